What follows belongs to an exercise in optimizing a design on an open flow for small area; a production flow would make more cautious choices.
Where RTL was checked, it was by simulation tests only, not by an equivalence proof against the original.
The runs stand in the order in which they began. Some may have run side by side, so a run need not build on the results above it, and the first need not be the original design.
Some runs may be left out. An edit can pass the tests and still lose a function that they never use.
No functional check of the RTL was part of runs 20 and 21.
No driver is modelled on the clock port, so clocking that relies on it looks cheaper here than on a real chip.

==> design.v <==
module LFSR (
    input clock,
    input enable,
    input init,
    input [6-1:0] init_val,
    output [6-1:0] out_val
);
    reg [6:1] LFSR_reg;
    wire              XNOR_reg;
    always @(posedge clock)
    begin
    if (init == 1'b1)
        LFSR_reg <= init_val;
    else if (enable == 1'b1)
        LFSR_reg <= {LFSR_reg[6-1:1], XNOR_reg};
    end
    assign XNOR_reg = LFSR_reg[6] ^~ LFSR_reg[5];
    assign out_val = LFSR_reg[6:1];
endmodule
module SNG (
    input clock,
    input reset,
    input enable,
    input [(6 - 1) : 0] in_val,
    output out_val
);
    wire [(6 - 1) : 0] random_number;
    LFSR UUT (
        .clock(clock),
        .enable(enable),
        .init(reset),
        .init_val(6'd10),
        .out_val(random_number)
    );
    assign out_val = (in_val >= random_number) ? 1 : 0;
endmodule
module ESL_multiplier(
    input a_x, a_y, b_x, b_y,
    output o_x, o_y
);
    assign o_x = a_x ~^ b_x;
    assign o_y = a_y ~^ b_y;
endmodule
module ESL_adder(
    input half_sc,
    input half_cnt,
    input a_x, a_y, b_x, b_y,
    output o_x, o_y
);
    assign o_x = (half_cnt == 1) ? a_x ~^ b_y : a_y ~^ b_x;
    assign o_y = a_y ~^ b_y ~^ half_sc;
endmodule
module one_counter(
    input clock,
    input reset,
    input enable,
    output reg count
);
    always@(posedge clock) begin
        if(reset) begin
            count <= 0;
        end else if(enable) begin
            count <= 1 - count;
        end
    end
endmodule
module processing_element(
    input clock,
    input reset,
    input enable,
    input input_val_x,
    input input_val_y,
    input init_val_x,
    input init_val_y,
    input [(6 - 1) : 0] weight_val,
    output reg output_val_x,
    output reg output_val_y
);
    wire weight_x;
    wire mult_x, mult_y;
    wire half_cnt;
    wire half_sc;
    wire output_val_x_tmp;
    wire output_val_y_tmp;
    SNG SNG_weight_inst(
        .clock(clock),
        .reset(reset),
        .enable(enable),
        .in_val(weight_val),
        .out_val(weight_x)
    );
    ESL_multiplier multiplier_inst(
        .a_x(weight_x),
        .a_y(1'b1),
        .b_x(input_val_x),
        .b_y(input_val_y),
        .o_x(mult_x),
        .o_y(mult_y)
    );
    SNG SNG_half_inst(
        .clock(clock),
        .reset(reset),
        .enable(enable),
        .in_val({1'b1, {(6 - 1){1'b0}}}),
        .out_val(half_sc)
    );
    one_counter one_counter_inst(
        .clock(clock),
        .reset(reset),
        .enable(enable),
        .count(half_cnt)
    );
    ESL_adder adder_inst(
        .half_sc(half_sc),
        .half_cnt(half_cnt),
        .a_x(mult_x),
        .a_y(mult_y),
        .b_x(init_val_x),
        .b_y(init_val_y),
        .o_x(output_val_x_tmp),
        .o_y(output_val_y_tmp)
    );
    always@(posedge clock) begin
        if(reset) begin
            output_val_x <= 0;
            output_val_y <= 0;
        end else if(enable) begin
            output_val_x <= output_val_x_tmp;
            output_val_y <= output_val_y_tmp;
        end
    end
endmodule
module P2B(
    input clock,
    input reset,
    input enable,
    input in_val,
    output reg [(6 - 1) : 0] out_val
);
    reg [(6 - 1) : 0] n_out_val;
    reg [(6 - 1) : 0] modulus_m;
    wire storage_ld;
    always@(posedge clock) begin
        if(reset || storage_ld) begin
            n_out_val <= 0;
        end else if(enable && in_val) begin
            n_out_val <= n_out_val + 1;
        end
    end
    always@(posedge clock) begin
        if(reset) begin
            modulus_m <= 0;
        end else if(enable) begin
            if(storage_ld) begin
                modulus_m <= 0;
            end else begin
                modulus_m <= modulus_m + 1;
            end
        end
    end
    assign storage_ld = (modulus_m == 6'd10 - 1) ? 1 : 0;
    always@(posedge clock) begin
        if(reset) begin
            out_val <= 0;
        end else if (enable && storage_ld) begin
            out_val <= n_out_val;
        end
    end
endmodule
module ESL_bioilar_divider(
    input clock,
    input reset,
    input enable,
    input a_x, a_y,
    output reg [(6 - 1) : 0] out_bin
);
    wire up_or_down;
    wire up_down_count_enable;
    reg est_max;
    reg est_min;
    wire SC_estimation;
    reg [(6 - 1) : 0] estimation_tmp;
    wire [(6 - 1) : 0] a_y_bin;
    assign est_max = (estimation_tmp == {6{1'b1}}) ? 1 : 0;
    assign est_min = (estimation_tmp == 0) ? 1 : 0;
    assign up_or_down = (~est_max) & (a_x | est_min);
    assign up_down_count_enable = a_x ^ (a_y ~^ SC_estimation);
    assign out_bin = (a_y_bin >= {1'b1, {(6-1){1'b0}}}) ? estimation_tmp : ~estimation_tmp;
    P2B P2B_inst(
        .clock(clock),
        .reset(reset),
        .enable(enable),
        .in_val(a_y),
        .out_val(a_y_bin)
    );
    always@(posedge clock) begin
        if(reset) begin
            estimation_tmp <= 0;
        end else if (enable && up_down_count_enable) begin
            if(up_or_down) begin
                estimation_tmp <= estimation_tmp + 1;
            end else begin
                estimation_tmp <= estimation_tmp - 1;
            end
        end
    end
    SNG SNG_inst(
        .clock(clock),
        .reset(reset),
        .enable(enable),
        .in_val(estimation_tmp),
        .out_val(SC_estimation)
    );
endmodule
module index_counter(
    input clock,
    input reset,
    input enable,
    output reg [($clog2(4) - 1) : 0] width_index,
    output reg [($clog2(4) - 1) : 0] height_index
);
    always@(posedge clock) begin
        if(reset) begin
            width_index <= 0;
            height_index <= 0;
        end else if (enable) begin
            if(width_index == 4 - 1) begin
                width_index <= 0;
                height_index <= height_index + 1;
            end else begin
                width_index <= width_index + 1;
            end
        end
    end
endmodule
module sc_counter(
    input clock,
    input reset,
    input enable,
    output reg [($clog2(64) - 1) : 0] sc_count,
    output wire sc_count_done
);
    always@(posedge clock) begin
        if(reset) begin
            sc_count <= 0;
        end else if(enable) begin
            sc_count <= sc_count + 1;
        end
    end
    assign sc_count_done = (sc_count == 64-1) ? 1 : 0;
endmodule
module partial_result_buffer(
    input clock,
    input reset,
    input enable,
    input [(2 - 1) : 0] store_vals_x,
    input [(2 - 1) : 0] store_vals_y,
    input [($clog2(4) - 1) : 0] width_index,
    input [($clog2(64) - 1) : 0] sc_count,
    output reg [(2 - 1) : 0] fetch_vals_x,
    output reg [(2 - 1) : 0] fetch_vals_y
);
    reg [(64 - 1) : 0] stored_partial_sums_x [(2 - 2) : 0][(4 - 1) : 0];
    reg [(64 - 1) : 0] stored_partial_sums_y [(2 - 2) : 0][(4 - 1) : 0];
    always@(posedge clock) begin
        if(reset) begin
            for(int i = 0; i < 2 - 1; i++) begin
                for(int j = 0; j < 4; j++) begin
                    stored_partial_sums_x[i][j] <= 0;
                    stored_partial_sums_y[i][j] <= 0;
                end
            end
        end else if(enable && (width_index >= (2 - 1))) begin
            for(int i = 0; i < 2 - 1; i++) begin
                stored_partial_sums_x[i][width_index - (2 - 1)][sc_count] <= store_vals_x[i];
                stored_partial_sums_y[i][width_index - (2 - 1)][sc_count] <= store_vals_y[i];
            end
        end
    end
    always@(*) begin
        for (int i = 1; i < 2; i = i + 1) begin
            fetch_vals_x[i] = stored_partial_sums_x[i - 1][width_index][sc_count];
            fetch_vals_y[i] = stored_partial_sums_y[i - 1][width_index][sc_count];
        end
        fetch_vals_x[0] = 0;
        fetch_vals_y[0] = 1;
    end
endmodule
module controller(
    input clock,
    input reset,
    input start,
    input input_ready,
    input sc_count_done,
    input [($clog2(4) - 1) : 0] width_index,
    input [($clog2(4) - 1) : 0] height_index,
    output reg PE_reset,
    output reg PE_enable,
    output reg PE_init,
    output reg index_reset,
    output reg index_enable,
    output reg partial_sum_reset,
    output reg partial_sum_enable,
    output reg output_valid,
    output reg input_req,
    output reg sc_count_enable,
    output reg sc_count_reset,
    output reg SNG_enable,
    output reg ESL_bipolar_divider_enable,
    output reg done
);
    parameter   WAIT_FOR_START = 3'd0,
                RESET_SIGNALS = 3'd1,
                WAIT_FOR_INPUT = 3'd2,
                INIT_SIGNALS = 3'd3,
                WAIT_FOR_ZERO = 3'd4,
                OUTPUT_IS_READY = 3'd5,
                INDEX_INCREMENT = 3'd6,
                DONE_FLAG = 3'd7;
    reg [2:0] state, next_state;
    always@(state) begin
        input_req = 0;
        PE_reset = 0;
        PE_enable = 0;
        PE_init = 0;
        index_reset = 0;
        index_enable = 0;
        partial_sum_reset = 0;
        partial_sum_enable = 0;
        output_valid = 0;
        sc_count_enable = 0;
        sc_count_reset = 0;
        SNG_enable = 0;
        ESL_bipolar_divider_enable = 0;
        done = 0;
        case (state)
            RESET_SIGNALS: begin
                index_reset = 1;
                PE_reset = 1;
                partial_sum_reset = 1;
            end
            WAIT_FOR_INPUT: input_req = 1;
            INIT_SIGNALS: begin
                PE_init = 1;
                sc_count_reset = 1;
            end
            WAIT_FOR_ZERO: begin
                PE_enable = 1;
                SNG_enable = 1;
                sc_count_enable = 1;
                partial_sum_enable = 1;
                ESL_bipolar_divider_enable = 1;
            end
            OUTPUT_IS_READY: begin
                output_valid = 1;
            end
            INDEX_INCREMENT: begin
                index_enable = 1;
            end
            DONE_FLAG: done = 1;
            default: begin
                input_req = 0;
                PE_reset = 0;
                PE_enable = 0;
                PE_init = 0;
                index_reset = 0;
                index_enable = 0;
                partial_sum_reset = 0;
                partial_sum_enable = 0;
                output_valid = 0;
                sc_count_enable = 0;
                sc_count_reset = 0;
                SNG_enable = 0;
                ESL_bipolar_divider_enable = 0;
                done = 0;
            end
        endcase
    end
    always@(*) begin
        next_state = WAIT_FOR_START;
        case (state)
            WAIT_FOR_START:
                if(start)
                    next_state = RESET_SIGNALS;
                else
                    next_state = WAIT_FOR_START;
            RESET_SIGNALS: next_state = WAIT_FOR_INPUT;
            WAIT_FOR_INPUT:
                if(input_ready)
                    next_state = INIT_SIGNALS;
                else
                    next_state = WAIT_FOR_INPUT;
            INIT_SIGNALS: next_state = WAIT_FOR_ZERO;
            WAIT_FOR_ZERO:
                if(sc_count_done)
                    next_state = OUTPUT_IS_READY;
                else
                    next_state = WAIT_FOR_ZERO;
            OUTPUT_IS_READY:
                next_state = INDEX_INCREMENT;
            INDEX_INCREMENT:
                if((width_index == 4 - 1) && (height_index == 4 - 1))
                    next_state = DONE_FLAG;
                else
                    next_state = WAIT_FOR_INPUT;
            DONE_FLAG: next_state = WAIT_FOR_START;
            default: next_state = WAIT_FOR_START;
        endcase
    end
    always@(posedge clock) begin
        if(reset) begin
            state <= WAIT_FOR_START;
        end else begin
            state <= next_state;
        end
    end
endmodule
module processing_unit(
    input clock,
    input reset,
    input start,
    output input_req,
    input [(6 - 1) : 0] input_val,
    input input_ready,
    input [(2 * 2 * 6 - 1) : 0] weight_vals,
    output [(6 - 1) : 0] output_val,
    output output_valid,
    output done
);
    genvar i, j;
    wire input_x;
    reg init_vals_x [(2 - 1) : 0][(2 - 1) : 0];
    reg init_vals_y [(2 - 1) : 0][(2 - 1) : 0];
    reg enables [(2 - 1) : 0][(2 - 1) : 0];
    reg [($clog2(4) - 1) : 0] width_index;
    reg [($clog2(4) - 1) : 0] height_index;
    wire PE_reset, PE_enable, PE_init;
    wire index_reset, index_enable;
    wire partial_sum_reset, partial_sum_enable;
    wire SNG_enable;
    wire output_valid_tmp;
    wire sc_count_enable, sc_count_reset;
    wire [($clog2(64) - 1) : 0] sc_count;
    wire sc_count_done;
    wire ESL_bipolar_divider_enable;
    wire [(2 - 1) : 0][(2 - 1) : 0] output_val_x, output_val_y;
    reg [(2 - 1) : 0] store_vals_x;
    reg [(2 - 1) : 0] store_vals_y;
    wire [(2 - 1) : 0] fetch_vals_x;
    wire [(2 - 1) : 0] fetch_vals_y;
    controller controller_inst(
        .clock(clock),
        .reset(reset),
        .start(start),
        .input_ready(input_ready),
        .sc_count_done(sc_count_done),
        .width_index(width_index),
        .height_index(height_index),
        .PE_reset(PE_reset),
        .PE_enable(PE_enable),
        .PE_init(PE_init),
        .index_reset(index_reset),
        .index_enable(index_enable),
        .partial_sum_reset(partial_sum_reset),
        .partial_sum_enable(partial_sum_enable),
        .output_valid(output_valid_tmp),
        .input_req(input_req),
        .sc_count_enable(sc_count_enable),
        .sc_count_reset(sc_count_reset),
        .SNG_enable(SNG_enable),
        .ESL_bipolar_divider_enable(ESL_bipolar_divider_enable),
        .done(done)
    );
    SNG SNG_inst(
        .clock(clock),
        .reset(reset),
        .enable(SNG_enable),
        .in_val(input_val),
        .out_val(input_x)
    );
    for (i = 0; i < 2; i = i + 1) begin : PE_row
        for (j = 0; j < 2; j = j + 1) begin : PE_column
            processing_element PEs(
                .clock(clock),
                .reset(PE_reset|reset),
                .enable(enables[i][j] && PE_enable),
                .input_val_x(input_x),
                .input_val_y(1'b1),
                .init_val_x(init_vals_x[i][j]),
                .init_val_y(init_vals_y[i][j]),
                .weight_val(weight_vals[((i * 2 + j) * 6) +: 6]),
                .output_val_x(output_val_x[i][j]),
                .output_val_y(output_val_y[i][j])
            );
        end
    end
    always@(*) begin
        for (int i = 0; i < 2; i = i + 1) begin
            for (int j = 1; j < 2; j = j + 1) begin
                init_vals_x[i][j] = output_val_x[i][j-1];
                init_vals_y[i][j] = output_val_y[i][j-1];
            end
            for (int j = 0; j < 2; j = j + 1) begin
                enables[i][j] = ((i <= height_index) && (j <= width_index) && (width_index + 2 - 1 - j < 4) && (height_index + 2 - 1 - i < 4)) ? 1 : 0;
            end
            store_vals_x[i] = output_val_x[i][(2 - 1)];
            store_vals_y[i] = output_val_y[i][(2 - 1)];
            init_vals_x[i][0] = fetch_vals_x[i];
            init_vals_y[i][0] = fetch_vals_y[i];
        end
    end
    assign output_valid = ((output_valid_tmp == 1) && (width_index >= (2 - 1)) && (height_index >= (2 - 1))) ? 1 : 0;
    ESL_bioilar_divider ESL_bioilar_divider_inst(
        .clock(clock),
        .reset(reset),
        .enable(ESL_bipolar_divider_enable),
        .a_x(output_val_x[(2 - 1)][(2 - 1)]),
        .a_y(output_val_y[(2 - 1)][(2 - 1)]),
        .out_bin(output_val)
    );
    index_counter index_counter_inst(
        .clock(clock),
        .reset(index_reset|reset),
        .enable(index_enable),
        .width_index(width_index),
        .height_index(height_index)
    );
    partial_result_buffer partial_result_buffer_inst(
        .clock(clock),
        .reset(partial_sum_reset|reset),
        .enable(partial_sum_enable),
        .store_vals_x(store_vals_x),
        .store_vals_y(store_vals_y),
        .width_index(width_index),
        .sc_count(sc_count),
        .fetch_vals_x(fetch_vals_x),
        .fetch_vals_y(fetch_vals_y)
    );
    sc_counter sc_counter_inst(
        .clock(clock),
        .reset(sc_count_reset|reset),
        .enable(sc_count_enable),
        .sc_count(sc_count),
        .sc_count_done(sc_count_done)
    );
endmodule
==> run.sh <==
#!/bin/bash
# synth_recipe.tcl (not shown) runs the flow's synth.tcl, then flattens the netlist and writes it again
# the make line also repeats each setting of config.mk as NAME=value (left out here)
make -C /OpenROAD-flow-scripts/flow DESIGN_CONFIG=/design/flow/config.mk WORK_HOME=/design/flow/orfs CLKGATE_MAP_FILE= SYNTH_SCRIPT=/design/flow/synth_recipe.tcl finish
==> config.mk <==
export PLATFORM = sky130hd
export DESIGN_NAME = processing_unit
export DESIGN_NICKNAME = processing_unit
export VERILOG_FILES = /design/flow/design.v
export SDC_FILE = /design/flow/constraint.sdc
export NUM_CORES = 4
export LEC_CHECK = 0
export CAP_MARGIN = 20
export CORE_MARGIN = 2
export CORE_UTILIZATION = 40
export SLEW_MARGIN = 20
==> constraint.sdc <==
create_clock -name core_clock -period 6.0 [get_ports {clock}]
set_input_delay 1.2000 -clock core_clock [delete_from_list [all_inputs] [get_ports {clock}]]
set_output_delay 1.2000 -clock core_clock [all_outputs]
set_load 0.01 [all_outputs]
==> metrics.md, run 1 <==
| Metric | Value |
|---|---|
| WP data required | 6.28 ns |
| Final setup viols | 0 |
| Number of routed nets with antenna violations | 0 |
| Biggest regs | partial_result_buffer_inst.stored_partial_sums_x: 256 flops, partial_result_buffer_inst.stored_partial_sums_y: 256 flops |
| Peak Freq | 0.207 GHz |
| Critical path launch point type | flop |
| Initial antenna violation count | 2 |
| H-tree Lvls | 3 |
| Area grow syn2layout | 10.7% |
| Top-count cell post-synth | nor2_1 |
| Number of port buffers | 42 |
| Synth Flop Type | edfxtp_1 |
| Total DRC errors in the routed layout | 0 |
| Vias per std cell | 6.01 |
| Core area | 77200 sq um |
| Post-Synthesis Net Count | 2951 |
| Synth cell types | 72 |
| I/O pins | 43 |
| Post-Synthesis Cells | 2855 |
| Outcome | no timing/DRC/antenna violations |
| First-pass iteration count of the detailed router | 6 |
| Final slew viol count | 0 |
| FFs w/ async S/R, synth | 0% |
| Root buffer cell | clkbuf_16 |
| Largest net degree at the start of global routing | 122 |
| Gpl congestion | 0.963 |
| Row cnt | 102 |
| Area leader, netlist | edfxtp_1 |
| Largest fanout on the critical path | 49 |
| Post-CTS Hold Buffers | 0 |
| NumNets Final | 2900 |
| Iter 0 DRT Violations | 2787 |
| Final hold violations | 0 |
| Starting density of the core | 40.3% |
| Arr. time, crit path | 5.10 ns |
| Final worst-path cycle share | 80.5% |
| Setup TNS | 0 ns |
| Max_cap viols | 0 |
| Share of cells above drive strength 1 | 11.7% |
| Die Width | 283 microns |
| Worst Tran Pin Value | 0.969 ns |
| Area contributors post-synth | edfxtp_1 49%, mux4_2 8.5%, nor2_1 7.3%, dfxtp_1 6.7%, o21ai_0 3.8% |
| Vias in the first global route | 23100 |
| Worst Hold Class | flop to flop |
| Worst setup EP type | flop |
| Gr ovfl total | 0 |
| CTS tree | built |
| Synthesized area | 31100 sq um |
| Clk sink count | 616 |
| CTS Buffer Depth | 3 |
| Total CTS buffers | 69 |
| Worst-Skew Late Latency | 0.61 ns |
| Yosys warns | 19 |
| Max-slew headroom | 34.5% |
| DP HPWL | 63.9 mm |
| Number of synthesized flops with an enable pin | 512 |
| Post-CTS sizing | 0 |
| Sequential fraction of the synthesis area | 56.1% |
| Kind of critical path | flop to flop |
| Global-route wire length before repair | 143 mm |
| Post-Syn Area per Cell | 10.9 sq um |
| Clk pin slew, worst setup/hold paths | 0.06 ns |
| GRT Overall Usage | 24.1% |
| Skew final | 0.0251 ns |
| Post-CTS Setup Bufs | 0 |
| Die Height | 283 microns |
| Synth top cells by count | 602 x nor2_1, 512 x edfxtp_1, 290 x nand2_1 |
| Final WL | 95.8 mm |
| RSZ-0062 raised after global routing | false |
| Post-synth top area share | 49.5% |
| Area of the die | 80000 sq um |
| Fin crit period | 4.83 ns |
| # diodes | 0 |
| Register bit total from synthesis | 616 |
| Wire per inst | 24.6 microns |
| Vias | 23400 |
placed cells by master (no fill, tap or decap), types with 14 or more instances in the layout:
cell type	instances
o21ai_0	235
edfxtp_1	512
or2_2	23
o211ai_1	14
buf_4	57
a21oi_2	14
a21o_1	22
mux2i_1	41
ha_1	61
a22oi_1	24
nor2_1	596
nor3_1	47
or3_1	19
inv_1	57
clkdlybuf4s50_1	42
mux4_2	117
nand2_1	290
clkbuf_1	18
dfxtp_1	101
xnor2_1	30
clkbuf_16	72
a21oi_1	146
nor2b_1	22
o22ai_1	14
nand3_1	81
path summary, 6_finish.rpt:
| path | cells after the start | endpoint | from | slack (ns) |
|---|---|---|---|---|
| setup reg to reg | 9 | flop | index_counter_inst.width_index[0] | 1.17 |
| hold / removal | 2 | flop | flop | 0.44 |
| hold reg to reg | 2 | flop | flop | 0.44 |
| setup / recovery | 9 | flop | index_counter_inst.width_index[0] | 1.17 |
worst max-delay path: stages, from the launching register on:
cell and delay, ns:
dfxtp_4 0.83, inv_1 0.29, ha_1 0.33, nor3b_1 0.65, nand3_1 0.42, nor2_1 0.23, or3_4 0.28, nand3b_4 0.34
or2_4 0.65, o21ai_0 0.41
metrics by stage:
stage	util [%]	std cells	instance area [sq um]	hold WS [ns]	setup slack, ns
after CTS	44.6	3893	34400	0.438	1.34
final	44.6	3893	34400	0.438	1.17
after global placement	41.8	3773	32300	0.438	1.36
after global routing	44.6	3893	34400	0.465	0.929
after detailed placement	41.8	3773	32300	0.452	1.22
after floorplan	-	2855	31100	0.431	2.48
cell families (layout without fill, tap and decap cells):
| kind of cell | count (synthesis) | after routing | share of synthesized area [%] |
|---|---|---|---|
| fa+ha+maj | 62 | 62 | 2.52 |
| flops | 616 | 616 | 56.1 |
| mux | 159 | 159 | 9.83 |
| xor+xnor | 43 | 43 | 1.31 |
| compound gates | 534 | 534 | 10.0 |
| buf+inv | 287 | 285 | 4.44 |
| simple gates | 1154 | 1154 | 15.7 |
layout make-up:
| cell class | count | area, sq um |
|---|---|---|
| Fill cell | 7158 | 42800 |
| Sequential cell | 616 | 17500 |
| Multi-Input combinational cell | 1952 | 12300 |
| Clock buffer | 96 | 1940 |
| Tap cell | 1040 | 1300 |
| Timing Repair Buffer | 106 | 988 |
| Inverter | 59 | 221 |
| Clock inverter | 24 | 171 |
per-layer routing:
metal  up-vias  GRT usage (%)  routed length [microns]  share of wire [%]
li1      10200              -                        -                  -
met2      1440           38.6                    44400                 46
met3       276           5.01                    10400                 11
met5         -              0                       13              0.014
met1     11500           31.4                    36200                 38
met4         2           11.0                     4850                5.1
Power of run 1 is not shown: the default activity estimate is doubtful for this run.
==> run 2: changes to the inputs <==
==> design.v (replaced) <==
module processing_unit(
    input clock,
    input reset,
    input start,
    output input_req,
    input [(6 - 1) : 0] input_val,
    input input_ready,
    input [(2 * 2 * 6 - 1) : 0] weight_vals,
    output [(6 - 1) : 0] output_val,
    output output_valid,
    output done
);
    localparam  WAIT_FOR_START = 3'd0,
                RESET_SIGNALS = 3'd1,
                WAIT_FOR_INPUT = 3'd2,
                INIT_SIGNALS = 3'd3,
                WAIT_FOR_ZERO = 3'd4,
                OUTPUT_IS_READY = 3'd5,
                INDEX_INCREMENT = 3'd6,
                DONE_FLAG = 3'd7;
    reg [2:0] state, next_state;
    reg [5:0] sc_count;
    reg [1:0] width_index, height_index;
    wire s_frame = (state == RESET_SIGNALS);
    wire run     = (state == WAIT_FOR_ZERO);
    wire last    = (sc_count == 6'd63);
    assign input_req = (state == WAIT_FOR_INPUT);
    assign done = (state == DONE_FLAG);
    assign output_valid = (state == OUTPUT_IS_READY) && (width_index != 2'd0) && (height_index != 2'd0);
    always @(*) begin
        case (state)
            WAIT_FOR_START:  next_state = start ? RESET_SIGNALS : WAIT_FOR_START;
            RESET_SIGNALS:   next_state = WAIT_FOR_INPUT;
            WAIT_FOR_INPUT:  next_state = input_ready ? INIT_SIGNALS : WAIT_FOR_INPUT;
            INIT_SIGNALS:    next_state = WAIT_FOR_ZERO;
            WAIT_FOR_ZERO:   next_state = last ? OUTPUT_IS_READY : WAIT_FOR_ZERO;
            OUTPUT_IS_READY: next_state = INDEX_INCREMENT;
            INDEX_INCREMENT: next_state = ((width_index == 2'd3) && (height_index == 2'd3)) ? DONE_FLAG : WAIT_FOR_INPUT;
            default:         next_state = WAIT_FOR_START;
        endcase
    end
    always @(posedge clock) begin
        if (reset)
            state <= WAIT_FOR_START;
        else
            state <= next_state;
    end
    always @(posedge clock) begin
        if (reset)
            sc_count <= 0;
        else if (run)
            sc_count <= sc_count + 1'b1;
    end
    always @(posedge clock) begin
        if (s_frame)
            {height_index, width_index} <= 4'd0;
        else if (state == INDEX_INCREMENT)
            {height_index, width_index} <= {height_index, width_index} + 1'b1;
    end
    wire half_cnt = sc_count[0];
    reg [6:1] g;
    always @(posedge clock) begin
        if (reset)
            g <= 6'd10;
        else if (run)
            g <= {g[5:1], g[6] ~^ g[5]};
    end
    reg [7:1] q;
    wire q_en = run && !((width_index == 2'd3) && last);
    always @(posedge clock) begin
        if (s_frame)
            q[6:1] <= 6'd25;
        else if (q_en)
            q[6:1] <= {q[5:1], q[6] ~^ q[5]};
        if (q_en)
            q[7] <= q[6];
    end
    wire [5:0] l3 = q[6:1];
    wire [5:0] l4 = q[7:2];
    wire h3 = (6'd32 >= l3);
    wire h4 = (6'd32 >= l4);
    wire in_x = (input_val >= g);
    wire mx10 = (weight_vals[12 +: 6] >= l3) ~^ in_x;
    wire mx11 = (weight_vals[18 +: 6] >= l4) ~^ in_x;
    wire ry00 = (width_index == 2'd2) ? height_index[1] : h3;
    reg ry01, x10, y10, x11, y11;
    always @(posedge clock) begin
        if (s_frame) begin
            {ry01, x10, y10, x11, y11} <= 5'd0;
        end else if (run && (height_index != 2'd0)) begin
            if (width_index != 2'd3) begin
                ry01 <= ry00 ~^ h3;
                x10 <= mx10 ~^ ry01;
                y10 <= ry01 ~^ h3;
            end
            if (width_index != 2'd0) begin
                x11 <= half_cnt ? (mx11 ~^ y10) : x10;
                y11 <= y10 ~^ h4;
            end
        end
    end
    reg [5:0] est;
    wire sc_est = (est >= g);
    wire est_max = (est == 6'd63);
    wire est_min = (est == 6'd0);
    wire up = (~est_max) & (x11 | est_min);
    wire cnt_en = x11 ^ (y11 ~^ sc_est);
    always @(posedge clock) begin
        if (reset)
            est <= 0;
        else if (run && cnt_en)
            est <= up ? est + 1'b1 : est - 1'b1;
    end
    assign output_val = ~est;
endmodule
==> run 2 against run 1 <==
  * Critical path depth is 6 lower
  * Largest cell class is now multi-input combinational cells
  * Via count is 92% lower
  * Final cell count is 90% lower
  * Highest routed layer is now met4
==> metrics.md, run 2 <==
| Metric | Value |
|---|---|
| Arr. time, crit path | 2.09 ns (-3.01 ns) |
| Fin crit period | 3.29 ns (-1.54 ns) |
| Area leader, netlist | dfxtp_1 |
| Row cnt | 28 (-73%) |
| Final core occ | 48.5% (+3.9 points) |
| Post-synth top area share | 29.7% (-20 points) |
| # diodes | 0 (unchanged) |
| GRT Overall Usage | 14.9% (-9.2 points) |
| Area of the die | 6710 sq um (-92%) |
| Top-count cell post-synth | dfxtp_1 |
| Clk pin slew, worst setup/hold paths | 0.07 ns (about the same) |
| Synth Flop Type | dfxtp_1 |
| Gpl congestion | 0.772 (-20%) |
| Final setup viols | 0 (unchanged) |
| Number of synthesized flops with an enable pin | 1 (-99.8%) |
| Worst Tran Pin Value | 0.911 ns (-0.0587 ns) |
| Number of port buffers | 30 (-29%) |
| H-tree Lvls | 2 (-1) |
| Outcome | no timing/DRC/antenna violations |
| Yosys warns | 1 (-18) |
| Min-delay src | q[4] |
| Register bit total from synthesis | 37 (-94%) |
| Area contributors post-synth | dfxtp_1 30%, ha_1 17%, a21oi_1 5.4%, nor2_1 4.8%, inv_1 4.2% |
| Vias | 1962 (-92%) |
| Max_cap viols | 0 (unchanged) |
| Reg-to-reg startpoint | est[1] |
| Largest fanout on the critical path | 19 (-61%) |
| Worst setup EP type | output pin |
| Final WL | 4.63 mm (-95%) |
| Synth cell types | 43 (-40%) |
| Clk sink count | 37 (-94%) |
| CTS Buffer Depth | 2 (-1) |
| Setup TNS | 0 ns (unchanged) |
| Critical path launch point type | flop |
| First-pass iteration count of the detailed router | 4 (-2) |
| Starting density of the core | 41.3% (+1.0 points) |
| Post-CTS Setup Bufs | 0 (unchanged) |
| Gr ovfl total | 0 (unchanged) |
| Skew final | 0.00575 ns (-0.0193 ns) |
| DP HPWL | 3.61 mm (-94%) |
| Post-Synthesis Cells | 285 (-90%) |
| Core area | 5890 sq um (-92%) |
| Most frequent cells in the layout | 36 x dfxtp_1, 33 x ha_1, 31 x nor2_1 |
| Number of routed nets with antenna violations | 0 (unchanged) |
| RR Endpoint | est[5] |
| NumNets Final | 381 (-87%) |
| Total CTS buffers | 5 (-93%) |
| Wire per inst | 11.9 microns (-52%) |
| Iter 0 DRT Violations | 52 (-98%) |
| Post-Synthesis Net Count | 353 (-88%) |
| Max FFs per register | 7 |
| Reg2reg path depth | 11 (+2) |
| Kind of critical path | flop to output pin |
| I/O pins | 43 (unchanged) |
| Die Width | 81.9 microns (-71%) |
| Vias in the first global route | 1767 (-92%) |
| Post-CTS Hold Buffers | 0 (unchanged) |
| Worst reg-to-reg setup slack | 3.50 ns (+2.33 ns) |
| Vias per std cell | 5.04 (-16%) |
| Peak Freq | 0.304 GHz (+47%) |
| Die Height | 81.9 microns (-71%) |
| FFs w/ async S/R, synth | 0% (unchanged) |
| Total DRC errors in the routed layout | 0 (unchanged) |
| Synth top cells by count | 36 x dfxtp_1, 33 x ha_1, 31 x nor2_1 |
| WP data required | 4.80 ns (-1.48 ns) |
| Share of cells above drive strength 1 | 4.46% (-7.3 points) |
| RSZ-0062 raised after global routing | false |
| Biggest register | q |
| Max-slew headroom | 39.3% (+4.8 points) |
| Final worst-path cycle share | 54.8% (-26 points) |
| Hold Path End | q[5] |
| Area grow syn2layout | 17.6% |
| CTS tree | built |
| Initial antenna violation count | 0 (-2) |
| Synthesized area | 2430 sq um (-92%) |
| Global-route wire length before repair | 7.91 mm (-94%) |
| Post-CTS sizing | 0 (unchanged) |
| Worst hold stages | 1 (-1) |
| Sequential fraction of the synthesis area | 30.9% (-25 points) |
| Post-Syn Area per Cell | 8.52 sq um (-22%) |
| Root buffer cell | clkbuf_8 |
| Most common cell after layout, fill and taps aside | dfxtp_1 |
| Final slew viol count | 0 (unchanged) |
| Final hold violations | 0 (unchanged) |
| Largest net degree at the start of global routing | 21 (-83%) |
| Worst Hold Class | flop to flop |
| Worst-Skew Late Latency | 0.28 ns (-0.33 ns) |
run 2: area by class of cell:
class                   count  area (sq um)
clock buffers               6          72.6
clock inverters             2          10.0
fillers                   597          3030
inverters                  27           101
multi-input cells         212          1530
flip-flops and latches     37           751
well taps                  75          93.8
repair buffers             30           300
run 2: metrics by stage:
| stage | hold WS (ns) | cells | setup slack [ns] | area [sq um] |
|---|---|---|---|---|
| after floorplan | 0.432 | 285 | 3.34 | 2430 |
| after global placement | 0.444 | 381 | 2.77 | 2770 |
| after detailed placement | 0.446 | 381 | 2.73 | 2770 |
| after CTS | 0.465 | 389 | 2.70 | 2860 |
| after global routing | 0.492 | 389 | 2.59 | 2860 |
| final | 0.463 | 389 | 2.71 | 2860 |
run 2: kinds of logic after synthesis:
kind of cell	synth area share [%]
compound gates	18.0
fa+ha+maj	17.8
flops	30.9
simple gates	17.3
mux	3.40
buf+inv	6.23
xor+xnor	6.34
run 2: worst max-delay path by stage:
stage / start / endpoint / cells after the start
after CTS: state[2] / output_valid / 3
after detailed placement: input_val[0] / x10 / 9
after global placement: input_val[0] / x10 / 9
final: state[2] / output_valid / 3
after global routing: state[2] / output_valid / 3
after floorplan: input_val[2] / x10 / 7
run 2: metal layers:
layer	track usage, %	wire length, microns	vias up
li1	-	-	1053
met1	21.1	2420	878
met2	23.2	2000	27
met3	3.08	181	4
met4	3.50	29	0
met5	0	0	-
run 2: worst max-delay path: stages (launching register included):
cell and delay [ns]:
dfxtp_1 0.74, nand2_1 0.14, nor4_1 0.33, clkdlybuf4s50_1 0.60
Power of run 2 is not shown: the default activity estimate is doubtful for this run.
==> run 3: changes to the inputs <==
--- a/design.v
+++ b/design.v
@@ -24,4 +24,5 @@
     wire s_frame = (state == RESET_SIGNALS);
     wire run     = (state == WAIT_FOR_ZERO);
+    wire s_inc   = (state == INDEX_INCREMENT);
     wire last    = (sc_count == 6'd63);
     assign input_req = (state == WAIT_FOR_INPUT);
@@ -49,13 +50,26 @@
         if (reset)
             sc_count <= 0;
-        else if (run)
-            sc_count <= sc_count + 1'b1;
+        else
+            sc_count <= sc_count ^ {run & (&sc_count[4:0]), run & (&sc_count[3:0]), run & (&sc_count[2:0]),
+                                    run & (&sc_count[1:0]), run & sc_count[0], run};
     end
     always @(posedge clock) begin
         if (s_frame)
             {height_index, width_index} <= 4'd0;
-        else if (state == INDEX_INCREMENT)
-            {height_index, width_index} <= {height_index, width_index} + 1'b1;
+        else begin
+            width_index[0] <= width_index[0] ^ s_inc;
+            width_index[1] <= width_index[1] ^ (s_inc & width_index[0]);
+            height_index[0] <= height_index[0] ^ (s_inc & (&width_index));
+            height_index[1] <= height_index[1] ^ (s_inc & (&width_index) & height_index[0]);
+        end
     end
+    function automatic ge6(input [5:0] a, input [5:0] b);
+        integer k;
+        begin
+            ge6 = 1'b1;
+            for (k = 0; k < 6; k = k + 1)
+                ge6 = (a[k] ^ b[k]) ? a[k] : ge6;
+        end
+    endfunction
     wire half_cnt = sc_count[0];
     reg [6:1] g;
@@ -80,7 +94,7 @@
     wire h3 = (6'd32 >= l3);
     wire h4 = (6'd32 >= l4);
-    wire in_x = (input_val >= g);
-    wire mx10 = (weight_vals[12 +: 6] >= l3) ~^ in_x;
-    wire mx11 = (weight_vals[18 +: 6] >= l4) ~^ in_x;
+    wire in_x = ge6(input_val, g);
+    wire mx10 = ge6(weight_vals[12 +: 6], l3) ~^ in_x;
+    wire mx11 = ge6(weight_vals[18 +: 6], l4) ~^ in_x;
     wire ry00 = (width_index == 2'd2) ? height_index[1] : h3;
     reg ry01, x10, y10, x11, y11;
@@ -100,16 +114,23 @@
         end
     end
-    reg [5:0] est;
-    wire sc_est = (est >= g);
-    wire est_max = (est == 6'd63);
-    wire est_min = (est == 6'd0);
+    reg [5:0] ne;
+    wire sc_est = ge6(~g, ne);
+    wire est_max = (ne == 6'd0);
+    wire est_min = (ne == 6'd63);
     wire up = (~est_max) & (x11 | est_min);
     wire cnt_en = x11 ^ (y11 ~^ sc_est);
+    reg [6:0] ne_t;
+    integer k;
+    always @(*) begin
+        ne_t[0] = run & cnt_en;
+        for (k = 0; k < 6; k = k + 1)
+            ne_t[k + 1] = ne_t[k] & (ne[k] ^ up);
+    end
     always @(posedge clock) begin
         if (reset)
-            est <= 0;
-        else if (run && cnt_en)
-            est <= up ? est + 1'b1 : est - 1'b1;
+            ne <= 6'd63;
+        else
+            ne <= ne ^ ne_t[5:0];
     end
-    assign output_val = ~est;
+    assign output_val = ne;
 endmodule
==> run 3 against run 2 <==
  * Still clean
  * Hold slack gained 0.039 ns
  * Non-clock buffer count is the same
  * Maximum frequency grew 6.7%
  * Clock skew fell by 0.00072 ns
  * Wire length decreased by 5.6%
  * Synthesized area down 12%
  * First-iteration DRC count rose by 110%
  * Register-to-register slack improved by 0.09 ns
  * Sequential share of layout area grew 2.6 points
==> metrics.md, run 3 <==
| Metric | Value |
|---|---|
| Worst Tran Pin Value | 0.796 ns (-0.114 ns) |
| Most frequent CP cell | maj3_1 |
| Hold Path End | g[1] |
| First-pass iteration count of the detailed router | 4 (unchanged) |
| Max-slew headroom | 46.5% (+7.2 points) |
| I/O pins | 43 (unchanged) |
| Area of the die | 5970 sq um (-11%) |
| Gpl congestion | 0.805 (+4.2%) |
| Register area | 751 sq um (unchanged) |
| Critical path launch point type | input pin |
| Area leader, netlist | dfxtp_1 |
| Reg2reg path depth | 5 (-6) |
| CP Cell Sequence | clkdlybuf4s50_1 -> nand2b_1 -> maj3_1 -> maj3_1 -> o2bb2ai_1 -> nor2b_1 -> a41o_1 -> o21a_1 |
| Max_cap viols | 0 (unchanged) |
| Synthesized area | 2150 sq um (-12%) |
| Fin crit period | 3.09 ns (-0.206 ns) |
| NumNets Final | 327 (-14%) |
| Final setup viols | 0 (unchanged) |
| Min-delay src | g[1] |
| Global-route wire length before repair | 7.51 mm (-5.1%) |
| Starting density of the core | 41.8% (+0.51 points) |
| # diodes | 0 (unchanged) |
| Peak Freq | 0.324 GHz (+6.7%) |
| Outcome | no timing/DRC/antenna violations |
| Row cnt | 26 (-7.1%) |
| Top-count cell post-synth | dfxtp_1 |
| Core area | 5140 sq um (-13%) |
| Register bit total from synthesis | 37 (unchanged) |
| Crit-path max cell delay | 0.39 ns (-0.35 ns) |
| Worst path slowest cell | clkdlybuf4s50_1 |
| Post-CTS sizing | 0 (unchanged) |
| Largest fanout on the critical path | 3 (-16) |
| Post-CTS Setup Bufs | 0 (unchanged) |
| Worst reg-to-reg setup slack | 3.59 ns (+0.09 ns) |
| Worst hold stages | 2 (+1) |
| Die Width | 77.3 microns (-5.7%) |
| Yosys warns | 1 (unchanged) |
| CTS Buffer Depth | 2 (unchanged) |
| Area grow syn2layout | 20.9% |
| Final worst-path cycle share | 51.4% (-3.4 points) |
| Total CTS buffers | 5 (unchanged) |
| GRT Overall Usage | 15.3% (+0.42 points) |
| DP HPWL | 3.21 mm (-11%) |
| Most common cell after layout, fill and taps aside | dfxtp_1 |
| Footprint of the multi-input gates | 1270 sq um (-17%) |
| Synth Flop Type | dfxtp_1 |
| FILL cells | 528 (-12%) |
| Gr ovfl total | 0 (unchanged) |
| Vias | 1862 (-5.1%) |
| Share of cells above drive strength 1 | 5.52% (+1.1 points) |
| Final slew viol count | 0 (unchanged) |
| Worst Hold Class | flop to flop |
| Clk pin slew, worst setup/hold paths | 0.07 ns (about the same) |
| Arr. time, crit path | 3.26 ns (+1.17 ns) |
| Wire per inst | 12.1 microns (+2.0%) |
| Start point of the critical path | input_val[0] |
| Skew final | 0.00502 ns (-0.000723 ns) |
| Largest net degree at the start of global routing | 22 (+4.8%) |
| Setup TNS | 0 ns (unchanged) |
| Initial antenna violation count | 0 (unchanged) |
| Number of routed nets with antenna violations | 0 (unchanged) |
| Number of port buffers | 30 (unchanged) |
| Die Height | 77.3 microns (-5.7%) |
| Synth top cells by count | 36 x dfxtp_1, 29 x nand2_1, 29 x nor2_1 |
| Post-synth top area share | 33.6% (+3.9 points) |
| Most frequent cells in the layout | 36 x dfxtp_1, 30 x clkdlybuf4s50_1, 29 x nand2_1, 29 x nor2_1, 18 x inv_1 |
| Clk sink count | 37 (unchanged) |
| Biggest register | q |
| Area contributors post-synth | dfxtp_1 34%, nand2_1 5.1%, nor2_1 5.1%, xnor2_1 4.1%, mux2i_1 3.3% |
| Post-Synthesis Cells | 266 (-6.7%) |
| Total DRC errors in the routed layout | 0 (unchanged) |
| Root buffer cell | clkbuf_8 |
| Iter 0 DRT Violations | 107 (+110%) |
| Worst-Skew Late Latency | 0.28 ns (about the same) |
| Post-Syn Area per Cell | 8.07 sq um (-5.3%) |
| Vias in the first global route | 1616 (-8.5%) |
| H-tree Lvls | 2 (unchanged) |
| RR Endpoint | q[7] |
| Final hold violations | 0 (unchanged) |
| RSZ-0062 raised after global routing | false |
| Post-CTS Hold Buffers | 0 (unchanged) |
| Sequential fraction of the synthesis area | 35.0% (+4.1 points) |
| WP data required | 6.18 ns (+1.38 ns) |
| Number of synthesized flops with an enable pin | 1 (unchanged) |
| Vias per std cell | 5.17 (+2.5%) |
| Kind of critical path | input pin to flop |
| FFs w/ async S/R, synth | 0% (unchanged) |
| Reg-to-reg startpoint | state[2] |
| Final WL | 4.37 mm (-5.6%) |
| Synth cell types | 54 (+26%) |
| CTS tree | built |
| Worst setup EP type | flop |
| Max FFs per register | 7 (unchanged) |
| Post-Synthesis Net Count | 304 (-14%) |
-- run 3: changes by cell type after synthesis, sizes merged, moves of 6 or more --
cell | before | now
inv | 27 | 18
a21oi | 26 | 12
a21o | 7 | 0
clkbuf | 3 | 13
maj3 | 0 | 8
ha | 33 | 4
nor2b | 2 | 8
-- run 3: worst max path at each step --
stage | end | cells after the start
detailed placement | x11 | 8
global route | x11 | 8
global placement | x11 | 8
finish | x11 | 8
CTS | x11 | 8
floorplan | x11 | 7
-- run 3: critical path, delay by kind of cell --
kind / cells / cell delay, ns
buffers and inverters: 1 / 0.39
AND/OR/NAND/NOR: 2 / 0.30
adder cells (fa/ha/maj): 2 / 0.75
AO/OA/AOI/OAI: 3 / 0.62
-- run 3: cell families (layout without fill, tap and decap cells) --
group,Yosys count,after routing,share of synthesized area (%)
buffers and inverters,32,56,5.77
AO/OA/AOI/OAI,59,59,19.1
flip-flops,37,37,35.0
AND/OR/NAND/NOR,103,103,24.2
XOR/XNOR,16,16,6.53
adder cells (fa/ha/maj),12,12,6.18
multiplexers,7,7,3.26
-- run 3: layout make-up --
cell class | count | area share, %
clock buffer | 7 | 3.33
clock inverter | 1 | 1.16
inverter | 18 | 2.60
multi-input combinational | 197 | 49.0
sequential | 37 | 28.9
tap | 70 | 3.38
timing repair buffer | 30 | 11.6
-- run 3: routing by layer --
layer	GRT usage, %	wire, microns	vias up
met3	2.94	133	5
met1	22.6	2360	847
met2	22.1	1830	30
li1	-	-	980
met4	5.36	50	0
met5	0	0	-
-- run 3: stage by stage --
stage          utilization [%]  hold slack, ns  instance area [sq um]  std cells  setup slack [ns]
2_1_floorplan                -           0.458                   2150        266              3.18
3_3_place_gp              48.2           0.477                   2480        352              2.63
3_5_place_dp              48.2           0.495                   2480        352              2.60
4_1_cts                   50.5           0.506                   2590        360              2.90
5_1_grt                   50.5           0.536                   2590        360              2.82
6_report                  50.5           0.502                   2590        360              2.91
Power of run 3 is not shown: the default activity estimate is doubtful for this run.
==> run 4: changes to the inputs <==
==> flow/run.sh (new file) <==
#!/bin/bash
# Standard layout, with plain buf_1 cells as the port buffers.
set -euo pipefail
export BUFFER_PORTS_ARGS="-buffer_cell sky130_fd_sc_hd__buf_1"
bash standard.sh > standard.log 2>&1
==> standard.sh (new file) <==
#!/bin/bash
# synth_recipe.tcl (not shown) runs the flow's synth.tcl, then flattens the netlist and writes it again
# the make line also repeats each setting of config.mk as NAME=value (left out here)
make -C /OpenROAD-flow-scripts/flow DESIGN_CONFIG=/design/flow/config.mk WORK_HOME=/design/flow/orfs CLKGATE_MAP_FILE= SYNTH_SCRIPT=/design/flow/synth_recipe.tcl "${@:-finish}"
removed: run.sh
==> run 4 against run 3 <==
  * Critical path depth unchanged
  * Setup slack improved by 0.34 ns
  * Maximum frequency increased by 12%
  * Synthesized cell count is the same
  * Synthesized area unchanged
  * Highest routed layer unchanged
==> metrics.md, run 4 <==
| Metric | Value |
|---|---|
| CTS Buffer Depth | 2 (unchanged) |
| GRT Overall Usage | 15.9% (+0.59 points) |
| Crit-path max cell delay | 0.40 ns (about the same) |
| Gpl congestion | 0.810 (+0.63%) |
| Final worst-path cycle share | 45.7% (-5.7 points) |
| Largest net degree at the start of global routing | 22 (unchanged) |
| Vias | 1866 (+0.21%) |
| H-tree Lvls | 2 (unchanged) |
| DP HPWL | 3.09 mm (-3.7%) |
| Skew final | 0.00558 ns (+0.000556 ns) |
| Register bit total from synthesis | 37 (unchanged) |
| Post-Synthesis Net Count | 304 (unchanged) |
| Die Width | 77.3 microns (unchanged) |
| Area leader, netlist | dfxtp_1 |
| Outcome | no timing/DRC/antenna violations |
| Area grow syn2layout | 12.1% |
| Setup WS post-layout | 3.26 ns (+0.342 ns) |
| Buf/Inv on CP | 1 (unchanged) |
| Core area | 5140 sq um (unchanged) |
| # diodes | 0 (unchanged) |
| Vias in the first global route | 1704 (+5.4%) |
| Final slew viol count | 0 (unchanged) |
| Die Height | 77.3 microns (unchanged) |
| Number of routed nets with antenna violations | 0 (unchanged) |
| Setup TNS | 0 ns (unchanged) |
| I/O pins | 43 (unchanged) |
| Post-CTS Hold Buffers | 0 (unchanged) |
| Iter 0 DRT Violations | 77 (-28%) |
| Wire per inst | 12.2 microns (+0.57%) |
| Most common cell after layout, fill and taps aside | dfxtp_1 |
| Sequential fraction of the synthesis area | 35.0% (unchanged) |
| Row cnt | 26 (unchanged) |
| Share of cells above drive strength 1 | 5.86% (+0.34 points) |
| Biggest register | q |
| Max FFs per register | 7 (unchanged) |
| Yosys warns | 1 (unchanged) |
| Synthesized area | 2150 sq um (unchanged) |
| Total DRC errors in the routed layout | 0 (unchanged) |
| Worst Hold Class | flop to flop |
| Most frequent cells in the layout | 36 x dfxtp_1, 30 x buf_1, 29 x nand2_1, 29 x nor2_1, 18 x inv_1 |
| CP Cell Sequence | buf_1 -> nand2b_1 -> maj3_1 -> maj3_1 -> o2bb2ai_1 -> nor2b_1 -> a41o_1 -> o21a_1 |
| Clk pin slew, worst setup/hold paths | 0.08 ns (about the same) |
| Number of synthesized flops with an enable pin | 1 (unchanged) |
| Largest fanout on the critical path | 3 (unchanged) |
| Synth cell types | 54 (unchanged) |
| Initial antenna violation count | 0 (unchanged) |
| Post-Synthesis Cells | 266 (unchanged) |
| Starting density of the core | 41.8% (unchanged) |
| Post-CTS Setup Bufs | 0 (unchanged) |
| NumNets Final | 327 (unchanged) |
| Post-synth top area share | 33.6% (unchanged) |
| Worst slack, placed | 2.94 ns (+0.345 ns) |
| Clk sink count | 37 (unchanged) |
| Final hold violations | 0 (unchanged) |
| WP data required | 6.19 ns (about the same) |
| Worst-Skew Late Latency | 0.29 ns (about the same) |
| Post-CTS sizing | 0 (unchanged) |
| Arr. time, crit path | 2.93 ns (-0.33 ns) |
| FFs w/ async S/R, synth | 0% (unchanged) |
| Area of the die | 5970 sq um (unchanged) |
| Final WL | 4.40 mm (+0.57%) |
| Area contributors post-synth | dfxtp_1 34%, nand2_1 5.1%, nor2_1 5.1%, xnor2_1 4.1%, mux2i_1 3.3% |
| Placed cell area | 2290 sq um (-7.6%) |
| CTS tree | built |
| Crit-path leading delay family | adder cells |
| Post-Syn Area per Cell | 8.07 sq um (unchanged) |
| Synth top cells by count | 36 x dfxtp_1, 29 x nand2_1, 29 x nor2_1 |
| Gr ovfl total | 0 (unchanged) |
| Number of port buffers | 30 (unchanged) |
| Worst path slowest cell | maj3_1 |
| RSZ-0062 raised after global routing | false |
| Max_cap viols | 0 (unchanged) |
| First-pass iteration count of the detailed router | 4 (unchanged) |
| Worst setup EP type | flop |
| Vias per std cell | 5.18 (+0.21%) |
| Kind of critical path | input pin to flop |
| Critical path launch point type | input pin |
| Root buffer cell | clkbuf_8 |
| Top-count cell post-synth | dfxtp_1 |
| Max-slew headroom | 47.7% (+1.2 points) |
| Global-route wire length before repair | 7.68 mm (+2.2%) |
| Worst Tran Pin Value | 0.778 ns (-0.0181 ns) |
| Final setup viols | 0 (unchanged) |
| Non-Filler Cell Area, Final | 2410 sq um (-7.3%) |
| Fin crit period | 2.74 ns (-0.342 ns) |
| Peak Freq | 0.365 GHz (+12%) |
| Synth Flop Type | dfxtp_1 |
| Most frequent CP cell | maj3_1 |
| Final core occ | 46.8% (-3.7 points) |
| Total CTS buffers | 5 (unchanged) |
==> run 4: final timing paths <==
path	start	end	slack (ns)	cells past startpoint
max reg2reg	state[2]	q[7]	3.59	5
max	input_val[0]	x11	3.26	8
min reg2reg	g[2]	g[3]	0.49	2
min	g[2]	g[3]	0.49	2
==> run 4: final cells by class <==
| type | instances | area (sq um) |
|---|---|---|
| tap | 70 | 87.6 |
| fill | 553 | 2730 |
| sequential | 37 | 751 |
| clock inverter | 3 | 46.3 |
| inverter | 18 | 67.6 |
| clock buffer | 5 | 68.8 |
| multi-input combinational | 197 | 1270 |
| timing repair buffer | 30 | 113 |
==> run 4: kinds of logic (layout without fill, tap and decap cells) <==
group                    after synthesis  in the layout  share of synthesized area [%]
flip-flops                            37             37                           35.0
multiplexers                           7              7                           3.26
AND/OR/NAND/NOR                      103            103                           24.2
AO/OA/AOI/OAI                         59             59                           19.1
adder cells (fa/ha/maj)               12             12                           6.18
XOR/XNOR                              16             16                           6.53
buffers and inverters                 32             56                           5.77
==> run 4: stage by stage <==
stage,hold WS (ns),std cells
2_1_floorplan,0.458,266
3_3_place_gp,0.482,352
3_5_place_dp,0.485,352
4_1_cts,0.496,360
5_1_grt,0.528,360
6_report,0.490,360
==> run 4: layer usage <==
| metal | track usage, % | wire length [microns] |
|---|---|---|
| met4 | 6.07 | 70 |
| met2 | 24.8 | 1880 |
| met5 | 0 | 0 |
| met1 | 21.2 | 2300 |
| met3 | 4.00 | 155 |
==> run 4: worst reg2reg max path: stages (launching register included) <==
cell and delay, ns:
dfxtp_1 0.43, inv_1 0.12, or3_1 0.49, inv_1 0.52
nand2_1 0.35, inv_1 0.20
Power of run 4 is not shown: the default activity estimate is doubtful for this run.
==> run 5: changes to the inputs <==
==> run.sh (new file) <==
#!/bin/bash
# synth_recipe.tcl (not shown) runs the flow's synth.tcl, then flattens the netlist and writes it again
# the make line also repeats each setting of config.mk as NAME=value (left out here)
make -C /OpenROAD-flow-scripts/flow DESIGN_CONFIG=/design/flow/config.mk WORK_HOME=/design/flow/orfs CLKGATE_MAP_FILE= SYNTH_SCRIPT=/design/flow/synth_recipe.tcl finish
--- a/config.mk
+++ b/config.mk
@@ -8,4 +8,4 @@
 export CAP_MARGIN = 20
 export CORE_MARGIN = 2
-export CORE_UTILIZATION = 40
+export CORE_UTILIZATION = 70
 export SLEW_MARGIN = 20
removed: flow/run.sh
removed: standard.sh
==> run 5 against run 4 <==
  * Clock skew increased by 0.0046 ns
  * Critical path depth stayed put
  * Sequential cell count is the same
  * Count of clock-buffer cells in the layout up 2
  * Synthesized area stayed put
  * Design area is 4.6% higher
  * Utilization is 38 points higher
  * Sequential share of layout area shrank 1.4 points
  * Die area fell by 41%
  * First-iteration DRC count grew 6.5%
  * Synthesized cell count did not move
  * Final cell count is 10% lower
  * Critical path type unchanged
  * Critical endpoint unchanged
==> metrics.md, run 5 <==
| Metric | Value |
|---|---|
| Reg-to-reg startpoint | state[2] |
| Register bit total from synthesis | 37 (unchanged) |
| DP HPWL | 3.12 mm (+0.78%) |
| Worst-Skew Late Latency | 0.35 ns (+0.06 ns) |
| Placed cell area | 2430 sq um (+6.2%) |
| Initial antenna violation count | 0 (unchanged) |
| Final setup viols | 0 (unchanged) |
| Vias in the first global route | 1795 (+5.3%) |
| Fin crit period | 3.03 ns (+0.292 ns) |
| Max_cap viols | 0 (unchanged) |
| Post-CTS Setup Bufs | 0 (unchanged) |
| Global-route wire length before repair | 7.28 mm (-5.2%) |
| Post-synth top area share | 33.6% (unchanged) |
| Final hold violations | 0 (unchanged) |
| Peak Freq | 0.329 GHz (-9.6%) |
| CTS tree | built |
| Post-Synthesis Net Count | 304 (unchanged) |
| Post-Syn Area per Cell | 8.07 sq um (unchanged) |
| Hold Path End | g[3] |
| Worst reg-to-reg setup slack | 3.62 ns (+0.03 ns) |
| Sequential fraction of the synthesis area | 35.0% (unchanged) |
| Post-CTS sizing | 0 (unchanged) |
| Outcome | no timing/DRC/antenna violations |
| Starting density of the core | 72.1% (+30 points) |
| Area leader, netlist | dfxtp_1 |
| Gr ovfl total | 0 (unchanged) |
| RR Endpoint | q[7] |
| Worst Hold Class | flop to flop |
| FILL cells | 183 (-67%) |
| Number of routed nets with antenna violations | 0 (unchanged) |
| Dpl cells | 315 (-11%) |
| WP data required | 6.25 ns (+0.06 ns) |
| Total CTS buffers | 5 (unchanged) |
| Synthesized area | 2150 sq um (unchanged) |
| Reg2reg path depth | 5 (unchanged) |
| Total DRC errors in the routed layout | 0 (unchanged) |
| Non-Filler Cell Area, Final | 2520 sq um (+4.6%) |
| Max-slew headroom | 52.6% (+4.9 points) |
| FFs w/ async S/R, synth | 0% (unchanged) |
| Min-delay src | g[2] |
| Clk sink count | 37 (unchanged) |
| Synth cell types | 54 (unchanged) |
| # diodes | 0 (unchanged) |
| Most common cell after layout, fill and taps aside | dfxtp_1 |
| Synth top cells by count | 36 x dfxtp_1, 29 x nand2_1, 29 x nor2_1 |
| Wire per inst | 13.4 microns (+9.5%) |
| Area grow syn2layout | 17.2% |
| Top-count cell post-synth | dfxtp_1 |
| Gpl congestion | 0.855 (+5.6%) |
| RSZ-0062 raised after global routing | false |
| Post-Synthesis Cells | 266 (unchanged) |
| Die Width | 59.4 microns (-23%) |
| Final worst-path cycle share | 50.6% (+4.9 points) |
| Final WL | 4.32 mm (-1.7%) |
| Area contributors post-synth | dfxtp_1 34%, nand2_1 5.1%, nor2_1 5.1%, xnor2_1 4.1%, mux2i_1 3.3% |
| GRT Overall Usage | 27.4% (+12 points) |
| Largest net degree at the start of global routing | 22 (unchanged) |
| Row cnt | 20 (-23%) |
| Arr. time, crit path | 3.28 ns (+0.35 ns) |
| Critical path launch point type | input pin |
| H-tree Lvls | 2 (unchanged) |
| Setup TNS | 0 ns (unchanged) |
| Yosys warns | 1 (unchanged) |
| Worst hold stages | 2 (unchanged) |
| Vias | 1926 (+3.2%) |
| Most frequent cells in the layout | 36 x dfxtp_1, 30 x clkdlybuf4s50_1, 29 x nand2_1, 29 x nor2_1, 18 x inv_1 |
| Kind of critical path | input pin to flop |
| Share of cells above drive strength 1 | 5.52% (-0.34 points) |
| CTS Buffer Depth | 2 (unchanged) |
| Largest fanout on the critical path | 3 (unchanged) |
| Die Height | 59.4 microns (-23%) |
| Core area | 2980 sq um (-42%) |
| Clk pin slew, worst setup/hold paths | 0.11 ns (+0.03 ns) |
| Root buffer cell | clkbuf_4 |
| Final slew viol count | 0 (unchanged) |
| Vias per std cell | 5.96 (+15%) |
| Skew final | 0.0102 ns (+0.00462 ns) |
| Biggest register | q |
| Worst Tran Pin Value | 0.706 ns (-0.0726 ns) |
| Post-CTS Hold Buffers | 0 (unchanged) |
| Worst setup EP type | flop |
| Final cell count without fillers | 323 (-10%) |
| Iter 0 DRT Violations | 82 (+6.5%) |
| Synth Flop Type | dfxtp_1 |
| NumNets Final | 327 (unchanged) |
| Area of the die | 3530 sq um (-41%) |
| Number of port buffers | 30 (unchanged) |
| I/O pins | 43 (unchanged) |
| Max FFs per register | 7 (unchanged) |
| First-pass iteration count of the detailed router | 4 (unchanged) |
| Number of synthesized flops with an enable pin | 1 (unchanged) |
run 5: cell families after synthesis:
family	Yosys count	share of synthesized area (%)
XOR/XNOR	16	6.53
AND/OR/NAND/NOR	103	24.2
adder cells (fa/ha/maj)	12	6.18
buffers and inverters	32	5.77
flip-flops	37	35.0
AO/OA/AOI/OAI	59	19.1
multiplexers	7	3.26
run 5: final cells by class:
class                      count  area, sq um  area share, %
multi-input combinational    197         1270           50.5
inverter                      18         67.6           2.68
sequential                    37          751           29.8
timing repair buffer          30          300           11.9
clock inverter                 1         30.0           1.19
clock buffer                   7         55.1           2.19
tap                           33         41.3           1.64
run 5: how the worst max path moves through the flow:
stage / start / end / slack (ns) / depth (start not counted)
3_5_place_dp: input_val[0] / x11 / 2.61 / 8
3_3_place_gp: input_val[0] / x11 / 2.63 / 8
4_1_cts: input_val[0] / x11 / 2.97 / 8
5_1_grt: input_val[0] / x11 / 2.93 / 8
2_1_floorplan: input_val[0] / x11 / 3.18 / 7
6_report: input_val[0] / x11 / 2.97 / 8
run 5: critical path: stages:
cell and delay (ns):
clkdlybuf4s50_1 0.39, nand2b_1 0.14, maj3_1 0.35, maj3_1 0.37, o2bb2ai_1 0.23, nor2b_1 0.18
a41o_1 0.23, o21a_1 0.18
run 5: layer usage:
layer / track usage, % / part of all wire (%)
met1: 30.5 / 44
met2: 47.6 / 49
met3: 6.77 / 3.8
met4: 14.9 / 2.8
met5: 0 / 0
run 5: per-stage QoR:
stage	utilization (%)	setup slack (ns)	hold WS [ns]
final	84.5	2.97	0.526
after floorplan	-	3.18	0.458
after detailed placement	81.7	2.61	0.496
after CTS	84.5	2.97	0.519
after global routing	84.5	2.93	0.543
after global placement	81.7	2.63	0.477
Power of run 5 is not shown: the default activity estimate is doubtful for this run.
==> run 6: changes to the inputs <==
==> flow/run.sh (new file) <==
#!/bin/bash
# Standard layout, with plain buf_1 cells as the port buffers.
set -euo pipefail
export BUFFER_PORTS_ARGS="-buffer_cell sky130_fd_sc_hd__buf_1"
bash standard.sh > standard.log 2>&1
==> standard.sh (new file) <==
#!/bin/bash
# synth_recipe.tcl (not shown) runs the flow's synth.tcl, then flattens the netlist and writes it again
# the make line also repeats each setting of config.mk as NAME=value (left out here)
make -C /OpenROAD-flow-scripts/flow DESIGN_CONFIG=/design/flow/config.mk WORK_HOME=/design/flow/orfs CLKGATE_MAP_FILE= SYNTH_SCRIPT=/design/flow/synth_recipe.tcl "${@:-finish}"
--- a/config.mk
+++ b/config.mk
@@ -8,4 +8,7 @@
 export CAP_MARGIN = 20
 export CORE_MARGIN = 2
-export CORE_UTILIZATION = 70
+export CORE_UTILIZATION = 40
+export CTS_BUF_LIST = sky130_fd_sc_hd__clkbuf_8
+export CTS_CLUSTER_DIAMETER = 200
+export CTS_CLUSTER_SIZE = 40
 export SLEW_MARGIN = 20
removed: run.sh
==> run 6 against run 5 <==
  * Still clean
  * Via count down 3.1%
  * Utilization down 38 points
  * Maximum frequency up 11%
  * Register-to-register slack worse by 0.03 ns
  * Critical path depth unchanged
  * Critical path type unchanged
  * Critical endpoint unchanged
  * Largest cell class unchanged
  * Highest routed layer unchanged
==> metrics.md, run 6 <==
| Metric | Value |
|---|---|
| Most common cell after layout, fill and taps aside | dfxtp_1 |
| Most frequent CP cell | maj3_1 |
| Critical path launch point type | input pin |
| Worst Tran Pin Value | 0.778 ns (+0.0726 ns) |
| Initial antenna violation count | 0 (unchanged) |
| Starting density of the core | 41.8% (-30 points) |
| Worst hold stages | 2 (unchanged) |
| Max_cap viols | 0 (unchanged) |
| Area of the die | 5970 sq um (+69%) |
| Worst slack, placed | 2.94 ns (+0.328 ns) |
| CTS Buffer Depth | 2 (unchanged) |
| First-pass iteration count of the detailed router | 4 (unchanged) |
| RR Endpoint | q[7] |
| Sequential fraction of the synthesis area | 35.0% (unchanged) |
| Clk sink count | 37 (unchanged) |
| Kind of critical path | input pin to flop |
| Area contributors post-synth | dfxtp_1 34%, nand2_1 5.1%, nor2_1 5.1%, xnor2_1 4.1%, mux2i_1 3.3% |
| Row cnt | 26 (+30%) |
| Global-route wire length before repair | 7.68 mm (+5.5%) |
| Gr ovfl total | 0 (unchanged) |
| Met1 Use GR | 21.2% (-9.3 points) |
| Total DRC errors in the routed layout | 0 (unchanged) |
| Gpl congestion | 0.810 (-5.3%) |
| Min-delay src | g[2] |
| DP HPWL | 3.09 mm (-0.77%) |
| Worst-Skew Late Latency | 0.29 ns (-0.06 ns) |
| Max FFs per register | 7 (unchanged) |
| Worst reg-to-reg setup slack | 3.59 ns (-0.03 ns) |
| Synth Flop Type | dfxtp_1 |
| Vias in the first global route | 1704 (-5.1%) |
| Setup WS post-layout | 3.26 ns (+0.292 ns) |
| H-tree Lvls | 2 (unchanged) |
| NumNets Final | 327 (unchanged) |
| Crit-path max cell delay | 0.40 ns (about the same) |
| WP data required | 6.19 ns (-0.06 ns) |
| Post-Syn Area per Cell | 8.07 sq um (unchanged) |
| Non-Filler Cell Area, Final | 2410 sq um (-4.4%) |
| FILL cells | 553 (+200%) |
| Max-slew headroom | 47.7% (-4.9 points) |
| Hold Path End | g[3] |
| Biggest register | q |
| Post-Synthesis Cells | 266 (unchanged) |
| Clk pin slew, worst setup/hold paths | 0.08 ns (-0.03 ns) |
| Reg-to-reg startpoint | state[2] |
| CP Cell Sequence | buf_1 -> nand2b_1 -> maj3_1 -> maj3_1 -> o2bb2ai_1 -> nor2b_1 -> a41o_1 -> o21a_1 |
| Iter 0 DRT Violations | 77 (-6.1%) |
| Area leader, netlist | dfxtp_1 |
| Peak Freq | 0.365 GHz (+11%) |
| Synth cell types | 54 (unchanged) |
| Post-synth top area share | 33.6% (unchanged) |
| Largest fanout on the critical path | 3 (unchanged) |
| RSZ-0062 raised after global routing | false |
| Post-CTS Hold Buffers | 0 (unchanged) |
| Area grow syn2layout | 12.1% |
| Setup TNS | 0 ns (unchanged) |
| CTS tree | built |
| Outcome | no timing/DRC/antenna violations |
| Reg2reg path depth | 5 (unchanged) |
| I/O pins | 43 (unchanged) |
| Final setup viols | 0 (unchanged) |
| GR Layer Usage met3 | 4.00% (-2.8 points) |
| Number of synthesized flops with an enable pin | 1 (unchanged) |
| Worst setup EP type | flop |
| # diodes | 0 (unchanged) |
| GRT Overall Usage | 15.9% (-12 points) |
| Top-count cell post-synth | dfxtp_1 |
| Number of routed nets with antenna violations | 0 (unchanged) |
| Wire per inst | 12.2 microns (-8.7%) |
| Skew final | 0.00558 ns (-0.00462 ns) |
| Synthesized area | 2150 sq um (unchanged) |
| Core area | 5140 sq um (+73%) |
| Placed cell area | 2290 sq um (-5.8%) |
| Total CTS buffers | 5 (unchanged) |
| Final worst-path cycle share | 45.7% (-4.9 points) |
| Yosys warns | 1 (unchanged) |
| Post-CTS Setup Bufs | 0 (unchanged) |
| Die Height | 77.3 microns (+30%) |
| Most frequent cells in the layout | 36 x dfxtp_1, 30 x buf_1, 29 x nand2_1, 29 x nor2_1, 18 x inv_1 |
| Arr. time, crit path | 2.93 ns (-0.35 ns) |
| Vias per std cell | 5.18 (-13%) |
| Final slew viol count | 0 (unchanged) |
| Vias | 1866 (-3.1%) |
| Worst Hold Class | flop to flop |
| Synth top cells by count | 36 x dfxtp_1, 29 x nand2_1, 29 x nor2_1 |
| Number of port buffers | 30 (unchanged) |
| M2 GR Usage | 24.8% (-23 points) |
| Worst path slowest cell | maj3_1 |
| Register bit total from synthesis | 37 (unchanged) |
| Start point of the critical path | input_val[0] |
| Most used routing layer | met2 |
| Die Width | 77.3 microns (+30%) |
| Final hold violations | 0 (unchanged) |
| Largest net degree at the start of global routing | 22 (unchanged) |
| Final WL | 4.40 mm (+1.8%) |
| Root buffer cell | clkbuf_8 |
| Post-Synthesis Net Count | 304 (unchanged) |
| Post-CTS sizing | 0 (unchanged) |
| Fin crit period | 2.74 ns (-0.292 ns) |
| FFs w/ async S/R, synth | 0% (unchanged) |
| Share of cells above drive strength 1 | 5.86% (+0.34 points) |
[run 6: cells by family after synthesis]
| group | count (synthesis) | synth area share (%) |
|---|---|---|
| buf+inv | 32 | 5.77 |
| xor+xnor | 16 | 6.53 |
| simple gates | 103 | 24.2 |
| fa+ha+maj | 12 | 6.18 |
| compound gates | 59 | 19.1 |
| mux | 7 | 3.26 |
| flops | 37 | 35.0 |
[run 6: final cells by class]
cell class | count | area, sq um | area share (%)
sequential | 37 | 751 | 31.2
timing repair buffer | 30 | 113 | 4.68
tap | 70 | 87.6 | 3.64
inverter | 18 | 67.6 | 2.81
clock buffer | 5 | 68.8 | 2.86
multi-input combinational | 197 | 1270 | 52.9
clock inverter | 3 | 46.3 | 1.92
[run 6: through the flow]
stage | hold WS [ns] | cells | util, %
finish | 0.490 | 360 | 46.8
global placement | 0.482 | 352 | 44.6
detailed placement | 0.485 | 352 | 44.6
global route | 0.528 | 360 | 46.8
CTS | 0.496 | 360 | 46.8
floorplan | 0.458 | 266 | -
[run 6: worst max-delay path by stage]
stage	depth (start not counted)	end
finish	8	x11
global route	8	x11
CTS	8	x11
detailed placement	8	x11
global placement	8	x11
floorplan	7	x11
[run 6: routing by layer]
| metal | share of wire, % | routed length (microns) | up-vias |
|---|---|---|---|
| li1 | - | - | 978 |
| met1 | 52 | 2300 | 853 |
| met2 | 43 | 1880 | 28 |
| met3 | 3.5 | 155 | 7 |
| met4 | 1.6 | 70 | 0 |
| met5 | 0 | 0 | - |
[run 6: worst max-delay path, delay by kind of cell]
family / cells / cell delay [ns]
adders and majority gates: 2 / 0.75
AOI/OAI and AO/OA: 3 / 0.62
and+or+nand+nor: 2 / 0.29
buffers and inverters: 1 / 0.06
Power of run 6 is not shown: the default activity estimate is doubtful for this run.
==> run 7: changes to the inputs <==
--- a/config.mk
+++ b/config.mk
@@ -9,5 +9,5 @@
 export CORE_MARGIN = 2
 export CORE_UTILIZATION = 40
-export CTS_BUF_LIST = sky130_fd_sc_hd__clkbuf_8
+export CTS_BUF_LIST = sky130_fd_sc_hd__clkbuf_4
 export CTS_CLUSTER_DIAMETER = 200
 export CTS_CLUSTER_SIZE = 40
==> run 7 against run 6 <==
  * Still clean
  * Synthesized area unchanged
  * Hold slack better by 0.0085 ns
  * Setup slack better by 0.065 ns
  * Via count about the same
  * Count of clock-buffer cells in the layout unchanged
  * Global-route usage down 0.40 points
  * Register-to-register slack about the same
  * Utilization down 0.61 points
  * Maximum frequency up 2.4%
==> metrics.md, run 7 <==
| Metric | Value |
|---|---|
| Most frequent CP cell | maj3_1 |
| Post-synth top area share | 33.6% (unchanged) |
| Worst Hold Class | flop to flop |
| Number of port buffers | 30 (unchanged) |
| Worst hold stages | 2 (unchanged) |
| Sequential fraction of the synthesis area | 35.0% (unchanged) |
| WP data required | 6.24 ns (+0.05 ns) |
| First-pass iteration count of the detailed router | 4 (unchanged) |
| Final core occ | 46.2% (-0.61 points) |
| Outcome | no timing/DRC/antenna violations |
| Max_cap viols | 0 (unchanged) |
| Area grow syn2layout | 10.6% |
| RSZ-0062 raised after global routing | false |
| Area leader, netlist | dfxtp_1 |
| Peak Freq | 0.373 GHz (+2.4%) |
| Skew final | 0.0111 ns (+0.00549 ns) |
| Footprint of the multi-input gates | 1270 sq um (unchanged) |
| Global-route wire length before repair | 7.59 mm (-1.2%) |
| Synthesized area | 2150 sq um (unchanged) |
| Starting density of the core | 41.8% (unchanged) |
| CTS tree | built |
| DP HPWL | 3.09 mm (unchanged) |
| Vias in the first global route | 1687 (-1.0%) |
| Biggest register | q |
| Worst-Skew Late Latency | 0.34 ns (+0.05 ns) |
| Clk pin slew, worst setup/hold paths | 0.12 ns (+0.04 ns) |
| Final WL | 4.33 mm (-1.6%) |
| Final slew viol count | 0 (unchanged) |
| Worst slack, placed | 2.94 ns (unchanged) |
| CTS Buffer Depth | 2 (unchanged) |
| Max FFs per register | 7 (unchanged) |
| Most frequent cells in the layout | 36 x dfxtp_1, 30 x buf_1, 29 x nand2_1, 29 x nor2_1, 18 x inv_1 |
| Register bit total from synthesis | 37 (unchanged) |
| Area of the die | 5970 sq um (unchanged) |
| FILL cells | 552 (-0.18%) |
| Most common cell after layout, fill and taps aside | dfxtp_1 |
| Yosys warns | 1 (unchanged) |
| Area contributors post-synth | dfxtp_1 34%, nand2_1 5.1%, nor2_1 5.1%, xnor2_1 4.1%, mux2i_1 3.3% |
| Post-Synthesis Net Count | 304 (unchanged) |
| Worst Tran Pin Value | 0.761 ns (-0.0170 ns) |
| Max-slew headroom | 48.9% (+1.1 points) |
| Final worst-path cycle share | 44.6% (-1.1 points) |
| Register area | 751 sq um (unchanged) |
| Post-CTS Hold Buffers | 0 (unchanged) |
| Final cell count without fillers | 360 (unchanged) |
| Largest fanout on the critical path | 3 (unchanged) |
| Reg2reg path depth | 5 (unchanged) |
| Core area | 5140 sq um (unchanged) |
| GRT Overall Usage | 15.5% (-0.40 points) |
| # diodes | 0 (unchanged) |
| Vias | 1865 (-0.054%) |
| Vias per std cell | 5.18 (about the same) |
| Worst setup EP type | flop |
| Final setup viols | 0 (unchanged) |
| Synth top cells by count | 36 x dfxtp_1, 29 x nand2_1, 29 x nor2_1 |
| Initial antenna violation count | 0 (unchanged) |
| Worst path slowest cell | maj3_1 |
| Total CTS buffers | 5 (unchanged) |
| Critical path launch point type | input pin |
| Number of synthesized flops with an enable pin | 1 (unchanged) |
| Total DRC errors in the routed layout | 0 (unchanged) |
| Dpl cells | 352 (unchanged) |
| Wire per inst | 12.0 microns (-1.6%) |
| Clk sink count | 37 (unchanged) |
| Post-Syn Area per Cell | 8.07 sq um (unchanged) |
| NumNets Final | 327 (unchanged) |
| Iter 0 DRT Violations | 68 (-12%) |
| H-tree Lvls | 2 (unchanged) |
| Top-count cell post-synth | dfxtp_1 |
| Row cnt | 26 (unchanged) |
| Share of cells above drive strength 1 | 5.86% (unchanged) |
| FFs w/ async S/R, synth | 0% (unchanged) |
| Number of routed nets with antenna violations | 0 (unchanged) |
| CP Cell Sequence | buf_1 -> nand2b_1 -> maj3_1 -> maj3_1 -> o2bb2ai_1 -> nor2b_1 -> a41o_1 -> o21a_1 |
| Root buffer cell | clkbuf_4 |
| I/O pins | 43 (unchanged) |
| Kind of critical path | input pin to flop |
| Setup TNS | 0 ns (unchanged) |
| Final hold violations | 0 (unchanged) |
| Post-CTS Setup Bufs | 0 (unchanged) |
| Arr. time, crit path | 2.92 ns (about the same) |
| Post-CTS sizing | 0 (unchanged) |
| Synth Flop Type | dfxtp_1 |
| Post-Synthesis Cells | 266 (unchanged) |
| Largest net degree at the start of global routing | 22 (unchanged) |
| Setup WS post-layout | 3.32 ns (+0.0654 ns) |
| Die Height | 77.3 microns (unchanged) |
| Die Width | 77.3 microns (unchanged) |
| Crit-path max cell delay | 0.40 ns (about the same) |
| Synth cell types | 54 (unchanged) |
| Fin crit period | 2.68 ns (-0.0654 ns) |
| Gr ovfl total | 0 (unchanged) |
| Gpl congestion | 0.810 (unchanged) |
==> run 7: routing by layer <==
metal / vias to the layer above / GRT usage [%] / part of all wire (%)
met1: 852 / 21.3 / 52
li1: 981 / - / -
met3: 2 / 4.35 / 3.6
met2: 30 / 24.0 / 43
met4: 0 / 3.93 / 0.62
met5: - / 0 / 0
==> run 7: final cells by class <==
type | count | area share, %
clock buffers | 5 | 1.58
clock inverters | 3 | 1.95
inverters | 18 | 2.85
multi-input cells | 197 | 53.6
flip-flops and latches | 37 | 31.6
well taps | 70 | 3.69
repair buffers | 30 | 4.74
==> run 7: worst paths after layout <==
kind | from | to | slack (ns)
max reg2reg | state[2] | q[7] | 3.60
max | input_val[0] | x11 | 3.32
min reg2reg | g[2] | g[3] | 0.50
min | g[2] | g[3] | 0.50
==> run 7: through the flow <==
stage	cell area (sq um)	hold slack (ns)
2_1_floorplan	2150	0.458
3_3_place_gp	2290	0.482
3_5_place_dp	2290	0.485
4_1_cts	2370	0.502
5_1_grt	2370	0.534
6_report	2370	0.498
==> run 7: worst max-delay path: cells and delay by family <==
family,cells,cell delay (ns)
simple gates,2,0.29
fa+ha+maj,2,0.75
compound gates,3,0.62
buf+inv,1,0.06
==> run 7: logic make-up after synthesis <==
logic type               after synthesis  share of synthesized area (%)
adder cells (fa/ha/maj)               12                           6.18
XOR/XNOR                              16                           6.53
multiplexers                           7                           3.26
flip-flops                            37                           35.0
AND/OR/NAND/NOR                      103                           24.2
AO/OA/AOI/OAI                         59                           19.1
buffers and inverters                 32                           5.77
Power of run 7 is not shown: the default activity estimate is doubtful for this run.
==> run 8: changes to the inputs <==
--- a/config.mk
+++ b/config.mk
@@ -9,5 +9,5 @@
 export CORE_MARGIN = 2
 export CORE_UTILIZATION = 40
-export CTS_BUF_LIST = sky130_fd_sc_hd__clkbuf_4
+export CTS_BUF_LIST = sky130_fd_sc_hd__clkbuf_16
 export CTS_CLUSTER_DIAMETER = 200
 export CTS_CLUSTER_SIZE = 40
==> run 8 against run 7 <==
  * Largest cell class unchanged
  * Synthesized cell count unchanged
  * Final cell count unchanged
  * Hold slack worse by 0.0099 ns
  * Design area up 3.7%
  * Sequential cell count unchanged
  * Non-clock buffer count unchanged
  * Register-to-register slack about the same
  * Wire length up 2.8%
  * Critical path type unchanged
==> metrics.md, run 8 <==
| Metric | Value |
|---|---|
| Outcome | no timing/DRC/antenna violations |
| Die Height | 77.3 microns (unchanged) |
| Synthesized area | 2150 sq um (unchanged) |
| Biggest register | q |
| RSZ-0062 raised after global routing | false |
| Final WL | 4.45 mm (+2.8%) |
| GRT Overall Usage | 15.9% (+0.42 points) |
| Die Width | 77.3 microns (unchanged) |
| CP Cell Sequence | buf_1 -> nand2b_1 -> maj3_1 -> maj3_1 -> o2bb2ai_1 -> nor2b_1 -> a41o_1 -> o21a_1 |
| Most frequent cells in the layout | 36 x dfxtp_1, 30 x buf_1, 29 x nand2_1, 29 x nor2_1, 18 x inv_1 |
| Arr. time, crit path | 2.94 ns (+0.02 ns) |
| Post-CTS sizing | 0 (unchanged) |
| Synth Flop Type | dfxtp_1 |
| Final slew viol count | 0 (unchanged) |
| Area grow syn2layout | 14.7% |
| Yosys warns | 1 (unchanged) |
| Area leader, netlist | dfxtp_1 |
| WP data required | 6.17 ns (-0.07 ns) |
| Final setup viols | 0 (unchanged) |
| Non-Filler Cell Area, Final | 2460 sq um (+3.7%) |
| Starting density of the core | 41.8% (unchanged) |
| CTS Buffer Depth | 2 (unchanged) |
| Largest fanout on the critical path | 3 (unchanged) |
| Peak Freq | 0.361 GHz (-3.2%) |
| Vias per std cell | 5.22 (+0.70%) |
| Final core occ | 47.9% (+1.7 points) |
| Most common cell after layout, fill and taps aside | dfxtp_1 |
| Synth top cells by count | 36 x dfxtp_1, 29 x nand2_1, 29 x nor2_1 |
| CTS tree | built |
| Vias | 1878 (+0.70%) |
| Placed cell area | 2290 sq um (unchanged) |
| Vias in the first global route | 1726 (+2.3%) |
| H-tree Lvls | 2 (unchanged) |
| Core area | 5140 sq um (unchanged) |
| Skew final | 0.00424 ns (-0.00683 ns) |
| Fin crit period | 2.77 ns (+0.0889 ns) |
| Kind of critical path | input pin to flop |
| Total CTS buffers | 5 (unchanged) |
| Post-CTS Setup Bufs | 0 (unchanged) |
| DP HPWL | 3.09 mm (unchanged) |
| FFs w/ async S/R, synth | 0% (unchanged) |
| Post-Syn Area per Cell | 8.07 sq um (unchanged) |
| Crit-path leading delay family | adder cells |
| Worst Tran Pin Value | 0.755 ns (-0.00660 ns) |
| Max-slew headroom | 49.3% (+0.44 points) |
| Setup TNS | 0 ns (unchanged) |
| Max_cap viols | 0 (unchanged) |
| # diodes | 0 (unchanged) |
| Worst path slowest cell | maj3_1 |
| Post-Synthesis Net Count | 304 (unchanged) |
| Post-synth top area share | 33.6% (unchanged) |
| First-pass iteration count of the detailed router | 4 (unchanged) |
| Area of the die | 5970 sq um (unchanged) |
| Worst slack, placed | 2.94 ns (unchanged) |
| Area contributors post-synth | dfxtp_1 34%, nand2_1 5.1%, nor2_1 5.1%, xnor2_1 4.1%, mux2i_1 3.3% |
| Share of cells above drive strength 1 | 5.86% (unchanged) |
| I/O pins | 43 (unchanged) |
| Final hold violations | 0 (unchanged) |
| Total DRC errors in the routed layout | 0 (unchanged) |
| Setup WS post-layout | 3.23 ns (-0.0889 ns) |
| Worst reg-to-reg setup slack | 3.61 ns (about the same) |
| NumNets Final | 327 (unchanged) |
| Final worst-path cycle share | 46.1% (+1.5 points) |
| Max FFs per register | 7 (unchanged) |
| Root buffer cell | clkbuf_16 |
| Post-Synthesis Cells | 266 (unchanged) |
| Initial antenna violation count | 0 (unchanged) |
| Number of routed nets with antenna violations | 0 (unchanged) |
| Sequential fraction of the synthesis area | 35.0% (unchanged) |
| Global-route wire length before repair | 7.73 mm (+1.8%) |
| Largest net degree at the start of global routing | 22 (unchanged) |
| Wire per inst | 12.4 microns (+2.8%) |
| Buf/Inv on CP | 1 (unchanged) |
| Worst setup EP type | flop |
| Synth cell types | 54 (unchanged) |
| Iter 0 DRT Violations | 72 (+5.9%) |
| Clk pin slew, worst setup/hold paths | 0.06 ns (-0.06 ns) |
| Most frequent CP cell | maj3_1 |
| Gr ovfl total | 0 (unchanged) |
| Number of synthesized flops with an enable pin | 1 (unchanged) |
| FILL cells | 538 (-2.5%) |
| Register bit total from synthesis | 37 (unchanged) |
| Number of port buffers | 30 (unchanged) |
| Crit-path max cell delay | 0.41 ns (about the same) |
| Post-CTS Hold Buffers | 0 (unchanged) |
| Row cnt | 26 (unchanged) |
| Gpl congestion | 0.810 (unchanged) |
| Worst-Skew Late Latency | 0.28 ns (-0.06 ns) |
| Worst Hold Class | flop to flop |
| Critical path launch point type | input pin |
| Top-count cell post-synth | dfxtp_1 |
| Clk sink count | 37 (unchanged) |
[run 8: cell count changes in the layout (fill, tap and decap cells not counted)]
cell	change
clkbuf_4	-5
clkbuf_16	+5
[run 8: path summary, 6_finish.rpt]
check | end | startpoint | cells after the start
min | g[3] | g[2] | 2
min reg2reg | g[3] | g[2] | 2
max | x11 | input_val[0] | 8
max reg2reg | q[7] | state[2] | 5
[run 8: area by class of cell]
type,instances,area (sq um),share of cell area [%]
Tap cell,70,87.6,3.56
Sequential cell,37,751,30.5
Timing Repair Buffer,30,113,4.57
Clock inverter,3,46.3,1.88
Clock buffer,5,125,5.08
Multi-Input combinational cell,197,1270,51.7
Inverter,18,67.6,2.74
[run 8: routing by layer]
layer | global-route usage [%] | vias up | share of wire [%]
met2 | 24.5 | 30 | 45
li1 | - | 982 | -
met3 | 4.59 | 4 | 3.4
met1 | 21.1 | 862 | 51
met4 | 6.07 | 0 | 1.4
met5 | 0 | - | 0
[run 8: cell families (layout without fill, tap and decap cells)]
family,count (synthesis),count (layout),synth area share (%)
xor+xnor,16,16,6.53
buf+inv,32,56,5.77
simple gates,103,103,24.2
flops,37,37,35.0
compound gates,59,59,19.1
fa+ha+maj,12,12,6.18
mux,7,7,3.26
[run 8: worst register-to-register path, cell delays in order (launching register included)]
cell and delay, ns:
dfxtp_1 0.43, inv_1 0.12, or3_1 0.49, inv_1 0.52
nand2_1 0.34, inv_1 0.20
[run 8: stage by stage]
stage,instances,hold WS [ns]
after global routing,360,0.524
after global placement,352,0.482
after floorplan,266,0.458
after CTS,360,0.493
final,360,0.489
after detailed placement,352,0.485
Power of run 8 is not shown: the default activity estimate is doubtful for this run.
==> run 9: changes to the inputs <==
==> flow/run.sh (replaced) <==
#!/bin/bash
set -euo pipefail
export BUFFER_PORTS_ARGS="-buffer_cell sky130_fd_sc_hd__buf_1"
export CTS_ARGS="-sink_clustering_enable -repair_clock_nets -dont_use_dummy_load -buf_list sky130_fd_sc_hd__clkbuf_16 -sink_clustering_size 40 -sink_clustering_max_diameter 200"
bash standard.sh > standard.log 2>&1
--- a/config.mk
+++ b/config.mk
@@ -9,6 +9,3 @@
 export CORE_MARGIN = 2
 export CORE_UTILIZATION = 40
-export CTS_BUF_LIST = sky130_fd_sc_hd__clkbuf_16
-export CTS_CLUSTER_DIAMETER = 200
-export CTS_CLUSTER_SIZE = 40
 export SLEW_MARGIN = 20
==> run 9 against run 8 <==
  * Still clean on timing, DRC and antenna
  * Hold slack lost 0.0027 ns
  * Sequential share of layout area grew 0.58 points
  * Via count shrank 0.75%
  * Critical path type unchanged
==> metrics.md, run 9 <==
| Metric | Value |
|---|---|
| Most common cell after layout, fill and taps aside | dfxtp_1 |
| FFs w/ async S/R, synth | 0% (unchanged) |
| Max_cap viols | 0 (unchanged) |
| Post-Synthesis Net Count | 304 (unchanged) |
| Largest net degree at the start of global routing | 22 (unchanged) |
| WP data required | 6.16 ns (about the same) |
| First-pass iteration count of the detailed router | 4 (unchanged) |
| Area contributors post-synth | dfxtp_1 34%, nand2_1 5.1%, nor2_1 5.1%, xnor2_1 4.1%, mux2i_1 3.3% |
| Die Width | 77.3 microns (unchanged) |
| Clk sink count | 37 (unchanged) |
| RSZ-0062 raised after global routing | false |
| Clk pin slew, worst setup/hold paths | 0.05 ns (about the same) |
| Post-CTS Setup Bufs | 0 (unchanged) |
| Total DRC errors in the routed layout | 0 (unchanged) |
| Root buffer cell | clkbuf_16 |
| Area of the die | 5970 sq um (unchanged) |
| DP HPWL | 3.09 mm (unchanged) |
| Gpl congestion | 0.810 (unchanged) |
| Max-slew headroom | 50.1% (+0.82 points) |
| Register bit total from synthesis | 37 (unchanged) |
| Post-Synthesis Cells | 266 (unchanged) |
| Critical path launch point type | input pin |
| Vias in the first global route | 1707 (-1.1%) |
| Arr. time, crit path | 2.94 ns (about the same) |
| Yosys warns | 1 (unchanged) |
| Gr ovfl total | 0 (unchanged) |
| Final WL | 4.41 mm (-0.88%) |
| Final slew viol count | 0 (unchanged) |
| Iter 0 DRT Violations | 83 (+15%) |
| Worst setup EP type | flop |
| Post-CTS Hold Buffers | 0 (unchanged) |
| Sequential fraction of the synthesis area | 35.0% (unchanged) |
| Worst reg-to-reg setup slack | 3.60 ns (about the same) |
| Starting density of the core | 41.8% (unchanged) |
| Most frequent cells in the layout | 36 x dfxtp_1, 30 x buf_1, 29 x nand2_1, 29 x nor2_1, 18 x inv_1 |
| Vias | 1864 (-0.75%) |
| Share of cells above drive strength 1 | 4.88% (-0.98 points) |
| Final worst-path cycle share | 46.4% (+0.30 points) |
| # diodes | 0 (unchanged) |
| Post-Syn Area per Cell | 8.07 sq um (unchanged) |
| Final setup viols | 0 (unchanged) |
| Skew final | 0.0148 ns (+0.0106 ns) |
| Number of routed nets with antenna violations | 0 (unchanged) |
| Dpl cells | 352 (unchanged) |
| Global-route wire length before repair | 7.67 mm (-0.82%) |
| CTS tree | built |
| Number of synthesized flops with an enable pin | 1 (unchanged) |
| Synth Flop Type | dfxtp_1 |
| Worst Hold Class | flop to flop |
| Initial antenna violation count | 0 (unchanged) |
| Wire per inst | 12.4 microns (about the same) |
| Area grow syn2layout | 12.5% |
| Post-synth top area share | 33.6% (unchanged) |
| Top-count cell post-synth | dfxtp_1 |
| CTS Buffer Depth | 2 (unchanged) |
| Largest fanout on the critical path | 3 (unchanged) |
| Final cell count without fillers | 357 (-0.83%) |
| Max FFs per register | 7 (unchanged) |
| Number of port buffers | 30 (unchanged) |
| Post-CTS sizing | 0 (unchanged) |
| Final core occ | 47.0% (-0.90 points) |
| Final hold violations | 0 (unchanged) |
| H-tree Lvls | 2 (unchanged) |
| I/O pins | 43 (unchanged) |
| Row cnt | 26 (unchanged) |
| Worst-Skew Late Latency | 0.28 ns (about the same) |
| NumNets Final | 327 (unchanged) |
| Kind of critical path | input pin to flop |
| Fin crit period | 2.78 ns (+0.0179 ns) |
| Outcome | no timing/DRC/antenna violations |
| Total CTS buffers | 5 (unchanged) |
| Die Height | 77.3 microns (unchanged) |
| Area leader, netlist | dfxtp_1 |
| Core area | 5140 sq um (unchanged) |
| Synth cell types | 54 (unchanged) |
| Synthesized area | 2150 sq um (unchanged) |
| Synth top cells by count | 36 x dfxtp_1, 29 x nand2_1, 29 x nor2_1 |
| Biggest register | q |
| Peak Freq | 0.359 GHz (-0.64%) |
| Vias per std cell | 5.22 (about the same) |
| Worst Tran Pin Value | 0.743 ns (-0.0122 ns) |
| GRT Overall Usage | 15.8% (-0.12 points) |
| Setup TNS | 0 ns (unchanged) |
## run 9: changes by cell type in the layout (fill, tap and decap cells not counted)
cell	change
bufinv_16	-1
clkinvlp_4	-1
clkinv_4	-1
## run 9: layout make-up
cell class                 instances  area [sq um]
inverter                          18          67.6
multi-input combinational        197          1270
timing repair buffer              30           113
fill                             548          2720
tap                               70          87.6
sequential                        37           751
clock buffer                       5           125
## run 9: worst max-delay path: stages
cell,delay [ns]
buf_1,0.06
nand2b_1,0.13
maj3_1,0.35
maj3_1,0.41
o2bb2ai_1,0.21
nor2b_1,0.16
a41o_1,0.23
o21a_1,0.18
## run 9: stage by stage
step / setup slack [ns] / instance area, sq um / hold WS, ns
3_5_place_dp: 2.94 / 2290 / 0.485
6_report: 3.22 / 2420 / 0.486
5_1_grt: 3.12 / 2420 / 0.523
4_1_cts: 3.22 / 2420 / 0.492
3_3_place_gp: 2.95 / 2290 / 0.482
2_1_floorplan: 3.18 / 2150 / 0.458
## run 9: final timing paths
path,start,end,cells after the start
hold reg to reg,g[2],g[3],2
setup / recovery,input_val[0],x11,8
setup reg to reg,state[2],q[7],5
hold / removal,g[2],g[3],2
## run 9: routing by layer
layer / up-vias / track usage, % / share of wire (%)
li1: 980 / - / -
met1: 847 / 21.1 / 51
met3: 4 / 4.59 / 3.7
met5: - / 0 / 0
met2: 33 / 24.1 / 44
met4: 0 / 6.07 / 1.5
## run 9: kinds of logic after synthesis
kind of cell / Yosys count / synth area share, %
AND/OR/NAND/NOR: 103 / 24.2
AO/OA/AOI/OAI: 59 / 19.1
flip-flops: 37 / 35.0
buffers and inverters: 32 / 5.77
XOR/XNOR: 16 / 6.53
adder cells (fa/ha/maj): 12 / 6.18
multiplexers: 7 / 3.26
Power of run 9 is not shown: the default activity estimate is doubtful for this run.
==> run 10: changes to the inputs <==
==> flow/run.sh (replaced) <==
#!/bin/bash
set -euo pipefail
export BUFFER_PORTS_ARGS="-buffer_cell sky130_fd_sc_hd__buf_1"
export CTS_ARGS="-sink_clustering_enable -repair_clock_nets -dont_use_dummy_load"
bash standard.sh > standard.log 2>&1
==> run 10 against run 9 <==
  * Sequential share of layout area rose by 0.74 points
  * Hold slack improved by 0.0017 ns
  * Critical path depth did not move
  * Via count fell by 0.97%
  * Final cell count did not move
  * Count of clock-buffer cells in the layout did not move
  * Die area did not move
  * Global-route usage fell by 0.099 points
  * Critical endpoint unchanged
  * Largest cell class unchanged
==> metrics.md, run 10 <==
| Metric | Value |
|---|---|
| Reg-to-reg startpoint | state[2] |
| FILL cells | 558 (+1.8%) |
| Final slew viol count | 0 (unchanged) |
| Worst Tran Pin Value | 0.748 ns (+0.00537 ns) |
| Die Height | 77.3 microns (unchanged) |
| Total DRC errors in the routed layout | 0 (unchanged) |
| NumNets Final | 327 (unchanged) |
| Core area | 5140 sq um (unchanged) |
| Gpl congestion | 0.810 (unchanged) |
| H-tree Lvls | 2 (unchanged) |
| CTS tree | built |
| Peak Freq | 0.364 GHz (+1.5%) |
| Post-Synthesis Net Count | 304 (unchanged) |
| Total CTS buffers | 5 (unchanged) |
| Critical path launch point type | input pin |
| Area contributors post-synth | dfxtp_1 34%, nand2_1 5.1%, nor2_1 5.1%, xnor2_1 4.1%, mux2i_1 3.3% |
| CTS Buffer Depth | 2 (unchanged) |
| Max_cap viols | 0 (unchanged) |
| Post-CTS sizing | 0 (unchanged) |
| Starting density of the core | 41.8% (unchanged) |
| Post-CTS Hold Buffers | 0 (unchanged) |
| Register bit total from synthesis | 37 (unchanged) |
| Wire per inst | 12.2 microns (-1.1%) |
| Sequential fraction of the synthesis area | 35.0% (unchanged) |
| Post-Synthesis Cells | 266 (unchanged) |
| Worst Hold Class | flop to flop |
| Final setup viols | 0 (unchanged) |
| Largest net degree at the start of global routing | 22 (unchanged) |
| Kind of critical path | input pin to flop |
| Post-synth top area share | 33.6% (unchanged) |
| Worst reg-to-reg setup slack | 3.60 ns (about the same) |
| Arr. time, crit path | 2.92 ns (-0.02 ns) |
| Final worst-path cycle share | 45.7% (-0.68 points) |
| Vias per std cell | 5.17 (-0.97%) |
| Min-delay src | g[2] |
| Iter 0 DRT Violations | 78 (-6.0%) |
| Worst slack, placed | 2.94 ns (unchanged) |
| Vias in the first global route | 1687 (-1.2%) |
| Final core occ | 45.9% (-1.1 points) |
| Initial antenna violation count | 0 (unchanged) |
| Fin crit period | 2.74 ns (-0.0406 ns) |
| Max-slew headroom | 49.8% (-0.36 points) |
| Clk sink count | 37 (unchanged) |
| Final hold violations | 0 (unchanged) |
| First-pass iteration count of the detailed router | 4 (unchanged) |
| Most frequent cells in the layout | 36 x dfxtp_1, 30 x buf_1, 29 x nand2_1, 29 x nor2_1, 18 x inv_1 |
| Synthesized area | 2150 sq um (unchanged) |
| Dpl cells | 352 (unchanged) |
| Most common cell after layout, fill and taps aside | dfxtp_1 |
| Die Width | 77.3 microns (unchanged) |
| Setup TNS | 0 ns (unchanged) |
| Start point of the critical path | input_val[0] |
| Gr ovfl total | 0 (unchanged) |
| Skew final | 0.0188 ns (+0.00399 ns) |
| Clk pin slew, worst setup/hold paths | 0.06 ns (about the same) |
| Synth Flop Type | dfxtp_1 |
| Row cnt | 26 (unchanged) |
| I/O pins | 43 (unchanged) |
| Root buffer cell | clkbuf_8 |
| Worst setup EP type | flop |
| GRT Overall Usage | 15.7% (-0.099 points) |
| Vias | 1846 (-0.97%) |
| Final cell count without fillers | 357 (unchanged) |
| Area grow syn2layout | 9.91% |
| RSZ-0062 raised after global routing | false |
| Outcome | no timing/DRC/antenna violations |
| Largest fanout on the critical path | 3 (unchanged) |
| Yosys warns | 1 (unchanged) |
| Share of cells above drive strength 1 | 4.88% (unchanged) |
| # diodes | 0 (unchanged) |
| Number of routed nets with antenna violations | 0 (unchanged) |
| Post-CTS Setup Bufs | 0 (unchanged) |
| Number of synthesized flops with an enable pin | 1 (unchanged) |
| Biggest register | q |
| Top-count cell post-synth | dfxtp_1 |
| WP data required | 6.17 ns (about the same) |
| Setup WS post-layout | 3.26 ns (+0.0406 ns) |
| Global-route wire length before repair | 7.59 mm (-0.98%) |
| Post-Syn Area per Cell | 8.07 sq um (unchanged) |
| Synth cell types | 54 (unchanged) |
| Area leader, netlist | dfxtp_1 |
| Number of port buffers | 30 (unchanged) |
| Final WL | 4.36 mm (-1.1%) |
| Area of the die | 5970 sq um (unchanged) |
| Max FFs per register | 7 (unchanged) |
| FFs w/ async S/R, synth | 0% (unchanged) |
| Worst-Skew Late Latency | 0.29 ns (about the same) |
| DP HPWL | 3.09 mm (unchanged) |
| Synth top cells by count | 36 x dfxtp_1, 29 x nand2_1, 29 x nor2_1 |
[run 10: layer usage]
layer	part of all wire (%)	routed length [microns]	global-route usage (%)
met1	52	2290	21.2
met4	0.78	34	5.54
met3	3.0	133	4.35
met5	0	0	0
met2	44	1910	24.1
[run 10: cell families (layout without fill, tap and decap cells)]
kind of cell / after synthesis / count (layout) / share of synthesized area, %
DFF: 37 / 37 / 35.0
and+or+nand+nor: 103 / 103 / 24.2
AOI/OAI and AO/OA: 59 / 59 / 19.1
buffers and inverters: 32 / 53 / 5.77
adders and majority gates: 12 / 12 / 6.18
muxes: 7 / 7 / 3.26
xor gates and xnor gates: 16 / 16 / 6.53
[run 10: through the flow]
step,instance area (sq um),hold slack [ns]
5_1_grt,2360,0.526
4_1_cts,2360,0.494
3_3_place_gp,2290,0.482
2_1_floorplan,2150,0.458
6_report,2360,0.488
3_5_place_dp,2290,0.485
[run 10: final cells by class]
type	instances	area [sq um]	area share [%]
repair buffers	30	113	4.77
inverters	18	67.6	2.86
flip-flops and latches	37	751	31.8
clock buffers	5	68.8	2.92
multi-input cells	197	1270	53.9
well taps	70	87.6	3.71
[run 10: worst paths after layout]
path	cells past startpoint	to
worst max-delay path	8	x11
worst min-delay path	2	g[3]
worst max register to register	5	q[7]
worst min register to register	2	g[3]
[run 10: critical path, stage by stage]
cell	delay, ns
buf_1	0.06
nand2b_1	0.13
maj3_1	0.35
maj3_1	0.40
o2bb2ai_1	0.20
nor2b_1	0.16
a41o_1	0.23
o21a_1	0.18
Power of run 10 is not shown: the default activity estimate is doubtful for this run.
==> run 11: changes to the inputs <==
==> flow/run.sh (replaced) <==
#!/bin/bash
set -euo pipefail
export BUFFER_PORTS_ARGS="-buffer_cell sky130_fd_sc_hd__buf_1"
export CTS_ARGS="-sink_clustering_enable -repair_clock_nets -dont_use_dummy_load -buf_list sky130_fd_sc_hd__clkbuf_8 -sink_clustering_size 40 -sink_clustering_max_diameter 200"
bash standard.sh > standard.log 2>&1
==> run 11 against run 10 <==
  * Sequential share of layout area is the same
  * Wire length is the same
  * Global-route usage is the same
  * Synthesized cell count is the same
  * Non-clock buffer count is the same
  * Clock skew is the same
  * Die area is the same
  * Critical path depth is the same
  * Register-to-register slack is essentially flat
  * Sequential cell count is the same
  * Highest routed layer unchanged
==> metrics.md, run 11 <==
| Metric | Value |
|---|---|
| Outcome | no timing/DRC/antenna violations |
| Post-CTS Setup Bufs | 0 (unchanged) |
| RSZ-0062 raised after global routing | false |
| Max FFs per register | 7 (unchanged) |
| Vias | 1846 (unchanged) |
| WP data required | 6.17 ns (about the same) |
| Wire per inst | 12.2 microns (unchanged) |
| Synth Flop Type | dfxtp_1 |
| Vias per std cell | 5.17 (unchanged) |
| Area of the die | 5970 sq um (unchanged) |
| Post-synth top area share | 33.6% (unchanged) |
| Fin crit period | 2.74 ns (unchanged) |
| Post-CTS Hold Buffers | 0 (unchanged) |
| Worst Tran Pin Value | 0.748 ns (unchanged) |
| Most common cell after layout, fill and taps aside | dfxtp_1 |
| Final worst-path cycle share | 45.7% (unchanged) |
| Largest net degree at the start of global routing | 22 (unchanged) |
| FILL cells | 558 (unchanged) |
| Row cnt | 26 (unchanged) |
| Post-CTS sizing | 0 (unchanged) |
| Total DRC errors in the routed layout | 0 (unchanged) |
| FFs w/ async S/R, synth | 0% (unchanged) |
| H-tree Lvls | 2 (unchanged) |
| NumNets Final | 327 (unchanged) |
| Post-Synthesis Cells | 266 (unchanged) |
| Final WL | 4.36 mm (unchanged) |
| Gr ovfl total | 0 (unchanged) |
| Number of routed nets with antenna violations | 0 (unchanged) |
| Kind of critical path | input pin to flop |
| Area contributors post-synth | dfxtp_1 34%, nand2_1 5.1%, nor2_1 5.1%, xnor2_1 4.1%, mux2i_1 3.3% |
| CTS Buffer Depth | 2 (unchanged) |
| Area leader, netlist | dfxtp_1 |
| Number of synthesized flops with an enable pin | 1 (unchanged) |
| Max-slew headroom | 49.8% (unchanged) |
| Biggest register | q |
| Clk sink count | 37 (unchanged) |
| Global-route wire length before repair | 7.59 mm (unchanged) |
| Top-count cell post-synth | dfxtp_1 |
| Share of cells above drive strength 1 | 4.88% (unchanged) |
| Peak Freq | 0.364 GHz (unchanged) |
| Register bit total from synthesis | 37 (unchanged) |
| Synthesized area | 2150 sq um (unchanged) |
| Sequential fraction of the synthesis area | 35.0% (unchanged) |
| Worst setup EP type | flop |
| Iter 0 DRT Violations | 78 (unchanged) |
| Initial antenna violation count | 0 (unchanged) |
| Yosys warns | 1 (unchanged) |
| CTS tree | built |
| Arr. time, crit path | 2.92 ns (about the same) |
| Final slew viol count | 0 (unchanged) |
| Worst Hold Class | flop to flop |
| Post-Syn Area per Cell | 8.07 sq um (unchanged) |
| Vias in the first global route | 1687 (unchanged) |
| Largest fanout on the critical path | 3 (unchanged) |
| Max_cap viols | 0 (unchanged) |
| Post-Synthesis Net Count | 304 (unchanged) |
| Final setup viols | 0 (unchanged) |
| Root buffer cell | clkbuf_8 |
| Total CTS buffers | 5 (unchanged) |
| Final hold violations | 0 (unchanged) |
| Die Width | 77.3 microns (unchanged) |
| DP HPWL | 3.09 mm (unchanged) |
| # diodes | 0 (unchanged) |
| Synth cell types | 54 (unchanged) |
| Clk pin slew, worst setup/hold paths | 0.06 ns (about the same) |
| Skew final | 0.0188 ns (unchanged) |
| First-pass iteration count of the detailed router | 4 (unchanged) |
| I/O pins | 43 (unchanged) |
| Core area | 5140 sq um (unchanged) |
| Worst-Skew Late Latency | 0.29 ns (about the same) |
| Area grow syn2layout | 9.91% (unchanged) |
| Starting density of the core | 41.8% (unchanged) |
| Final core occ | 45.9% (unchanged) |
| Critical path launch point type | input pin |
| Most frequent cells in the layout | 36 x dfxtp_1, 30 x buf_1, 29 x nand2_1, 29 x nor2_1, 18 x inv_1 |
| Die Height | 77.3 microns (unchanged) |
| Setup TNS | 0 ns (unchanged) |
| Gpl congestion | 0.810 (unchanged) |
| Synth top cells by count | 36 x dfxtp_1, 29 x nand2_1, 29 x nor2_1 |
| Number of port buffers | 30 (unchanged) |
| GRT Overall Usage | 15.7% (unchanged) |
-- run 11: cell counts after synthesis --
Identical to the previous run, type by type.
-- run 11: worst paths after layout --
path	start	end	slack (ns)	cells past startpoint
hold / removal	g[2]	g[3]	0.49	2
setup / recovery	input_val[0]	x11	3.26	8
hold reg to reg	g[2]	g[3]	0.49	2
setup reg to reg	state[2]	q[7]	3.60	5
-- run 11: area by class of cell --
class                           count  area (sq um)  share of cell area (%)
Clock buffer                        5          68.8                    2.92
Inverter                           18          67.6                    2.86
Multi-Input combinational cell    197          1270                    53.9
Sequential cell                    37           751                    31.8
Tap cell                           70          87.6                    3.71
Timing Repair Buffer               30           113                    4.77
-- run 11: metal layers --
metal	up-vias	global-route usage [%]	part of all wire (%)
met5	-	0	0
met4	0	5.54	0.78
met3	4	4.35	3.0
met2	21	24.1	44
met1	846	21.2	52
li1	975	-	-
-- run 11: cell families (layout without fill, tap and decap cells) --
group	after synthesis	count (layout)	share of synthesized area, %
AO/OA/AOI/OAI	59	59	19.1
buffers and inverters	32	53	5.77
flip-flops	37	37	35.0
AND/OR/NAND/NOR	103	103	24.2
XOR/XNOR	16	16	6.53
adder cells (fa/ha/maj)	12	12	6.18
multiplexers	7	7	3.26
-- run 11: critical path: stages --
cell,delay (ns)
buf_1,0.06
nand2b_1,0.13
maj3_1,0.35
maj3_1,0.40
o2bb2ai_1,0.20
nor2b_1,0.16
a41o_1,0.23
o21a_1,0.18
-- run 11: per-stage QoR --
stage	hold slack [ns]	worst slack [ns]	instances	area, sq um
floorplan	0.458	3.18	266	2150
finish	0.488	3.26	357	2360
detailed placement	0.485	2.94	352	2290
global placement	0.482	2.95	352	2290
global route	0.526	3.14	357	2360
CTS	0.494	3.24	357	2360
Power of run 11 is not shown: the default activity estimate is doubtful for this run.
==> run 12: changes to the inputs <==
==> flow/run.sh (replaced) <==
#!/bin/bash
set -euo pipefail
export BUFFER_PORTS_ARGS="-buffer_cell sky130_fd_sc_hd__buf_1"
export CTS_ARGS="-repair_clock_nets -dont_use_dummy_load -buf_list sky130_fd_sc_hd__clkbuf_16"
bash standard.sh > standard.log 2>&1
==> run 12 against run 11 <==
  * Utilization up 1.1 points
  * Critical path depth did not move
  * First-iteration DRC count grew 6.4%
  * Clock skew fell by 0.0040 ns
  * Still clean
==> metrics.md, run 12 <==
| Metric | Value |
|---|---|
| Outcome | no timing/DRC/antenna violations |
| End of the critical path | x11 |
| Reg2reg path depth | 5 (unchanged) |
| FFs w/ async S/R, synth | 0% (unchanged) |
| Gr ovfl total | 0 (unchanged) |
| Area contributors post-synth | dfxtp_1 34%, nand2_1 5.1%, nor2_1 5.1%, xnor2_1 4.1%, mux2i_1 3.3% |
| Crit-path leading delay family | adder cells |
| Wire per inst | 12.4 microns (+1.1%) |
| Number of synthesized flops with an enable pin | 1 (unchanged) |
| Largest net degree at the start of global routing | 22 (unchanged) |
| CP Cell Sequence | buf_1 -> nand2b_1 -> maj3_1 -> maj3_1 -> o2bb2ai_1 -> nor2b_1 -> a41o_1 -> o21a_1 |
| Row cnt | 26 (unchanged) |
| Vias in the first global route | 1707 (+1.2%) |
| RR Endpoint | q[7] |
| Clk pin slew, worst setup/hold paths | 0.05 ns (about the same) |
| Critical path launch point type | input pin |
| Synth cell types | 54 (unchanged) |
| Crit-path max cell delay | 0.41 ns (about the same) |
| Iter 0 DRT Violations | 83 (+6.4%) |
| Max_cap viols | 0 (unchanged) |
| Initial antenna violation count | 0 (unchanged) |
| Die Width | 77.3 microns (unchanged) |
| Global-route wire length before repair | 7.67 mm (+0.99%) |
| Synth Flop Type | dfxtp_1 |
| GRT Overall Usage | 15.8% (+0.099 points) |
| Post-CTS Setup Bufs | 0 (unchanged) |
| # diodes | 0 (unchanged) |
| Start point of the critical path | input_val[0] |
| Starting density of the core | 41.8% (unchanged) |
| Synth top cells by count | 36 x dfxtp_1, 29 x nand2_1, 29 x nor2_1 |
| Most common cell after layout, fill and taps aside | dfxtp_1 |
| NumNets Final | 327 (unchanged) |
| Arr. time, crit path | 2.94 ns (+0.02 ns) |
| CTS tree | built |
| CTS Buffer Depth | 2 (unchanged) |
| Share of cells above drive strength 1 | 4.88% (unchanged) |
| Final hold violations | 0 (unchanged) |
| Most frequent CP cell | maj3_1 |
| WP data required | 6.16 ns (about the same) |
| Core area | 5140 sq um (unchanged) |
| Largest fanout on the critical path | 3 (unchanged) |
| Synthesized area | 2150 sq um (unchanged) |
| Final slew viol count | 0 (unchanged) |
| CP Depth | 8 (unchanged) |
| Fin crit period | 2.78 ns (+0.0406 ns) |
| Post-CTS sizing | 0 (unchanged) |
| Top-count cell post-synth | dfxtp_1 |
| I/O pins | 43 (unchanged) |
| Worst path slowest cell | maj3_1 |
| Max-slew headroom | 50.1% (+0.36 points) |
| Post-Synthesis Net Count | 304 (unchanged) |
| Final worst-path cycle share | 46.4% (+0.68 points) |
| Register bit total from synthesis | 37 (unchanged) |
| Peak Freq | 0.359 GHz (-1.5%) |
| Final cell count without fillers | 357 (unchanged) |
| Die Height | 77.3 microns (unchanged) |
| Vias per std cell | 5.22 (+0.98%) |
| Biggest register | q |
| RSZ-0062 raised after global routing | false |
| H-tree Lvls | 2 (unchanged) |
| Total CTS buffers | 5 (unchanged) |
| Area leader, netlist | dfxtp_1 |
| Worst reg-to-reg setup slack | 3.60 ns (about the same) |
| Yosys warns | 1 (unchanged) |
| Sequential fraction of the synthesis area | 35.0% (unchanged) |
| Buf/Inv on CP | 1 (unchanged) |
| Hold WS | 0.486 ns (-0.00175 ns) |
| Dpl cells | 352 (unchanged) |
| Vias | 1864 (+0.98%) |
| Final WL | 4.41 mm (+1.1%) |
| Total DRC errors in the routed layout | 0 (unchanged) |
| Worst Tran Pin Value | 0.743 ns (-0.00537 ns) |
| Setup TNS | 0 ns (unchanged) |
| Max FFs per register | 7 (unchanged) |
| Worst-Skew Late Latency | 0.28 ns (about the same) |
| Skew final | 0.0148 ns (-0.00399 ns) |
| Clk sink count | 37 (unchanged) |
| Area grow syn2layout | 12.5% |
| Gpl congestion | 0.810 (unchanged) |
| First-pass iteration count of the detailed router | 4 (unchanged) |
| Post-Syn Area per Cell | 8.07 sq um (unchanged) |
| DP HPWL | 3.09 mm (unchanged) |
| Most frequent cells in the layout | 36 x dfxtp_1, 30 x buf_1, 29 x nand2_1, 29 x nor2_1, 18 x inv_1 |
| Area of the die | 5970 sq um (unchanged) |
| Kind of critical path | input pin to flop |
| Root buffer cell | clkbuf_16 |
| Post-CTS Hold Buffers | 0 (unchanged) |
| Worst setup EP type | flop |
| Number of routed nets with antenna violations | 0 (unchanged) |
| Final setup viols | 0 (unchanged) |
| Post-synth top area share | 33.6% (unchanged) |
| Reg-to-reg startpoint | state[2] |
| Number of port buffers | 30 (unchanged) |
| Post-Synthesis Cells | 266 (unchanged) |
| Worst Hold Class | flop to flop |
run 12: cell counts after synthesis:
Identical to the previous run, type by type.
run 12: how the worst min path moves through the flow:
stage,startpoint,endpoint,slack (ns),cells past startpoint
after floorplan,g[2],g[3],0.46,2
after global placement,g[3],g[3],0.48,2
after detailed placement,g[2],g[3],0.48,2
after CTS,g[2],g[3],0.49,2
after global routing,g[2],g[3],0.52,2
final,g[2],g[3],0.49,2
run 12: cell type report:
cell class / instances / area (sq um)
fillers: 548 / 2720
clock buffers: 5 / 125
well taps: 70 / 87.6
repair buffers: 30 / 113
inverters: 18 / 67.6
flip-flops and latches: 37 / 751
multi-input cells: 197 / 1270
run 12: worst reg2reg max path, cell delays in order, from the launching register on:
cell and delay, ns:
dfxtp_1 0.43, inv_1 0.12, or3_1 0.49, inv_1 0.52, nand2_1 0.35, inv_1 0.20
run 12: metal layers:
layer  vias up  global-route usage [%]  wire, microns
met5         -                       0              0
met1       847                    21.1           2260
met4         0                    6.07             64
li1        980                       -              -
met2        33                    24.1           1920
met3         4                    4.59            163
run 12: per-stage QoR:
step | util, % | worst slack [ns] | area [sq um]
3_5_place_dp | 44.6 | 2.94 | 2290
6_report | 47.0 | 3.22 | 2420
4_1_cts | 47.0 | 3.22 | 2420
2_1_floorplan | - | 3.18 | 2150
3_3_place_gp | 44.6 | 2.95 | 2290
5_1_grt | 47.0 | 3.12 | 2420
run 12: kinds of logic after synthesis:
kind of cell	share of synthesized area, %
AOI/OAI and AO/OA	19.1
adders and majority gates	6.18
DFF	35.0
and+or+nand+nor	24.2
buffers and inverters	5.77
xor gates and xnor gates	6.53
muxes	3.26
Power of run 12 is not shown: the default activity estimate is doubtful for this run.
==> run 13: changes to the inputs <==
==> flow/run.sh (replaced) <==
#!/bin/bash
set -euo pipefail
export BUFFER_PORTS_ARGS="-buffer_cell sky130_fd_sc_hd__buf_1"
export CTS_ARGS="-sink_clustering_enable -sink_clustering_levels 1 -sink_clustering_size 40 -sink_clustering_max_diameter 300 -repair_clock_nets -dont_use_dummy_load -buf_list sky130_fd_sc_hd__clkbuf_16"
bash standard.sh > standard.log 2>&1
==> run 13 against run 12 <==
  * Still clean
  * Sequential cell count did not move
  * Design area did not move
  * Sequential share of layout area is the same
  * Synthesized area did not move
  * Die area unchanged
  * Non-clock buffer count unchanged
  * Critical path depth unchanged
  * Wire length unchanged
  * Count of clock-buffer cells in the layout unchanged
  * Synthesized cell count unchanged
  * Utilization is the same
==> metrics.md, run 13 <==
| Metric | Value |
|---|---|
| Outcome | no timing/DRC/antenna violations |
| CTS Buffer Depth | 2 (unchanged) |
| Root buffer cell | clkbuf_16 |
| WP data required | 6.16 ns (about the same) |
| Global-route wire length before repair | 7.67 mm (unchanged) |
| Post-Synthesis Cells | 266 (unchanged) |
| Kind of critical path | input pin to flop |
| Die Height | 77.3 microns (unchanged) |
| Worst Hold Class | flop to flop |
| Final slew viol count | 0 (unchanged) |
| NumNets Final | 327 (unchanged) |
| First-pass iteration count of the detailed router | 4 (unchanged) |
| Hold WS | 0.486 ns (unchanged) |
| Worst-Skew Late Latency | 0.28 ns (about the same) |
| Post-CTS Hold Buffers | 0 (unchanged) |
| Clk pin slew, worst setup/hold paths | 0.05 ns (about the same) |
| RSZ-0062 raised after global routing | false |
| Yosys warns | 1 (unchanged) |
| Number of routed nets with antenna violations | 0 (unchanged) |
| Number of port buffers | 30 (unchanged) |
| Reg2reg path depth | 5 (unchanged) |
| DP HPWL | 3.09 mm (unchanged) |
| I/O pins | 43 (unchanged) |
| Total CTS buffers | 5 (unchanged) |
| H-tree Lvls | 2 (unchanged) |
| Critical path launch point type | input pin |
| Largest fanout on the critical path | 3 (unchanged) |
| Core area | 5140 sq um (unchanged) |
| Vias in the first global route | 1707 (unchanged) |
| GRT Overall Usage | 15.8% (unchanged) |
| Worst hold stages | 2 (unchanged) |
| Met1 Use GR | 21.1% (unchanged) |
| Register bit total from synthesis | 37 (unchanged) |
| Max-slew headroom | 50.1% (unchanged) |
| Largest net degree at the start of global routing | 22 (unchanged) |
| Synth cell types | 54 (unchanged) |
| Fin crit period | 2.78 ns (unchanged) |
| Starting density of the core | 41.8% (unchanged) |
| CTS tree | built |
| Post-Synthesis Net Count | 304 (unchanged) |
| Synthesized area | 2150 sq um (unchanged) |
| Synth Flop Type | dfxtp_1 |
| Max FFs per register | 7 (unchanged) |
| Vias per std cell | 5.22 (unchanged) |
| Top-count cell post-synth | dfxtp_1 |
| Die Width | 77.3 microns (unchanged) |
| Post-CTS sizing | 0 (unchanged) |
| Final worst-path cycle share | 46.4% (unchanged) |
| M2 GR Usage | 24.1% (unchanged) |
| Most common cell after layout, fill and taps aside | dfxtp_1 |
| Share of cells above drive strength 1 | 4.88% (unchanged) |
| Worst Tran Pin Value | 0.743 ns (unchanged) |
| Post-CTS Setup Bufs | 0 (unchanged) |
| Final WL | 4.41 mm (unchanged) |
| Gpl congestion | 0.810 (unchanged) |
| Setup TNS | 0 ns (unchanged) |
| FFs w/ async S/R, synth | 0% (unchanged) |
| Final setup viols | 0 (unchanged) |
| Biggest register | q |
| Synth top cells by count | 36 x dfxtp_1, 29 x nand2_1, 29 x nor2_1 |
| Area grow syn2layout | 12.5% (unchanged) |
| Vias | 1864 (unchanged) |
| Post-synth top area share | 33.6% (unchanged) |
| Arr. time, crit path | 2.94 ns (about the same) |
| Post-Syn Area per Cell | 8.07 sq um (unchanged) |
| Clk sink count | 37 (unchanged) |
| Non-Filler Cell Area, Final | 2420 sq um (unchanged) |
| Gr ovfl total | 0 (unchanged) |
| Most used routing layer | met2 |
| Iter 0 DRT Violations | 83 (unchanged) |
| Area of the die | 5970 sq um (unchanged) |
| Wire per inst | 12.4 microns (unchanged) |
| Number of synthesized flops with an enable pin | 1 (unchanged) |
| Worst setup EP type | flop |
| Most frequent cells in the layout | 36 x dfxtp_1, 30 x buf_1, 29 x nand2_1, 29 x nor2_1, 18 x inv_1 |
| Skew final | 0.0148 ns (unchanged) |
| Initial antenna violation count | 0 (unchanged) |
| Final hold violations | 0 (unchanged) |
| Sequential fraction of the synthesis area | 35.0% (unchanged) |
| Total DRC errors in the routed layout | 0 (unchanged) |
| Placed cell area | 2290 sq um (unchanged) |
| Area leader, netlist | dfxtp_1 |
| # diodes | 0 (unchanged) |
| GR Layer Usage met3 | 4.59% (unchanged) |
| Max_cap viols | 0 (unchanged) |
| Peak Freq | 0.359 GHz (unchanged) |
| Area contributors post-synth | dfxtp_1 34%, nand2_1 5.1%, nor2_1 5.1%, xnor2_1 4.1%, mux2i_1 3.3% |
| Row cnt | 26 (unchanged) |
[run 13: cell counts after synthesis]
Identical to the previous run, type by type.
[run 13: path summary, 6_finish.rpt]
| kind | startpoint | end | slack (ns) |
|---|---|---|---|
| setup / recovery | input_val[0] | x11 | 3.22 |
| hold / removal | g[2] | g[3] | 0.49 |
| setup reg to reg | state[2] | q[7] | 3.60 |
| hold reg to reg | g[2] | g[3] | 0.49 |
[run 13: area by class of cell]
type                       instances  area (sq um)
tap                               70          87.6
clock buffer                       5           125
inverter                          18          67.6
multi-input combinational        197          1270
timing repair buffer              30           113
sequential                        37           751
fill                             548          2720
[run 13: per-layer routing]
layer	vias up	share of wire [%]
met4	0	1.5
met3	4	3.7
li1	980	-
met2	33	44
met1	847	51
met5	-	0
[run 13: kinds of logic after synthesis]
family,share of synthesized area (%)
AO/OA/AOI/OAI,19.1
XOR/XNOR,6.53
adder cells (fa/ha/maj),6.18
buffers and inverters,5.77
flip-flops,35.0
multiplexers,3.26
AND/OR/NAND/NOR,24.2
[run 13: critical path: stages]
cell       delay (ns)
buf_1            0.06
nand2b_1         0.13
maj3_1           0.35
maj3_1           0.41
o2bb2ai_1        0.21
nor2b_1          0.16
a41o_1           0.23
o21a_1           0.18
[run 13: metrics by stage]
stage               util [%]  setup slack (ns)  instances
floorplan                  -              3.18        266
global route            47.0              3.12        357
detailed placement      44.6              2.94        352
global placement        44.6              2.95        352
finish                  47.0              3.22        357
CTS                     47.0              3.22        357
Power of run 13 is not shown: the default activity estimate is doubtful for this run.
==> run 14: changes to the inputs <==
==> flow/run.sh (replaced) <==
#!/bin/bash
# Standard layout, except:
# - port buffers are plain buf_1 cells;
# - the clock tree is a single clock buffer driving every register, built by
#   flow/cts_one_buffer.tcl in place of ORFS's CTS step.
set -euo pipefail
export BUFFER_PORTS_ARGS="-buffer_cell sky130_fd_sc_hd__buf_1"
bash standard.sh place > standard_place.log 2>&1
R=orfs/results/${FLOW_PLATFORM}/processing_unit/base
export RESULTS_DIR=$PWD/$R
export CLKBUF_CELL=${CLKBUF_CELL:-sky130_fd_sc_hd__clkbuf_16}
export CLKBUF_COUNT=${CLKBUF_COUNT:-1}
openroad -no_init -exit flow/cts_one_buffer.tcl > cts_one_buffer.log 2>&1
cp $R/4_1_cts.odb $R/4_cts.odb
touch $R/4_cts.sdc
bash standard.sh finish > standard_finish.log 2>&1
==> flow/cts_one_buffer.tcl (new file) <==
# Small clock tree: the clock port drives CLKBUF_COUNT clock buffers, each at
# the centre of its share of the registers (split by x position), and each
# buffer drives its registers' clock pins directly.
set plat $::env(FLOW_HOME)/platforms/$::env(FLOW_PLATFORM)
read_liberty $plat/lib/sky130_fd_sc_hd__tt_025C_1v80.lib
read_db $::env(RESULTS_DIR)/3_place.odb
read_sdc $::env(RESULTS_DIR)/3_place.sdc
source $plat/setRC.tcl

set block [ord::get_db_block]
set dbu [$block getDbUnitsPerMicron]
set k $::env(CLKBUF_COUNT)
set regs {}
foreach inst [$block getInsts] {
  if { [[$inst getMaster] isSequential] } {
    set bb [$inst getBBox]
    lappend regs [list [expr {([$bb xMin] + [$bb xMax]) / 2.0 / $dbu}] \
                       [expr {([$bb yMin] + [$bb yMax]) / 2.0 / $dbu}] [$inst getName]]
  }
}
set regs [lsort -real -index 0 $regs]
set n [llength $regs]
puts "registers: $n, clock buffers: $k"
for {set g 0} {$g < $k} {incr g} {
  set lo [expr {$g * $n / $k}]
  set hi [expr {($g + 1) * $n / $k - 1}]
  set sx 0.0; set sy 0.0; set pins {}
  foreach r [lrange $regs $lo $hi] {
    set sx [expr {$sx + [lindex $r 0]}]
    set sy [expr {$sy + [lindex $r 1]}]
    lappend pins [get_pins "[lindex $r 2]/CLK"]
  }
  set m [expr {$hi - $lo + 1}]
  insert_buffer -buffer_cell $::env(CLKBUF_CELL) -net clock -load_pins $pins \
    -location [list [expr {$sx / $m}] [expr {$sy / $m}]] -buffer_name clkbuf_$g
}
set clkin [$block findNet clock]
$clkin setSigType CLOCK
foreach it [$clkin getITerms] {
  set buf [$it getInst]
  set net [[$buf findITerm X] getNet]
  $net setSigType CLOCK
  puts "clock buffer [$buf getName] ([[$buf getMaster] getName]) drives [llength [$net getITerms]] pins"
}
if { [llength [$clkin getITerms]] != $k } { error "clock port drives [llength [$clkin getITerms]] pins" }

detailed_placement
check_placement -verbose
set_propagated_clock [all_clocks]
estimate_parasitics -placement
report_clock_skew
report_checks -path_delay min_max
report_check_types -max_slew -max_capacitance -violators
write_db $::env(RESULTS_DIR)/4_1_cts.odb
write_sdc -no_timestamp $::env(RESULTS_DIR)/4_cts.sdc
--- a/config.mk
+++ b/config.mk
@@ -8,4 +8,4 @@
 export CAP_MARGIN = 20
 export CORE_MARGIN = 2
-export CORE_UTILIZATION = 40
+export CORE_UTILIZATION = 70
 export SLEW_MARGIN = 20
==> run 14 against run 13 <==
  * Count of clock-buffer cells in the layout down 4
  * Register-to-register slack better by 0.04 ns
  * Still clean on timing, DRC and antenna
  * Synthesized cell count unchanged
  * Critical path depth is the same
  * Global-route usage grew 7.1 points
  * Wire length shrank 8.1%
  * Sequential cell count unchanged
==> metrics.md, run 14 <==
| Metric | Value |
|---|---|
| Max-slew headroom | 51.4% (+1.3 points) |
| Area leader, netlist | dfxtp_1 |
| Die Height | 59.4 microns (-23%) |
| Arr. time, crit path | 2.90 ns (-0.04 ns) |
| Die Width | 59.4 microns (-23%) |
| Biggest register | q |
| Largest fanout on the critical path | 3 (unchanged) |
| Core area | 2980 sq um (-42%) |
| Post-Synthesis Cells | 266 (unchanged) |
| DP HPWL | 3.05 mm (-1.2%) |
| Final worst-path cycle share | 46.8% (+0.43 points) |
| Max FFs per register | 7 (unchanged) |
| Synth top cells by count | 36 x dfxtp_1, 29 x nand2_1, 29 x nor2_1 |
| Iter 0 DRT Violations | 141 (+70%) |
| Starting density of the core | 72.1% (+30 points) |
| # diodes | 0 (unchanged) |
| Synthesized area | 2150 sq um (unchanged) |
| CP Cell Sequence | buf_1 -> nand2b_1 -> maj3_1 -> maj3_1 -> o2bb2ai_1 -> nor2b_1 -> a41o_1 -> o21a_1 |
| Worst setup EP type | flop |
| WP data required | 6.09 ns (-0.07 ns) |
| Skew final | 0.00425 ns (-0.0106 ns) |
| Final WL | 4.05 mm (-8.1%) |
| Register bit total from synthesis | 37 (unchanged) |
| Worst Hold Class | flop to flop |
| Vias in the first global route | 1534 (-10%) |
| Synth Flop Type | dfxtp_1 |
| Setup TNS | 0 ns (unchanged) |
| I/O pins | 43 (unchanged) |
| Gr ovfl total | 0 (unchanged) |
| Crit-path max cell delay | 0.36 ns (-0.05 ns) |
| Most frequent CP cell | maj3_1 |
| Worst reg-to-reg setup slack | 3.64 ns (+0.04 ns) |
| Final hold violations | 0 (unchanged) |
| Number of routed nets with antenna violations | 0 (unchanged) |
| Wire per inst | 12.8 microns (+3.8%) |
| Max_cap viols | 0 (unchanged) |
| Number of port buffers | 30 (unchanged) |
| NumNets Final | 323 (-1.2%) |
| Clk pin slew, worst setup/hold paths | 0.12 ns (+0.07 ns) |
| Post-synth top area share | 33.6% (unchanged) |
| Final slew viol count | 0 (unchanged) |
| Area of the die | 3530 sq um (-41%) |
| Worst slack, placed | 2.97 ns (+0.0251 ns) |
| Area contributors post-synth | dfxtp_1 34%, nand2_1 5.1%, nor2_1 5.1%, xnor2_1 4.1%, mux2i_1 3.3% |
| Critical path launch point type | input pin |
| Share of cells above drive strength 1 | 3.53% (-1.3 points) |
| Setup WS post-layout | 3.19 ns (-0.0258 ns) |
| Area grow syn2layout | 5.71% |
| Most frequent cells in the layout | 36 x dfxtp_1, 30 x buf_1, 29 x nand2_1, 29 x nor2_1, 18 x inv_1 |
| Number of synthesized flops with an enable pin | 1 (unchanged) |
| FFs w/ async S/R, synth | 0% (unchanged) |
| GRT Overall Usage | 23.0% (+7.1 points) |
| Post-Synthesis Net Count | 304 (unchanged) |
| Vias | 1869 (+0.27%) |
| Total DRC errors in the routed layout | 0 (unchanged) |
| Sequential fraction of the synthesis area | 35.0% (unchanged) |
| Peak Freq | 0.356 GHz (-0.92%) |
| Yosys warns | 1 (unchanged) |
| Kind of critical path | input pin to flop |
| Final setup viols | 0 (unchanged) |
| Dpl cells | 315 (-11%) |
| Initial antenna violation count | 0 (unchanged) |
| FILL cells | 224 (-59%) |
| Worst Tran Pin Value | 0.724 ns (-0.0188 ns) |
| RSZ-0062 raised after global routing | false |
| Fin crit period | 2.81 ns (+0.0258 ns) |
| Synth cell types | 54 (unchanged) |
| Vias per std cell | 5.91 (+13%) |
| Global-route wire length before repair | 6.49 mm (-15%) |
| Largest net degree at the start of global routing | 38 (+73%) |
| Top-count cell post-synth | dfxtp_1 |
| First-pass iteration count of the detailed router | 4 (unchanged) |
| Post-Syn Area per Cell | 8.07 sq um (unchanged) |
| Gpl congestion | 0.812 (+0.23%) |
| Outcome | no timing/DRC/antenna violations |
| Most common cell after layout, fill and taps aside | dfxtp_1 |
| Worst path slowest cell | maj3_1 |
| Worst-Skew Late Latency | 0.18 ns (-0.10 ns) |
| Row cnt | 20 (-23%) |
| Final cell count without fillers | 316 (-11%) |
[run 14: cell counts after synthesis]
Identical to the previous run, type by type.
[run 14: cells by family (layout without fill, tap and decap cells)]
family,Yosys count,after routing,share of synthesized area (%)
buffers and inverters,32,49,5.77
muxes,7,7,3.26
adders and majority gates,12,12,6.18
xor gates and xnor gates,16,16,6.53
and+or+nand+nor,103,103,24.2
AOI/OAI and AO/OA,59,59,19.1
DFF,37,37,35.0
[run 14: worst max-delay path: cells and delay by family]
kind | cells | cell delay [ns]
AOI/OAI and AO/OA | 3 | 0.62
adders and majority gates | 2 | 0.71
buffers and inverters | 1 | 0.06
and+or+nand+nor | 2 | 0.30
[run 14: final timing paths]
kind / endpoint / startpoint / cells past startpoint
setup / recovery: x11 / input_val[0] / 8
hold reg to reg: g[3] / g[2] / 2
hold / removal: g[3] / g[2] / 2
setup reg to reg: q[7] / state[2] / 5
[run 14: final cells by class]
class	instances	area [sq um]	area share [%]
flip-flops and latches	37	751	33.1
inverters	18	67.6	2.98
multi-input cells	197	1270	56.1
repair buffers	30	113	4.96
well taps	33	41.3	1.82
clock buffers	1	25.0	1.10
[run 14: layer usage]
metal,track usage [%],vias to the layer above,routed length [microns]
li1,-,973,-
met3,1.09,2,116
met4,2.27,0,17
met1,28.2,861,1890
met2,45.1,33,2030
met5,0,-,0
[run 14: metrics by stage]
step                area, sq um  utilization (%)  hold WS [ns]
floorplan                  2150                -         0.458
global placement           2240             75.4         0.485
detailed placement         2240             75.4         0.486
global route               2270             76.2         0.531
finish                     2270             76.2         0.507
Power of run 14 is not shown: the default activity estimate is doubtful for this run.
==> run 15: changes to the inputs <==
--- a/flow/run.sh
+++ b/flow/run.sh
@@ -9,6 +9,6 @@
 R=orfs/results/${FLOW_PLATFORM}/processing_unit/base
 export RESULTS_DIR=$PWD/$R
-export CLKBUF_CELL=${CLKBUF_CELL:-sky130_fd_sc_hd__clkbuf_16}
-export CLKBUF_COUNT=${CLKBUF_COUNT:-1}
+export CLKBUF_CELL=${CLKBUF_CELL:-sky130_fd_sc_hd__clkbuf_8}
+export CLKBUF_COUNT=${CLKBUF_COUNT:-2}
 openroad -no_init -exit flow/cts_one_buffer.tcl > cts_one_buffer.log 2>&1
 cp $R/4_1_cts.odb $R/4_cts.odb
--- a/config.mk
+++ b/config.mk
@@ -8,4 +8,4 @@
 export CAP_MARGIN = 20
 export CORE_MARGIN = 2
-export CORE_UTILIZATION = 70
+export CORE_UTILIZATION = 40
 export SLEW_MARGIN = 20
==> run 15 against run 14 <==
  * Final cell count is 12% higher
  * Highest routed layer unchanged
  * Non-clock buffer count stayed put
  * Utilization is 31 points lower
  * Sequential cell count stayed put
  * Synthesized area stayed put
  * Hold slack worse by 0.023 ns
  * Register-to-register slack worse by 0.04 ns
  * Design area is 2.1% higher
  * Via count is 2.0% lower
  * Die area is 69% higher
  * Critical path type unchanged
==> metrics.md, run 15 <==
| Metric | Value |
|---|---|
| GRT Overall Usage | 14.3% (-8.7 points) |
| Final worst-path cycle share | 47.3% (+0.44 points) |
| Total DRC errors in the routed layout | 0 (unchanged) |
| Final setup viols | 0 (unchanged) |
| Synth Flop Type | dfxtp_1 |
| Most frequent cells in the layout | 36 x dfxtp_1, 30 x buf_1, 29 x nand2_1, 29 x nor2_1, 18 x inv_1 |
| Largest fanout on the critical path | 3 (unchanged) |
| Vias per std cell | 5.17 (-13%) |
| Synthesized area | 2150 sq um (unchanged) |
| Clk pin slew, worst setup/hold paths | 0.12 ns (about the same) |
| Worst Tran Pin Value | 0.757 ns (+0.0328 ns) |
| Non-Filler Cell Area, Final | 2320 sq um (+2.1%) |
| Final hold violations | 0 (unchanged) |
| Biggest register | q |
| Number of synthesized flops with an enable pin | 1 (unchanged) |
| Area leader, netlist | dfxtp_1 |
| Most common cell after layout, fill and taps aside | dfxtp_1 |
| Core area | 5140 sq um (+73%) |
| Footprint of the multi-input gates | 1270 sq um (unchanged) |
| Die Width | 77.3 microns (+30%) |
| NumNets Final | 324 (+0.31%) |
| Area contributors post-synth | dfxtp_1 34%, nand2_1 5.1%, nor2_1 5.1%, xnor2_1 4.1%, mux2i_1 3.3% |
| Top-count cell post-synth | dfxtp_1 |
| Outcome | no timing/DRC/antenna violations |
| Arr. time, crit path | 2.92 ns (+0.02 ns) |
| Register area | 751 sq um (unchanged) |
| Gpl congestion | 0.810 (-0.23%) |
| Vias in the first global route | 1666 (+8.6%) |
| Post-Syn Area per Cell | 8.07 sq um (unchanged) |
| I/O pins | 43 (unchanged) |
| First-pass iteration count of the detailed router | 4 (unchanged) |
| Largest net degree at the start of global routing | 22 (-42%) |
| Vias | 1831 (-2.0%) |
| Area of the die | 5970 sq um (+69%) |
| Setup WS post-layout | 3.16 ns (-0.0262 ns) |
| Area grow syn2layout | 7.98% |
| Gr ovfl total | 0 (unchanged) |
| Kind of critical path | input pin to flop |
| Critical path launch point type | input pin |
| WP data required | 6.08 ns (about the same) |
| Initial antenna violation count | 0 (unchanged) |
| Starting density of the core | 41.8% (-30 points) |
| Max_cap viols | 0 (unchanged) |
| Max FFs per register | 7 (unchanged) |
| Max-slew headroom | 49.2% (-2.2 points) |
| Sequential fraction of the synthesis area | 35.0% (unchanged) |
| # diodes | 0 (unchanged) |
| Share of cells above drive strength 1 | 3.87% (+0.34 points) |
| Final WL | 4.27 mm (+5.5%) |
| Placed cell area | 2290 sq um (+2.1%) |
| Die Height | 77.3 microns (+30%) |
| Worst-Skew Late Latency | 0.17 ns (about the same) |
| Synth top cells by count | 36 x dfxtp_1, 29 x nand2_1, 29 x nor2_1 |
| Skew final | 0.00949 ns (+0.00524 ns) |
| Number of port buffers | 30 (unchanged) |
| Post-Synthesis Net Count | 304 (unchanged) |
| Yosys warns | 1 (unchanged) |
| Iter 0 DRT Violations | 66 (-53%) |
| RSZ-0062 raised after global routing | false |
| Synth cell types | 54 (unchanged) |
| Row cnt | 26 (+30%) |
| Number of routed nets with antenna violations | 0 (unchanged) |
| Worst reg-to-reg setup slack | 3.60 ns (-0.04 ns) |
| Wire per inst | 12.1 microns (-5.9%) |
| Post-Synthesis Cells | 266 (unchanged) |
| FILL cells | 556 (+150%) |
| Setup TNS | 0 ns (unchanged) |
| Fin crit period | 2.84 ns (+0.0262 ns) |
| Global-route wire length before repair | 7.45 mm (+15%) |
| Peak Freq | 0.353 GHz (-0.92%) |
| Final slew viol count | 0 (unchanged) |
| Post-synth top area share | 33.6% (unchanged) |
| Worst Hold Class | flop to flop |
| Worst slack, placed | 2.94 ns (-0.0251 ns) |
| Register bit total from synthesis | 37 (unchanged) |
| FFs w/ async S/R, synth | 0% (unchanged) |
| DP HPWL | 3.09 mm (+1.3%) |
| Worst setup EP type | flop |
-- run 15: through the flow --
stage	std cells	hold slack [ns]	util, %
2_1_floorplan	266	0.458	-
3_3_place_gp	352	0.482	44.6
3_5_place_dp	352	0.485	44.6
5_1_grt	354	0.532	45.1
6_report	354	0.484	45.1
-- run 15: cell type report --
| class | count | share of cell area, % |
|---|---|---|
| clock buffers | 2 | 1.19 |
| repair buffers | 30 | 4.86 |
| flip-flops and latches | 37 | 32.4 |
| multi-input cells | 197 | 54.9 |
| inverters | 18 | 2.91 |
| well taps | 70 | 3.78 |
-- run 15: worst paths after layout --
check / from / endpoint / depth (start not counted)
hold reg to reg: g[2] / g[3] / 2
hold / removal: g[2] / g[3] / 2
setup / recovery: input_val[0] / x11 / 8
setup reg to reg: state[2] / q[7] / 5
-- run 15: metal layers --
metal	GRT usage (%)	up-vias	share of wire, %
met4	0.714	0	0.51
li1	-	968	-
met2	24.5	23	43
met3	0.941	2	3.3
met5	0	-	0
met1	20.7	838	53
-- run 15: critical path: stages --
cell and delay [ns]:
buf_1 0.06, nand2b_1 0.13, maj3_1 0.35, maj3_1 0.40, o2bb2ai_1 0.20, nor2b_1 0.16
a41o_1 0.23, o21a_1 0.18
-- run 15: logic make-up (layout without fill, tap and decap cells) --
group                    Yosys count  count (layout)  synth area share [%]
multiplexers                       7               7                  3.26
adder cells (fa/ha/maj)           12              12                  6.18
AND/OR/NAND/NOR                  103             103                  24.2
flip-flops                        37              37                  35.0
buffers and inverters             32              50                  5.77
AO/OA/AOI/OAI                     59              59                  19.1
XOR/XNOR                          16              16                  6.53
Power of run 15 is not shown: the default activity estimate is doubtful for this run.
==> run 16: changes to the inputs <==
--- a/config.mk
+++ b/config.mk
@@ -8,4 +8,4 @@
 export CAP_MARGIN = 20
 export CORE_MARGIN = 2
-export CORE_UTILIZATION = 40
+export CORE_UTILIZATION = 70
 export SLEW_MARGIN = 20
==> run 16 against run 15 <==
  * Maximum frequency shrank 0.43%
  * Via count up 1.9%
  * Synthesized cell count is the same
  * Design area is 2.0% lower
  * First-iteration DRC count grew 130%
  * Hold slack improved by 0.028 ns
==> metrics.md, run 16 <==
| Metric | Value |
|---|---|
| Setup TNS | 0 ns (unchanged) |
| Share of cells above drive strength 1 | 3.87% (unchanged) |
| Gpl congestion | 0.812 (+0.23%) |
| Final core occ | 76.3% (+31 points) |
| Skew final | 0.00560 ns (-0.00389 ns) |
| Simple-Gate Fraction of Synth Area | 24.2% (unchanged) |
| Die Height | 59.4 microns (-23%) |
| Sequential fraction of the synthesis area | 35.0% (unchanged) |
| Post-Synthesis Net Count | 304 (unchanged) |
| CP Cell Sequence | buf_1 -> nand2b_1 -> maj3_1 -> maj3_1 -> o2bb2ai_1 -> nor2b_1 -> a41o_1 -> o21a_1 |
| Peak Freq | 0.351 GHz (-0.43%) |
| Worst Hold Class | flop to flop |
| Max-slew headroom | 51.5% (+2.3 points) |
| RSZ-0062 raised after global routing | false |
| Synth Area in Adders | 6.18% (unchanged) |
| Fin crit period | 2.85 ns (+0.0123 ns) |
| Dpl cells | 315 (-11%) |
| Vias per std cell | 5.89 (+14%) |
| Die Width | 59.4 microns (-23%) |
| Worst Tran Pin Value | 0.723 ns (-0.0338 ns) |
| Synthesized area | 2150 sq um (unchanged) |
| Area of the die | 3530 sq um (-41%) |
| Yosys warns | 1 (unchanged) |
| Final worst-path cycle share | 47.5% (+0.20 points) |
| Register bit total from synthesis | 37 (unchanged) |
| Final slew viol count | 0 (unchanged) |
| Most frequent CP cell | maj3_1 |
| Core area | 2980 sq um (-42%) |
| Post-synth top area share | 33.6% (unchanged) |
| Mux share of post-synthesis cell area | 3.26% (unchanged) |
| Arr. time, crit path | 2.91 ns (about the same) |
| Biggest register | q |
| Final cell count without fillers | 317 (-10%) |
| Synth cell types | 54 (unchanged) |
| Total DRC errors in the routed layout | 0 (unchanged) |
| Max FFs per register | 7 (unchanged) |
| Most common cell after layout, fill and taps aside | dfxtp_1 |
| Worst setup EP type | flop |
| Outcome | no timing/DRC/antenna violations |
| Largest family of logic cells by synthesized area | simple AND/OR/NAND/NOR gates |
| Vias in the first global route | 1579 (-5.2%) |
| Max_cap viols | 0 (unchanged) |
| First-pass iteration count of the detailed router | 4 (unchanged) |
| Largest net degree at the start of global routing | 22 (unchanged) |
| Post-Synthesis Cells | 266 (unchanged) |
| WP data required | 6.06 ns (-0.02 ns) |
| Area contributors post-synth | dfxtp_1 34%, nand2_1 5.1%, nor2_1 5.1%, xnor2_1 4.1%, mux2i_1 3.3% |
| Largest fanout on the critical path | 3 (unchanged) |
| Post-Syn Area per Cell | 8.07 sq um (unchanged) |
| Starting density of the core | 72.1% (+30 points) |
| # diodes | 0 (unchanged) |
| Global-route wire length before repair | 6.53 mm (-12%) |
| Number of port buffers | 30 (unchanged) |
| Worst path slowest cell | maj3_1 |
| Wire per inst | 12.9 microns (+6.9%) |
| Area leader, netlist | dfxtp_1 |
| Number of synthesized flops with an enable pin | 1 (unchanged) |
| Iter 0 DRT Violations | 150 (+130%) |
| Most frequent cells in the layout | 36 x dfxtp_1, 30 x buf_1, 29 x nand2_1, 29 x nor2_1, 18 x inv_1 |
| NumNets Final | 324 (unchanged) |
| Final WL | 4.09 mm (-4.3%) |
| Row cnt | 20 (-23%) |
| Setup WS post-layout | 3.15 ns (-0.0123 ns) |
| DP HPWL | 3.05 mm (-1.2%) |
| Kind of critical path | input pin to flop |
| Gr ovfl total | 0 (unchanged) |
| GRT Overall Usage | 23.1% (+8.8 points) |
| Clk pin slew, worst setup/hold paths | 0.11 ns (about the same) |
| I/O pins | 43 (unchanged) |
| Area grow syn2layout | 5.83% |
| Compound-Gate Fraction of Synth Area | 19.1% (unchanged) |
| Critical path launch point type | input pin |
| Crit-path max cell delay | 0.36 ns (-0.04 ns) |
| Number of routed nets with antenna violations | 0 (unchanged) |
| Final setup viols | 0 (unchanged) |
| Worst slack, placed | 2.97 ns (+0.0251 ns) |
| Worst-Skew Late Latency | 0.16 ns (about the same) |
| Vias | 1866 (+1.9%) |
| Synth Flop Type | dfxtp_1 |
| Final hold violations | 0 (unchanged) |
| Synth top cells by count | 36 x dfxtp_1, 29 x nand2_1, 29 x nor2_1 |
| FFs w/ async S/R, synth | 0% (unchanged) |
| Initial antenna violation count | 0 (unchanged) |
| Top-count cell post-synth | dfxtp_1 |
| Xor/xnor cell area share of the yosys netlist | 6.53% (unchanged) |
run 16: worst paths after layout:
kind                startpoint    to  slack, ns  cells after the start
setup reg to reg      state[2]  q[7]       3.65                      5
hold / removal            g[2]  g[3]       0.51                      2
setup / recovery  input_val[0]   x11       3.15                      8
hold reg to reg           g[2]  g[3]       0.51                      2
run 16: metal layers:
layer  GRT usage, %  up-vias  wire [microns]
met1           27.7      852            1870
met4           3.57        0              22
met3           2.40        2             156
li1               -      972               -
met2           44.3       40            2040
met5              0        -               0
run 16: final cells by class:
class                      count  area [sq um]
multi-input combinational    197          1270
sequential                    37           751
fill                         219           706
timing repair buffer          30           113
inverter                      18          67.6
tap                           33          41.3
clock buffer                   2          27.5
run 16: cell families (layout without fill, tap and decap cells):
group,count (synthesis),count (layout)
AOI/OAI and AO/OA,59,59
xor gates and xnor gates,16,16
adders and majority gates,12,12
buffers and inverters,32,50
DFF,37,37
muxes,7,7
and+or+nand+nor,103,103
run 16: critical path, delay by kind of cell:
kind	cells	cell delay (ns)
compound gates	3	0.63
fa+ha+maj	2	0.71
simple gates	2	0.31
buf+inv	1	0.06
run 16: stage by stage:
step                hold WS (ns)  instance area [sq um]
finish                     0.512                   2270
global route               0.529                   2270
detailed placement         0.486                   2240
global placement           0.485                   2240
floorplan                  0.458                   2150
Power of run 16 is not shown: the default activity estimate is doubtful for this run.
==> run 17: changes to the inputs <==
--- a/design.v
+++ b/design.v
@@ -48,9 +48,6 @@
     end
     always @(posedge clock) begin
-        if (reset)
-            sc_count <= 0;
-        else
-            sc_count <= sc_count ^ {run & (&sc_count[4:0]), run & (&sc_count[3:0]), run & (&sc_count[2:0]),
-                                    run & (&sc_count[1:0]), run & sc_count[0], run};
+        sc_count <= {6{run}} & (sc_count ^ {&sc_count[4:0], &sc_count[3:0], &sc_count[2:0],
+                                            &sc_count[1:0], sc_count[0], 1'b1});
     end
     always @(posedge clock) begin
@@ -101,5 +98,5 @@
     always @(posedge clock) begin
         if (s_frame) begin
-            {ry01, x10, y10, x11, y11} <= 5'd0;
+            {ry01, x11, y11} <= 3'd0;
         end else if (run && (height_index != 2'd0)) begin
             if (width_index != 2'd3) begin
==> run 17 against run 16 <==
  * Synthesized cell count shrank 1.5%
  * Design area is essentially flat
  * Highest routed layer unchanged
  * Setup slack gained 0.076 ns
  * Maximum frequency grew 2.8%
  * First-iteration DRC count shrank 5.3%
  * Non-clock buffer count grew 1
  * Critical endpoint is now x10
  * Count of clock-buffer cells in the layout is the same
  * Clock skew grew 0.0075 ns
  * Largest cell class unchanged
==> metrics.md, run 17 <==
| Metric | Value |
|---|---|
| Worst hold stages | 1 (-1) |
| Worst Tran Pin Value | 0.752 ns (+0.0290 ns) |
| Total DRC errors in the routed layout | 0 (unchanged) |
| Worst setup EP type | flop |
| Arr. time, crit path | 2.69 ns (-0.22 ns) |
| Max-slew headroom | 49.5% (-1.9 points) |
| Hold WS | 0.481 ns (-0.0314 ns) |
| Synth cell types | 51 (-5.6%) |
| Iter 0 DRT Violations | 142 (-5.3%) |
| Yosys warns | 1 (unchanged) |
| FILL cells | 230 (+5.0%) |
| DP HPWL | 2.99 mm (-2.0%) |
| Vias | 1834 (-1.7%) |
| Most common cell after layout, fill and taps aside | dfxtp_1 |
| Starting density of the core | 71.8% (-0.27 points) |
| Post-Synthesis Net Count | 302 (-0.66%) |
| Post-synth top area share | 31.6% (-2.0 points) |
| Largest net degree at the start of global routing | 20 (-9.1%) |
| RSZ-0062 raised after global routing | false |
| Worst-Skew Late Latency | 0.17 ns (about the same) |
| Final setup viols | 0 (unchanged) |
| Largest fanout on the critical path | 1 (-2) |
| Worst Hold Class | flop to flop |
| Final slew viol count | 0 (unchanged) |
| Sequential fraction of the synthesis area | 35.7% (+0.77 points) |
| Kind of critical path | input pin to flop |
| Core area | 3000 sq um (+0.84%) |
| Final hold violations | 0 (unchanged) |
| Wire per inst | 13.1 microns (+1.8%) |
| Synthesized area | 2160 sq um (+0.47%) |
| Vias in the first global route | 1676 (+6.1%) |
| # diodes | 0 (unchanged) |
| Clk pin slew, worst setup/hold paths | 0.12 ns (about the same) |
| Final worst-path cycle share | 46.2% (-1.3 points) |
| WP data required | 5.92 ns (-0.14 ns) |
| Global-route wire length before repair | 6.91 mm (+5.7%) |
| Fin crit period | 2.77 ns (-0.0763 ns) |
| Outcome | no timing/DRC/antenna violations |
| Final WL | 4.10 mm (+0.15%) |
| Skew final | 0.0131 ns (+0.00752 ns) |
| Post-Syn Area per Cell | 8.23 sq um (+2.0%) |
| Number of routed nets with antenna violations | 0 (unchanged) |
| Die Width | 59.5 microns (+0.22%) |
| Number of synthesized flops with an enable pin | 3 (+2) |
| Peak Freq | 0.361 GHz (+2.8%) |
| Critical path launch point type | input pin |
| Area of the die | 3540 sq um (+0.44%) |
| Synth top cells by count | 34 x dfxtp_1, 25 x nand2_1, 25 x nor2_1 |
| Area leader, netlist | dfxtp_1 |
| FFs w/ async S/R, synth | 0% (unchanged) |
| I/O pins | 43 (unchanged) |
| Max_cap viols | 0 (unchanged) |
| Gpl congestion | 0.825 (+1.6%) |
| Area grow syn2layout | 5.39% |
| NumNets Final | 321 (-0.93%) |
| Gr ovfl total | 0 (unchanged) |
| Start point of the critical path | weight_vals[12] |
| GRT Overall Usage | 24.0% (+0.91 points) |
| Row cnt | 20 (unchanged) |
| Register bit total from synthesis | 37 (unchanged) |
| Share of cells above drive strength 1 | 4.30% (+0.43 points) |
| Reg-to-reg startpoint | state[2] |
| Biggest register | q |
| Top-count cell post-synth | dfxtp_1 |
| Post-Synthesis Cells | 262 (-1.5%) |
| Max FFs per register | 7 (unchanged) |
| Number of port buffers | 30 (unchanged) |
| Die Height | 59.5 microns (+0.22%) |
| Area contributors post-synth | dfxtp_1 32%, nand2_1 4.4%, nor2_1 4.4%, edfxtp_1 4.2%, xnor2_1 3.7% |
| Setup TNS | 0 ns (unchanged) |
| First-pass iteration count of the detailed router | 4 (unchanged) |
| Synth Flop Type | dfxtp_1 |
| Reg2reg path depth | 5 (unchanged) |
| Most frequent cells in the layout | 34 x dfxtp_1, 30 x buf_1, 25 x nand2_1, 25 x nor2_1, 15 x inv_1 |
| Min-delay src | sc_count[0] |
| Initial antenna violation count | 0 (unchanged) |
| Vias per std cell | 5.88 (-0.14%) |
-- run 17: layer usage --
metal	vias to the layer above	track usage (%)	share of wire [%]
met4	0	4.76	0.78
met2	36	44.0	49
met3	4	2.40	4.5
met5	-	0	0
met1	833	30.4	45
li1	961	-	-
-- run 17: cell families after synthesis --
group | synth area share (%)
multiplexers | 3.31
AO/OA/AOI/OAI | 17.6
XOR/XNOR | 4.47
buffers and inverters | 5.97
flip-flops | 35.7
adder cells (fa/ha/maj) | 6.84
AND/OR/NAND/NOR | 26.0
-- run 17: critical path: stages --
cell and delay, ns:
buf_1 0.07, nand2b_1 0.13, maj3_1 0.35, maj3_1 0.36
maj3_2 0.31, o2bb2ai_1 0.18, xnor2_1 0.09
-- run 17: worst paths after layout --
check / endpoint / slack, ns
setup reg to reg: x11 / 3.90
hold reg to reg: sc_count[0] / 0.48
setup / recovery: x10 / 3.23
hold / removal: sc_count[0] / 0.48
-- run 17: layout make-up --
| type | count | area (sq um) | share of cell area [%] |
|---|---|---|---|
| multi-input combinational | 194 | 1260 | 55.3 |
| sequential | 37 | 771 | 33.9 |
| timing repair buffer | 31 | 120 | 5.28 |
| inverter | 15 | 56.3 | 2.48 |
| tap | 33 | 41.3 | 1.82 |
| clock buffer | 2 | 27.5 | 1.21 |
-- run 17: per-stage QoR --
step	utilization, %	area [sq um]	worst slack (ns)	instances
6_report	75.7	2270	3.23	312
3_5_place_dp	74.8	2250	3.03	310
2_1_floorplan	-	2160	3.17	262
3_3_place_gp	74.8	2250	3.04	310
5_1_grt	75.7	2270	3.12	312
Power of run 17 is not shown: the default activity estimate is doubtful for this run.
==> run 18: changes to the inputs <==
==> flow/run.sh (replaced) <==
#!/bin/bash
# The standard layout (standard.sh), with three changes:
# - synthesis is the standard one (synth_recipe.tcl and ORFS's synth.tcl) with
#   only ABC's script swapped for an area-oriented one (flow/area.abc); the
#   registers are mapped before ABC runs, so they are the standard ones;
# - port buffers are plain buf_1 cells;
# - the clock tree is CLKBUF_COUNT clock buffers built by
#   flow/cts_one_buffer.tcl in place of ORFS's CTS step.
# Each tool's output goes to a log file of its own in this folder.
set -euo pipefail
W=$PWD
export BUFFER_PORTS_ARGS="-buffer_cell sky130_fd_sc_hd__buf_1"
export AREA_ABC_SCRIPT=$W/flow/area.abc

sed -e 's#log_cmd abc {\*}\$abc_args#set abc_args [lreplace $abc_args 1 1 $::env(AREA_ABC_SCRIPT)]\n  log_cmd abc {*}$abc_args#' \
  $FLOW_HOME/scripts/synth.tcl > $W/synth_area.tcl
grep -q AREA_ABC_SCRIPT $W/synth_area.tcl
sed -e "s#source \$::env(SCRIPTS_DIR)/synth.tcl#source $W/synth_area.tcl#" synth_recipe.tcl > $W/synth_recipe_area.tcl
grep -q synth_area.tcl $W/synth_recipe_area.tcl
sed -e "s#SYNTH_SCRIPT=[^ ]*#SYNTH_SCRIPT=$W/synth_recipe_area.tcl#" standard.sh > $W/synth_area.sh
grep -q synth_recipe_area.tcl $W/synth_area.sh
bash $W/synth_area.sh synth > synth_area.log 2>&1

bash standard.sh place > standard_place.log 2>&1
R=orfs/results/${FLOW_PLATFORM}/processing_unit/base
export RESULTS_DIR=$W/$R
export CLKBUF_CELL=${CLKBUF_CELL:-sky130_fd_sc_hd__clkbuf_8}
export CLKBUF_COUNT=${CLKBUF_COUNT:-2}
openroad -no_init -exit flow/cts_one_buffer.tcl > cts_one_buffer.log 2>&1
cp $R/4_1_cts.odb $R/4_cts.odb
touch $R/4_cts.sdc
bash standard.sh finish > standard_finish.log 2>&1
==> flow/area.abc (new file) <==
strash
dch
map -a
topo
stime -c
==> run 18 against run 17 <==
  * Wire length is 10% lower
  * Non-clock buffer count unchanged
  * Die area shrank 14%
  * Final cell count decreased by 5.4%
  * Hold slack improved by 0.0064 ns
  * Count of clock-buffer cells in the layout unchanged
  * Maximum frequency down 9.3%
  * Clock skew shrank 0.0028 ns
  * Register-to-register slack got worse by 0.49 ns
  * First-iteration DRC count fell by 68%
  * Synthesized area decreased by 15%
==> metrics.md, run 18 <==
| Metric | Value |
|---|---|
| Outcome | no timing/DRC/antenna violations |
| DP HPWL | 2.84 mm (-5.2%) |
| Vias per std cell | 5.74 (-2.3%) |
| Hold WS | 0.487 ns (+0.00642 ns) |
| Post-synth top area share | 37.2% (+5.6 points) |
| Die Width | 55.2 microns (-7.3%) |
| First-pass iteration count of the detailed router | 4 (unchanged) |
| Sequential fraction of the synthesis area | 42.1% (+6.3 points) |
| Critical path launch point type | input pin |
| Number of routed nets with antenna violations | 0 (unchanged) |
| Biggest register | q |
| Post-Syn Area per Cell | 7.90 sq um (-4.1%) |
| Worst hold stages | 2 (+1) |
| Clk pin slew, worst setup/hold paths | 0.11 ns (about the same) |
| Reg2reg path depth | 14 (+9) |
| Core area | 2480 sq um (-17%) |
| Area contributors post-synth | dfxtp_1 37%, clkinv_1 7.6%, a21oi_1 6.8%, o21ai_0 6.6%, nor2_1 5.9% |
| Gpl congestion | 0.777 (-5.8%) |
| Initial antenna violation count | 0 (unchanged) |
| NumNets Final | 307 (-4.4%) |
| Worst setup EP type | flop |
| Row cnt | 18 (-10%) |
| Final hold violations | 0 (unchanged) |
| Peak Freq | 0.327 GHz (-9.3%) |
| Worst Tran Pin Value | 0.946 ns (+0.194 ns) |
| Most frequent cells in the layout | 37 x clkinv_1, 34 x dfxtp_1, 30 x buf_1 |
| Synth top cells by count | 37 x clkinv_1, 34 x dfxtp_1, 29 x nor2_1 |
| Vias in the first global route | 1415 (-16%) |
| Setup TNS | 0 ns (unchanged) |
| Fin crit period | 3.06 ns (+0.285 ns) |
| Synth Flop Type | dfxtp_1 |
| Number of port buffers | 30 (unchanged) |
| Total DRC errors in the routed layout | 0 (unchanged) |
| Max FFs per register | 7 (unchanged) |
| Area grow syn2layout | 10.1% |
| Iter 0 DRT Violations | 46 (-68%) |
| Worst Hold Class | flop to flop |
| Synth cell types | 25 (-51%) |
| Global-route wire length before repair | 5.70 mm (-17%) |
| Post-Synthesis Net Count | 272 (-9.9%) |
| Worst reg-to-reg setup slack | 3.41 ns (-0.49 ns) |
| Die Height | 55.2 microns (-7.3%) |
| Register bit total from synthesis | 37 (unchanged) |
| Final WL | 3.69 mm (-10%) |
| GRT Overall Usage | 25.0% (+0.99 points) |
| Max_cap viols | 0 (unchanged) |
| Number of synthesized flops with an enable pin | 3 (unchanged) |
| Gr ovfl total | 0 (unchanged) |
| Largest fanout on the critical path | 2 (+1) |
| Starting density of the core | 73.9% (+2.1 points) |
| Yosys warns | 1 (unchanged) |
| Top-count cell post-synth | clkinv_1 |
| Arr. time, crit path | 3.16 ns (+0.47 ns) |
| Most common cell after layout, fill and taps aside | clkinv_1 |
| Setup WS post-layout | 2.94 ns (-0.285 ns) |
| WP data required | 6.10 ns (+0.18 ns) |
| Post-Synthesis Cells | 232 (-11%) |
| Final core occ | 81.4% (+5.7 points) |
| Skew final | 0.0103 ns (-0.00279 ns) |
| Largest net degree at the start of global routing | 20 (unchanged) |
| Worst slack, placed | 2.76 ns (-0.266 ns) |
| # diodes | 0 (unchanged) |
| Final worst-path cycle share | 50.9% (+4.7 points) |
| I/O pins | 43 (unchanged) |
| Area leader, netlist | dfxtp_1 |
| RSZ-0062 raised after global routing | false |
| Final setup viols | 0 (unchanged) |
| Max-slew headroom | 36.1% (-13 points) |
| Wire per inst | 12.5 microns (-4.8%) |
| Vias | 1694 (-7.6%) |
| Final slew viol count | 0 (unchanged) |
| Worst-Skew Late Latency | 0.17 ns (about the same) |
| Area of the die | 3040 sq um (-14%) |
| Kind of critical path | input pin to flop |
| Share of cells above drive strength 1 | 2.26% (-2.0 points) |
| Synthesized area | 1830 sq um (-15%) |
| FFs w/ async S/R, synth | 0% (unchanged) |
==> run 18: cell types whose count changed after synthesis, sizes merged, moves of 6 or more <==
cell and delta:
clkinv +37, and2 -6, o21ai +16, a21oi +14
mux2i -6, clkbuf -11, nor2b -10, nand2b -9
nand2 -9, inv -15
==> run 18: layout make-up <==
cell class / instances / area, sq um
multi-input cells: 158 / 922
flip-flops and latches: 37 / 771
fillers: 178 / 460
inverters: 37 / 139
repair buffers: 31 / 120
well taps: 30 / 37.5
clock buffers: 2 / 27.5
==> run 18: stage by stage <==
stage / area [sq um] / instances
final: 2020 / 295
after floorplan: 1830 / 232
after global routing: 2020 / 295
after global placement: 1990 / 293
after detailed placement: 1990 / 293
==> run 18: worst paths after layout <==
check,startpoint,end
setup / recovery,weight_vals[19],x11
hold / removal,q[1],q[2]
setup reg to reg,ne[1],ne[5]
hold reg to reg,q[1],q[2]
==> run 18: logic make-up (layout without fill, tap and decap cells) <==
| family | after synthesis | in the layout | share of synthesized area, % |
|---|---|---|---|
| compound gates | 77 | 77 | 25.1 |
| xor+xnor | 13 | 13 | 6.22 |
| fa+ha+maj | 9 | 9 | 5.74 |
| buf+inv | 37 | 70 | 7.58 |
| flops | 37 | 37 | 42.1 |
| simple gates | 59 | 59 | 13.3 |
==> run 18: worst max-delay path, cell delays in order <==
cell and delay [ns]:
buf_1 0.08, o22ai_1 0.17, a31oi_1 0.10, maj3_1 0.33
maj3_1 0.34, maj3_1 0.35, xor2_1 0.18, nand2_1 0.08
nand2_1 0.07, o221ai_1 0.11, a21oi_1 0.15
==> run 18: layer usage <==
layer / global-route usage [%] / vias up / part of all wire [%]
met5: 0 / - / 0
met4: 3.25 / 0 / 0.90
met3: 2.15 / 6 / 3.5
met2: 49.4 / 38 / 50
met1: 29.5 / 768 / 45
li1: - / 882 / -
Power of run 18 is not shown: the default activity estimate is doubtful for this run.
==> run 19: changes to the inputs <==
==> flow/area.abc (replaced) <==
strash
dch -f
amap
topo
stime -c
==> run 19 against run 18 <==
  * Via count grew 5.1%
  * Utilization shrank 0.25 points
  * First-iteration DRC count grew 22%
  * Wire length grew 7.1%
  * Setup slack lost 0.086 ns
  * Critical path type is now flop to flop
  * Critical endpoint is now ne[4]
==> metrics.md, run 19 <==
| Metric | Value |
|---|---|
| FFs w/ async S/R, synth | 0% (unchanged) |
| Kind of critical path | flop to flop |
| Number of port buffers | 30 (unchanged) |
| Arr. time, crit path | 3.24 ns (+0.08 ns) |
| Sequential fraction of the synthesis area | 42.2% (+0.14 points) |
| Vias | 1780 (+5.1%) |
| Critical path launch point type | flop |
| Largest fanout on the critical path | 6 (+4) |
| Crit-path max cell delay | 0.45 ns (+0.10 ns) |
| Vias per std cell | 6.33 (+10%) |
| Xor/xnor cell area share of the yosys netlist | 0% (-6.2 points) |
| Yosys warns | 1 (unchanged) |
| Post-Syn Area per Cell | 8.37 sq um (+6.1%) |
| Final core occ | 81.2% (-0.25 points) |
| Worst Tran Pin Value | 0.812 ns (-0.134 ns) |
| Starting density of the core | 73.7% (-0.25 points) |
| Number of synthesized flops with an enable pin | 3 (unchanged) |
| Number of routed nets with antenna violations | 0 (unchanged) |
| Area leader, netlist | dfxtp_1 |
| Synth cell types | 26 (+4.0%) |
| Top-count cell post-synth | clkinv_1 |
| NumNets Final | 293 (-4.6%) |
| GR Layer Usage met3 | 2.42% (+0.27 points) |
| Max_cap viols | 0 (unchanged) |
| Simple-Gate Fraction of Synth Area | 14.7% (+1.3 points) |
| RSZ-0062 raised after global routing | false |
| Worst Hold Class | flop to flop |
| Initial antenna violation count | 0 (unchanged) |
| Post-synth top area share | 37.3% (+0.13 points) |
| M2 GR Usage | 51.6% (+2.2 points) |
| Biggest register | q |
| Die Width | 55.1 microns (-0.16%) |
| Max-slew headroom | 45.3% (+9.2 points) |
| GRT Overall Usage | 26.7% (+1.7 points) |
| Area of the die | 3030 sq um (-0.33%) |
| Outcome | no timing/DRC/antenna violations |
| Gpl congestion | 0.896 (+15%) |
| Area contributors post-synth | dfxtp_1 37%, clkinv_1 8.2%, nor2_1 5.8%, o221ai_1 5.8%, edfxtp_1 4.9% |
| Max FFs per register | 7 (unchanged) |
| Hold WS | 0.471 ns (-0.0170 ns) |
| First-pass iteration count of the detailed router | 5 (+1) |
| Peak Freq | 0.318 GHz (-2.7%) |
| Final worst-path cycle share | 52.4% (+1.4 points) |
| Mux share of post-synthesis cell area | 0% (unchanged) |
| Worst reg-to-reg setup slack | 2.86 ns (-0.55 ns) |
| Largest net degree at the start of global routing | 20 (unchanged) |
| Worst hold stages | 1 (-1) |
| Final setup viols | 0 (unchanged) |
| Synth top cells by count | 40 x clkinv_1, 34 x dfxtp_1, 28 x nor2_1 |
| Share of cells above drive strength 1 | 1.20% (-1.1 points) |
| Dpl cells | 279 (-4.8%) |
| Reg-to-reg startpoint | ne[1] |
| Vias in the first global route | 1496 (+5.7%) |
| Row cnt | 18 (unchanged) |
| Synth Area in Adders | 4.11% (-1.6 points) |
| Met1 Use GR | 32.4% (+2.8 points) |
| Total DRC errors in the routed layout | 0 (unchanged) |
| Largest family of logic cells by synthesized area | compound AO/OA/AOI/OAI gates |
| Reg2reg path depth | 17 (+3) |
| I/O pins | 43 (unchanged) |
| Final cell count without fillers | 281 (-4.7%) |
| Most used routing layer | met2 |
| Worst-Skew Late Latency | 0.17 ns (about the same) |
| RR Endpoint | ne[4] |
| Gr ovfl total | 0 (unchanged) |
| Final WL | 3.95 mm (+7.1%) |
| Area grow syn2layout | 10.1% (about the same) |
| Clk pin slew, worst setup/hold paths | 0.11 ns (about the same) |
| Post-Synthesis Cells | 218 (-6.0%) |
| WP data required | 6.10 ns (about the same) |
| Worst setup EP type | flop |
| Iter 0 DRT Violations | 56 (+22%) |
| Compound-Gate Fraction of Synth Area | 30.8% (+5.7 points) |
| Hold Path End | sc_count[3] |
| Most common cell after layout, fill and taps aside | clkinv_1 |
| Min-delay src | sc_count[3] |
| Die Height | 55.1 microns (-0.16%) |
| Synth Flop Type | dfxtp_1 |
| Most frequent CP cell | clkinv_1 |
| Fin crit period | 3.14 ns (+0.0857 ns) |
| Setup TNS | 0 ns (unchanged) |
| Core area | 2480 sq um (unchanged) |
| Worst path slowest cell | dfxtp_1 |
| Post-Synthesis Net Count | 258 (-5.1%) |
| DP HPWL | 3.07 mm (+8.2%) |
| Skew final | 0.00763 ns (-0.00270 ns) |
| Most frequent cells in the layout | 40 x clkinv_1, 34 x dfxtp_1, 30 x buf_1 |
| Final hold violations | 0 (unchanged) |
| CP Cell Sequence | clkinv_1 -> a222oi_1 -> a221oi_1 -> a221o_1 -> a32oi_1 -> a21oi_1 -> o21ai_0 -> clkinv_1 -> o221ai_1 -> clkinv_1 -> o221ai_1 -> clkinv_1 -> o221ai_1 -> clkinv_1 -> o221ai_1 -> a21oi_1 -> o21ai_0 |
| Global-route wire length before repair | 6.13 mm (+7.6%) |
| # diodes | 0 (unchanged) |
| Register bit total from synthesis | 37 (unchanged) |
| Final slew viol count | 0 (unchanged) |
| Synthesized area | 1830 sq um (-0.34%) |
| Wire per inst | 14.0 microns (+12%) |
-- run 19: how the worst max path moves through the flow --
| stage | from | endpoint | slack, ns | cells past startpoint |
|---|---|---|---|---|
| floorplan | weight_vals[19] | x11 | 3.18 | 12 |
| global placement | weight_vals[19] | x11 | 2.98 | 13 |
| detailed placement | weight_vals[19] | x11 | 2.91 | 13 |
| global route | ne[1] | ne[4] | 2.59 | 17 |
| finish | ne[1] | ne[4] | 2.86 | 17 |
-- run 19: area by class of cell --
cell class / count / area [sq um]
Clock buffer: 2 / 27.5
Fill cell: 185 / 467
Inverter: 40 / 150
Multi-Input combinational cell: 141 / 905
Sequential cell: 37 / 771
Tap cell: 30 / 37.5
Timing Repair Buffer: 31 / 120
-- run 19: kinds of logic (layout without fill, tap and decap cells) --
family | Yosys count | count (layout)
buffers and inverters | 40 | 73
AOI/OAI and AO/OA | 76 | 76
and+or+nand+nor | 59 | 59
adders and majority gates | 6 | 6
DFF | 37 | 37
-- run 19: critical path, delay by kind of cell, from the launching register on --
family	cells	cell delay, ns
buffers and inverters	5	0.73
DFF	1	0.45
AOI/OAI and AO/OA	12	1.87
-- run 19: through the flow --
stage,setup slack [ns],instance area [sq um]
final,2.86,2010
after global routing,2.59,2010
after floorplan,3.18,1830
after global placement,2.98,1980
after detailed placement,2.91,1980
-- run 19: layer usage --
| metal | routed length (microns) | share of wire (%) | up-vias |
|---|---|---|---|
| met5 | 0 | 0 | - |
| met4 | 42 | 1.1 | 0 |
| met3 | 239 | 6.1 | 7 |
| met2 | 2030 | 51 | 72 |
| met1 | 1640 | 41 | 809 |
| li1 | - | - | 892 |
Power of run 19 is not shown: the default activity estimate is doubtful for this run.
==> run 20: changes to the inputs <==
--- a/design.v
+++ b/design.v
@@ -11,43 +11,29 @@
     output done
 );
-    localparam  WAIT_FOR_START = 3'd0,
-                RESET_SIGNALS = 3'd1,
-                WAIT_FOR_INPUT = 3'd2,
-                INIT_SIGNALS = 3'd3,
-                WAIT_FOR_ZERO = 3'd4,
-                OUTPUT_IS_READY = 3'd5,
-                INDEX_INCREMENT = 3'd6,
-                DONE_FLAG = 3'd7;
-    reg [2:0] state, next_state;
-    reg [5:0] sc_count;
+    reg run_f;
+    reg [5:0] c;
     reg [1:0] width_index, height_index;
-    wire s_frame = (state == RESET_SIGNALS);
-    wire run     = (state == WAIT_FOR_ZERO);
-    wire s_inc   = (state == INDEX_INCREMENT);
-    wire last    = (sc_count == 6'd63);
-    assign input_req = (state == WAIT_FOR_INPUT);
-    assign done = (state == DONE_FLAG);
-    assign output_valid = (state == OUTPUT_IS_READY) && (width_index != 2'd0) && (height_index != 2'd0);
-    always @(*) begin
-        case (state)
-            WAIT_FOR_START:  next_state = start ? RESET_SIGNALS : WAIT_FOR_START;
-            RESET_SIGNALS:   next_state = WAIT_FOR_INPUT;
-            WAIT_FOR_INPUT:  next_state = input_ready ? INIT_SIGNALS : WAIT_FOR_INPUT;
-            INIT_SIGNALS:    next_state = WAIT_FOR_ZERO;
-            WAIT_FOR_ZERO:   next_state = last ? OUTPUT_IS_READY : WAIT_FOR_ZERO;
-            OUTPUT_IS_READY: next_state = INDEX_INCREMENT;
-            INDEX_INCREMENT: next_state = ((width_index == 2'd3) && (height_index == 2'd3)) ? DONE_FLAG : WAIT_FOR_INPUT;
-            default:         next_state = WAIT_FOR_START;
-        endcase
-    end
+    wire run     = run_f;
+    wire c_is3   = (c == 6'd3);
+    wire last    = run_f & c_is3;
+    wire [2:0] st = c[2:0];
+    wire s_frame = !run_f && (st == 3'd1);
+    wire s_inc   = !run_f && (st == 3'd5);
+    wire last_px = (width_index == 2'd3) && (height_index == 2'd3);
+    assign input_req = !run_f && (st == 3'd2);
+    assign done = !run_f && (st == 3'd6);
+    assign output_valid = !run_f && (st == 3'd4) && (width_index != 2'd0) && (height_index != 2'd0);
+    wire c_inc = run_f || (st == 3'd1) || (st == 3'd3) || (st == 3'd4)
+              || ((st == 3'd2) && input_ready) || ((st == 3'd0) && start)
+              || ((st == 3'd5) && last_px);
     always @(posedge clock) begin
-        if (reset)
-            state <= WAIT_FOR_START;
+        if (reset || (!run_f && (st == 3'd6)))
+            c <= 6'd0;
+        else if (!run_f && (st == 3'd5) && !last_px)
+            c <= 6'd2;
         else
-            state <= next_state;
-    end
-    always @(posedge clock) begin
-        sc_count <= {6{run}} & (sc_count ^ {&sc_count[4:0], &sc_count[3:0], &sc_count[2:0],
-                                            &sc_count[1:0], sc_count[0], 1'b1});
+            c <= c ^ {c_inc & (&c[4:0]), c_inc & (&c[3:0]), c_inc & (&c[2:0]),
+                      c_inc & (&c[1:0]), c_inc & c[0], c_inc};
+        run_f <= !reset && (run_f ^ c_is3);
     end
     always @(posedge clock) begin
@@ -69,5 +55,5 @@
         end
     endfunction
-    wire half_cnt = sc_count[0];
+    wire half_cnt = c[0];
     reg [6:1] g;
     always @(posedge clock) begin
==> flow/run.sh (replaced) <==
#!/bin/bash
# Standard layout, except:
# - port buffers are plain buf_1 cells;
# - the clock tree is a single clock buffer driving every register, built by
#   flow/cts_one_buffer.tcl in place of ORFS's CTS step.
set -euo pipefail
export BUFFER_PORTS_ARGS="-buffer_cell sky130_fd_sc_hd__buf_1"
bash standard.sh place > standard_place.log 2>&1
R=orfs/results/${FLOW_PLATFORM}/processing_unit/base
export RESULTS_DIR=$PWD/$R
export CLKBUF_CELL=${CLKBUF_CELL:-sky130_fd_sc_hd__clkbuf_8}
export CLKBUF_COUNT=${CLKBUF_COUNT:-2}
openroad -no_init -exit flow/cts_one_buffer.tcl > cts_one_buffer.log 2>&1
cp $R/4_1_cts.odb $R/4_cts.odb
touch $R/4_cts.sdc
bash standard.sh finish > standard_finish.log 2>&1
removed: flow/area.abc
==> run 20 against run 19 <==
  * Largest cell class unchanged
  * Critical path depth down 9
  * Global-route usage down 3.0 points
  * First-iteration DRC count up 150%
  * Register-to-register slack better by 0.73 ns
  * Still clean
  * Utilization down 4.5 points
  * Critical endpoint is now x10
  * Non-clock buffer count down 1
  * Sequential cell count down 2
  * Design area up 14%
  * Die area up 17%
  * Synthesized cell count up 26%
  * Clock skew up 0.0078 ns
  * Via count up 8.7%
  * Highest routed layer unchanged
==> metrics.md, run 20 <==
| Metric | Value |
|---|---|
| Outcome | no timing/DRC/antenna violations |
| Register bit total from synthesis | 35 (-5.4%) |
| GRT Overall Usage | 23.6% (-3.0 points) |
| Number of port buffers | 30 (unchanged) |
| Footprint of the multi-input gates | 1320 sq um (+46%) |
| Area of the die | 3560 sq um (+17%) |
| Number of synthesized flops with an enable pin | 3 (unchanged) |
| Post-synth top area share | 29.6% (-7.7 points) |
| Starting density of the core | 72.1% (-1.6 points) |
| Total DRC errors in the routed layout | 0 (unchanged) |
| Fin crit period | 3.17 ns (+0.0317 ns) |
| FFs w/ async S/R, synth | 0% (unchanged) |
| Synth Flop Type | dfxtp_1 |
| Row cnt | 20 (+2) |
| Final slew viol count | 0 (unchanged) |
| RSZ-0062 raised after global routing | false |
| Synth top cells by count | 32 x dfxtp_1, 29 x nor2_1, 28 x nand2_1 |
| Post-Syn Area per Cell | 7.90 sq um (-5.6%) |
| Final worst-path cycle share | 52.9% (+0.53 points) |
| Share of cells above drive strength 1 | 7.48% (+6.3 points) |
| Number of routed nets with antenna violations | 0 (unchanged) |
| Iter 0 DRT Violations | 139 (+150%) |
| Largest net degree at the start of global routing | 19 (-5.0%) |
| Biggest register | q |
| CP Cell Sequence | buf_1 -> nand2b_1 -> maj3_2 -> maj3_2 -> maj3_2 -> maj3_2 -> maj3_2 -> xnor2_1 |
| Area grow syn2layout | 6.24% |
| I/O pins | 43 (unchanged) |
| First-pass iteration count of the detailed router | 4 (-1) |
| Global-route wire length before repair | 6.80 mm (+11%) |
| Critical path launch point type | input pin |
| Area leader, netlist | dfxtp_1 |
| Gr ovfl total | 0 (unchanged) |
| Most frequent CP cell | maj3_2 |
| Crit-path max cell delay | 0.33 ns (-0.12 ns) |
| Vias | 1935 (+8.7%) |
| # diodes | 0 (unchanged) |
| Post-Synthesis Cells | 274 (+26%) |
| NumNets Final | 335 (+14%) |
| Core area | 3000 sq um (+21%) |
| Die Width | 59.6 microns (+8.3%) |
| Clk pin slew, worst setup/hold paths | 0.11 ns (about the same) |
| Final setup viols | 0 (unchanged) |
| Peak Freq | 0.315 GHz (-1.0%) |
| Gpl congestion | 0.762 (-15%) |
| Vias in the first global route | 1627 (+8.8%) |
| Sequential fraction of the synthesis area | 33.7% (-8.5 points) |
| Yosys warns | 1 (unchanged) |
| Skew final | 0.0154 ns (+0.00777 ns) |
| Initial antenna violation count | 0 (unchanged) |
| Die Height | 59.6 microns (+8.3%) |
| Worst Hold Class | flop to flop |
| Setup TNS | 0 ns (unchanged) |
| Largest fanout on the critical path | 1 (-5) |
| Final hold violations | 0 (unchanged) |
| Worst-Skew Late Latency | 0.17 ns (about the same) |
| Max_cap viols | 0 (unchanged) |
| Most frequent cells in the layout | 32 x dfxtp_1, 30 x buf_1, 29 x nor2_1 |
| Register area | 731 sq um (-5.2%) |
| Max-slew headroom | 53.6% (+8.3 points) |
| WP data required | 5.91 ns (-0.19 ns) |
| Synthesized area | 2170 sq um (+19%) |
| Kind of critical path | input pin to flop |
| Post-Synthesis Net Count | 313 (+21%) |
| Wire per inst | 12.7 microns (-9.6%) |
| Worst Tran Pin Value | 0.690 ns (-0.122 ns) |
| FILL cells | 240 (+30%) |
| Vias per std cell | 5.92 (-6.6%) |
| Area contributors post-synth | dfxtp_1 30%, nor2_1 5.0%, nand2_1 4.9%, maj3_2 4.7%, edfxtp_1 4.2% |
| Worst path slowest cell | maj3_2 |
| Synth cell types | 51 (+96%) |
| Worst setup EP type | flop |
| Top-count cell post-synth | dfxtp_1 |
| DP HPWL | 3.08 mm (+0.31%) |
| Final WL | 4.15 mm (+5.2%) |
| Max FFs per register | 7 (unchanged) |
| Most common cell after layout, fill and taps aside | dfxtp_1 |
| Arr. time, crit path | 3.09 ns (-0.15 ns) |
==> run 20: cells by family after synthesis <==
group                    count (synthesis)  synth area share, %
flip-flops                              35                 33.7
XOR/XNOR                                13                 5.26
AO/OA/AOI/OAI                           55                 16.8
buffers and inverters                   30                 5.26
adder cells (fa/ha/maj)                 14                 7.57
AND/OR/NAND/NOR                        118                 26.9
multiplexers                             9                 4.45
==> run 20: worst max-delay path, delay by kind of cell <==
family                   cells  cell delay [ns]
XOR/XNOR                     1             0.13
adder cells (fa/ha/maj)      5             1.56
buffers and inverters        1             0.07
AND/OR/NAND/NOR              1             0.13
==> run 20: worst paths after layout <==
check	startpoint	endpoint	slack [ns]	cells past startpoint
min reg2reg	q[2]	q[3]	0.47	2
max	weight_vals[12]	x10	2.83	8
min	q[2]	q[3]	0.47	2
max reg2reg	q[1]	x10	3.59	7
==> run 20: metal layers <==
| metal | global-route usage, % | up-vias | share of wire, % |
|---|---|---|---|
| li1 | - | 1003 | - |
| met1 | 33.8 | 898 | 49 |
| met2 | 41.4 | 31 | 47 |
| met3 | 1.09 | 3 | 3.6 |
| met4 | 1.59 | 0 | 0.53 |
| met5 | 0 | - | 0 |
==> run 20: cell type report <==
cell class,count,area share [%]
Multi-Input combinational cell,209,57.4
Tap cell,33,1.79
Inverter,18,2.94
Sequential cell,35,31.8
Clock buffer,2,1.20
Timing Repair Buffer,30,4.89
==> run 20: stage by stage <==
stage / cells / hold slack, ns / setup WS [ns] / utilization (%) / area (sq um)
2_1_floorplan: 274 / 0.453 / 2.78 / - / 2170
3_3_place_gp: 325 / 0.468 / 2.65 / 75.7 / 2270
3_5_place_dp: 325 / 0.478 / 2.64 / 75.7 / 2270
5_1_grt: 327 / 0.490 / 2.75 / 76.6 / 2300
6_report: 327 / 0.470 / 2.83 / 76.6 / 2300
Power of run 20 is not shown: the default activity estimate is doubtful for this run.
==> run 21: changes to the inputs <==
==> flow/run.sh (replaced) <==
#!/bin/bash
# The standard layout (standard.sh), with three changes:
# - synthesis is the standard one (synth_recipe.tcl and ORFS's synth.tcl) with
#   only ABC's script swapped for an area-oriented one (flow/area.abc); the
#   registers are mapped before ABC runs, so they are the standard ones;
# - port buffers are plain buf_1 cells;
# - the clock tree is CLKBUF_COUNT clock buffers built by
#   flow/cts_one_buffer.tcl in place of ORFS's CTS step.
# Each tool's output goes to a log file of its own in this folder.
set -euo pipefail
W=$PWD
export BUFFER_PORTS_ARGS="-buffer_cell sky130_fd_sc_hd__buf_1"
export AREA_ABC_SCRIPT=$W/flow/area.abc

sed -e 's#log_cmd abc {\*}\$abc_args#set abc_args [lreplace $abc_args 1 1 $::env(AREA_ABC_SCRIPT)]\n  log_cmd abc {*}$abc_args#' \
  $FLOW_HOME/scripts/synth.tcl > $W/synth_area.tcl
grep -q AREA_ABC_SCRIPT $W/synth_area.tcl
sed -e "s#source \$::env(SCRIPTS_DIR)/synth.tcl#source $W/synth_area.tcl#" synth_recipe.tcl > $W/synth_recipe_area.tcl
grep -q synth_area.tcl $W/synth_recipe_area.tcl
sed -e "s#SYNTH_SCRIPT=[^ ]*#SYNTH_SCRIPT=$W/synth_recipe_area.tcl#" standard.sh > $W/synth_area.sh
grep -q synth_recipe_area.tcl $W/synth_area.sh
bash $W/synth_area.sh synth > synth_area.log 2>&1

bash standard.sh place > standard_place.log 2>&1
R=orfs/results/${FLOW_PLATFORM}/processing_unit/base
export RESULTS_DIR=$W/$R
export CLKBUF_CELL=${CLKBUF_CELL:-sky130_fd_sc_hd__clkbuf_8}
export CLKBUF_COUNT=${CLKBUF_COUNT:-2}
openroad -no_init -exit flow/cts_one_buffer.tcl > cts_one_buffer.log 2>&1
cp $R/4_1_cts.odb $R/4_cts.odb
touch $R/4_cts.sdc
bash standard.sh finish > standard_finish.log 2>&1
==> flow/area.abc (new file) <==
strash
dch
map -a
strash
dch
map -a
topo
stime -c
==> run 21 against run 20 <==
  * Still clean on timing, DRC and antenna
  * Critical path depth grew 5
  * Wire length fell by 7.4%
  * Non-clock buffer count is 1 higher
  * Synthesized cell count down 10%
  * Sequential share of layout area is 4.8 points higher
  * Setup slack better by 0.31 ns
  * Design area fell by 13%
  * Count of clock-buffer cells in the layout stayed put
  * Highest routed layer unchanged
==> metrics.md, run 21 <==
| Metric | Value |
|---|---|
| Worst-Skew Late Latency | 0.16 ns (about the same) |
| Final WL | 3.84 mm (-7.4%) |
| I/O pins | 43 (unchanged) |
| Row cnt | 18 (-10%) |
| Vias | 1802 (-6.9%) |
| Gr ovfl total | 0 (unchanged) |
| Peak Freq | 0.350 GHz (+11%) |
| Clk pin slew, worst setup/hold paths | 0.11 ns (about the same) |
| Die Height | 54.9 microns (-8.0%) |
| Kind of critical path | flop to flop |
| Max FFs per register | 7 (unchanged) |
| Global-route wire length before repair | 5.96 mm (-12%) |
| Met1 Use GR | 30.7% (-3.1 points) |
| Register bit total from synthesis | 35 (unchanged) |
| Yosys warns | 1 (unchanged) |
| First-pass iteration count of the detailed router | 4 (unchanged) |
| Final hold violations | 0 (unchanged) |
| Worst Tran Pin Value | 0.841 ns (+0.151 ns) |
| Number of routed nets with antenna violations | 0 (unchanged) |
| Fin crit period | 2.86 ns (-0.314 ns) |
| Reg-to-reg startpoint | ne[4] |
| Area grow syn2layout | 10.2% |
| Max_cap viols | 0 (unchanged) |
| Wire per inst | 12.4 microns (-2.1%) |
| Total DRC errors in the routed layout | 0 (unchanged) |
| Most common cell after layout, fill and taps aside | clkinv_1 |
| RSZ-0062 raised after global routing | false |
| Setup TNS | 0 ns (unchanged) |
| Top-count cell post-synth | clkinv_1 |
| M2 GR Usage | 51.6% (+10 points) |
| Vias in the first global route | 1459 (-10%) |
| FFs w/ async S/R, synth | 0% (unchanged) |
| Worst Hold Class | flop to flop |
| Post-Synthesis Cells | 246 (-10%) |
| Final slew viol count | 0 (unchanged) |
| Gpl congestion | 0.817 (+7.2%) |
| Post-Syn Area per Cell | 7.36 sq um (-6.8%) |
| Biggest register | q |
| Number of synthesized flops with an enable pin | 3 (unchanged) |
| Largest net degree at the start of global routing | 22 (+3) |
| Number of port buffers | 30 (unchanged) |
| WP data required | 6.10 ns (+0.19 ns) |
| GRT Overall Usage | 26.2% (+2.6 points) |
| Synthesized area | 1810 sq um (-16%) |
| Most used routing layer | met2 |
| Final worst-path cycle share | 47.7% (-5.2 points) |
| Largest fanout on the critical path | 9 (+8) |
| Reg2reg path depth | 13 (+6) |
| End of the critical path | ne[5] |
| Iter 0 DRT Violations | 45 (-68%) |
| Most frequent cells in the layout | 38 x clkinv_1, 32 x nor2_1, 32 x dfxtp_1 |
| Post-Synthesis Net Count | 285 (-8.9%) |
| Critical path launch point type | flop |
| Area contributors post-synth | dfxtp_1 35%, clkinv_1 7.9%, o21ai_0 7.7%, a21oi_1 7.2%, nor2_1 6.6% |
| Initial antenna violation count | 0 (unchanged) |
| Non-Filler Cell Area, Final | 2000 sq um (-13%) |
| Synth Flop Type | dfxtp_1 |
| Share of cells above drive strength 1 | 1.43% (-6.0 points) |
| Worst setup EP type | flop |
| Start point of the critical path | ne[4] |
| Outcome | no timing/DRC/antenna violations |
| Starting density of the core | 73.8% (+1.7 points) |
| Vias per std cell | 5.83 (-1.4%) |
| # diodes | 0 (unchanged) |
| Max-slew headroom | 43.9% (-9.7 points) |
| Synth top cells by count | 38 x clkinv_1, 32 x dfxtp_1, 32 x nor2_1 |
| Sequential fraction of the synthesis area | 40.3% (+6.6 points) |
| Area leader, netlist | dfxtp_1 |
| RR Endpoint | ne[5] |
| Worst slack, placed | 3.20 ns (+0.558 ns) |
| Core area | 2450 sq um (-18%) |
| Skew final | 0.0153 ns (-0.000131 ns) |
| Post-synth top area share | 35.4% (+5.8 points) |
| Arr. time, crit path | 2.96 ns (-0.13 ns) |
| Placed cell area | 1970 sq um (-13%) |
| Synth cell types | 26 (-49%) |
| DP HPWL | 2.92 mm (-5.1%) |
| NumNets Final | 320 (-4.5%) |
| GR Layer Usage met3 | 1.91% (+0.82 points) |
| Area of the die | 3010 sq um (-15%) |
| Die Width | 54.9 microns (-8.0%) |
| Setup WS post-layout | 3.14 ns (+0.314 ns) |
| Worst reg-to-reg setup slack | 3.14 ns (-0.45 ns) |
| Final setup viols | 0 (unchanged) |
run 21: changes by cell type after synthesis, sizes merged, moves of 11 or more:
cell | before | now
o21ai | 13 | 28
a21oi | 14 | 26
inv | 17 | 0
clkinv | 1 | 38
clkbuf | 11 | 0
run 21: worst min-delay path by stage:
stage	from	slack, ns	cells after the start	to
floorplan	q[1]	0.44	2	q[2]
global placement	q[1]	0.48	2	q[2]
detailed placement	c[5]	0.49	2	c[5]
global route	q[1]	0.53	2	q[2]
finish	c[5]	0.50	2	c[5]
run 21: layout make-up:
class	count	area (sq um)
Timing Repair Buffer	31	120
Multi-Input combinational cell	173	938
Clock buffer	2	27.5
Fill cell	193	458
Tap cell	30	37.5
Inverter	38	143
Sequential cell	35	731
run 21: layer usage:
metal,routed length [microns],up-vias
met5,0,-
li1,-,927
met4,57,0
met1,1630,809
met2,1960,58
met3,197,8
run 21: cell families after synthesis:
family,share of synthesized area (%)
simple gates,17.5
compound gates,25.5
buf+inv,7.87
fa+ha+maj,3.45
xor+xnor,5.32
flops,40.3
run 21: through the flow:
step | hold WS (ns) | util, % | instances
6_report | 0.496 | 81.3 | 309
5_1_grt | 0.531 | 81.3 | 309
3_5_place_dp | 0.489 | 80.2 | 307
3_3_place_gp | 0.477 | 80.2 | 307
2_1_floorplan | 0.445 | - | 246
run 21: critical path: stages, from the launching register on:
cell      delay [ns]
dfxtp_1         0.50
clkinv_1        0.10
nor2_1          0.12
a41oi_1         0.18
a31oi_1         0.42
xor2_1          0.21
nand4_1         0.15
nor2_1          0.22
nand2_1         0.07
a21oi_1         0.21
o211ai_1        0.16
a211oi_1        0.26
a21oi_1         0.10
o21ai_0         0.09
Power of run 21 is not shown: the default activity estimate is doubtful for this run.
==> run 22: changes to the inputs <==
==> design.v: back to that of run 17 <==
--- a/config.mk
+++ b/config.mk
@@ -7,5 +7,5 @@
 export LEC_CHECK = 0
 export CAP_MARGIN = 20
-export CORE_MARGIN = 2
-export CORE_UTILIZATION = 70
+export CORE_AREA = 2.3 2.72 59.8 59.84
+export DIE_AREA = 0 0 62 62
 export SLEW_MARGIN = 20
==> run 22 against run 21 <==
  * Final cell count stayed put
  * Via count is 6.2% lower
  * Clock skew hardly changed
  * First-iteration DRC count is 40% higher
  * Global-route usage is 6.1 points lower
  * Die area is 28% higher
  * Synthesized area stayed put
  * Sequential share of layout area is 1.7 points higher
  * Critical path depth is 3 higher
  * Non-clock buffer count is 1 lower
  * Count of clock-buffer cells in the layout stayed put
  * Setup slack worse by 0.026 ns
  * Critical endpoint unchanged
  * Highest routed layer unchanged
==> metrics.md, run 22 <==
| Metric | Value |
|---|---|
| Outcome | no timing/DRC/antenna violations |
| Compound-Gate Fraction of Synth Area | 27.8% (+2.3 points) |
| Top-count cell post-synth | clkinv_1 |
| Largest fanout on the critical path | 7 (-2) |
| Final hold violations | 0 (unchanged) |
| Arr. time, crit path | 2.99 ns (+0.03 ns) |
| Peak Freq | 0.346 GHz (-0.92%) |
| Max-slew headroom | 35.8% (-8.2 points) |
| Final WL | 3.78 mm (-1.6%) |
| Synth Flop Type | dfxtp_1 |
| Register bit total from synthesis | 37 (+5.7%) |
| Worst Tran Pin Value | 0.959 ns (+0.118 ns) |
| Mux share of post-synthesis cell area | 0% (unchanged) |
| Reg2reg path depth | 16 (+3) |
| Gpl congestion | 0.858 (+4.9%) |
| Gr ovfl total | 0 (unchanged) |
| Yosys warns | 1 (unchanged) |
| Starting density of the core | 55.2% (-19 points) |
| Simple-Gate Fraction of Synth Area | 12.7% (-4.8 points) |
| NumNets Final | 305 (-4.7%) |
| Skew final | 0.0156 ns (+0.000290 ns) |
| Worst-Skew Late Latency | 0.17 ns (about the same) |
| Core area | 3280 sq um (+34%) |
| Worst Hold Class | flop to flop |
| Start point of the critical path | ne[0] |
| Min-delay src | sc_count[0] |
| Synth Area in Adders | 4.14% (+0.69 points) |
| Area contributors post-synth | dfxtp_1 38%, a21oi_1 8.0%, clkinv_1 7.5%, o21ai_0 7.5%, edfxtp_1 5.0% |
| Setup TNS | 0 ns (unchanged) |
| Die Width | 62 microns (+13%) |
| Number of synthesized flops with an enable pin | 3 (unchanged) |
| First-pass iteration count of the detailed router | 6 (+2) |
| Area leader, netlist | dfxtp_1 |
| Vias in the first global route | 1443 (-1.1%) |
| Vias per std cell | 5.47 (-6.2%) |
| Vias | 1690 (-6.2%) |
| Area grow syn2layout | 11.2% |
| Most frequent cells in the layout | 36 x clkinv_1, 34 x dfxtp_1, 30 x buf_1 |
| Worst reg-to-reg setup slack | 3.11 ns (-0.03 ns) |
| Total DRC errors in the routed layout | 0 (unchanged) |
| FFs w/ async S/R, synth | 0% (unchanged) |
| Worst setup EP type | flop |
| RSZ-0062 raised after global routing | false |
| GRT Overall Usage | 20.1% (-6.1 points) |
| Post-Synthesis Net Count | 271 (-4.9%) |
| Max FFs per register | 7 (unchanged) |
| # diodes | 0 (unchanged) |
| Synth top cells by count | 36 x clkinv_1, 34 x dfxtp_1, 29 x a21oi_1 |
| Max_cap viols | 0 (unchanged) |
| Iter 0 DRT Violations | 63 (+40%) |
| Final worst-path cycle share | 48.1% (+0.44 points) |
| Fin crit period | 2.89 ns (+0.0265 ns) |
| Most common cell after layout, fill and taps aside | clkinv_1 |
| Sequential fraction of the synthesis area | 42.5% (+2.2 points) |
| Reg-to-reg startpoint | ne[0] |
| Critical path launch point type | flop |
| Kind of critical path | flop to flop |
| Row cnt | 21 (+3) |
| Clk pin slew, worst setup/hold paths | 0.12 ns (about the same) |
| Post-Synthesis Cells | 231 (-6.1%) |
| WP data required | 6.11 ns (about the same) |
| Global-route wire length before repair | 6.10 mm (+2.3%) |
| Final slew viol count | 0 (unchanged) |
| Synthesized area | 1810 sq um (unchanged) |
| Post-synth top area share | 37.6% (+2.2 points) |
| Share of cells above drive strength 1 | 1.90% (+0.47 points) |
| Area of the die | 3840 sq um (+28%) |
| I/O pins | 43 (unchanged) |
| Synth cell types | 24 (-7.7%) |
| Number of port buffers | 30 (unchanged) |
| Number of routed nets with antenna violations | 0 (unchanged) |
| End of the critical path | ne[5] |
| Biggest register | q |
| DP HPWL | 2.91 mm (-0.36%) |
| Die Height | 62 microns (+13%) |
| RR Endpoint | ne[5] |
| Final setup viols | 0 (unchanged) |
| Wire per inst | 12.2 microns (-1.6%) |
| Xor/xnor cell area share of the yosys netlist | 5.32% (about the same) |
| Largest family of logic cells by synthesized area | compound AO/OA/AOI/OAI gates |
| Post-Syn Area per Cell | 7.84 sq um (+6.5%) |
| Initial antenna violation count | 0 (unchanged) |
| Largest net degree at the start of global routing | 22 (unchanged) |
-- run 22: cell types whose count changed after synthesis, sizes merged, moves of 2 or more --
| cell | before | now |
|---|---|---|
| a221oi | 3 | 1 |
| o221ai | 1 | 6 |
| a21oi | 26 | 29 |
| nor3 | 10 | 7 |
| nor2 | 32 | 20 |
| nand2 | 24 | 17 |
| clkinv | 38 | 36 |
| dfxtp | 32 | 34 |
-- run 22: critical path: stages, from the launching register on --
cell and delay, ns:
dfxtp_1 0.46, clkinv_1 0.12, o22ai_1 0.16, o221ai_1 0.13, o221ai_1 0.09, o221ai_1 0.14, o221ai_1 0.08, o21ai_0 0.12
a21oi_1 0.12, o21ai_0 0.16, a211oi_1 0.35, clkinv_1 0.11, a21oi_1 0.24, o21ai_0 0.19, a21oi_1 0.19, a21oi_1 0.08
o21ai_0 0.09
-- run 22: area by class of cell --
class | instances | area (sq um)
fill | 318 | 1270
multi-input combinational | 158 | 911
sequential | 37 | 771
inverter | 36 | 135
timing repair buffer | 30 | 113
tap | 46 | 57.6
clock buffer | 2 | 27.5
-- run 22: kinds of logic after synthesis --
group	Yosys count
adder cells (fa/ha/maj)	6
flip-flops	37
buffers and inverters	36
XOR/XNOR	11
AND/OR/NAND/NOR	54
AO/OA/AOI/OAI	87
-- run 22: per-layer routing --
layer  share of wire (%)  vias up  routed length [microns]  track usage [%]
met5                   0        -                        0                0
met4                0.66        0                       25            0.912
met3                 2.3        3                       87             1.24
met2                  48       21                     1810             39.0
met1                  49      769                     1860             25.5
li1                    -      897                        -                -
-- run 22: how the worst min path moves through the flow --
stage	cells after the start	slack (ns)	endpoint
global placement	1	0.45	sc_count[0]
floorplan	1	0.43	sc_count[0]
detailed placement	1	0.47	sc_count[0]
global route	1	0.52	sc_count[0]
finish	1	0.49	sc_count[0]
-- run 22: stage by stage --
stage / std cells / cell area (sq um) / hold slack, ns / utilization [%] / worst slack, ns
floorplan: 231 / 1810 / 0.429 / - / 3.47
global placement: 307 / 1980 / 0.455 / 60.3 / 3.13
detailed placement: 307 / 1990 / 0.471 / 60.5 / 3.12
global route: 309 / 2010 / 0.515 / 61.3 / 2.68
finish: 309 / 2010 / 0.491 / 61.3 / 3.11
Power of run 22 is not shown: the default activity estimate is doubtful for this run.
==> run 23: changes to the inputs <==
--- a/flow/run.sh
+++ b/flow/run.sh
@@ -25,6 +25,6 @@
 R=orfs/results/${FLOW_PLATFORM}/processing_unit/base
 export RESULTS_DIR=$W/$R
-export CLKBUF_CELL=${CLKBUF_CELL:-sky130_fd_sc_hd__clkbuf_8}
-export CLKBUF_COUNT=${CLKBUF_COUNT:-2}
+export CLKBUF_CELL=${CLKBUF_CELL:-sky130_fd_sc_hd__clkbuf_16}
+export CLKBUF_COUNT=${CLKBUF_COUNT:-1}
 openroad -no_init -exit flow/cts_one_buffer.tcl > cts_one_buffer.log 2>&1
 cp $R/4_1_cts.odb $R/4_cts.odb
--- a/flow/cts_one_buffer.tcl
+++ b/flow/cts_one_buffer.tcl
@@ -22,14 +22,34 @@
 set n [llength $regs]
 puts "registers: $n, clock buffers: $k"
+# k-means on the register positions, seeded with strips sorted by x
+for {set i 0} {$i < $n} {incr i} { set grp($i) [expr {$i * $k / $n}] }
+for {set it 0} {$it < 20} {incr it} {
+  for {set g 0} {$g < $k} {incr g} { set cx($g) 0.0; set cy($g) 0.0; set cn($g) 0 }
+  for {set i 0} {$i < $n} {incr i} {
+    set g $grp($i); set r [lindex $regs $i]
+    set cx($g) [expr {$cx($g) + [lindex $r 0]}]; set cy($g) [expr {$cy($g) + [lindex $r 1]}]; incr cn($g)
+  }
+  for {set g 0} {$g < $k} {incr g} {
+    if { $cn($g) > 0 } { set cx($g) [expr {$cx($g) / $cn($g)}]; set cy($g) [expr {$cy($g) / $cn($g)}] }
+  }
+  for {set i 0} {$i < $n} {incr i} {
+    set r [lindex $regs $i]; set best -1; set bd 1e18
+    for {set g 0} {$g < $k} {incr g} {
+      if { $cn($g) == 0 } continue
+      set d [expr {pow([lindex $r 0] - $cx($g), 2) + pow([lindex $r 1] - $cy($g), 2)}]
+      if { $d < $bd } { set bd $d; set best $g }
+    }
+    set grp($i) $best
+  }
+}
 for {set g 0} {$g < $k} {incr g} {
-  set lo [expr {$g * $n / $k}]
-  set hi [expr {($g + 1) * $n / $k - 1}]
-  set sx 0.0; set sy 0.0; set pins {}
-  foreach r [lrange $regs $lo $hi] {
-    set sx [expr {$sx + [lindex $r 0]}]
-    set sy [expr {$sy + [lindex $r 1]}]
+  set pins {}; set sx 0.0; set sy 0.0; set m 0
+  for {set i 0} {$i < $n} {incr i} {
+    if { $grp($i) != $g } continue
+    set r [lindex $regs $i]
+    set sx [expr {$sx + [lindex $r 0]}]; set sy [expr {$sy + [lindex $r 1]}]; incr m
     lappend pins [get_pins "[lindex $r 2]/CLK"]
   }
-  set m [expr {$hi - $lo + 1}]
+  if { $m == 0 } continue
   insert_buffer -buffer_cell $::env(CLKBUF_CELL) -net clock -load_pins $pins \
     -location [list [expr {$sx / $m}] [expr {$sy / $m}]] -buffer_name clkbuf_$g
@@ -43,5 +63,5 @@
   puts "clock buffer [$buf getName] ([[$buf getMaster] getName]) drives [llength [$net getITerms]] pins"
 }
-if { [llength [$clkin getITerms]] != $k } { error "clock port drives [llength [$clkin getITerms]] pins" }
+if { [llength [$clkin getITerms]] > $k || [llength [$clkin getITerms]] > 4 } { error "clock port drives [llength [$clkin getITerms]] pins" }
 
 detailed_placement
==> run 23 against run 22 <==
  * Sequential share of layout area is essentially flat
  * Setup slack worse by 0.0056 ns
  * Sequential cell count unchanged
  * Hold slack improved by 0.0038 ns
  * First-iteration DRC count down 9.5%
  * Non-clock buffer count did not move
==> metrics.md, run 23 <==
| Metric | Value |
|---|---|
| Sequential fraction of the synthesis area | 42.5% (unchanged) |
| RSZ-0062 raised after global routing | false |
| Vias | 1672 (-1.1%) |
| Max-slew headroom | 35.5% (-0.27 points) |
| Kind of critical path | flop to flop |
| Global-route wire length before repair | 6.09 mm (-0.23%) |
| Post-Synthesis Cells | 231 (unchanged) |
| Largest family of logic cells by synthesized area | compound AO/OA/AOI/OAI gates |
| Synth Flop Type | dfxtp_1 |
| Core area | 3280 sq um (unchanged) |
| Max FFs per register | 7 (unchanged) |
| Synthesized area | 1810 sq um (unchanged) |
| # diodes | 0 (unchanged) |
| Yosys warns | 1 (unchanged) |
| Arr. time, crit path | 3.01 ns (+0.02 ns) |
| Final hold violations | 0 (unchanged) |
| Row cnt | 21 (unchanged) |
| Crit-path leading delay family | compound AO/OA/AOI/OAI gates |
| Vias per std cell | 5.43 (-0.74%) |
| Final slew viol count | 0 (unchanged) |
| Gr ovfl total | 0 (unchanged) |
| GRT Overall Usage | 20.2% (+0.043 points) |
| WP data required | 6.12 ns (about the same) |
| Compound-Gate Fraction of Synth Area | 27.8% (unchanged) |
| Final cell count without fillers | 308 (-0.32%) |
| Dpl cells | 307 (unchanged) |
| Mux share of post-synthesis cell area | 0% (unchanged) |
| Skew final | 0.00797 ns (-0.00758 ns) |
| Max_cap viols | 0 (unchanged) |
| Starting density of the core | 55.2% (unchanged) |
| Synth Area in Adders | 4.14% (unchanged) |
| Synth top cells by count | 36 x clkinv_1, 34 x dfxtp_1, 29 x a21oi_1 |
| Post-Syn Area per Cell | 7.84 sq um (unchanged) |
| Iter 0 DRT Violations | 57 (-9.5%) |
| Simple-Gate Fraction of Synth Area | 12.7% (unchanged) |
| Largest fanout on the critical path | 7 (unchanged) |
| Register bit total from synthesis | 37 (unchanged) |
| M2 GR Usage | 38.2% (-0.74 points) |
| Die Width | 62 microns (unchanged) |
| Post-synth top area share | 37.6% (unchanged) |
| Largest net degree at the start of global routing | 38 (+73%) |
| First-pass iteration count of the detailed router | 4 (-2) |
| Outcome | no timing/DRC/antenna violations |
| Die Height | 62 microns (unchanged) |
| Worst Hold Class | flop to flop |
| Most frequent cells in the layout | 36 x clkinv_1, 34 x dfxtp_1, 30 x buf_1 |
| Setup TNS | 0 ns (unchanged) |
| Wire per inst | 12.2 microns (-0.52%) |
| Top-count cell post-synth | clkinv_1 |
| DP HPWL | 2.91 mm (unchanged) |
| Met1 Use GR | 26.3% (+0.77 points) |
| Area contributors post-synth | dfxtp_1 38%, a21oi_1 8.0%, clkinv_1 7.5%, o21ai_0 7.5%, edfxtp_1 5.0% |
| Number of routed nets with antenna violations | 0 (unchanged) |
| Vias in the first global route | 1431 (-0.83%) |
| NumNets Final | 304 (-0.33%) |
| Most common cell after layout, fill and taps aside | clkinv_1 |
| Number of synthesized flops with an enable pin | 3 (unchanged) |
| Share of cells above drive strength 1 | 1.53% (-0.37 points) |
| Post-Synthesis Net Count | 271 (unchanged) |
| Number of port buffers | 30 (unchanged) |
| Final worst-path cycle share | 48.2% (+0.093 points) |
| FFs w/ async S/R, synth | 0% (unchanged) |
| Area leader, netlist | dfxtp_1 |
| Total DRC errors in the routed layout | 0 (unchanged) |
| Xor/xnor cell area share of the yosys netlist | 5.32% (unchanged) |
| Worst Tran Pin Value | 0.963 ns (+0.00404 ns) |
| Area of the die | 3840 sq um (unchanged) |
| Worst path slowest cell | dfxtp_1 |
| Area grow syn2layout | 11.0% |
| Initial antenna violation count | 0 (unchanged) |
| Worst-Skew Late Latency | 0.18 ns (about the same) |
| Worst setup EP type | flop |
| Final setup viols | 0 (unchanged) |
| I/O pins | 43 (unchanged) |
| Crit-path max cell delay | 0.47 ns (about the same) |
| Final WL | 3.75 mm (-0.85%) |
| Fin crit period | 2.89 ns (+0.00555 ns) |
| Synth cell types | 24 (unchanged) |
| Peak Freq | 0.346 GHz (-0.19%) |
| CP Cell Sequence | clkinv_1 -> o22ai_1 -> o221ai_1 -> o221ai_1 -> o221ai_1 -> o221ai_1 -> o21ai_0 -> a21oi_1 -> o21ai_0 -> a211oi_1 -> clkinv_1 -> a21oi_1 -> o21ai_0 -> a21oi_1 -> a21oi_1 -> o21ai_0 |
| Gpl congestion | 0.858 (unchanged) |
| Most used routing layer | met2 |
| Buf/Inv on CP | 2 (unchanged) |
| Biggest register | q |
| GR Layer Usage met3 | 0.828% (-0.41 points) |
| Critical path launch point type | flop |
| Clk pin slew, worst setup/hold paths | 0.13 ns (about the same) |
-- run 23: changes by cell type in the layout (fill, tap and decap cells not counted), sizes merged --
cell and delta:
clkbuf -1
-- run 23: final timing paths --
kind	startpoint	slack, ns	depth (start not counted)	end
setup reg to reg	ne[0]	3.11	16	ne[5]
setup / recovery	ne[0]	3.11	16	ne[5]
hold / removal	sc_count[0]	0.49	1	sc_count[0]
hold reg to reg	sc_count[0]	0.49	1	sc_count[0]
-- run 23: routing by layer --
layer | routed length [microns] | share of wire, %
met2 | 1780 | 48
met3 | 98 | 2.6
met5 | 0 | 0
met1 | 1830 | 49
met4 | 34 | 0.91
-- run 23: cells by family (layout without fill, tap and decap cells) --
kind of cell,after synthesis,count (layout)
AOI/OAI and AO/OA,87,87
xor gates and xnor gates,11,11
adders and majority gates,6,6
buffers and inverters,36,67
DFF,37,37
and+or+nand+nor,54,54
-- run 23: cell type report --
class	count	area, sq um
fill	320	1270
sequential	37	771
multi-input combinational	158	911
inverter	36	135
tap	46	57.6
clock buffer	1	25.0
timing repair buffer	30	113
-- run 23: worst reg2reg max path: stages (launching register included) --
cell and delay (ns):
dfxtp_1 0.47, clkinv_1 0.12, o22ai_1 0.16, o221ai_1 0.13
o221ai_1 0.09, o221ai_1 0.14, o221ai_1 0.08, o21ai_0 0.12
a21oi_1 0.12, o21ai_0 0.16, a211oi_1 0.35, clkinv_1 0.11
a21oi_1 0.24, o21ai_0 0.19, a21oi_1 0.19, a21oi_1 0.08
o21ai_0 0.09
-- run 23: through the flow --
step	util, %	setup WS [ns]	hold WS, ns	instance area, sq um
after floorplan	-	3.47	0.429	1810
after global placement	60.3	3.13	0.455	1980
after detailed placement	60.5	3.12	0.471	1990
after global routing	61.3	2.68	0.518	2010
final	61.3	3.11	0.495	2010
Power of run 23 is not shown: the default activity estimate is doubtful for this run.
==> run 24: changes to the inputs <==
--- a/flow/run.sh
+++ b/flow/run.sh
@@ -25,6 +25,6 @@
 R=orfs/results/${FLOW_PLATFORM}/processing_unit/base
 export RESULTS_DIR=$W/$R
-export CLKBUF_CELL=${CLKBUF_CELL:-sky130_fd_sc_hd__clkbuf_16}
-export CLKBUF_COUNT=${CLKBUF_COUNT:-1}
+export CLKBUF_CELL=${CLKBUF_CELL:-sky130_fd_sc_hd__clkbuf_8}
+export CLKBUF_COUNT=${CLKBUF_COUNT:-2}
 openroad -no_init -exit flow/cts_one_buffer.tcl > cts_one_buffer.log 2>&1
 cp $R/4_1_cts.odb $R/4_cts.odb
==> run 24 against run 23 <==
  * Sequential cell count did not move
  * Utilization grew 0.076 points
  * Synthesized cell count stayed put
  * Still clean
  * Via count is 0.18% higher
  * Critical endpoint unchanged
==> metrics.md, run 24 <==
| Metric | Value |
|---|---|
| Outcome | no timing/DRC/antenna violations |
| Largest fanout on the critical path | 7 (unchanged) |
| Die Width | 62 microns (unchanged) |
| Register bit total from synthesis | 37 (unchanged) |
| Max-slew headroom | 36.0% (+0.50 points) |
| Metal-1 WL | 1.80 mm (-1.7%) |
| Initial antenna violation count | 0 (unchanged) |
| RSZ-0062 raised after global routing | false |
| Setup TNS | 0 ns (unchanged) |
| Most common cell after layout, fill and taps aside | clkinv_1 |
| Kind of critical path | flop to flop |
| Largest net degree at the start of global routing | 22 (-42%) |
| Wire per inst | 12.1 microns (-0.54%) |
| Area contributors post-synth | dfxtp_1 38%, a21oi_1 8.0%, clkinv_1 7.5%, o21ai_0 7.5%, edfxtp_1 5.0% |
| Peak Freq | 0.347 GHz (+0.43%) |
| Max_cap viols | 0 (unchanged) |
| Metal3 WL | 105 microns (+7.1%) |
| Crit-path leading delay family | compound AO/OA/AOI/OAI gates |
| # diodes | 0 (unchanged) |
| Final slew viol count | 0 (unchanged) |
| FFs w/ async S/R, synth | 0% (unchanged) |
| Worst path slowest cell | dfxtp_1 |
| Sequential fraction of the synthesis area | 42.5% (unchanged) |
| Post-Synthesis Net Count | 271 (unchanged) |
| Final hold violations | 0 (unchanged) |
| Worst Hold Class | flop to flop |
| Starting density of the core | 55.2% (unchanged) |
| Iter 0 DRT Violations | 59 (+3.5%) |
| Vias | 1675 (+0.18%) |
| Post-synth top area share | 37.6% (unchanged) |
| Core area | 3280 sq um (unchanged) |
| Final WL | 3.74 mm (-0.21%) |
| I/O pins | 43 (unchanged) |
| Synth cell types | 24 (unchanged) |
| Worst-Skew Late Latency | 0.16 ns (-0.02 ns) |
| Number of port buffers | 30 (unchanged) |
| Share of cells above drive strength 1 | 1.90% (+0.37 points) |
| CP Depth | 16 (unchanged) |
| NumNets Final | 305 (+0.33%) |
| WP data required | 6.10 ns (-0.02 ns) |
| Arr. time, crit path | 2.98 ns (-0.03 ns) |
| Biggest register | q |
| Buf/Inv on CP | 2 (unchanged) |
| CP Cell Sequence | clkinv_1 -> o22ai_1 -> o221ai_1 -> o221ai_1 -> o221ai_1 -> o221ai_1 -> o21ai_0 -> a21oi_1 -> o21ai_0 -> a211oi_1 -> clkinv_1 -> a21oi_1 -> o21ai_0 -> a21oi_1 -> a21oi_1 -> o21ai_0 |
| Final setup viols | 0 (unchanged) |
| Final worst-path cycle share | 48.0% (-0.21 points) |
| Min-delay src | sc_count[0] |
| Post-Syn Area per Cell | 7.84 sq um (unchanged) |
| Max FFs per register | 7 (unchanged) |
| DP HPWL | 2.91 mm (unchanged) |
| Area grow syn2layout | 11.2% |
| Met2 Wirelength | 1.81 mm (+1.6%) |
| Gpl congestion | 0.858 (unchanged) |
| Reg-to-reg startpoint | ne[0] |
| Total DRC errors in the routed layout | 0 (unchanged) |
| Vias per std cell | 5.42 (-0.14%) |
| Gr ovfl total | 0 (unchanged) |
| Yosys warns | 1 (unchanged) |
| Crit-path max cell delay | 0.46 ns (about the same) |
| Synth top cells by count | 36 x clkinv_1, 34 x dfxtp_1, 29 x a21oi_1 |
| Global-route wire length before repair | 6.09 mm (unchanged) |
| Skew final | 0.00480 ns (-0.00317 ns) |
| Number of routed nets with antenna violations | 0 (unchanged) |
| Synthesized area | 1810 sq um (unchanged) |
| Post-Synthesis Cells | 231 (unchanged) |
| Worst setup EP type | flop |
| Fin crit period | 2.88 ns (-0.0123 ns) |
| Start point of the critical path | ne[0] |
| Area of the die | 3840 sq um (unchanged) |
| Clk pin slew, worst setup/hold paths | 0.10 ns (-0.03 ns) |
| GRT Overall Usage | 20.1% (-0.086 points) |
| Top-count cell post-synth | clkinv_1 |
| Area leader, netlist | dfxtp_1 |
| Reg2reg path depth | 16 (unchanged) |
| First-pass iteration count of the detailed router | 4 (unchanged) |
| Vias in the first global route | 1443 (+0.84%) |
| Worst Tran Pin Value | 0.956 ns (-0.00753 ns) |
| Die Height | 62 microns (unchanged) |
| DR top layer | met4 |
| Worst hold stages | 1 (unchanged) |
| Most frequent cells in the layout | 36 x clkinv_1, 34 x dfxtp_1, 30 x buf_1 |
| Synth Flop Type | dfxtp_1 |
| Number of synthesized flops with an enable pin | 3 (unchanged) |
| Critical path launch point type | flop |
| Row cnt | 21 (unchanged) |
[run 24: changes by cell type in the layout (fill, tap and decap cells not counted)]
cell	change
clkbuf_8	+2
clkbuf_16	-1
[run 24: layer usage]
layer  up-vias  GRT usage, %
li1        893             -
met1       754          25.4
met2        25          39.0
met3         3          1.24
met4         0         0.912
met5         -             0
[run 24: stage by stage]
stage               instances  utilization (%)  worst slack (ns)  cell area (sq um)  hold WS, ns
detailed placement        307             60.5              3.12               1990        0.471
global route              309             61.3              2.68               2010        0.514
finish                    309             61.3              3.12               2010        0.488
floorplan                 231                -              3.47               1810        0.429
global placement          307             60.3              3.13               1980        0.455
[run 24: path summary, 6_finish.rpt]
kind / endpoint / slack, ns
worst min-delay path: sc_count[0] / 0.49
worst max-delay path: ne[5] / 3.12
worst min register to register: sc_count[0] / 0.49
worst max register to register: ne[5] / 3.12
[run 24: logic make-up (layout without fill, tap and decap cells)]
family	after synthesis	after routing	share of synthesized area [%]
AO/OA/AOI/OAI	87	87	27.8
flip-flops	37	37	42.5
buffers and inverters	36	68	7.46
XOR/XNOR	11	11	5.32
AND/OR/NAND/NOR	54	54	12.7
adder cells (fa/ha/maj)	6	6	4.14
[run 24: final cells by class]
cell class                      count  area [sq um]
Timing Repair Buffer               30           113
Clock buffer                        2          27.5
Sequential cell                    37           771
Inverter                           36           135
Multi-Input combinational cell    158           911
Fill cell                         320          1270
Tap cell                           46          57.6
Power of run 24 is not shown: the default activity estimate is doubtful for this run.
==> run 25: changes to the inputs <==
--- a/design.v
+++ b/design.v
@@ -70,20 +70,22 @@
     endfunction
     wire half_cnt = sc_count[0];
-    reg [6:1] g;
+    reg [6:1] gn;
+    wire [6:1] g = ~gn;
     always @(posedge clock) begin
         if (reset)
-            g <= 6'd10;
+            gn <= ~6'd10;
         else if (run)
-            g <= {g[5:1], g[6] ~^ g[5]};
+            gn <= ~{g[5:1], g[6] ~^ g[5]};
     end
-    reg [7:1] q;
+    reg [7:1] qn;
+    wire [7:1] q = ~qn;
     wire q_en = run && !((width_index == 2'd3) && last);
     always @(posedge clock) begin
         if (s_frame)
-            q[6:1] <= 6'd25;
+            qn[6:1] <= ~6'd25;
         else if (q_en)
-            q[6:1] <= {q[5:1], q[6] ~^ q[5]};
+            qn[6:1] <= ~{q[5:1], q[6] ~^ q[5]};
         if (q_en)
-            q[7] <= q[6];
+            qn[7] <= ~q[6];
     end
     wire [5:0] l3 = q[6:1];
--- a/flow/run.sh
+++ b/flow/run.sh
@@ -1,7 +1,10 @@
 #!/bin/bash
-# The standard layout (standard.sh), with three changes:
+# The standard layout (standard.sh), with these changes:
 # - synthesis is the standard one (synth_recipe.tcl and ORFS's synth.tcl) with
-#   only ABC's script swapped for an area-oriented one (flow/area.abc); the
-#   registers are mapped before ABC runs, so they are the standard ones;
+#   only the combinational mapping changed: no full/half-adder extraction
+#   (ADDER_MAP_FILE empty) and an area-oriented ABC script. The synthesis is
+#   tried with each script in flow/abc/ and the one giving the smallest cell
+#   area is used. Registers are mapped before ABC runs, so they are the
+#   standard ones;
 # - port buffers are plain buf_1 cells;
 # - the clock tree is CLKBUF_COUNT clock buffers built by
@@ -11,5 +14,4 @@
 W=$PWD
 export BUFFER_PORTS_ARGS="-buffer_cell sky130_fd_sc_hd__buf_1"
-export AREA_ABC_SCRIPT=$W/flow/area.abc
 
 sed -e 's#log_cmd abc {\*}\$abc_args#set abc_args [lreplace $abc_args 1 1 $::env(AREA_ABC_SCRIPT)]\n  log_cmd abc {*}$abc_args#' \
@@ -18,7 +20,27 @@
 sed -e "s#source \$::env(SCRIPTS_DIR)/synth.tcl#source $W/synth_area.tcl#" synth_recipe.tcl > $W/synth_recipe_area.tcl
 grep -q synth_area.tcl $W/synth_recipe_area.tcl
-sed -e "s#SYNTH_SCRIPT=[^ ]*#SYNTH_SCRIPT=$W/synth_recipe_area.tcl#" standard.sh > $W/synth_area.sh
-grep -q synth_recipe_area.tcl $W/synth_area.sh
-bash $W/synth_area.sh synth > synth_area.log 2>&1
+
+# synth_area.sh WORK_HOME: standard.sh's make command with our synthesis script
+make_synth() {
+  sed -e "s#SYNTH_SCRIPT=[^ ]*#SYNTH_SCRIPT=$W/synth_recipe_area.tcl ADDER_MAP_FILE=#" \
+      -e "s#WORK_HOME=[^ ]*#WORK_HOME=$1#" standard.sh > $2
+  grep -q synth_recipe_area.tcl $2
+}
+
+best=""; best_area=""
+for a in $W/flow/abc/*.abc; do
+  n=$(basename $a .abc)
+  make_synth $W/try_$n $W/try_$n.sh
+  AREA_ABC_SCRIPT=$a bash $W/try_$n.sh synth > try_$n.log 2>&1 || continue
+  area=$(grep "Chip area" $W/try_$n/reports/${FLOW_PLATFORM}/processing_unit/base/synth_stat.txt | awk '{print $NF}')
+  echo "$n $area" >> synth_tries.log
+  if [[ -z "$best" ]] || awk -v a="$area" -v b="$best_area" 'BEGIN{exit !(a < b)}'; then
+    best=$a; best_area=$area
+  fi
+done
+echo "chosen: $best $best_area" >> synth_tries.log
+rm -rf $W/try_*/objects $W/try_*/results
+make_synth $W/orfs $W/synth_area.sh
+AREA_ABC_SCRIPT=$best bash $W/synth_area.sh synth > synth_area.log 2>&1
 
 bash standard.sh place > standard_place.log 2>&1
==> flow/abc/s12.abc (new file) <==
strash
dch
amap
topo
stime -c
==> flow/abc/s18.abc (new file) <==
strash
dch
map -a
strash
dch
amap
topo
stime -c
==> flow/abc/s21.abc (new file) <==
&get -n
&st
&dch -f
&nf -R 1000 -p
&put
topo
stime -c
==> flow/abc/s22.abc (new file) <==
&get -n
&st
&dch -f
&nf -R 1000 -p -F 8 -C 32
&put
topo
stime -c
==> flow/abc/s23.abc (new file) <==
strash
dch -f
amap -m -F 4 -A 8
topo
stime -c
==> flow/abc/s24.abc (new file) <==
strash
dch -f
amap -F 4 -A 8 -C 1000
topo
stime -c
==> flow/abc/s7.abc (new file) <==
strash
dch -f
amap
topo
stime -c
==> flow/abc/s9.abc (new file) <==
strash
dch
map -a
strash
dch
map -a
topo
stime -c
removed: flow/area.abc
==> run 25 against run 24 <==
  * Final cell count down 3.6%
  * Non-clock buffer count unchanged
  * Utilization decreased by 2.6 points
  * Sequential cell count is the same
  * Synthesized area is 4.5% lower
  * First-iteration DRC count is 75% higher
  * Via count grew 3.6%
  * Sequential share of layout area is 1.7 points higher
  * Hold slack better by 0.0079 ns
==> metrics.md, run 25 <==
| Metric | Value |
|---|---|
| Area leader, netlist | dfxtp_1 |
| Most used routing layer | met2 |
| Core area | 3280 sq um (unchanged) |
| Worst setup EP type | flop |
| Die Height | 62 microns (unchanged) |
| RR Endpoint | ne[5] |
| Post-Synthesis Net Count | 254 (-6.3%) |
| Row cnt | 21 (unchanged) |
| Met1 Use GR | 23.7% (-1.7 points) |
| Post-Synthesis Cells | 220 (-4.8%) |
| Post-Syn Area per Cell | 7.87 sq um (+0.29%) |
| Area of the die | 3840 sq um (unchanged) |
| Synth cell types | 24 (unchanged) |
| Worst path slowest cell | dfxtp_1 |
| Worst-Skew Late Latency | 0.17 ns (about the same) |
| RSZ-0062 raised after global routing | false |
| Worst hold stages | 1 (unchanged) |
| Kind of critical path | flop to flop |
| Worst Tran Pin Value | 0.874 ns (-0.0816 ns) |
| Most common cell after layout, fill and taps aside | nor2_1 |
| Skew final | 0.00873 ns (+0.00393 ns) |
| GRT Overall Usage | 20.1% (about the same) |
| Hold Path End | sc_count[0] |
| Vias in the first global route | 1507 (+4.4%) |
| Final slew viol count | 0 (unchanged) |
| Total DRC errors in the routed layout | 0 (unchanged) |
| Area grow syn2layout | 11.4% |
| Gpl congestion | 0.823 (-4.0%) |
| Synthesized area | 1730 sq um (-4.5%) |
| Critical path launch point type | flop |
| Reg-to-reg startpoint | ne[1] |
| Top-count cell post-synth | nor2_1 |
| Outcome | no timing/DRC/antenna violations |
| Global-route wire length before repair | 6.11 mm (+0.35%) |
| Biggest register | qn |
| WP data required | 6.06 ns (-0.04 ns) |
| First-pass iteration count of the detailed router | 5 (+1) |
| Worst Hold Class | flop to flop |
| Iter 0 DRT Violations | 103 (+75%) |
| Arr. time, crit path | 3.71 ns (+0.73 ns) |
| Peak Freq | 0.274 GHz (-21%) |
| # diodes | 0 (unchanged) |
| Vias | 1735 (+3.6%) |
| Max-slew headroom | 41.3% (+5.3 points) |
| Final setup viols | 0 (unchanged) |
| Initial antenna violation count | 0 (unchanged) |
| Footprint of the multi-input gates | 855 sq um (-6.2%) |
| FILL cells | 310 (-3.1%) |
| Worst reg-to-reg setup slack | 2.35 ns (-0.77 ns) |
| Max FFs per register | 7 (unchanged) |
| Share of cells above drive strength 1 | 0.794% (-1.1 points) |
| Final worst-path cycle share | 60.9% (+13 points) |
| FFs w/ async S/R, synth | 0% (unchanged) |
| Starting density of the core | 52.7% (-2.5 points) |
| Most frequent cells in the layout | 37 x nor2_1, 34 x dfxtp_1, 30 x buf_1 |
| Fin crit period | 3.65 ns (+0.772 ns) |
| Crit-path max cell delay | 0.43 ns (-0.03 ns) |
| Register bit total from synthesis | 37 (unchanged) |
| Register area | 771 sq um (unchanged) |
| Gr ovfl total | 0 (unchanged) |
| Area contributors post-synth | dfxtp_1 39%, nor2_1 8.0%, o21ai_0 7.2%, clkinv_1 6.1%, a21oi_1 5.2% |
| Post-synth top area share | 39.3% (+1.8 points) |
| Number of synthesized flops with an enable pin | 3 (unchanged) |
| Largest fanout on the critical path | 5 (-2) |
| Vias per std cell | 5.82 (+7.4%) |
| Final hold violations | 0 (unchanged) |
| GR Layer Usage met3 | 1.24% (unchanged) |
| Sequential fraction of the synthesis area | 44.5% (+2.0 points) |
| Die Width | 62 microns (unchanged) |
| Start point of the critical path | ne[1] |
| I/O pins | 43 (unchanged) |
| Number of port buffers | 30 (unchanged) |
| DP HPWL | 3.01 mm (+3.3%) |
| Wire per inst | 12.7 microns (+5.3%) |
| Clk pin slew, worst setup/hold paths | 0.11 ns (about the same) |
| Synth Flop Type | dfxtp_1 |
| M2 GR Usage | 40.8% (+1.8 points) |
| Min-delay src | sc_count[0] |
| Number of routed nets with antenna violations | 0 (unchanged) |
| Largest net degree at the start of global routing | 20 (-9.1%) |
| Yosys warns | 1 (unchanged) |
| Setup TNS | 0 ns (unchanged) |
| CP Cell Sequence | clkinv_1 -> a222oi_1 -> nor3_1 -> a221o_1 -> a32oi_1 -> o21ai_0 -> a221oi_1 -> o221ai_1 -> a221oi_1 -> o221ai_1 -> a221o_1 -> a21oi_1 -> o21ai_0 |
| Max_cap viols | 0 (unchanged) |
| Synth top cells by count | 37 x nor2_1, 34 x dfxtp_1, 28 x clkinv_1 |
| NumNets Final | 288 (-5.6%) |
| Reg2reg path depth | 13 (-3) |
| Final WL | 3.80 mm (+1.6%) |
-- run 25: cell count changes after synthesis, sizes merged, moves of 5 or more --
| cell | previous run | this run |
|---|---|---|
| xor2 | 6 | 0 |
| clkinv | 36 | 28 |
| a21oi | 29 | 18 |
| nand3 | 6 | 0 |
| xnor2 | 5 | 0 |
| ha | 6 | 0 |
| a221oi | 1 | 7 |
| nor2 | 20 | 37 |
-- run 25: critical path: cells and delay by family, from the launching register on --
kind / cells / cell delay, ns
buffers and inverters: 1 / 0.18
AND/OR/NAND/NOR: 1 / 0.08
flip-flops: 1 / 0.43
AO/OA/AOI/OAI: 11 / 2.85
-- run 25: logic make-up (layout without fill, tap and decap cells) --
logic type             after synthesis  in the layout  share of synthesized area (%)
buffers and inverters               28             60                           6.07
AND/OR/NAND/NOR                     67             67                           16.0
flip-flops                          37             37                           44.5
AO/OA/AOI/OAI                       88             88                           33.4
-- run 25: metrics by stage --
step           cells  hold WS (ns)  util, %  setup slack [ns]  instance area, sq um
2_1_floorplan    220         0.439        -              2.75                  1730
3_3_place_gp     296         0.466     57.9              2.48                  1900
3_5_place_dp     296         0.472     57.9              2.38                  1900
5_1_grt          298         0.544     58.7              2.08                  1930
6_report         298         0.496     58.7              2.35                  1930
-- run 25: per-layer routing --
metal	vias up	part of all wire (%)
met5	-	0
met4	0	0.82
met3	4	2.7
met2	22	54
met1	816	43
li1	893	-
-- run 25: how the worst max path moves through the flow --
| stage | end | slack (ns) | cells after the start |
|---|---|---|---|
| after global placement | ne[5] | 2.48 | 13 |
| final | ne[5] | 2.35 | 13 |
| after detailed placement | ne[5] | 2.38 | 13 |
| after global routing | ne[5] | 2.08 | 13 |
| after floorplan | ne[5] | 2.75 | 13 |
-- run 25: final cells by class --
type / count / share of cell area (%)
Sequential cell: 37 / 40.0
Tap cell: 46 / 2.99
Inverter: 28 / 5.45
Multi-Input combinational cell: 155 / 44.3
Clock buffer: 2 / 1.43
Timing Repair Buffer: 30 / 5.84
Power of run 25 is not shown: the default activity estimate is doubtful for this run.
==> run 26: changes to the inputs <==
--- a/design.v
+++ b/design.v
@@ -78,17 +78,15 @@
             gn <= ~{g[5:1], g[6] ~^ g[5]};
     end
-    reg [7:1] qn;
-    wire [7:1] q = ~qn;
+    reg [6:1] qn;
+    wire [6:1] q = ~qn;
     wire q_en = run && !((width_index == 2'd3) && last);
     always @(posedge clock) begin
         if (s_frame)
-            qn[6:1] <= ~6'd25;
+            qn <= ~6'd12;
         else if (q_en)
-            qn[6:1] <= ~{q[5:1], q[6] ~^ q[5]};
-        if (q_en)
-            qn[7] <= ~q[6];
+            qn <= ~{q[5:1], q[6] ~^ q[5]};
     end
-    wire [5:0] l3 = q[6:1];
-    wire [5:0] l4 = q[7:2];
+    wire [5:0] l4 = q[6:1];
+    wire [5:0] l3 = {q[5:1], q[6] ~^ q[5]};
     wire h3 = (6'd32 >= l3);
     wire h4 = (6'd32 >= l4);
@@ -96,12 +94,13 @@
     wire mx10 = ge6(weight_vals[12 +: 6], l3) ~^ in_x;
     wire mx11 = ge6(weight_vals[18 +: 6], l4) ~^ in_x;
-    wire ry00 = (width_index == 2'd2) ? height_index[1] : h3;
-    reg ry01, x10, y10, x11, y11;
+    wire t0 = (sc_count == 6'd0);
+    wire ry01 = (width_index == 2'd2) ? (t0 | (height_index[1] ~^ h4))
+                                      : !((width_index == 2'd0) && t0);
+    reg x10, y10, x11, y11;
     always @(posedge clock) begin
         if (s_frame) begin
-            {ry01, x11, y11} <= 3'd0;
+            {x11, y11} <= 2'd0;
         end else if (run && (height_index != 2'd0)) begin
             if (width_index != 2'd3) begin
-                ry01 <= ry00 ~^ h3;
                 x10 <= mx10 ~^ ry01;
                 y10 <= ry01 ~^ h3;
@@ -115,14 +114,13 @@
     reg [5:0] ne;
     wire sc_est = ge6(~g, ne);
-    wire est_max = (ne == 6'd0);
-    wire est_min = (ne == 6'd63);
-    wire up = (~est_max) & (x11 | est_min);
     wire cnt_en = x11 ^ (y11 ~^ sc_est);
-    reg [6:0] ne_t;
-    integer k;
-    always @(*) begin
-        ne_t[0] = run & cnt_en;
-        for (k = 0; k < 6; k = k + 1)
-            ne_t[k + 1] = ne_t[k] & (ne[k] ^ up);
+    wire en = run & cnt_en;
+    wire [5:0] a = ne ^ {6{x11}};
+    wire wrap = &a;
+    wire [5:0] flip;
+    assign flip[0] = en;
+    genvar k;
+    for (k = 1; k < 6; k = k + 1) begin : flips
+        assign flip[k] = en & (&a[k-1:0]) & ~wrap;
     end
     always @(posedge clock) begin
@@ -130,5 +128,5 @@
             ne <= 6'd63;
         else
-            ne <= ne ^ ne_t[5:0];
+            ne <= ne ^ flip;
     end
     assign output_val = ne;
==> run 26 against run 25 <==
  * Sequential share of layout area fell by 1.9 points
  * Die area unchanged
  * Wire length increased by 2.1%
  * First-iteration DRC count is 23% lower
  * Maximum frequency up 42%
  * Sequential cell count is 2 lower
  * Utilization fell by 1.1 points
  * Critical path depth rose by 1
  * Non-clock buffer count grew 1
==> metrics.md, run 26 <==
| Metric | Value |
|---|---|
| Vias in the first global route | 1530 (+1.5%) |
| Sequential fraction of the synthesis area | 42.8% (-1.8 points) |
| Setup TNS | 0 ns (unchanged) |
| Max_cap viols | 0 (unchanged) |
| Fin crit period | 2.57 ns (-1.08 ns) |
| Final hold violations | 0 (unchanged) |
| Share of cells above drive strength 1 | 1.20% (+0.41 points) |
| Initial antenna violation count | 0 (unchanged) |
| Number of port buffers | 30 (unchanged) |
| Area of the die | 3840 sq um (unchanged) |
| Yosys warns | 1 (unchanged) |
| Die Width | 62 microns (unchanged) |
| Critical path launch point type | flop |
| Peak Freq | 0.389 GHz (+42%) |
| Max-slew headroom | 64.0% (+23 points) |
| Outcome | no timing/DRC/antenna violations |
| Core area | 3280 sq um (unchanged) |
| Post-Synthesis Cells | 217 (-1.4%) |
| Final setup viols | 0 (unchanged) |
| Arr. time, crit path | 2.67 ns (-1.04 ns) |
| DP HPWL | 3.08 mm (+2.4%) |
| Number of routed nets with antenna violations | 0 (unchanged) |
| Area leader, netlist | dfxtp_1 |
| I/O pins | 43 (unchanged) |
| Post-synth top area share | 39.2% (-0.14 points) |
| Starting density of the core | 51.3% (-1.4 points) |
| Number of synthesized flops with an enable pin | 2 (-1) |
| First-pass iteration count of the detailed router | 4 (-1) |
| Kind of critical path | flop to flop |
| FFs w/ async S/R, synth | 0% (unchanged) |
| WP data required | 6.10 ns (+0.04 ns) |
| Largest net degree at the start of global routing | 19 (-5.0%) |
| GRT Overall Usage | 20.9% (+0.82 points) |
| Area grow syn2layout | 12.2% |
| Final core occ | 57.6% (-1.1 points) |
| # diodes | 0 (unchanged) |
| Die Height | 62 microns (unchanged) |
| Worst hold stages | 1 (unchanged) |
| Wire per inst | 13.1 microns (+2.7%) |
| Largest fanout on the critical path | 4 (-1) |
| Most frequent cells in the layout | 34 x nor2_1, 33 x dfxtp_1, 30 x buf_1 |
| Worst Hold Class | flop to flop |
| Final WL | 3.88 mm (+2.1%) |
| Worst-Skew Late Latency | 0.16 ns (about the same) |
| Final worst-path cycle share | 42.9% (-18 points) |
| Worst Tran Pin Value | 0.539 ns (-0.336 ns) |
| RSZ-0062 raised after global routing | false |
| Synth top cells by count | 34 x nor2_1, 33 x dfxtp_1, 29 x clkinv_1 |
| Final slew viol count | 0 (unchanged) |
| Row cnt | 21 (unchanged) |
| Total DRC errors in the routed layout | 0 (unchanged) |
| Top-count cell post-synth | nor2_1 |
| Area contributors post-synth | dfxtp_1 39%, nor2_1 7.6%, clkinv_1 6.5%, a21oi_1 5.6%, o22ai_1 4.8% |
| Global-route wire length before repair | 6.30 mm (+3.2%) |
| Reg2reg path depth | 14 (+1) |
| Worst setup EP type | flop |
| NumNets Final | 286 (-0.69%) |
| Clk pin slew, worst setup/hold paths | 0.11 ns (about the same) |
| Post-Synthesis Net Count | 251 (-1.2%) |
| Synthesized area | 1690 sq um (-2.6%) |
| Vias per std cell | 5.81 (-0.25%) |
| Iter 0 DRT Violations | 79 (-23%) |
| Synth cell types | 29 (+21%) |
| Vias | 1719 (-0.92%) |
| Skew final | 0.00828 ns (-0.000448 ns) |
| Most common cell after layout, fill and taps aside | nor2_1 |
| Synth Flop Type | dfxtp_1 |
| Post-Syn Area per Cell | 7.77 sq um (-1.3%) |
| Gr ovfl total | 0 (unchanged) |
| Gpl congestion | 0.825 (+0.19%) |
| Register bit total from synthesis | 35 (-5.4%) |
[run 26: cell type report]
cell class	instances	area [sq um]
inverter	29	109
clock buffer	2	27.5
sequential	35	721
multi-input combinational	153	856
tap	46	57.6
fill	339	1390
timing repair buffer	31	120
[run 26: final timing paths]
kind	slack, ns	endpoint	start
max	3.43	ne[3]	gn[2]
min reg2reg	0.50	sc_count[0]	sc_count[0]
min	0.50	sc_count[0]	sc_count[0]
max reg2reg	3.43	ne[3]	gn[2]
[run 26: metrics by stage]
stage,cell area [sq um],hold slack [ns],worst slack (ns),std cells
2_1_floorplan,1690,0.442,3.57,217
3_5_place_dp,1860,0.476,3.27,294
5_1_grt,1890,0.542,3.13,296
6_report,1890,0.496,3.43,296
3_3_place_gp,1860,0.470,3.34,294
[run 26: per-layer routing]
layer / vias up / GRT usage [%] / routed length [microns]
met5: - / 0 / 0
met4: 0 / 2.43 / 16
met3: 2 / 2.07 / 107
met2: 19 / 40.9 / 2070
met1: 813 / 25.1 / 1680
li1: 885 / - / -
[run 26: cell families (layout without fill, tap and decap cells)]
logic type / Yosys count / in the layout / share of synthesized area (%)
AO/OA/AOI/OAI: 82 / 82 / 32.4
buffers and inverters: 29 / 62 / 6.46
AND/OR/NAND/NOR: 71 / 71 / 18.3
flip-flops: 35 / 35 / 42.8
[run 26: critical path, stage by stage (launching register included)]
cell and delay (ns):
dfxtp_1 0.40, clkinv_1 0.14, a22oi_1 0.15, a21oi_1 0.05
o21ai_0 0.08, a31oi_1 0.11, o32ai_1 0.27, o21ai_0 0.24
nor3_1 0.27, clkinv_1 0.13, nor2_1 0.15, clkinv_1 0.10
a211oi_1 0.24, a21oi_1 0.10, o21ai_0 0.09
Power of run 26 is not shown: the default activity estimate is doubtful for this run.
==> run 27: changes to the inputs <==
--- a/design.v
+++ b/design.v
@@ -99,15 +99,15 @@
     reg x10, y10, x11, y11;
     always @(posedge clock) begin
-        if (s_frame) begin
+        if (run && (width_index != 2'd3)) begin
+            x10 <= mx10 ~^ ry01;
+            y10 <= ry01 ~^ h3;
+        end
+    end
+    always @(posedge clock) begin
+        if (s_frame)
             {x11, y11} <= 2'd0;
-        end else if (run && (height_index != 2'd0)) begin
-            if (width_index != 2'd3) begin
-                x10 <= mx10 ~^ ry01;
-                y10 <= ry01 ~^ h3;
-            end
-            if (width_index != 2'd0) begin
-                x11 <= half_cnt ? (mx11 ~^ y10) : x10;
-                y11 <= y10 ~^ h4;
-            end
+        else if (run && (height_index != 2'd0) && (width_index != 2'd0)) begin
+            x11 <= half_cnt ? (mx11 ~^ y10) : x10;
+            y11 <= y10 ~^ h4;
         end
     end
==> run 27 against run 26 <==
  * Synthesized cell count is 2.8% lower
  * Final cell count down 2.4%
  * Sequential share of layout area is 0.18 points higher
  * Largest cell class unchanged
==> metrics.md, run 27 <==
| Metric | Value |
|---|---|
| Die Height | 62 microns (unchanged) |
| Worst Tran Pin Value | 0.979 ns (+0.440 ns) |
| Final slew viol count | 0 (unchanged) |
| Outcome | no timing/DRC/antenna violations |
| Sequential fraction of the synthesis area | 42.8% (about the same) |
| Final setup viols | 0 (unchanged) |
| Worst path slowest cell | nor3_1 |
| Area contributors post-synth | dfxtp_1 39%, clkinv_1 7.6%, o22ai_1 7.1%, o21ai_0 6.2%, o221ai_1 6.2% |
| Gpl congestion | 0.817 (-0.97%) |
| Top-count cell post-synth | clkinv_1 |
| Area leader, netlist | dfxtp_1 |
| Starting density of the core | 51.3% (about the same) |
| Largest net degree at the start of global routing | 19 (unchanged) |
| Worst slack, placed | 2.82 ns (-0.456 ns) |
| Die Width | 62 microns (unchanged) |
| Reg2reg path depth | 8 (-6) |
| Number of synthesized flops with an enable pin | 2 (unchanged) |
| GRT Overall Usage | 19.9% (-0.98 points) |
| Synth Flop Type | dfxtp_1 |
| Kind of critical path | flop to flop |
| Most common cell after layout, fill and taps aside | clkinv_1 |
| Global-route wire length before repair | 5.98 mm (-5.0%) |
| Area of the die | 3840 sq um (unchanged) |
| Worst setup EP type | flop |
| Register bit total from synthesis | 35 (unchanged) |
| WP data required | 6.08 ns (-0.02 ns) |
| Post-synth top area share | 39.2% (about the same) |
| Final WL | 3.85 mm (-0.65%) |
| Worst reg-to-reg setup slack | 2.81 ns (-0.61 ns) |
| Crit-path max cell delay | 0.77 ns (+0.37 ns) |
| Share of cells above drive strength 1 | 0.823% (-0.38 points) |
| Vias | 1660 (-3.4%) |
| Clk pin slew, worst setup/hold paths | 0.11 ns (about the same) |
| DP HPWL | 2.93 mm (-5.0%) |
| Most frequent cells in the layout | 34 x clkinv_1, 33 x dfxtp_1, 30 x buf_1 |
| Hold Path End | sc_count[0] |
| Number of routed nets with antenna violations | 0 (unchanged) |
| Worst Hold Class | flop to flop |
| Synthesized area | 1680 sq um (about the same) |
| Initial antenna violation count | 0 (unchanged) |
| Setup WS post-layout | 2.81 ns (-0.613 ns) |
| Arr. time, crit path | 3.27 ns (+0.60 ns) |
| CP Depth | 8 (-6) |
| Post-Synthesis Net Count | 245 (-2.4%) |
| RR Endpoint | qn[5] |
| Post-Synthesis Cells | 211 (-2.8%) |
| Final worst-path cycle share | 53.1% (+10 points) |
| Peak Freq | 0.314 GHz (-19%) |
| Crit-path leading delay family | buffers and inverters |
| Fin crit period | 3.19 ns (+0.613 ns) |
| FFs w/ async S/R, synth | 0% (unchanged) |
| Gr ovfl total | 0 (unchanged) |
| Area grow syn2layout | 11.7% |
| I/O pins | 43 (unchanged) |
| Wire per inst | 13.3 microns (+1.8%) |
| RSZ-0062 raised after global routing | false |
| Iter 0 DRT Violations | 93 (+18%) |
| Critical path launch point type | flop |
| Worst-Skew Late Latency | 0.16 ns (about the same) |
| Yosys warns | 1 (unchanged) |
| Post-Syn Area per Cell | 7.98 sq um (+2.8%) |
| FILL cells | 328 (-3.2%) |
| Buf/Inv on CP | 3 (unchanged) |
| NumNets Final | 279 (-2.4%) |
| Vias per std cell | 5.74 (-1.1%) |
| Final hold violations | 0 (unchanged) |
| Skew final | 0.00809 ns (-0.000199 ns) |
| Worst hold stages | 1 (unchanged) |
| Number of port buffers | 30 (unchanged) |
| # diodes | 0 (unchanged) |
| Vias in the first global route | 1400 (-8.5%) |
| CP Cell Sequence | clkinv_1 -> nor3_1 -> clkinv_1 -> a21oi_1 -> a21oi_1 -> clkinv_1 -> a21oi_1 -> o21ai_0 |
| Synth cell types | 27 (-6.9%) |
| Core area | 3280 sq um (unchanged) |
| First-pass iteration count of the detailed router | 4 (unchanged) |
| Max-slew headroom | 34.3% (-30 points) |
| Total DRC errors in the routed layout | 0 (unchanged) |
| Largest fanout on the critical path | 15 (+11) |
| Row cnt | 21 (unchanged) |
| Reg-to-reg startpoint | state[2] |
| Setup TNS | 0 ns (unchanged) |
| Synth top cells by count | 34 x clkinv_1, 33 x dfxtp_1, 21 x o21ai_0 |
| Max_cap viols | 0 (unchanged) |
| Min-delay src | sc_count[0] |
run 27: cell types whose count changed after synthesis, sizes merged, moves of 4 or more:
cell / before / now
clkinv: 29 / 34
nor2: 34 / 20
nor3: 14 / 10
o21ai: 14 / 21
o221ai: 8 / 12
o22ai: 13 / 19
run 27: worst max-delay path by stage:
stage | startpoint | end | slack [ns]
floorplan | input_val[0] | x11 | 3.54
global placement | state[2] | qn[1] | 2.99
detailed placement | state[2] | qn[5] | 2.82
global route | state[2] | qn[3] | 2.48
finish | state[2] | qn[5] | 2.81
run 27: cell type report:
cell class	count	area (sq um)	share of cell area [%]
Timing Repair Buffer	30	113	5.98
Inverter	34	128	6.78
Sequential cell	35	721	38.3
Clock buffer	2	27.5	1.46
Tap cell	46	57.6	3.06
Multi-Input combinational cell	142	836	44.4
run 27: metrics by stage:
step / std cells / hold WS [ns] / cell area (sq um) / utilization (%)
5_1_grt: 289 / 0.503 / 1880 / 57.3
3_5_place_dp: 287 / 0.452 / 1850 / 56.5
2_1_floorplan: 211 / 0.429 / 1680 / -
3_3_place_gp: 287 / 0.446 / 1850 / 56.5
6_report: 289 / 0.477 / 1880 / 57.3
run 27: logic make-up after synthesis:
| family | after synthesis | share of synthesized area (%) |
|---|---|---|
| AOI/OAI and AO/OA | 94 | 36.7 |
| xor gates and xnor gates | 2 | 1.04 |
| buffers and inverters | 34 | 7.58 |
| DFF | 35 | 42.8 |
| and+or+nand+nor | 46 | 11.9 |
run 27: worst register-to-register path: stages, from the launching register on:
cell	delay (ns)
dfxtp_1	0.42
clkinv_1	0.15
nor3_1	0.77
clkinv_1	0.66
a21oi_1	0.46
a21oi_1	0.20
clkinv_1	0.26
a21oi_1	0.09
o21ai_0	0.11
run 27: metal layers:
layer	track usage [%]	routed length, microns	up-vias
li1	-	-	865
met1	26.9	1770	758
met2	36.2	1910	35
met3	1.24	148	2
met4	2.13	20	0
met5	0	0	-
Power of run 27 is not shown: the default activity estimate is doubtful for this run.
==> run 28: changes to the inputs <==
--- a/design.v
+++ b/design.v
@@ -11,43 +11,29 @@
     output done
 );
-    localparam  WAIT_FOR_START = 3'd0,
-                RESET_SIGNALS = 3'd1,
-                WAIT_FOR_INPUT = 3'd2,
-                INIT_SIGNALS = 3'd3,
-                WAIT_FOR_ZERO = 3'd4,
-                OUTPUT_IS_READY = 3'd5,
-                INDEX_INCREMENT = 3'd6,
-                DONE_FLAG = 3'd7;
-    reg [2:0] state, next_state;
-    reg [5:0] sc_count;
+    reg run_f;
+    reg [5:0] c;
     reg [1:0] width_index, height_index;
-    wire s_frame = (state == RESET_SIGNALS);
-    wire run     = (state == WAIT_FOR_ZERO);
-    wire s_inc   = (state == INDEX_INCREMENT);
-    wire last    = (sc_count == 6'd63);
-    assign input_req = (state == WAIT_FOR_INPUT);
-    assign done = (state == DONE_FLAG);
-    assign output_valid = (state == OUTPUT_IS_READY) && (width_index != 2'd0) && (height_index != 2'd0);
-    always @(*) begin
-        case (state)
-            WAIT_FOR_START:  next_state = start ? RESET_SIGNALS : WAIT_FOR_START;
-            RESET_SIGNALS:   next_state = WAIT_FOR_INPUT;
-            WAIT_FOR_INPUT:  next_state = input_ready ? INIT_SIGNALS : WAIT_FOR_INPUT;
-            INIT_SIGNALS:    next_state = WAIT_FOR_ZERO;
-            WAIT_FOR_ZERO:   next_state = last ? OUTPUT_IS_READY : WAIT_FOR_ZERO;
-            OUTPUT_IS_READY: next_state = INDEX_INCREMENT;
-            INDEX_INCREMENT: next_state = ((width_index == 2'd3) && (height_index == 2'd3)) ? DONE_FLAG : WAIT_FOR_INPUT;
-            default:         next_state = WAIT_FOR_START;
-        endcase
-    end
+    wire run     = run_f;
+    wire c_is3   = (c == 6'd3);
+    wire last    = run_f & c_is3;
+    wire [2:0] st = c[2:0];
+    wire s_frame = !run_f && (st == 3'd1);
+    wire s_inc   = !run_f && (st == 3'd5);
+    wire last_px = (width_index == 2'd3) && (height_index == 2'd3);
+    assign input_req = !run_f && (st == 3'd2);
+    assign done = !run_f && (st == 3'd6);
+    assign output_valid = !run_f && (st == 3'd4) && (width_index != 2'd0) && (height_index != 2'd0);
+    wire c_inc = run_f || (st == 3'd1) || (st == 3'd3) || (st == 3'd4)
+              || ((st == 3'd2) && input_ready) || ((st == 3'd0) && start)
+              || ((st == 3'd5) && last_px);
     always @(posedge clock) begin
-        if (reset)
-            state <= WAIT_FOR_START;
+        if (reset || (!run_f && (st == 3'd6)))
+            c <= 6'd0;
+        else if (!run_f && (st == 3'd5) && !last_px)
+            c <= 6'd2;
         else
-            state <= next_state;
-    end
-    always @(posedge clock) begin
-        sc_count <= {6{run}} & (sc_count ^ {&sc_count[4:0], &sc_count[3:0], &sc_count[2:0],
-                                            &sc_count[1:0], sc_count[0], 1'b1});
+            c <= c ^ {c_inc & (&c[4:0]), c_inc & (&c[3:0]), c_inc & (&c[2:0]),
+                      c_inc & (&c[1:0]), c_inc & c[0], c_inc};
+        run_f <= !reset && (run_f ^ c_is3);
     end
     always @(posedge clock) begin
@@ -69,5 +55,5 @@
         end
     endfunction
-    wire half_cnt = sc_count[0];
+    wire half_cnt = c[0];
     reg [6:1] gn;
     wire [6:1] g = ~gn;
@@ -94,5 +80,5 @@
     wire mx10 = ge6(weight_vals[12 +: 6], l3) ~^ in_x;
     wire mx11 = ge6(weight_vals[18 +: 6], l4) ~^ in_x;
-    wire t0 = (sc_count == 6'd0);
+    wire t0 = run_f && (c == 6'd4);
     wire ry01 = (width_index == 2'd2) ? (t0 | (height_index[1] ~^ h4))
                                       : !((width_index == 2'd0) && t0);
==> run 28 against run 27 <==
  * Clock skew is 0.0037 ns higher
  * Sequential share of layout area is 1.9 points lower
  * Largest cell class unchanged
  * Highest routed layer unchanged
  * Die area did not move
==> metrics.md, run 28 <==
| Metric | Value |
|---|---|
| Outcome | no timing/DRC/antenna violations |
| Share of cells above drive strength 1 | 0.803% (-0.020 points) |
| Worst-Skew Late Latency | 0.16 ns (about the same) |
| Number of port buffers | 30 (unchanged) |
| Area leader, netlist | dfxtp_1 |
| Setup TNS | 0 ns (unchanged) |
| Synth Flop Type | dfxtp_1 |
| Register bit total from synthesis | 33 (-5.7%) |
| Vias in the first global route | 1376 (-1.7%) |
| Starting density of the core | 51.0% (-0.30 points) |
| Final cell count without fillers | 295 (+2.1%) |
| Synthesized area | 1670 sq um (-0.59%) |
| Die Width | 62 microns (unchanged) |
| NumNets Final | 285 (+2.2%) |
| Synth cell types | 28 (+3.7%) |
| Post-Synthesis Net Count | 251 (+2.4%) |
| Arr. time, crit path | 3.11 ns (-0.16 ns) |
| Gr ovfl total | 0 (unchanged) |
| Iter 0 DRT Violations | 101 (+8.6%) |
| Max-slew headroom | 40.7% (+6.4 points) |
| RSZ-0062 raised after global routing | false |
| Dpl cells | 293 (+2.1%) |
| Fin crit period | 3.02 ns (-0.162 ns) |
| Post-Synthesis Cells | 217 (+2.8%) |
| Final WL | 3.75 mm (-2.5%) |
| Worst setup EP type | flop |
| GRT Overall Usage | 19.3% (-0.68 points) |
| Skew final | 0.0118 ns (+0.00367 ns) |
| Clk pin slew, worst setup/hold paths | 0.11 ns (about the same) |
| I/O pins | 43 (unchanged) |
| Peak Freq | 0.331 GHz (+5.4%) |
| FFs w/ async S/R, synth | 0% (unchanged) |
| Kind of critical path | flop to flop |
| Sequential fraction of the synthesis area | 40.7% (-2.1 points) |
| First-pass iteration count of the detailed router | 4 (unchanged) |
| Global-route wire length before repair | 5.84 mm (-2.3%) |
| Wire per inst | 12.7 microns (-4.5%) |
| Final hold violations | 0 (unchanged) |
| Yosys warns | 1 (unchanged) |
| Area of the die | 3840 sq um (unchanged) |
| Post-Syn Area per Cell | 7.71 sq um (-3.3%) |
| Final worst-path cycle share | 50.4% (-2.7 points) |
| Post-synth top area share | 37.1% (-2.2 points) |
| Area contributors post-synth | dfxtp_1 37%, clkinv_1 7.6%, nor2_1 7.0%, o221ai_1 5.8%, a21oi_1 5.1% |
| Core area | 3280 sq um (unchanged) |
| Critical path launch point type | flop |
| FILL cells | 322 (-1.8%) |
| Die Height | 62 microns (unchanged) |
| Total DRC errors in the routed layout | 0 (unchanged) |
| Non-Filler Cell Area, Final | 1870 sq um (-0.53%) |
| Area grow syn2layout | 11.8% (about the same) |
| Largest fanout on the critical path | 6 (-9) |
| Worst Tran Pin Value | 0.883 ns (-0.0953 ns) |
| Most common cell after layout, fill and taps aside | clkinv_1 |
| Final slew viol count | 0 (unchanged) |
| Row cnt | 21 (unchanged) |
| Worst Hold Class | flop to flop |
| Number of routed nets with antenna violations | 0 (unchanged) |
| Largest net degree at the start of global routing | 20 (+1) |
| # diodes | 0 (unchanged) |
| Most frequent cells in the layout | 34 x clkinv_1, 31 x nor2_1, 31 x dfxtp_1 |
| Vias | 1713 (+3.2%) |
| Initial antenna violation count | 0 (unchanged) |
| Gpl congestion | 0.840 (+2.9%) |
| Max_cap viols | 0 (unchanged) |
| Placed cell area | 1840 sq um (-0.54%) |
| Final setup viols | 0 (unchanged) |
| Synth top cells by count | 34 x clkinv_1, 31 x dfxtp_1, 31 x nor2_1 |
| Vias per std cell | 5.81 (+1.1%) |
| DP HPWL | 2.92 mm (-0.33%) |
| Top-count cell post-synth | clkinv_1 |
| WP data required | 6.09 ns (about the same) |
| Number of synthesized flops with an enable pin | 2 (unchanged) |
## run 28: cell types whose count changed in the layout (fill, tap and decap cells not counted), sizes merged, moves of 3 or more
cell	before	now
a211oi	2	10
o21ai	21	14
a22oi	4	1
o211ai	3	0
a22o	3	0
nor4	1	4
nor2	20	31
o22ai	19	11
a21oi	20	17
nand2	10	14
## run 28: critical path, cell delays in order (launching register included)
cell and delay [ns]:
dfxtp_1 0.44, clkinv_1 0.15, a221oi_1 0.30, a221oi_1 0.07, a221oi_1 0.22, o32ai_1 0.13
nor2_1 0.11, a21oi_1 0.04, nor2_1 0.21, clkinv_1 0.13, a211oi_1 0.29, clkinv_1 0.16
nor2_1 0.16, clkinv_1 0.10, a211oi_1 0.23, a21oi_1 0.10, o21ai_0 0.08
## run 28: kinds of logic (layout without fill, tap and decap cells)
kind of cell	count (synthesis)	after routing	synth area share [%]
buffers and inverters	34	66	7.62
flip-flops	33	33	40.7
AO/OA/AOI/OAI	82	82	33.7
XOR/XNOR	1	1	0.523
AND/OR/NAND/NOR	67	67	17.5
## run 28: final timing paths
path	startpoint	endpoint	slack (ns)	cells past startpoint
hold / removal	c[4]	c[4]	0.47	2
setup reg to reg	ne[2]	ne[3]	2.98	16
setup / recovery	ne[2]	ne[3]	2.98	16
hold reg to reg	c[4]	c[4]	0.47	2
## run 28: layer usage
layer  track usage, %  share of wire (%)
met1             27.1                 48
met4             2.74               0.99
met5                0                  0
met3             1.24                4.3
met2             33.2                 47
## run 28: per-stage QoR
step / utilization, % / hold slack (ns) / setup WS, ns
floorplan: - / 0.428 / 3.20
global placement: 56.2 / 0.446 / 2.93
detailed placement: 56.2 / 0.453 / 2.94
global route: 57.0 / 0.501 / 2.59
finish: 57.0 / 0.469 / 2.98
## run 28: final cells by class
class / count / area, sq um / share of cell area [%]
sequential: 33 / 681 / 36.4
clock buffer: 2 / 27.5 / 1.47
inverter: 34 / 128 / 6.82
tap: 46 / 57.6 / 3.07
multi-input combinational: 150 / 866 / 46.3
timing repair buffer: 30 / 113 / 6.02
Power of run 28 is not shown: the default activity estimate is doubtful for this run.
==> run 29: changes to the inputs <==
--- a/flow/run.sh
+++ b/flow/run.sh
@@ -4,7 +4,8 @@
 #   only the combinational mapping changed: no full/half-adder extraction
 #   (ADDER_MAP_FILE empty) and an area-oriented ABC script. The synthesis is
-#   tried with each script in flow/abc/ and the one giving the smallest cell
-#   area is used. Registers are mapped before ABC runs, so they are the
-#   standard ones;
+#   tried with each script in flow/abc/ (some run ABC's &deepsyn with a fixed
+#   iteration limit and seed, so every script is deterministic) and the one
+#   giving the smallest cell area is used. Registers are mapped before ABC
+#   runs, so they are the standard ones;
 # - port buffers are plain buf_1 cells;
 # - the clock tree is CLKBUF_COUNT clock buffers built by
@@ -28,10 +29,23 @@
 }
 
+# try each script, at most NUM_CORES at a time
+try_one() {
+  local a=$1 n
+  n=$(basename $a .abc)
+  make_synth $W/try_$n $W/try_$n.sh
+  AREA_ABC_SCRIPT=$a bash $W/try_$n.sh synth > try_$n.log 2>&1 || true
+}
+jobs_max=${NUM_CORES:-4}
+for a in $W/flow/abc/*.abc; do
+  while [[ $(jobs -rp | wc -l) -ge $jobs_max ]]; do sleep 1; done
+  try_one $a &
+done
+wait
 best=""; best_area=""
 for a in $W/flow/abc/*.abc; do
   n=$(basename $a .abc)
-  make_synth $W/try_$n $W/try_$n.sh
-  AREA_ABC_SCRIPT=$a bash $W/try_$n.sh synth > try_$n.log 2>&1 || continue
-  area=$(grep "Chip area" $W/try_$n/reports/${FLOW_PLATFORM}/processing_unit/base/synth_stat.txt | awk '{print $NF}')
+  f=$W/try_$n/reports/${FLOW_PLATFORM}/processing_unit/base/synth_stat.txt
+  [[ -f $f ]] || continue
+  area=$(grep "Chip area" $f | awk '{print $NF}')
   echo "$n $area" >> synth_tries.log
   if [[ -z "$best" ]] || awk -v a="$area" -v b="$best_area" 'BEGIN{exit !(a < b)}'; then
@@ -39,4 +53,5 @@
   fi
 done
+[[ -n "$best" ]] || best=$W/flow/abc/s9.abc
 echo "chosen: $best $best_area" >> synth_tries.log
 rm -rf $W/try_*/objects $W/try_*/results
==> flow/abc/sdB.abc (new file) <==
strash
&get -n
&deepsyn -J 200
&put
dch
amap
topo
stime -c
==> flow/abc/sdS1.abc (new file) <==
strash
&get -n
&deepsyn -J 200 -S 1
&put
dch
amap
topo
stime -c
==> flow/abc/sdS3.abc (new file) <==
strash
&get -n
&deepsyn -J 200 -S 3
&put
dch
amap
topo
stime -c
==> flow/abc/sdS4.abc (new file) <==
strash
&get -n
&deepsyn -J 200 -S 4
&put
dch
amap
topo
stime -c
==> run 29 against run 28 <==
  * Still clean on timing, DRC and antenna
  * Count of clock-buffer cells in the layout did not move
  * Design area fell by 0.60%
  * Global-route usage fell by 0.81 points
  * First-iteration DRC count fell by 15%
  * Maximum frequency rose by 7.9%
==> metrics.md, run 29 <==
| Metric | Value |
|---|---|
| Outcome | no timing/DRC/antenna violations |
| WP data required | 6.05 ns (-0.04 ns) |
| Dpl cells | 302 (+3.1%) |
| Area contributors post-synth | dfxtp_1 37%, nor2_1 9.7%, clkinv_1 8.1%, o21ai_0 5.7%, a21oi_1 5.4% |
| NumNets Final | 294 (+3.2%) |
| Final worst-path cycle share | 46.7% (-3.7 points) |
| Area grow syn2layout | 11.9% (about the same) |
| Die Height | 62 microns (unchanged) |
| Number of routed nets with antenna violations | 0 (unchanged) |
| GRT Overall Usage | 18.5% (-0.81 points) |
| Arr. time, crit path | 2.85 ns (-0.26 ns) |
| Worst setup EP type | flop |
| Die Width | 62 microns (unchanged) |
| Gpl congestion | 0.787 (-6.3%) |
| Area of the die | 3840 sq um (unchanged) |
| FFs w/ async S/R, synth | 0% (unchanged) |
| Max-slew headroom | 59.3% (+19 points) |
| Kind of critical path | flop to flop |
| Share of cells above drive strength 1 | 0.775% (-0.028 points) |
| Largest fanout on the critical path | 6 (unchanged) |
| Most frequent cells in the layout | 43 x nor2_1, 36 x clkinv_1, 31 x dfxtp_1 |
| Critical path launch point type | flop |
| Vias per std cell | 5.34 (-8.0%) |
| Post-Synthesis Net Count | 260 (+3.6%) |
| Register area | 681 sq um (unchanged) |
| FILL cells | 324 (+0.62%) |
| Final WL | 3.49 mm (-6.9%) |
| CP Cell Sequence | clkinv_1 -> o22ai_1 -> o211ai_1 -> o221ai_1 -> o211ai_1 -> a21oi_1 -> nand2_1 -> o21ai_0 -> o21ai_0 -> a21oi_1 -> o2111ai_1 -> a21oi_1 -> o221ai_1 -> a21oi_1 -> o21ai_0 |
| Total DRC errors in the routed layout | 0 (unchanged) |
| Largest net degree at the start of global routing | 19 (-5.0%) |
| Area leader, netlist | dfxtp_1 |
| Worst Hold Class | flop to flop |
| Yosys warns | 1 (unchanged) |
| Top-count cell post-synth | nor2_1 |
| RSZ-0062 raised after global routing | false |
| Buf/Inv on CP | 1 (-3) |
| Skew final | 0.00385 ns (-0.00791 ns) |
| First-pass iteration count of the detailed router | 4 (unchanged) |
| Core area | 3280 sq um (unchanged) |
| Iter 0 DRT Violations | 86 (-15%) |
| Crit-path leading delay family | compound AO/OA/AOI/OAI gates |
| Worst Tran Pin Value | 0.605 ns (-0.279 ns) |
| Final slew viol count | 0 (unchanged) |
| Row cnt | 21 (unchanged) |
| Clk pin slew, worst setup/hold paths | 0.10 ns (about the same) |
| Post-Syn Area per Cell | 7.36 sq um (-4.6%) |
| Initial antenna violation count | 0 (unchanged) |
| DP HPWL | 2.81 mm (-3.7%) |
| Final setup viols | 0 (unchanged) |
| Synth top cells by count | 43 x nor2_1, 36 x clkinv_1, 31 x dfxtp_1 |
| Vias in the first global route | 1368 (-0.58%) |
| Most common cell after layout, fill and taps aside | nor2_1 |
| Synth cell types | 28 (unchanged) |
| Gr ovfl total | 0 (unchanged) |
| I/O pins | 43 (unchanged) |
| Post-synth top area share | 37.3% (+0.25 points) |
| Post-Synthesis Cells | 226 (+4.1%) |
| Footprint of the multi-input gates | 847 sq um (-2.2%) |
| Fin crit period | 2.80 ns (-0.221 ns) |
| Final cell count without fillers | 304 (+3.1%) |
| Synth Flop Type | dfxtp_1 |
| Most frequent CP cell | a21oi_1 |
| Sequential fraction of the synthesis area | 40.9% (+0.28 points) |
| Starting density of the core | 50.6% (-0.34 points) |
| Max_cap viols | 0 (unchanged) |
| Final hold violations | 0 (unchanged) |
| Crit-path max cell delay | 0.44 ns (about the same) |
| Setup TNS | 0 ns (unchanged) |
| Number of synthesized flops with an enable pin | 2 (unchanged) |
| Vias | 1624 (-5.2%) |
| # diodes | 0 (unchanged) |
| Global-route wire length before repair | 5.61 mm (-4.0%) |
| Worst-Skew Late Latency | 0.15 ns (about the same) |
| Worst path slowest cell | dfxtp_1 |
| Peak Freq | 0.357 GHz (+7.9%) |
| Wire per inst | 11.5 microns (-9.7%) |
| Synthesized area | 1660 sq um (-0.67%) |
| Number of port buffers | 30 (unchanged) |
| Register bit total from synthesis | 33 (unchanged) |
[run 29: layout make-up]
class | instances | share of cell area [%]
clock buffer | 2 | 1.48
inverter | 36 | 7.26
multi-input combinational | 157 | 45.5
sequential | 33 | 36.6
tap | 46 | 3.09
timing repair buffer | 30 | 6.05
[run 29: cells by family (layout without fill, tap and decap cells)]
group,Yosys count,in the layout,share of synthesized area [%]
AO/OA/AOI/OAI,78,78,31.0
buffers and inverters,36,68,8.13
flip-flops,33,33,40.9
AND/OR/NAND/NOR,79,79,19.9
[run 29: worst register-to-register path, cell delays in order (launching register included)]
cell       delay (ns)
dfxtp_1          0.44
clkinv_1         0.17
o22ai_1          0.17
o211ai_1         0.11
o221ai_1         0.08
o211ai_1         0.11
a21oi_1          0.17
nand2_1          0.06
o21ai_0          0.13
o21ai_0          0.12
a21oi_1          0.23
o2111ai_1        0.23
a21oi_1          0.26
o221ai_1         0.18
a21oi_1          0.15
o21ai_0          0.08
[run 29: layer usage]
metal	vias up	global-route usage, %	share of wire (%)
met2	17	33.8	48
met1	721	24.9	49
met5	-	0	0
met3	2	1.24	2.4
li1	884	-	-
met4	0	0.912	0.54
[run 29: path summary, 6_finish.rpt]
kind / startpoint / endpoint / slack [ns] / cells past startpoint
worst min register to register: c[5] / c[5] / 0.47 / 1
worst max register to register: ne[1] / ne[5] / 3.20 / 15
worst min-delay path: c[5] / c[5] / 0.47 / 1
worst max-delay path: ne[1] / ne[5] / 3.20 / 15
[run 29: stage by stage]
stage | setup WS (ns) | cell area (sq um) | utilization [%] | hold WS [ns]
floorplan | 3.37 | 1660 | - | 0.430
global placement | 3.12 | 1830 | 55.8 | 0.451
detailed placement | 3.11 | 1830 | 55.8 | 0.454
global route | 2.72 | 1860 | 56.6 | 0.495
finish | 3.20 | 1860 | 56.6 | 0.473
Power of run 29 is not shown: the default activity estimate is doubtful for this run.
==> run 30: changes to the inputs <==
--- a/flow/run.sh
+++ b/flow/run.sh
@@ -62,6 +62,6 @@
 R=orfs/results/${FLOW_PLATFORM}/processing_unit/base
 export RESULTS_DIR=$W/$R
-export CLKBUF_CELL=${CLKBUF_CELL:-sky130_fd_sc_hd__clkbuf_8}
-export CLKBUF_COUNT=${CLKBUF_COUNT:-2}
+export CLKBUF_CELL=${CLKBUF_CELL:-sky130_fd_sc_hd__clkbuf_16}
+export CLKBUF_COUNT=${CLKBUF_COUNT:-1}
 openroad -no_init -exit flow/cts_one_buffer.tcl > cts_one_buffer.log 2>&1
 cp $R/4_1_cts.odb $R/4_cts.odb
--- a/config.mk
+++ b/config.mk
@@ -9,3 +9,4 @@
 export CORE_AREA = 2.3 2.72 59.8 59.84
 export DIE_AREA = 0 0 62 62
+export PLACE_DENSITY = 0.9
 export SLEW_MARGIN = 20
==> run 30 against run 29 <==
  * Synthesized area unchanged
  * Still clean on timing, DRC and antenna
  * Clock skew increased by 0.00065 ns
  * Critical endpoint unchanged
  * Critical path depth unchanged
  * Hold slack improved by 0.0041 ns
  * Design area decreased by 0.13%
  * Maximum frequency decreased by 1.4%
  * Critical path type unchanged
  * Register-to-register slack got worse by 0.04 ns
==> metrics.md, run 30 <==
| Metric | Value |
|---|---|
| Most common cell after layout, fill and taps aside | nor2_1 |
| Post-Syn Area per Cell | 7.36 sq um (unchanged) |
| Area grow syn2layout | 11.7% |
| Largest net degree at the start of global routing | 34 (+15) |
| Final worst-path cycle share | 47.4% (+0.67 points) |
| Vias per std cell | 5.55 (+3.9%) |
| Worst path slowest cell | dfxtp_1 |
| Largest family of logic cells by synthesized area | compound AO/OA/AOI/OAI gates |
| CP Cell Sequence | clkinv_1 -> o22ai_1 -> o211ai_1 -> o221ai_1 -> o211ai_1 -> a21oi_1 -> nand2_1 -> o21ai_0 -> o21ai_0 -> a21oi_1 -> o2111ai_1 -> a21oi_1 -> o221ai_1 -> a21oi_1 -> o21ai_0 |
| Die Width | 62 microns (unchanged) |
| Number of synthesized flops with an enable pin | 2 (unchanged) |
| Fin crit period | 2.84 ns (+0.0399 ns) |
| Largest fanout on the critical path | 6 (unchanged) |
| Post-synth top area share | 37.3% (unchanged) |
| Dpl cells | 302 (unchanged) |
| Crit-path max cell delay | 0.45 ns (about the same) |
| Peak Freq | 0.352 GHz (-1.4%) |
| Global-route wire length before repair | 5.59 mm (-0.36%) |
| Compound-Gate Fraction of Synth Area | 31.0% (unchanged) |
| Area contributors post-synth | dfxtp_1 37%, nor2_1 9.7%, clkinv_1 8.1%, o21ai_0 5.7%, a21oi_1 5.4% |
| Hold Path End | c[4] |
| RSZ-0062 raised after global routing | false |
| Skew final | 0.00449 ns (+0.000646 ns) |
| Clk pin slew, worst setup/hold paths | 0.12 ns (+0.02 ns) |
| Vias in the first global route | 1419 (+3.7%) |
| Area of the die | 3840 sq um (unchanged) |
| Worst setup EP type | flop |
| Mux share of post-synthesis cell area | 0% (unchanged) |
| Number of routed nets with antenna violations | 0 (unchanged) |
| Arr. time, crit path | 2.91 ns (+0.06 ns) |
| FFs w/ async S/R, synth | 0% (unchanged) |
| First-pass iteration count of the detailed router | 4 (unchanged) |
| Xor/xnor cell area share of the yosys netlist | 0% (unchanged) |
| Die Height | 62 microns (unchanged) |
| Yosys warns | 1 (unchanged) |
| Total DRC errors in the routed layout | 0 (unchanged) |
| Reg-to-reg startpoint | ne[1] |
| Kind of critical path | flop to flop |
| Min-delay src | c[4] |
| # diodes | 0 (unchanged) |
| Synth cell types | 28 (unchanged) |
| Gr ovfl total | 0 (unchanged) |
| FILL cells | 331 (+2.2%) |
| Iter 0 DRT Violations | 90 (+4.7%) |
| Final slew viol count | 0 (unchanged) |
| Final hold violations | 0 (unchanged) |
| Most frequent cells in the layout | 43 x nor2_1, 36 x clkinv_1, 31 x dfxtp_1 |
| Synth Flop Type | dfxtp_1 |
| Post-Synthesis Cells | 226 (unchanged) |
| RR Endpoint | ne[5] |
| Gpl congestion | 0.855 (+8.6%) |
| NumNets Final | 293 (-0.34%) |
| WP data required | 6.07 ns (+0.02 ns) |
| Starting density of the core | 50.6% (unchanged) |
| Vias | 1682 (+3.6%) |
| Final WL | 3.55 mm (+1.6%) |
| Most frequent CP cell | a21oi_1 |
| Share of cells above drive strength 1 | 0.389% (-0.39 points) |
| Outcome | no timing/DRC/antenna violations |
| I/O pins | 43 (unchanged) |
| Sequential fraction of the synthesis area | 40.9% (unchanged) |
| Worst Tran Pin Value | 0.675 ns (+0.0700 ns) |
| Worst-Skew Late Latency | 0.18 ns (+0.03 ns) |
| Worst hold stages | 2 (+1) |
| Post-Synthesis Net Count | 260 (unchanged) |
| Register bit total from synthesis | 33 (unchanged) |
| Number of port buffers | 30 (unchanged) |
| Final setup viols | 0 (unchanged) |
| Simple-Gate Fraction of Synth Area | 19.9% (unchanged) |
| GRT Overall Usage | 18.2% (-0.28 points) |
| Final cell count without fillers | 303 (-0.33%) |
| Crit-path leading delay family | compound AO/OA/AOI/OAI gates |
| Critical path launch point type | flop |
| Wire per inst | 11.7 microns (+1.9%) |
| Initial antenna violation count | 0 (unchanged) |
| Setup TNS | 0 ns (unchanged) |
| Worst Hold Class | flop to flop |
| Max_cap viols | 0 (unchanged) |
| Row cnt | 21 (unchanged) |
| Top-count cell post-synth | nor2_1 |
| Synthesized area | 1660 sq um (unchanged) |
| Synth top cells by count | 43 x nor2_1, 36 x clkinv_1, 31 x dfxtp_1 |
| DP HPWL | 2.81 mm (about the same) |
| Buf/Inv on CP | 1 (unchanged) |
| Reg2reg path depth | 15 (unchanged) |
| Max-slew headroom | 54.6% (-4.7 points) |
| Synth Area in Adders | 0% (unchanged) |
| Core area | 3280 sq um (unchanged) |
| Area leader, netlist | dfxtp_1 |
| Worst reg-to-reg setup slack | 3.16 ns (-0.04 ns) |
[run 30: changes by cell type in the layout (fill, tap and decap cells not counted)]
| cell | before | now |
|---|---|---|
| clkbuf_8 | 2 | 0 |
| clkbuf_16 | 0 | 1 |
[run 30: worst max path at each step]
stage	endpoint	start	depth (start not counted)
after global routing	ne[5]	ne[1]	15
after detailed placement	x11	weight_vals[19]	10
final	ne[5]	ne[1]	15
after global placement	x11	weight_vals[19]	10
after floorplan	x11	weight_vals[19]	9
[run 30: cell families (layout without fill, tap and decap cells)]
logic type | Yosys count | after routing
simple gates | 79 | 79
compound gates | 78 | 78
buf+inv | 36 | 67
flops | 33 | 33
[run 30: final cells by class]
cell class                      instances  area, sq um  share of cell area (%)
Multi-Input combinational cell        157          847                    45.6
Sequential cell                        33          681                    36.6
Inverter                               36          135                    7.27
Timing Repair Buffer                   30          113                    6.06
Tap cell                               46         57.6                    3.10
Clock buffer                            1         25.0                    1.35
[run 30: routing by layer]
layer / vias up / track usage [%] / wire length, microns
li1: 881 / - / -
met1: 762 / 24.2 / 1600
met2: 37 / 33.2 / 1800
met3: 2 / 0.621 / 116
met4: 0 / 2.74 / 34
met5: - / 0 / 0
[run 30: through the flow]
stage          cell area, sq um  setup slack, ns  hold WS, ns  utilization, %
6_report                   1860             3.16        0.478            56.6
5_1_grt                    1860             2.54        0.506            56.6
3_5_place_dp               1830             3.09        0.454            55.8
3_3_place_gp               1830             3.14        0.449            55.8
2_1_floorplan              1660             3.37        0.430               -
[run 30: worst min-delay path, stage by stage (launching register included)]
cell	delay, ns
dfxtp_1	0.33
clkinv_1	0.05
a211oi_1	0.06
Power of run 30 is not shown: the default activity estimate is doubtful for this run.

afterwards: timing with drivers on the ports:
The results above use ideal ports. As a check the final layouts listed here were re-extracted and re-timed, cells and wires unchanged. Step 1 sets driving cells, clkbuf_16 on the clock port and buf_2 on the other inputs (assumed; they add their load-dependent delay and slew). Step 2 times the ports against the registers' clock, not the clock port: input delays grow and output delays shrink by t, the midpoint of the rising clock arrivals with the driver on. Three values: ideal, step 1, step 2; two values: the first two.
| run | t (ns) | setup WS [ns] | clock arrival spread, ns | worst register clock-pin slew, ns |
|---|---|---|---|---|
| run 1 | 0.666 | 1.173 / 1.173 / 1.149 | 0.036 / 0.036 | 0.06 / 0.06 |
| run 2 | 0.305 | 2.709 / 2.683 / 2.751 | 0.006 / 0.006 | 0.07 / 0.07 |
| run 3 | 0.308 | 2.915 / 2.919 / 2.611 | 0.006 / 0.006 | 0.07 / 0.07 |
| run 4 | 0.318 | 3.257 / 3.265 / 2.947 | 0.006 / 0.006 | 0.08 / 0.08 |
| run 5 | 0.366 | 2.965 / 2.963 / 2.597 | 0.011 / 0.010 | 0.11 / 0.11 |
| run 6 | 0.318 | 3.257 / 3.265 / 2.947 | 0.006 / 0.006 | 0.08 / 0.08 |
| run 7 | 0.362 | 3.323 / 3.329 / 2.966 | 0.011 / 0.011 | 0.13 / 0.13 |
| run 8 | 0.307 | 3.234 / 3.247 / 2.939 | 0.004 / 0.005 | 0.06 / 0.06 |
| run 9 | 0.303 | 3.216 / 3.228 / 2.925 | 0.014 / 0.015 | 0.06 / 0.06 |
| run 10 | 0.312 | 3.256 / 3.265 / 2.952 | 0.018 / 0.019 | 0.08 / 0.08 |
| run 11 | 0.312 | 3.256 / 3.265 / 2.952 | 0.018 / 0.019 | 0.08 / 0.08 |
| run 12 | 0.303 | 3.216 / 3.228 / 2.925 | 0.014 / 0.015 | 0.06 / 0.06 |
| run 13 | 0.303 | 3.216 / 3.228 / 2.925 | 0.014 / 0.015 | 0.06 / 0.06 |
| run 14 | 0.209 | 3.190 / 3.198 / 2.989 | 0.005 / 0.004 | 0.12 / 0.12 |
| run 15 | 0.203 | 3.164 / 3.181 / 2.978 | 0.009 / 0.010 | 0.12 / 0.12 |
| run 16 | 0.195 | 3.151 / 3.165 / 2.971 | 0.006 / 0.005 | 0.11 / 0.11 |
| run 17 | 0.199 | 3.228 / 3.243 / 3.045 | 0.014 / 0.013 | 0.12 / 0.12 |
| run 18 | 0.194 | 2.943 / 2.957 / 2.763 | 0.010 / 0.010 | 0.11 / 0.11 |
| run 19 | 0.200 | 2.857 / 2.857 / 2.857 | 0.008 / 0.008 | 0.11 / 0.11 |
| run 20 | 0.193 | 2.826 / 2.841 / 2.648 | 0.016 / 0.016 | 0.11 / 0.11 |
| run 21 | 0.190 | 3.140 / 3.140 / 3.140 | 0.015 / 0.015 | 0.11 / 0.11 |
| run 22 | 0.198 | 3.113 / 3.113 / 3.113 | 0.016 / 0.016 | 0.12 / 0.12 |
| run 23 | 0.212 | 3.108 / 3.108 / 3.108 | 0.008 / 0.008 | 0.13 / 0.13 |
| run 24 | 0.195 | 3.120 / 3.120 / 3.120 | 0.004 / 0.005 | 0.10 / 0.10 |
| run 25 | 0.202 | 2.348 / 2.348 / 2.348 | 0.009 / 0.009 | 0.11 / 0.11 |
| run 26 | 0.191 | 3.428 / 3.428 / 3.277 | 0.008 / 0.009 | 0.11 / 0.11 |
| run 27 | 0.196 | 2.815 / 2.815 / 2.815 | 0.008 / 0.008 | 0.11 / 0.11 |
| run 28 | 0.193 | 2.977 / 2.977 / 2.904 | 0.012 / 0.012 | 0.11 / 0.11 |
| run 29 | 0.188 | 3.198 / 3.198 / 3.112 | 0.005 / 0.005 | 0.10 / 0.10 |
| run 30 | 0.208 | 3.159 / 3.159 / 3.105 | 0.006 / 0.005 | 0.12 / 0.12 |
After both steps setup and hold are still met in every run listed. The setup slack of run 5, which loses most, moves by -0.002 ns with the drivers and by -0.368 ns with both steps.
